What follows belongs to an exercise in optimizing a design on an open flow for small area and a short achievable clock period; a production flow would make more cautious choices.
RTL that was checked went through simulation tests only; none was proved equivalent to the original.
The runs stand in the order in which they began. Some may have run side by side, so a run need not build on the results above it, and the first need not be the original design.
The series may have gaps, and a smaller design here may also do less where the tests do not look.
For runs 3 to 5, 8, 11 and 12, only the layout was checked, not whether the RTL still works.
Power is estimated from default activity; no workload was simulated.

File: flow/run.sh
#!/bin/bash
# synth_recipe.tcl (not shown) runs the flow's synth.tcl, then flattens the netlist and writes it again
# the make line also repeats each setting of config.mk as NAME=value (left out here)
make -C /OpenROAD-flow-scripts/flow DESIGN_CONFIG=/design/flow/config.mk WORK_HOME=/design/flow/orfs CLKGATE_MAP_FILE= SYNTH_SCRIPT=/design/flow/synth_recipe.tcl finish
File: flow/constraint.sdc
create_clock -name core_clock -period 6.0 [get_ports {clk}]
set_input_delay 1.2000 -clock core_clock [delete_from_list [all_inputs] [get_ports {clk}]]
set_output_delay 1.2000 -clock core_clock [all_outputs]
set_load 0.01 [all_outputs]
File: flow/config.mk
export PLATFORM = sky130hd
export DESIGN_NAME = rx_queue_map_top
export DESIGN_NICKNAME = rx_queue_map_top
export VERILOG_FILES = /design/flow/design.v
export SDC_FILE = /design/flow/constraint.sdc
export NUM_CORES = 4
export LEC_CHECK = 0
export CAP_MARGIN = 20
export CORE_MARGIN = 2
export CORE_UTILIZATION = 45
export PLACE_DENSITY = 0.6
export SLEW_MARGIN = 20
File: flow/design.v
`resetall
`timescale 1ns / 1ps
`default_nettype none
module mqnic_rx_queue_map #
(
    parameter PORTS = 1,
    parameter QUEUE_INDEX_WIDTH = 10,
    parameter INDIR_TBL_ADDR_WIDTH = QUEUE_INDEX_WIDTH > 8 ? 8 : QUEUE_INDEX_WIDTH,
    parameter ID_WIDTH = $clog2(PORTS),
    parameter DEST_WIDTH = QUEUE_INDEX_WIDTH+1,
    parameter HASH_WIDTH = 32,
    parameter TAG_WIDTH = 8,
    parameter REG_ADDR_WIDTH = $clog2(16 + PORTS*16),
    parameter REG_DATA_WIDTH = 32,
    parameter REG_STRB_WIDTH = (REG_DATA_WIDTH/8),
    parameter RB_BASE_ADDR = 0,
    parameter RB_NEXT_PTR = 0,
    parameter AXIL_DATA_WIDTH = 32,
    parameter AXIL_ADDR_WIDTH = $clog2(PORTS)+INDIR_TBL_ADDR_WIDTH+2,
    parameter AXIL_STRB_WIDTH = (AXIL_DATA_WIDTH/8),
    parameter AXIL_BASE_ADDR = 0
)
(
    input  wire                          clk,
    input  wire                          rst,
    input  wire [REG_ADDR_WIDTH-1:0]     reg_wr_addr,
    input  wire [REG_DATA_WIDTH-1:0]     reg_wr_data,
    input  wire [REG_STRB_WIDTH-1:0]     reg_wr_strb,
    input  wire                          reg_wr_en,
    output wire                          reg_wr_wait,
    output wire                          reg_wr_ack,
    input  wire [REG_ADDR_WIDTH-1:0]     reg_rd_addr,
    input  wire                          reg_rd_en,
    output wire [REG_DATA_WIDTH-1:0]     reg_rd_data,
    output wire                          reg_rd_wait,
    output wire                          reg_rd_ack,
    input  wire [AXIL_ADDR_WIDTH-1:0]    s_axil_awaddr,
    input  wire [2:0]                    s_axil_awprot,
    input  wire                          s_axil_awvalid,
    output wire                          s_axil_awready,
    input  wire [AXIL_DATA_WIDTH-1:0]    s_axil_wdata,
    input  wire [AXIL_STRB_WIDTH-1:0]    s_axil_wstrb,
    input  wire                          s_axil_wvalid,
    output wire                          s_axil_wready,
    output wire [1:0]                    s_axil_bresp,
    output wire                          s_axil_bvalid,
    input  wire                          s_axil_bready,
    input  wire [AXIL_ADDR_WIDTH-1:0]    s_axil_araddr,
    input  wire [2:0]                    s_axil_arprot,
    input  wire                          s_axil_arvalid,
    output wire                          s_axil_arready,
    output wire [AXIL_DATA_WIDTH-1:0]    s_axil_rdata,
    output wire [1:0]                    s_axil_rresp,
    output wire                          s_axil_rvalid,
    input  wire                          s_axil_rready,
    input  wire [ID_WIDTH-1:0]           req_id,
    input  wire [DEST_WIDTH-1:0]         req_dest,
    input  wire [HASH_WIDTH-1:0]         req_hash,
    input  wire [TAG_WIDTH-1:0]          req_tag,
    input  wire                          req_valid,
    output wire [QUEUE_INDEX_WIDTH-1:0]  resp_queue,
    output wire [TAG_WIDTH-1:0]          resp_tag,
    output wire                          resp_valid
);
localparam CL_PORTS = $clog2(PORTS);
localparam FULL_TABLE_ADDR_WIDTH = CL_PORTS+INDIR_TBL_ADDR_WIDTH;
localparam RBB = RB_BASE_ADDR & {REG_ADDR_WIDTH{1'b1}};
reg [AXIL_DATA_WIDTH-1:0] indir_tbl_mem[(2**FULL_TABLE_ADDR_WIDTH)-1:0];
reg reg_wr_ack_reg;
reg [REG_DATA_WIDTH-1:0] reg_rd_data_reg;
reg reg_rd_ack_reg;
reg [QUEUE_INDEX_WIDTH-1:0] offset_reg[PORTS-1:0];
reg [PORTS-1:0] app_direct_en_reg;
reg [QUEUE_INDEX_WIDTH-1:0] hash_mask_reg[PORTS-1:0];
reg [QUEUE_INDEX_WIDTH-1:0] app_mask_reg[PORTS-1:0];
reg [FULL_TABLE_ADDR_WIDTH-1:0] indir_tbl_index_reg;
reg [QUEUE_INDEX_WIDTH-1:0] indir_tbl_queue_reg;
reg [DEST_WIDTH-1:0] req_dest_d1_reg, req_dest_d2_reg;
reg [TAG_WIDTH-1:0] req_tag_d1_reg, req_tag_d2_reg;
reg req_valid_d1_reg, req_valid_d2_reg;
reg [QUEUE_INDEX_WIDTH-1:0] resp_queue_reg;
reg [TAG_WIDTH-1:0] resp_tag_reg;
reg resp_valid_reg;
assign reg_wr_wait = 1'b0;
assign reg_wr_ack = reg_wr_ack_reg;
assign reg_rd_data = reg_rd_data_reg;
assign reg_rd_wait = 1'b0;
assign reg_rd_ack = reg_rd_ack_reg;
assign resp_queue = resp_queue_reg;
assign resp_tag = resp_tag_reg;
assign resp_valid = resp_valid_reg;
integer k;
always @(posedge clk) begin
    reg_wr_ack_reg <= 1'b0;
    reg_rd_data_reg <= 0;
    reg_rd_ack_reg <= 1'b0;
    if (reg_wr_en && !reg_wr_ack_reg) begin
        reg_wr_ack_reg <= 1'b0;
        for (k = 0; k < PORTS; k = k + 1) begin
            if ({reg_wr_addr >> 2, 2'b00} == RBB+7'h14 + k*16) begin
                hash_mask_reg[k] <= reg_wr_data;
                reg_wr_ack_reg <= 1'b1;
            end
            if ({reg_wr_addr >> 2, 2'b00} == RBB+7'h18 + k*16) begin
                app_mask_reg[k] <= reg_wr_data[30:0];
                app_direct_en_reg[k] <= reg_wr_data[31];
                reg_wr_ack_reg <= 1'b1;
            end
        end
    end
    if (reg_rd_en && !reg_rd_ack_reg) begin
        reg_rd_ack_reg <= 1'b1;
        case ({reg_rd_addr >> 2, 2'b00})
            RBB+7'h00: reg_rd_data_reg <= 32'h0000C090;   
            RBB+7'h04: reg_rd_data_reg <= 32'h00000200;   
            RBB+7'h08: reg_rd_data_reg <= RB_NEXT_PTR;    
            RBB+7'h0C: begin
                reg_rd_data_reg[7:0]  <= PORTS;
                reg_rd_data_reg[15:8] <= INDIR_TBL_ADDR_WIDTH;
            end
            default: reg_rd_ack_reg <= 1'b0;
        endcase
        for (k = 0; k < PORTS; k = k + 1) begin
            if ({reg_rd_addr >> 2, 2'b00} == RBB+7'h10 + k*16) begin
                reg_rd_data_reg <= AXIL_BASE_ADDR + 2**(INDIR_TBL_ADDR_WIDTH+2)*k;
                reg_rd_ack_reg <= 1'b1;
            end
            if ({reg_rd_addr >> 2, 2'b00} == RBB+7'h14 + k*16) begin
                reg_rd_data_reg <= hash_mask_reg[k];
                reg_rd_ack_reg <= 1'b1;
            end
            if ({reg_rd_addr >> 2, 2'b00} == RBB+7'h18 + k*16) begin
                reg_rd_data_reg[30:0] <= app_mask_reg[k];
                reg_rd_data_reg[31] <= app_direct_en_reg[k];
                reg_rd_ack_reg <= 1'b1;
            end
        end
    end
    indir_tbl_index_reg[INDIR_TBL_ADDR_WIDTH-1:0] <= (req_dest & app_mask_reg[req_id]) + (req_hash & hash_mask_reg[req_id]);
    if (PORTS > 1) begin
        indir_tbl_index_reg[FULL_TABLE_ADDR_WIDTH-1:INDIR_TBL_ADDR_WIDTH] <= req_id;
    end
    req_dest_d1_reg <= req_dest;
    req_dest_d1_reg[DEST_WIDTH-1] <= req_dest[DEST_WIDTH-1] & app_direct_en_reg[req_id];
    req_tag_d1_reg <= req_tag;
    req_valid_d1_reg <= req_valid;
    indir_tbl_queue_reg <= indir_tbl_mem[indir_tbl_index_reg];
    req_dest_d2_reg <= req_dest_d1_reg;
    req_tag_d2_reg <= req_tag_d1_reg;
    req_valid_d2_reg <= req_valid_d1_reg;
    if (req_dest_d2_reg[DEST_WIDTH-1]) begin
        resp_queue_reg <= req_dest_d2_reg;
    end else begin
        resp_queue_reg <= indir_tbl_queue_reg;
    end
    resp_tag_reg <= req_tag_d2_reg;
    resp_valid_reg <= req_valid_d2_reg;
    if (rst) begin
        reg_wr_ack_reg <= 1'b0;
        reg_rd_ack_reg <= 1'b0;
        app_direct_en_reg <= 0;
        for (k = 0; k < PORTS; k = k + 1) begin
            offset_reg[k] <= 0;
            hash_mask_reg[k] <= 0;
            app_mask_reg[k] <= 0;
        end
        req_valid_d1_reg <= 1'b0;
        req_valid_d2_reg <= 1'b0;
        resp_valid_reg <= 1'b0;
    end
end
reg read_eligible;
reg write_eligible;
reg mem_wr_en;
reg mem_rd_en;
reg last_read_reg, last_read_next;
reg s_axil_awready_reg, s_axil_awready_next;
reg s_axil_wready_reg, s_axil_wready_next;
reg s_axil_bvalid_reg, s_axil_bvalid_next;
reg s_axil_arready_reg, s_axil_arready_next;
reg [AXIL_DATA_WIDTH-1:0] s_axil_rdata_reg, s_axil_rdata_next;
reg s_axil_rvalid_reg, s_axil_rvalid_next;
reg [AXIL_DATA_WIDTH-1:0] s_axil_rdata_pipe_reg;
reg s_axil_rvalid_pipe_reg;
wire [FULL_TABLE_ADDR_WIDTH-1:0] s_axil_awaddr_valid = s_axil_awaddr >> 2;
wire [FULL_TABLE_ADDR_WIDTH-1:0] s_axil_araddr_valid = s_axil_araddr >> 2;
assign s_axil_awready = s_axil_awready_reg;
assign s_axil_wready = s_axil_wready_reg;
assign s_axil_bresp = 2'b00;
assign s_axil_bvalid = s_axil_bvalid_reg;
assign s_axil_arready = s_axil_arready_reg;
assign s_axil_rdata = s_axil_rdata_pipe_reg;
assign s_axil_rresp = 2'b00;
assign s_axil_rvalid = s_axil_rvalid_pipe_reg;
always @* begin
    mem_wr_en = 1'b0;
    mem_rd_en = 1'b0;
    last_read_next = last_read_reg;
    s_axil_awready_next = 1'b0;
    s_axil_wready_next = 1'b0;
    s_axil_bvalid_next = s_axil_bvalid_reg && !s_axil_bready;
    s_axil_arready_next = 1'b0;
    s_axil_rvalid_next = s_axil_rvalid_reg && !(s_axil_rready || !s_axil_rvalid_pipe_reg);
    write_eligible = s_axil_awvalid && s_axil_wvalid && (!s_axil_bvalid || s_axil_bready) && (!s_axil_awready && !s_axil_wready);
    read_eligible = s_axil_arvalid && (!s_axil_rvalid || s_axil_rready || !s_axil_rvalid_pipe_reg) && (!s_axil_arready);
    if (write_eligible && (!read_eligible || last_read_reg)) begin
        last_read_next = 1'b0;
        s_axil_awready_next = 1'b1;
        s_axil_wready_next = 1'b1;
        s_axil_bvalid_next = 1'b1;
        mem_wr_en = 1'b1;
    end else if (read_eligible) begin
        last_read_next = 1'b1;
        s_axil_arready_next = 1'b1;
        s_axil_rvalid_next = 1'b1;
        mem_rd_en = 1'b1;
    end
end
always @(posedge clk) begin
    last_read_reg <= last_read_next;
    s_axil_awready_reg <= s_axil_awready_next;
    s_axil_wready_reg <= s_axil_wready_next;
    s_axil_bvalid_reg <= s_axil_bvalid_next;
    s_axil_arready_reg <= s_axil_arready_next;
    s_axil_rvalid_reg <= s_axil_rvalid_next;
    if (mem_rd_en) begin
        s_axil_rdata_reg <= indir_tbl_mem[s_axil_araddr_valid];
    end else begin
        if (mem_wr_en) begin
            indir_tbl_mem[s_axil_awaddr_valid] <= s_axil_wdata;
        end
    end
    if (!s_axil_rvalid_pipe_reg || s_axil_rready) begin
        s_axil_rdata_pipe_reg <= s_axil_rdata_reg;
        s_axil_rvalid_pipe_reg <= s_axil_rvalid_reg;
    end
    if (rst) begin
        last_read_reg <= 1'b0;
        s_axil_awready_reg <= 1'b0;
        s_axil_wready_reg <= 1'b0;
        s_axil_bvalid_reg <= 1'b0;
        s_axil_arready_reg <= 1'b0;
        s_axil_rvalid_reg <= 1'b0;
        s_axil_rvalid_pipe_reg <= 1'b0;
    end
end
endmodule
`resetall
`timescale 1ns / 1ps
module rx_queue_map_top (
    input  wire        clk,
    input  wire        rst,
    input  wire [5:0]  reg_wr_addr,
    input  wire [31:0] reg_wr_data,
    input  wire [3:0]  reg_wr_strb,
    input  wire        reg_wr_en,
    output wire        reg_wr_wait,
    output wire        reg_wr_ack,
    input  wire [5:0]  reg_rd_addr,
    input  wire        reg_rd_en,
    output wire [31:0] reg_rd_data,
    output wire        reg_rd_wait,
    output wire        reg_rd_ack,
    input  wire [6:0]  s_axil_awaddr,
    input  wire [2:0]  s_axil_awprot,
    input  wire        s_axil_awvalid,
    output wire        s_axil_awready,
    input  wire [31:0] s_axil_wdata,
    input  wire [3:0]  s_axil_wstrb,
    input  wire        s_axil_wvalid,
    output wire        s_axil_wready,
    output wire [1:0]  s_axil_bresp,
    output wire        s_axil_bvalid,
    input  wire        s_axil_bready,
    input  wire [6:0]  s_axil_araddr,
    input  wire [2:0]  s_axil_arprot,
    input  wire        s_axil_arvalid,
    output wire        s_axil_arready,
    output wire [31:0] s_axil_rdata,
    output wire [1:0]  s_axil_rresp,
    output wire        s_axil_rvalid,
    input  wire        s_axil_rready,
    input  wire [0:0]  req_id,
    input  wire [8:0]  req_dest,
    input  wire [31:0] req_hash,
    input  wire [7:0]  req_tag,
    input  wire        req_valid,
    output wire [7:0]  resp_queue,
    output wire [7:0]  resp_tag,
    output wire        resp_valid
);
mqnic_rx_queue_map #(
    .PORTS(2),
    .QUEUE_INDEX_WIDTH(8),
    .INDIR_TBL_ADDR_WIDTH(4),
    .ID_WIDTH(1),
    .DEST_WIDTH(9),
    .HASH_WIDTH(32),
    .TAG_WIDTH(8),
    .REG_ADDR_WIDTH(6),
    .REG_DATA_WIDTH(32),
    .REG_STRB_WIDTH(4),
    .RB_BASE_ADDR(0),
    .RB_NEXT_PTR(32'h100),
    .AXIL_DATA_WIDTH(32),
    .AXIL_ADDR_WIDTH(7),
    .AXIL_STRB_WIDTH(4),
    .AXIL_BASE_ADDR(32'h1000)
)
mqnic_rx_queue_map_inst (
    .clk(clk), .rst(rst),
    .reg_wr_addr(reg_wr_addr), .reg_wr_data(reg_wr_data), .reg_wr_strb(reg_wr_strb),
    .reg_wr_en(reg_wr_en), .reg_wr_wait(reg_wr_wait), .reg_wr_ack(reg_wr_ack),
    .reg_rd_addr(reg_rd_addr), .reg_rd_en(reg_rd_en), .reg_rd_data(reg_rd_data),
    .reg_rd_wait(reg_rd_wait), .reg_rd_ack(reg_rd_ack),
    .s_axil_awaddr(s_axil_awaddr), .s_axil_awprot(s_axil_awprot), .s_axil_awvalid(s_axil_awvalid),
    .s_axil_awready(s_axil_awready), .s_axil_wdata(s_axil_wdata), .s_axil_wstrb(s_axil_wstrb),
    .s_axil_wvalid(s_axil_wvalid), .s_axil_wready(s_axil_wready), .s_axil_bresp(s_axil_bresp),
    .s_axil_bvalid(s_axil_bvalid), .s_axil_bready(s_axil_bready),
    .s_axil_araddr(s_axil_araddr), .s_axil_arprot(s_axil_arprot), .s_axil_arvalid(s_axil_arvalid),
    .s_axil_arready(s_axil_arready), .s_axil_rdata(s_axil_rdata), .s_axil_rresp(s_axil_rresp),
    .s_axil_rvalid(s_axil_rvalid), .s_axil_rready(s_axil_rready),
    .req_id(req_id), .req_dest(req_dest), .req_hash(req_hash), .req_tag(req_tag), .req_valid(req_valid),
    .resp_queue(resp_queue), .resp_tag(resp_tag), .resp_valid(resp_valid)
);
endmodule
==> flow_summary.yaml, run 1 <==
grt:
  number_of_global_route_vias_before_repair: 26100
  grt_remaining_overflow: 0
  grt_antenna_before_repair: 3
  largest_net_degree_at_the_start_of_global_routing: 105
  grt_usage_pct: 22.0
  first_pass_grt_wire_length_mm: 174
sta:
  timing.clock.skew_ps: 31.4
  holdWs_ps: 324
  slew_headroom_pct: 27.7
  final_clock_period_utilization_by_the_worst_path_pct: 64.3
  finalWorstPathRequiredPeriod_ps: 3860
  tightestPinTransition_ps: 1080
  clock.fmax_ghz: 0.259
  hold_viol_final: 0
  fin_ws_ps: 2140
  setup_total_negative_slack_ps: 0
  finalMaxSlewViolations: 0
  setup_viol_count_final: 0
  rsz0062_at_grt: "no"
synthesis:
  synth.top_cell.area_share_pct: 68.7
  synthDistinctLibCells: 42
  ys.warnings.count: 4
  synth-seq-cells: 1210
  ys_seq_area_share_pct: 73.8
  synthesis.instances: 2761
  ys_top_cells_by_area: "sky130_fd_sc_hd__edfxtp_1 (69%), sky130_fd_sc_hd__mux2i_1 (12%), sky130_fd_sc_hd__dfxtp_1 (5.1%), sky130_fd_sc_hd__mux4_2 (3.8%), sky130_fd_sc_hd__a22oi_1 (1.5%)"
  synth_top_area_cell: "sky130_fd_sc_hd__edfxtp_1"
  mapped_area_sq_um: 47600
  avgSynthCellArea_sq_um: 17.2
critical_path:
  worstPathRequired_ps: 6340
  reg2reg_path_depth: 7
  worst_setup_path_start_kind: "input port"
  critPathMaxStageDelay_ps: 750
  timing.critical_path.fanout_max: 24
  r2r-start: "mqnic_rx_queue_map_inst.s_axil_rvalid_pipe_reg"
  critPathTopFamily: "simple AND/OR/NAND/NOR gates"
  crit_buf_inv: 3
  worstPathCellList: "clkdlybuf4s50_1 > nor2b_1 > inv_2 > nand3b_1 > o21a_1 > nand3b_1 > nor2_4 > buf_4"
  endpoint_kind: "flip-flop"
  worstReg2RegEnd: "mqnic_rx_queue_map_inst.indir_tbl_mem[1][22]"
  worst-setup-path-type: "input port to flip-flop"
  worst_ep_arrival_time_ps: 4200
  r2r_slack_ps: 2700
  cp.depth: 8
  timing.critical_path.slowest_stage_cell: "sky130_fd_sc_hd__nor2_4"
  critical-path-top-cell-by-count: "sky130_fd_sc_hd__nand3b_1"
worst_hold_path:
  min_delay_path_depth: 0
  worst_hold_path_type: "flip-flop to flip-flop"
  worstHoldStart: "mqnic_rx_queue_map_inst.req_tag_d2_reg[0]"
  min_to: "mqnic_rx_queue_map_inst.resp_tag_reg[0]"
floorplanning:
  start_util_pct: 45.3
  floorplan.die.height_microns: 329
  die_area_sq_um: 108000
  design.portCount: 258
  core_area_sq_um: 105000
  die_x_microns: 329
  std_cell_rows: 119
run_status:
  run_status: "timing/DRC/antenna clean"
cells_and_area:
  drive_gt1_share_pct: 13.8
  largest_register_ffs: 1024
  fillerInstances: 8407
  final-instance-count-excl-fill: 4465
  synth_to_layout_area_growth_pct: 16.1
  leading_cell_type_in_the_layout_fill_and_taps_excluded: "sky130_fd_sc_hd__edfxtp_1"
  final_net_count: 3139
  layout.cells.most_common_list: "sky130_fd_sc_hd__edfxtp_1 (1088), sky130_fd_sc_hd__mux2i_1 (553), sky130_fd_sc_hd__clkdlybuf4s50_1 (143)"
route:
  routed_wirelength_mm: 120
  post-route-drc-count: 0
  via_count: 26000
  routedWlPerCell_microns: 26.9
  vias_per_cell: 5.83
  drt_first_pass_iters: 6
  final_antenna_net_count: 0
  drtIter0Drc: 2470
placement:
  dp_hpwl_mm: 68.7
  dp_worst_setup_slack_ps: 1380
  numPlacedInstances: 4238
  port_buffers: 161
  gpl.final_weighted_congestion: 0.805
clock_network:
  clk_path_buf_depth: 3
  post-cts-setup-buffers: 0
  cts_tree: "done"
  worstSkewPairLatency_ps: 710
  clock-sinks: 1210
  hold_buffers: 0
  cts.root.buffer_cell: "sky130_fd_sc_hd__clkbuf_16"
  cts_max_level: 3
  clk_pin_slew_ps: 60
  number_of_instances_resized_during_post_cts_repair: 0
  cts-buffers-inserted: 121
job:
  max_cap_violations: 0
power_and_ir_drop:
  design_power_total_mw: 17.6
  power_leakage_nw: 19.3
  power_density_nw_per_um2: 318
  peak_vdd_ir_v: 0.000242
-- cells in the mapped netlist --
master / count
sky130_fd_sc_hd__dfxtp_1: 122
sky130_fd_sc_hd__nor3b_1: 2
sky130_fd_sc_hd__and2_1: 1
sky130_fd_sc_hd__inv_1: 2
sky130_fd_sc_hd__o21a_1: 2
sky130_fd_sc_hd__conb_1: 1
sky130_fd_sc_hd__buf_1: 23
sky130_fd_sc_hd__and3b_1: 2
sky130_fd_sc_hd__nor3_1: 38
sky130_fd_sc_hd__or2_2: 2
sky130_fd_sc_hd__nand4b_1: 1
sky130_fd_sc_hd__nand3_1: 101
sky130_fd_sc_hd__a21oi_1: 106
sky130_fd_sc_hd__buf_2: 44
sky130_fd_sc_hd__mux2_2: 18
sky130_fd_sc_hd__o31ai_1: 1
sky130_fd_sc_hd__nand2b_1: 9
sky130_fd_sc_hd__a211oi_1: 4
sky130_fd_sc_hd__nand2_1: 110
sky130_fd_sc_hd__fa_1: 1
sky130_fd_sc_hd__clkbuf_1: 84
sky130_fd_sc_hd__a222oi_1: 4
sky130_fd_sc_hd__and4b_1: 1
sky130_fd_sc_hd__or3_1: 2
sky130_fd_sc_hd__or3b_2: 1
sky130_fd_sc_hd__buf_6: 1
sky130_fd_sc_hd__buf_4: 31
sky130_fd_sc_hd__a22o_1: 68
sky130_fd_sc_hd__a21o_1: 2
sky130_fd_sc_hd__a22oi_1: 97
sky130_fd_sc_hd__xnor2_1: 1
sky130_fd_sc_hd__nor2b_1: 21
sky130_fd_sc_hd__nand3b_1: 6
sky130_fd_sc_hd__a31oi_1: 33
sky130_fd_sc_hd__mux4_2: 80
sky130_fd_sc_hd__nor2_1: 86
sky130_fd_sc_hd__edfxtp_1: 1088
sky130_fd_sc_hd__mux2i_1: 553
sky130_fd_sc_hd__o21ai_0: 4
sky130_fd_sc_hd__a2bb2oi_1: 2
sky130_fd_sc_hd__xor2_1: 3
sky130_fd_sc_hd__ha_1: 3
-- per-stage QoR --
| step | utilization, % | instance area (sq um) |
|---|---|---|
| floorplan | - | 47700 |
| global placement | 48.8 | 51300 |
| detailed placement | 48.9 | 51400 |
| CTS | 52.6 | 55300 |
| global route | 52.5 | 55200 |
| finish | 52.5 | 55200 |
-- worst max-delay path by stage --
stage | start | endpoint | slack, ps
6_report | s_axil_rready | mqnic_rx_queue_map_inst.indir_tbl_mem[1][22] | 2140
5_1_grt | s_axil_rready | mqnic_rx_queue_map_inst.indir_tbl_mem[1][12] | 2090
4_1_cts | s_axil_bready | mqnic_rx_queue_map_inst.indir_tbl_mem[20][9] | 2110
3_5_place_dp | s_axil_bready | mqnic_rx_queue_map_inst.indir_tbl_mem[20][10] | 1380
3_3_place_gp | s_axil_bready | mqnic_rx_queue_map_inst.indir_tbl_mem[20][9] | 1440
2_1_floorplan | s_axil_rready | mqnic_rx_queue_map_inst.indir_tbl_mem[12][0] | 1510
-- layout make-up --
type                       count  area, sq um  share of cell area [%]
antenna                        1         2.50                 0.00453
inverter                       2         7.51                  0.0136
sequential                  1210        35100                    63.6
multi-input combinational   1388        12000                    21.6
timing repair buffer         248         2530                    4.59
tap                         1391         1740                    3.15
clock inverter                63          482                   0.872
clock buffer                 162         3390                    6.14
-- report_power, final --
| group | switching, mW | leakage [nW] | internal, mW |
|---|---|---|---|
| clock network | 3.13 | 1.90 | 4.17 |
| logic | 0.583 | 6.49 | 0.358 |
| registers | 0.0409 | 10.9 | 9.29 |
-- worst reg2reg max path, stage by stage, from the launching register on --
cell	delay, ps
sky130_fd_sc_hd__dfxtp_1	320
sky130_fd_sc_hd__nor2b_1	240
sky130_fd_sc_hd__inv_2	70
sky130_fd_sc_hd__nand3b_1	150
sky130_fd_sc_hd__o21a_1	180
sky130_fd_sc_hd__nand3b_1	660
sky130_fd_sc_hd__nor2_4	750
sky130_fd_sc_hd__buf_4	540
-- layer usage --
layer,track usage (%),part of all wire [%]
met1,31.5,43
met2,34.7,47
met3,3.47,6.9
met4,6.79,2.5
met5,0,0.017
-- cell families after synthesis --
kind of cell,share of synthesized area (%)
AOI/OAI and AO/OA,4.64
xor gates and xnor gates,0.0736
adders and majority gates,0.121
buffers and inverters,1.84
DFF,73.8
muxes,15.8
other,0.00788
and+or+nand+nor,3.69
==> run 2, diff against run 1 <==
==> flow/design.v (replaced) <==
`resetall
`timescale 1ns / 1ps
`default_nettype none
module mqnic_rx_queue_map #
(
    parameter PORTS = 2,
    parameter QUEUE_INDEX_WIDTH = 8,
    parameter INDIR_TBL_ADDR_WIDTH = 4,
    parameter ID_WIDTH = 1,
    parameter DEST_WIDTH = QUEUE_INDEX_WIDTH+1,
    parameter HASH_WIDTH = 32,
    parameter TAG_WIDTH = 8,
    parameter REG_ADDR_WIDTH = 6,
    parameter REG_DATA_WIDTH = 32,
    parameter REG_STRB_WIDTH = (REG_DATA_WIDTH/8),
    parameter RB_BASE_ADDR = 0,
    parameter RB_NEXT_PTR = 0,
    parameter AXIL_DATA_WIDTH = 32,
    parameter AXIL_ADDR_WIDTH = 7,
    parameter AXIL_STRB_WIDTH = (AXIL_DATA_WIDTH/8),
    parameter AXIL_BASE_ADDR = 0
)
(
    input  wire                          clk,
    input  wire                          rst,
    input  wire [REG_ADDR_WIDTH-1:0]     reg_wr_addr,
    input  wire [REG_DATA_WIDTH-1:0]     reg_wr_data,
    input  wire [REG_STRB_WIDTH-1:0]     reg_wr_strb,
    input  wire                          reg_wr_en,
    output wire                          reg_wr_wait,
    output wire                          reg_wr_ack,
    input  wire [REG_ADDR_WIDTH-1:0]     reg_rd_addr,
    input  wire                          reg_rd_en,
    output wire [REG_DATA_WIDTH-1:0]     reg_rd_data,
    output wire                          reg_rd_wait,
    output wire                          reg_rd_ack,
    input  wire [AXIL_ADDR_WIDTH-1:0]    s_axil_awaddr,
    input  wire [2:0]                    s_axil_awprot,
    input  wire                          s_axil_awvalid,
    output wire                          s_axil_awready,
    input  wire [AXIL_DATA_WIDTH-1:0]    s_axil_wdata,
    input  wire [AXIL_STRB_WIDTH-1:0]    s_axil_wstrb,
    input  wire                          s_axil_wvalid,
    output wire                          s_axil_wready,
    output wire [1:0]                    s_axil_bresp,
    output wire                          s_axil_bvalid,
    input  wire                          s_axil_bready,
    input  wire [AXIL_ADDR_WIDTH-1:0]    s_axil_araddr,
    input  wire [2:0]                    s_axil_arprot,
    input  wire                          s_axil_arvalid,
    output wire                          s_axil_arready,
    output wire [AXIL_DATA_WIDTH-1:0]    s_axil_rdata,
    output wire [1:0]                    s_axil_rresp,
    output wire                          s_axil_rvalid,
    input  wire                          s_axil_rready,
    input  wire [ID_WIDTH-1:0]           req_id,
    input  wire [DEST_WIDTH-1:0]         req_dest,
    input  wire [HASH_WIDTH-1:0]         req_hash,
    input  wire [TAG_WIDTH-1:0]          req_tag,
    input  wire                          req_valid,
    output wire [QUEUE_INDEX_WIDTH-1:0]  resp_queue,
    output wire [TAG_WIDTH-1:0]          resp_tag,
    output wire                          resp_valid
);
reg [31:0] indir_tbl_mem[31:0];
reg reg_wr_ack_reg;
reg [31:0] reg_rd_data_reg;
reg reg_rd_ack_reg;
reg [1:0] app_direct_en_reg;
reg [7:0] hash_mask_reg[1:0];
reg [7:0] app_mask_reg[1:0];
reg       lk1_direct_reg, lk2_direct_reg;
reg [7:0] lk1_val_reg, lk2_val_reg;
reg [7:0] req_tag_d1_reg, req_tag_d2_reg;
reg req_valid_d1_reg, req_valid_d2_reg;
reg [7:0] resp_queue_reg;
reg [7:0] resp_tag_reg;
reg resp_valid_reg;
assign reg_wr_wait = 1'b0;
assign reg_wr_ack = reg_wr_ack_reg;
assign reg_rd_data = reg_rd_data_reg;
assign reg_rd_wait = 1'b0;
assign reg_rd_ack = reg_rd_ack_reg;
assign resp_queue = resp_queue_reg;
assign resp_tag = resp_tag_reg;
assign resp_valid = resp_valid_reg;
wire [3:0] wr_word = reg_wr_addr[5:2];
wire [3:0] rd_word = reg_rd_addr[5:2];
wire [7:0] cur_app_mask = app_mask_reg[req_id];
wire [7:0] cur_hash_mask = hash_mask_reg[req_id];
wire [3:0] lk_index = (req_dest[3:0] & cur_app_mask[3:0]) + (req_hash[3:0] & cur_hash_mask[3:0]);
wire lk_direct = req_dest[8] & app_direct_en_reg[req_id];
always @(posedge clk) begin
    reg_wr_ack_reg <= 1'b0;
    reg_rd_data_reg <= 32'd0;
    reg_rd_ack_reg <= 1'b0;
    if (reg_wr_en && !reg_wr_ack_reg) begin
        case (wr_word)
            4'h5: begin
                hash_mask_reg[0] <= reg_wr_data[7:0];
                reg_wr_ack_reg <= 1'b1;
            end
            4'h6: begin
                app_mask_reg[0] <= reg_wr_data[7:0];
                app_direct_en_reg[0] <= reg_wr_data[31];
                reg_wr_ack_reg <= 1'b1;
            end
            4'h9: begin
                hash_mask_reg[1] <= reg_wr_data[7:0];
                reg_wr_ack_reg <= 1'b1;
            end
            4'hA: begin
                app_mask_reg[1] <= reg_wr_data[7:0];
                app_direct_en_reg[1] <= reg_wr_data[31];
                reg_wr_ack_reg <= 1'b1;
            end
            default: ;
        endcase
    end
    if (reg_rd_en && !reg_rd_ack_reg) begin
        reg_rd_ack_reg <= 1'b1;
        case (rd_word)
            4'h0: reg_rd_data_reg <= 32'h0000C090;
            4'h1: reg_rd_data_reg <= 32'h00000200;
            4'h2: reg_rd_data_reg <= RB_NEXT_PTR;
            4'h3: reg_rd_data_reg <= 32'h00000402;
            4'h4: reg_rd_data_reg <= AXIL_BASE_ADDR;
            4'h5: reg_rd_data_reg <= {24'd0, hash_mask_reg[0]};
            4'h6: reg_rd_data_reg <= {app_direct_en_reg[0], 23'd0, app_mask_reg[0]};
            4'h8: reg_rd_data_reg <= AXIL_BASE_ADDR + 64;
            4'h9: reg_rd_data_reg <= {24'd0, hash_mask_reg[1]};
            4'hA: reg_rd_data_reg <= {app_direct_en_reg[1], 23'd0, app_mask_reg[1]};
            default: reg_rd_ack_reg <= 1'b0;
        endcase
    end
    lk1_direct_reg <= lk_direct;
    lk1_val_reg <= lk_direct ? req_dest[7:0] : {3'b000, req_id, lk_index};
    req_tag_d1_reg <= req_tag;
    req_valid_d1_reg <= req_valid;
    lk2_direct_reg <= lk1_direct_reg;
    lk2_val_reg <= lk1_val_reg;
    req_tag_d2_reg <= req_tag_d1_reg;
    req_valid_d2_reg <= req_valid_d1_reg;
    resp_queue_reg <= lk2_direct_reg ? lk2_val_reg : indir_tbl_mem[lk2_val_reg[4:0]][7:0];
    resp_tag_reg <= req_tag_d2_reg;
    resp_valid_reg <= req_valid_d2_reg;
    if (rst) begin
        reg_wr_ack_reg <= 1'b0;
        reg_rd_ack_reg <= 1'b0;
        app_direct_en_reg <= 2'b00;
        hash_mask_reg[0] <= 8'd0;
        hash_mask_reg[1] <= 8'd0;
        app_mask_reg[0] <= 8'd0;
        app_mask_reg[1] <= 8'd0;
        req_valid_d1_reg <= 1'b0;
        req_valid_d2_reg <= 1'b0;
        resp_valid_reg <= 1'b0;
    end
end
reg last_read_reg;
reg s_axil_awready_reg;
reg s_axil_bvalid_reg;
reg s_axil_arready_reg;
reg s_axil_rvalid_reg;
reg [31:0] s_axil_rdata_reg;
reg [31:0] s_axil_rdata_pipe_reg;
reg s_axil_rvalid_pipe_reg;
reg mem_wr_pend_reg;
reg [4:0] mem_wr_addr_reg;
reg [31:0] mem_wr_data_reg;
reg mem_rd_pend_reg;
reg [4:0] mem_rd_addr_reg;
assign s_axil_awready = s_axil_awready_reg;
assign s_axil_wready = s_axil_awready_reg;
assign s_axil_bresp = 2'b00;
assign s_axil_bvalid = s_axil_bvalid_reg;
assign s_axil_arready = s_axil_arready_reg;
assign s_axil_rdata = s_axil_rdata_pipe_reg;
assign s_axil_rresp = 2'b00;
assign s_axil_rvalid = s_axil_rvalid_pipe_reg;
wire pipe_ready = !s_axil_rvalid_pipe_reg || s_axil_rready;
wire write_eligible = s_axil_awvalid && s_axil_wvalid && (!s_axil_bvalid_reg || s_axil_bready) && !s_axil_awready_reg;
wire read_eligible = s_axil_arvalid && pipe_ready && !s_axil_arready_reg;
wire mem_wr_en = write_eligible && (!read_eligible || last_read_reg);
wire mem_rd_en = read_eligible && !mem_wr_en;
wire [31:0] rdata_cur = mem_rd_pend_reg ? indir_tbl_mem[mem_rd_addr_reg] : s_axil_rdata_reg;
always @(posedge clk) begin
    if (mem_wr_en) begin
        last_read_reg <= 1'b0;
    end else if (read_eligible) begin
        last_read_reg <= 1'b1;
    end
    s_axil_awready_reg <= mem_wr_en;
    s_axil_bvalid_reg <= mem_wr_en || (s_axil_bvalid_reg && !s_axil_bready);
    s_axil_arready_reg <= mem_rd_en;
    s_axil_rvalid_reg <= mem_rd_en || (s_axil_rvalid_reg && !pipe_ready);
    mem_wr_pend_reg <= mem_wr_en;
    mem_wr_addr_reg <= s_axil_awaddr[6:2];
    mem_wr_data_reg <= s_axil_wdata;
    if (mem_wr_pend_reg) begin
        indir_tbl_mem[mem_wr_addr_reg] <= mem_wr_data_reg;
    end
    mem_rd_pend_reg <= mem_rd_en;
    mem_rd_addr_reg <= s_axil_araddr[6:2];
    s_axil_rdata_reg <= rdata_cur;
    if (pipe_ready) begin
        s_axil_rdata_pipe_reg <= rdata_cur;
        s_axil_rvalid_pipe_reg <= s_axil_rvalid_reg;
    end
    if (rst) begin
        last_read_reg <= 1'b0;
        s_axil_awready_reg <= 1'b0;
        s_axil_bvalid_reg <= 1'b0;
        s_axil_arready_reg <= 1'b0;
        s_axil_rvalid_reg <= 1'b0;
        s_axil_rvalid_pipe_reg <= 1'b0;
    end
end
endmodule
`resetall
`timescale 1ns / 1ps
module rx_queue_map_top (
    input  wire        clk,
    input  wire        rst,
    input  wire [5:0]  reg_wr_addr,
    input  wire [31:0] reg_wr_data,
    input  wire [3:0]  reg_wr_strb,
    input  wire        reg_wr_en,
    output wire        reg_wr_wait,
    output wire        reg_wr_ack,
    input  wire [5:0]  reg_rd_addr,
    input  wire        reg_rd_en,
    output wire [31:0] reg_rd_data,
    output wire        reg_rd_wait,
    output wire        reg_rd_ack,
    input  wire [6:0]  s_axil_awaddr,
    input  wire [2:0]  s_axil_awprot,
    input  wire        s_axil_awvalid,
    output wire        s_axil_awready,
    input  wire [31:0] s_axil_wdata,
    input  wire [3:0]  s_axil_wstrb,
    input  wire        s_axil_wvalid,
    output wire        s_axil_wready,
    output wire [1:0]  s_axil_bresp,
    output wire        s_axil_bvalid,
    input  wire        s_axil_bready,
    input  wire [6:0]  s_axil_araddr,
    input  wire [2:0]  s_axil_arprot,
    input  wire        s_axil_arvalid,
    output wire        s_axil_arready,
    output wire [31:0] s_axil_rdata,
    output wire [1:0]  s_axil_rresp,
    output wire        s_axil_rvalid,
    input  wire        s_axil_rready,
    input  wire [0:0]  req_id,
    input  wire [8:0]  req_dest,
    input  wire [31:0] req_hash,
    input  wire [7:0]  req_tag,
    input  wire        req_valid,
    output wire [7:0]  resp_queue,
    output wire [7:0]  resp_tag,
    output wire        resp_valid
);
mqnic_rx_queue_map #(
    .PORTS(2),
    .QUEUE_INDEX_WIDTH(8),
    .INDIR_TBL_ADDR_WIDTH(4),
    .ID_WIDTH(1),
    .DEST_WIDTH(9),
    .HASH_WIDTH(32),
    .TAG_WIDTH(8),
    .REG_ADDR_WIDTH(6),
    .REG_DATA_WIDTH(32),
    .REG_STRB_WIDTH(4),
    .RB_BASE_ADDR(0),
    .RB_NEXT_PTR(32'h100),
    .AXIL_DATA_WIDTH(32),
    .AXIL_ADDR_WIDTH(7),
    .AXIL_STRB_WIDTH(4),
    .AXIL_BASE_ADDR(32'h1000)
)
mqnic_rx_queue_map_inst (
    .clk(clk), .rst(rst),
    .reg_wr_addr(reg_wr_addr), .reg_wr_data(reg_wr_data), .reg_wr_strb(reg_wr_strb),
    .reg_wr_en(reg_wr_en), .reg_wr_wait(reg_wr_wait), .reg_wr_ack(reg_wr_ack),
    .reg_rd_addr(reg_rd_addr), .reg_rd_en(reg_rd_en), .reg_rd_data(reg_rd_data),
    .reg_rd_wait(reg_rd_wait), .reg_rd_ack(reg_rd_ack),
    .s_axil_awaddr(s_axil_awaddr), .s_axil_awprot(s_axil_awprot), .s_axil_awvalid(s_axil_awvalid),
    .s_axil_awready(s_axil_awready), .s_axil_wdata(s_axil_wdata), .s_axil_wstrb(s_axil_wstrb),
    .s_axil_wvalid(s_axil_wvalid), .s_axil_wready(s_axil_wready), .s_axil_bresp(s_axil_bresp),
    .s_axil_bvalid(s_axil_bvalid), .s_axil_bready(s_axil_bready),
    .s_axil_araddr(s_axil_araddr), .s_axil_arprot(s_axil_arprot), .s_axil_arvalid(s_axil_arvalid),
    .s_axil_arready(s_axil_arready), .s_axil_rdata(s_axil_rdata), .s_axil_rresp(s_axil_rresp),
    .s_axil_rvalid(s_axil_rvalid), .s_axil_rready(s_axil_rready),
    .req_id(req_id), .req_dest(req_dest), .req_hash(req_hash), .req_tag(req_tag), .req_valid(req_valid),
    .resp_queue(resp_queue), .resp_tag(resp_tag), .resp_valid(resp_valid)
);
endmodule
==> run 2 against run 1 <==
Setup slack better by 250 ps. Synthesized cell count up 1.1%. Global-route usage up 0.85 points. Combinational power up 1%. Maximum frequency up 6.9%. Worst hold slack about the same. Critical path type is now flip-flop to flip-flop. Die area up 1.3%. Power up 7.0%.
==> flow_summary.yaml, run 2 <==
clock_network:
  cts-buffers-inserted: 133
  clk_pin_slew_ps: 60
  hold_buffers: 0
  number_of_instances_resized_during_post_cts_repair: 0
  clk_path_buf_depth: 3
  clock-sinks: 1241
  worstSkewPairLatency_ps: 730
  cts_max_level: 4
  cts_tree: "done"
  cts.root.buffer_cell: "sky130_fd_sc_hd__clkbuf_16"
  post-cts-setup-buffers: 0
grt:
  number_of_global_route_vias_before_repair: 26800
  grt_antenna_before_repair: 7
  grt_remaining_overflow: 0
  grt_usage_pct: 22.8
  first_pass_grt_wire_length_mm: 182
  largest_net_degree_at_the_start_of_global_routing: 97
sta:
  timing.clock.skew_ps: 18.3
  clock.fmax_ghz: 0.277
  final_clock_period_utilization_by_the_worst_path_pct: 60.1
  finalMaxSlewViolations: 0
  tightestPinTransition_ps: 1110
  rsz0062_at_grt: "no"
  setup_total_negative_slack_ps: 0
  finalWorstPathRequiredPeriod_ps: 3610
  slew_headroom_pct: 25.8
  setup_viol_count_final: 0
  hold_viol_final: 0
synthesis:
  synthArstFlopShare_pct: 0
  ys_seq_area_share_pct: 73.4
  avgSynthCellArea_sq_um: 17.3
  synthDistinctLibCells: 44
  fraction_of_the_mapped_netlist_area_in_simple_logic_gates_pct: 2.08
  synth_top_area_cell: "sky130_fd_sc_hd__edfxtp_1"
  main_combinational_cell_family_by_area_after_synthesis: "multiplexers"
  synth.top_cell.area_share_pct: 65.8
  ys_top_cells_by_area: "sky130_fd_sc_hd__edfxtp_1 (66%), sky130_fd_sc_hd__mux2i_1 (12%), sky130_fd_sc_hd__dfxtp_1 (7.7%), sky130_fd_sc_hd__a22oi_1 (4.1%), sky130_fd_sc_hd__mux4_2 (3.2%)"
  synth_top_cells_by_count: "sky130_fd_sc_hd__edfxtp_1 (1056), sky130_fd_sc_hd__mux2i_1 (573), sky130_fd_sc_hd__a22oi_1 (262)"
  synth_compound_area_share_pct: 6.25
  mapped_area_sq_um: 48200
  post_synth_xor_area_fraction_pct: 0.0363
  post_synth_fa_ha_maj_area_fraction_pct: 0.119
  synth-edff-count: 1056
  ys.warnings.count: 3
  muxShareOfSynthArea_pct: 16.0
  synthesis.instances: 2792
  yosys.cell_count.top_type: "sky130_fd_sc_hd__edfxtp_1"
  dominant_register_cell_in_the_synthesized_netlist: "sky130_fd_sc_hd__edfxtp_1"
  synth-seq-cells: 1241
floorplanning:
  die_area_sq_um: 110000
  std_cell_rows: 120
  design.portCount: 258
  die_x_microns: 331
  core_area_sq_um: 107000
  floorplan.die.height_microns: 331
  start_util_pct: 45.2
route:
  routed_wirelength_mm: 126
  via_count: 26400
  drtIter0Drc: 2419
  post-route-drc-count: 0
  routedWlPerCell_microns: 28.0
  vias_per_cell: 5.86
  drt_first_pass_iters: 5
  final_antenna_net_count: 0
critical_path:
  timing.critical_path.fanout_max: 55
  worst_setup_path_start_kind: "flip-flop"
  worstPathRequired_ps: 6590
  worst_ep_arrival_time_ps: 4200
  worst-setup-path-type: "flip-flop to flip-flop"
  endpoint_kind: "flip-flop"
cells_and_area:
  final_core_utilization_pct: 52.6
  final_net_count: 3158
  leading_cell_type_in_the_layout_fill_and_taps_excluded: "sky130_fd_sc_hd__edfxtp_1"
  sequential_cell_area_sq_um: 35400
  layout.cells.most_common_list: "sky130_fd_sc_hd__edfxtp_1 (1056), sky130_fd_sc_hd__mux2i_1 (573), sky130_fd_sc_hd__a22oi_1 (262)"
  largest_register_ffs: 1024
  multiInputGateArea_sq_um: 12200
  synth_to_layout_area_growth_pct: 16.4
  fillerInstances: 8429
  drive_gt1_share_pct: 13.6
placement:
  dp_hpwl_mm: 67.1
  port_buffers: 161
  gpl.final_weighted_congestion: 0.799
job:
  max_cap_violations: 0
power_and_ir_drop:
  power_leakage_nw: 19.4
  peak_vdd_ir_v: 0.000210
  power_density_nw_per_um2: 335
worst_hold_path:
  worst_hold_path_type: "flip-flop to flip-flop"
run_status:
  run_status: "timing/DRC/antenna clean"
==> run 2: changes by cell type in the layout (fill, tap and decap cells not counted), sizes merged, moves of 35 or more <==
cell,delta
dfxtp,+63
buf,-35
nand3,-92
nand2,-85
a22oi,+165
a21oi,+40
clkbuf,+39
a22o,-60
==> run 2: final timing paths <==
kind                                                   from                                          endpoint  slack (ps)  depth (start not counted)
hold reg to reg   mqnic_rx_queue_map_inst.req_tag_d2_reg[3]           mqnic_rx_queue_map_inst.resp_tag_reg[3]         320                          0
setup reg to reg                                  flip-flop  mqnic_rx_queue_map_inst.s_axil_rdata_pipe_reg[4]        2390                          6
hold / removal    mqnic_rx_queue_map_inst.req_tag_d2_reg[3]           mqnic_rx_queue_map_inst.resp_tag_reg[3]         320                          0
setup / recovery                                  flip-flop  mqnic_rx_queue_map_inst.s_axil_rdata_pipe_reg[4]        2390                          6
==> run 2: cell type report <==
class,instances,share of cell area (%)
diodes,1,0.00446
clock buffers,201,6.92
multi-input cells,1373,21.7
clock inverters,47,0.948
flip-flops and latches,1241,63.1
repair buffers,231,4.10
well taps,1403,3.13
inverters,10,0.0669
==> run 2: kinds of logic (layout without fill, tap and decap cells) <==
group,Yosys count,count (layout)
simple gates,211,211
compound gates,452,452
xor+xnor,2,2
flops,1241,1241
other cells,1,24
fa+ha+maj,4,4
buf+inv,200,489
mux,681,681
==> run 2: power breakdown <==
part           internal, mW  switching (mW)
clock                  4.88            3.28
sequential             9.53           0.157
combinational         0.434           0.515
total                  14.8            3.95
==> run 2: stage by stage <==
step	setup slack, ps	cell area [sq um]	cells	total power [mW]	hold WS (ps)
after global placement	2000	51600	4253	10.8	311
after global routing	2360	56100	4506	19.4	333
after floorplan	2750	48300	2814	10.4	310
final	2390	56100	4507	18.8	324
after CTS	2490	56100	4505	19.0	326
after detailed placement	2090	51700	4257	10.8	313
==> run 2: critical path, stage by stage (launching register included) <==
cell                      delay [ps]
sky130_fd_sc_hd__dfxtp_4        1050
sky130_fd_sc_hd__buf_4           760
sky130_fd_sc_hd__mux2i_1         180
sky130_fd_sc_hd__a22oi_1         250
sky130_fd_sc_hd__a21oi_1         150
sky130_fd_sc_hd__nor4_1          650
sky130_fd_sc_hd__mux2_2          290
==> run 2: layer usage <==
metal	up-vias	track usage [%]	part of all wire (%)
met5	-	0	0.043
met4	10	7.03	2.4
met3	209	4.61	7.4
met2	1043	37.2	48
met1	13600	30.9	42
li1	11500	-	-
==> run 3, diff against run 2 <==
--- a/flow/design.v
+++ b/flow/design.v
@@ -69,8 +69,8 @@
 reg [1:0] app_direct_en_reg;
 reg [7:0] hash_mask_reg[1:0];
 reg [7:0] app_mask_reg[1:0];
-reg       lk1_direct_reg, lk2_direct_reg;
-reg [7:0] lk1_val_reg, lk2_val_reg;
+reg       lk1_direct_reg;
+reg [7:0] lk1_val_reg, lk2_queue_reg;
 reg [7:0] req_tag_d1_reg, req_tag_d2_reg;
 reg req_valid_d1_reg, req_valid_d2_reg;
 reg [7:0] resp_queue_reg;
@@ -90,6 +90,14 @@
 wire [7:0] cur_hash_mask = hash_mask_reg[req_id];
 wire [3:0] lk_index = (req_dest[3:0] & cur_app_mask[3:0]) + (req_hash[3:0] & cur_hash_mask[3:0]);
 wire lk_direct = req_dest[8] & app_direct_en_reg[req_id];
+reg [7:0] lk_queue;
+integer i;
+always @* begin
+    lk_queue = lk1_direct_reg ? lk1_val_reg : 8'd0;
+    for (i = 0; i < 32; i = i + 1) begin
+        lk_queue = lk_queue | (indir_tbl_mem[i][7:0] & {8{!lk1_direct_reg && lk1_val_reg[4:0] == i}});
+    end
+end
 always @(posedge clk) begin
     reg_wr_ack_reg <= 1'b0;
     reg_rd_data_reg <= 32'd0;
@@ -137,11 +145,10 @@
     lk1_val_reg <= lk_direct ? req_dest[7:0] : {3'b000, req_id, lk_index};
     req_tag_d1_reg <= req_tag;
     req_valid_d1_reg <= req_valid;
-    lk2_direct_reg <= lk1_direct_reg;
-    lk2_val_reg <= lk1_val_reg;
+    lk2_queue_reg <= lk_queue;
     req_tag_d2_reg <= req_tag_d1_reg;
     req_valid_d2_reg <= req_valid_d1_reg;
-    resp_queue_reg <= lk2_direct_reg ? lk2_val_reg : indir_tbl_mem[lk2_val_reg[4:0]][7:0];
+    resp_queue_reg <= lk2_queue_reg;
     resp_tag_reg <= req_tag_d2_reg;
     resp_valid_reg <= req_valid_d2_reg;
     if (rst) begin
@@ -165,9 +172,6 @@
 reg [31:0] s_axil_rdata_reg;
 reg [31:0] s_axil_rdata_pipe_reg;
 reg s_axil_rvalid_pipe_reg;
-reg mem_wr_pend_reg;
-reg [4:0] mem_wr_addr_reg;
-reg [31:0] mem_wr_data_reg;
 reg mem_rd_pend_reg;
 reg [4:0] mem_rd_addr_reg;
 assign s_axil_awready = s_axil_awready_reg;
@@ -183,7 +187,14 @@
 wire read_eligible = s_axil_arvalid && pipe_ready && !s_axil_arready_reg;
 wire mem_wr_en = write_eligible && (!read_eligible || last_read_reg);
 wire mem_rd_en = read_eligible && !mem_wr_en;
-wire [31:0] rdata_cur = mem_rd_pend_reg ? indir_tbl_mem[mem_rd_addr_reg] : s_axil_rdata_reg;
+reg [31:0] rdata_cur;
+integer j;
+always @* begin
+    rdata_cur = mem_rd_pend_reg ? 32'd0 : s_axil_rdata_reg;
+    for (j = 0; j < 32; j = j + 1) begin
+        rdata_cur = rdata_cur | (indir_tbl_mem[j] & {32{mem_rd_pend_reg && mem_rd_addr_reg == j}});
+    end
+end
 always @(posedge clk) begin
     if (mem_wr_en) begin
         last_read_reg <= 1'b0;
@@ -194,11 +205,8 @@
     s_axil_bvalid_reg <= mem_wr_en || (s_axil_bvalid_reg && !s_axil_bready);
     s_axil_arready_reg <= mem_rd_en;
     s_axil_rvalid_reg <= mem_rd_en || (s_axil_rvalid_reg && !pipe_ready);
-    mem_wr_pend_reg <= mem_wr_en;
-    mem_wr_addr_reg <= s_axil_awaddr[6:2];
-    mem_wr_data_reg <= s_axil_wdata;
-    if (mem_wr_pend_reg) begin
-        indir_tbl_mem[mem_wr_addr_reg] <= mem_wr_data_reg;
+    if (mem_wr_en) begin
+        indir_tbl_mem[s_axil_awaddr[6:2]] <= s_axil_wdata;
     end
     mem_rd_pend_reg <= mem_rd_en;
     mem_rd_addr_reg <= s_axil_araddr[6:2];
--- a/flow/config.mk
+++ b/flow/config.mk
@@ -9,4 +9,5 @@
 export CORE_MARGIN = 2
 export CORE_UTILIZATION = 45
 export PLACE_DENSITY = 0.6
+export SETUP_SLACK_MARGIN = 3.3
 export SLEW_MARGIN = 20
==> run 3 against run 2 <==
Still clean on timing, DRC and antenna. Clock power decreased by 2.7%. Flip-flop and latch count is 39 lower. Worst hold slack improved by 1.9 ps. Via count grew 23%. Area after synthesis is 5.5% lower. Power fell by 3.0%. Largest power group unchanged. Highest routed layer unchanged.
==> flow_summary.yaml, run 3 <==
synthesis:
  synth-edff-count: 1056
  muxShareOfSynthArea_pct: 2.11
  mapped_area_sq_um: 45600
  synthesis.instances: 2839
  yosys.cell_count.top_type: "sky130_fd_sc_hd__edfxtp_1"
  synthDistinctLibCells: 73
  synth_compound_area_share_pct: 10.4
  ys.warnings.count: 3
  avgSynthCellArea_sq_um: 16.0
  fraction_of_the_mapped_netlist_area_in_simple_logic_gates_pct: 8.98
  post_synth_fa_ha_maj_area_fraction_pct: 0.126
  ys_seq_area_share_pct: 76.0
  ys_top_cells_by_area: "sky130_fd_sc_hd__edfxtp_1 (70%), sky130_fd_sc_hd__a22oi_1 (6.4%), sky130_fd_sc_hd__dfxtp_1 (6.4%), sky130_fd_sc_hd__and3_1 (1.9%), sky130_fd_sc_hd__mux2i_1 (1.7%)"
  dominant_register_cell_in_the_synthesized_netlist: "sky130_fd_sc_hd__edfxtp_1"
  synth_top_area_cell: "sky130_fd_sc_hd__edfxtp_1"
  synthArstFlopShare_pct: 0
  synth_top_cells_by_count: "sky130_fd_sc_hd__edfxtp_1 (1056), sky130_fd_sc_hd__a22oi_1 (391), sky130_fd_sc_hd__dfxtp_1 (146)"
  main_combinational_cell_family_by_area_after_synthesis: "compound AO/OA/AOI/OAI gates"
  post_synth_xor_area_fraction_pct: 0.0384
  synth.top_cell.area_share_pct: 69.6
  synth-seq-cells: 1202
clock_network:
  clock-sinks: 1202
  cts-buffers-inserted: 120
  clk_pin_slew_ps: 60
  cts_max_level: 3
  worstSkewPairLatency_ps: 740
  cts_tree: "done"
  clk_path_buf_depth: 3
  cts.root.buffer_cell: "sky130_fd_sc_hd__clkbuf_16"
sta:
  timing.clock.skew_ps: 64.1
  setup_total_negative_slack_ps: 0
  finalMaxSlewViolations: 0
  slew_headroom_pct: 18.1
  clock.fmax_ghz: 0.358
  final_clock_period_utilization_by_the_worst_path_pct: 46.5
  rsz0062_at_grt: "yes"
  tightestPinTransition_ps: 1220
  hold_viol_final: 0
  finalWorstPathRequiredPeriod_ps: 2790
  setup_viol_count_final: 0
job:
  max_cap_violations: 0
grt:
  grt_antenna_before_repair: 7
  grt_usage_pct: 35.2
  first_pass_grt_wire_length_mm: 250
  number_of_global_route_vias_before_repair: 30900
  grt_remaining_overflow: 0
  largest_net_degree_at_the_start_of_global_routing: 46
route:
  final_antenna_net_count: 0
  drtIter0Drc: 6235
  drt_first_pass_iters: 7
  vias_per_cell: 6.91
  via_count: 32400
  post-route-drc-count: 0
  routed_wirelength_mm: 185
  routedWlPerCell_microns: 39.4
run_status:
  run_status: "timing/DRC/antenna clean"
placement:
  post_placement_cell_area_sq_um: 49300
  dp_hpwl_mm: 94.5
  port_buffers: 161
  gpl.final_weighted_congestion: 0.926
cells_and_area:
  leading_cell_type_in_the_layout_fill_and_taps_excluded: "sky130_fd_sc_hd__edfxtp_1"
  sequential_cell_area_sq_um: 34700
  fin_area_sq_um: 56400
  drive_gt1_share_pct: 20.0
  fillerInstances: 7683
  largest_register_ffs: 1024
  final_net_count: 3376
  multiInputGateArea_sq_um: 11000
  layout.cells.most_common_list: "sky130_fd_sc_hd__edfxtp_1 (1056), sky130_fd_sc_hd__a22oi_1 (390), sky130_fd_sc_hd__buf_4 (150)"
  synth_to_layout_area_growth_pct: 23.7
critical_path:
  origin_of_the_worst_setup_path: "mqnic_rx_queue_map_inst.mem_rd_pend_reg"
  endpoint_kind: "flip-flop"
  worst-setup-path-type: "flip-flop to flip-flop"
  r2r-start: "mqnic_rx_queue_map_inst.mem_rd_pend_reg"
  timing.critical_path.fanout_max: 14
  worst_ep_arrival_time_ps: 3240
  worstPathRequired_ps: 6450
  worst_setup_path_start_kind: "flip-flop"
floorplanning:
  start_util_pct: 45.4
  design.portCount: 258
  std_cell_rows: 116
  die_area_sq_um: 104000
  core_area_sq_um: 100000
  die_x_microns: 322
  floorplan.die.height_microns: 322
worst_hold_path:
  worst_hold_path_type: "flip-flop to flip-flop"
  worstHoldStart: "mqnic_rx_queue_map_inst.req_tag_d2_reg[0]"
power_and_ir_drop:
  peak_vdd_ir_v: 0.000245
  power_density_nw_per_um2: 324
  power_leakage_nw: 19.4
run 3: area by class of cell:
class                   instances  share of cell area, %
flip-flops and latches       1202                   61.5
repair buffers                427                   8.46
clock inverters                72                   1.49
diodes                         14                 0.0622
multi-input cells            1448                   19.4
clock buffers                 158                   5.99
inverters                       9                 0.0622
well taps                    1357                   3.01
run 3: critical path, stage by stage, from the launching register on:
cell	delay, ps
sky130_fd_sc_hd__dfxtp_4	420
sky130_fd_sc_hd__buf_6	210
sky130_fd_sc_hd__and4b_4	300
sky130_fd_sc_hd__and2_4	220
sky130_fd_sc_hd__buf_6	200
sky130_fd_sc_hd__a2111oi_2	400
sky130_fd_sc_hd__nand3_1	150
sky130_fd_sc_hd__or4_4	600
run 3: timing repair:
item,4_1_cts,5_1_grt
gates cloned,21,1
setup endpoints to repair,1169,689
buffers inserted,117,21
pin swaps,46,12
hold buffers,0,0
endpoints found under the hold margin,0,0
gates resized for setup,311,57
run 3: per-layer routing:
layer	part of all wire, %	vias to the layer above	routed length [microns]	GRT usage (%)
met4	6.8	8	12500	19.3
met3	15	734	28200	10.7
met2	43	3037	79200	51.6
met1	35	16200	64700	47.0
li1	-	12400	-	-
met5	0.049	-	91	0
run 3: cells by family (layout without fill, tap and decap cells):
family | after synthesis | after routing
other | 1 | 37
flip-flops | 1202 | 1202
AO/OA/AOI/OAI | 606 | 606
XOR/XNOR | 2 | 2
multiplexers | 94 | 94
adder cells (fa/ha/maj) | 4 | 4
AND/OR/NAND/NOR | 712 | 719
buffers and inverters | 218 | 666
run 3: where the power goes:
| part | leakage [nW] | internal [mW] | switching, mW |
|---|---|---|---|
| sequential | 10.8 | 9.28 | 0.0656 |
| clock | 2.05 | 4.62 | 3.32 |
| combinational | 6.55 | 0.350 | 0.617 |
run 3: path summary, 6_finish.rpt:
check                                                      end  slack (ps)  depth (start not counted)
max          mqnic_rx_queue_map_inst.s_axil_rdata_pipe_reg[31]        3210                          7
min                    mqnic_rx_queue_map_inst.resp_tag_reg[0]         330                          0
max reg2reg  mqnic_rx_queue_map_inst.s_axil_rdata_pipe_reg[31]        3210                          7
min reg2reg            mqnic_rx_queue_map_inst.resp_tag_reg[0]         330                          0
run 3: through the flow:
stage          total power, mW  hold WS (ps)  utilization, %  setup slack [ps]  instances
2_1_floorplan             9.87           310               -              2790       2861
3_3_place_gp              10.4           311            49.2              1440       4282
3_5_place_dp              10.4           312            49.2              1410       4283
4_1_cts                   18.2           327            55.8              3180       4651
5_1_grt                   18.6           329            56.2              3210       4674
6_report                  18.2           326            56.2              3210       4687
==> run 4, diff against run 3 <==
--- a/flow/design.v
+++ b/flow/design.v
@@ -70,7 +70,10 @@
 reg [7:0] hash_mask_reg[1:0];
 reg [7:0] app_mask_reg[1:0];
 reg       lk1_direct_reg;
-reg [7:0] lk1_val_reg, lk2_queue_reg;
+reg [7:0] lk1_dest_reg;
+reg [3:0] lk1_lo_reg;
+reg [7:0] lk1_hi_reg;
+reg [7:0] lk2_queue_reg;
 reg [7:0] req_tag_d1_reg, req_tag_d2_reg;
 reg req_valid_d1_reg, req_valid_d2_reg;
 reg [7:0] resp_queue_reg;
@@ -93,9 +96,9 @@
 reg [7:0] lk_queue;
 integer i;
 always @* begin
-    lk_queue = lk1_direct_reg ? lk1_val_reg : 8'd0;
+    lk_queue = lk1_direct_reg ? lk1_dest_reg : 8'd0;
     for (i = 0; i < 32; i = i + 1) begin
-        lk_queue = lk_queue | (indir_tbl_mem[i][7:0] & {8{!lk1_direct_reg && lk1_val_reg[4:0] == i}});
+        lk_queue = lk_queue | (indir_tbl_mem[i][7:0] & {8{lk1_lo_reg[i%4] && lk1_hi_reg[i/4]}});
     end
 end
 always @(posedge clk) begin
@@ -142,7 +145,9 @@
         endcase
     end
     lk1_direct_reg <= lk_direct;
-    lk1_val_reg <= lk_direct ? req_dest[7:0] : {3'b000, req_id, lk_index};
+    lk1_dest_reg <= req_dest[7:0];
+    lk1_lo_reg <= 4'b0001 << lk_index[1:0];
+    lk1_hi_reg <= lk_direct ? 8'd0 : 8'b00000001 << {req_id, lk_index[3:2]};
     req_tag_d1_reg <= req_tag;
     req_valid_d1_reg <= req_valid;
     lk2_queue_reg <= lk_queue;
@@ -173,7 +178,8 @@
 reg [31:0] s_axil_rdata_pipe_reg;
 reg s_axil_rvalid_pipe_reg;
 reg mem_rd_pend_reg;
-reg [4:0] mem_rd_addr_reg;
+reg [3:0] mem_rd_lo_reg;
+reg [7:0] mem_rd_hi_reg;
 assign s_axil_awready = s_axil_awready_reg;
 assign s_axil_wready = s_axil_awready_reg;
 assign s_axil_bresp = 2'b00;
@@ -192,7 +198,7 @@
 always @* begin
     rdata_cur = mem_rd_pend_reg ? 32'd0 : s_axil_rdata_reg;
     for (j = 0; j < 32; j = j + 1) begin
-        rdata_cur = rdata_cur | (indir_tbl_mem[j] & {32{mem_rd_pend_reg && mem_rd_addr_reg == j}});
+        rdata_cur = rdata_cur | (indir_tbl_mem[j] & {32{mem_rd_lo_reg[j%4] && mem_rd_hi_reg[j/4]}});
     end
 end
 always @(posedge clk) begin
@@ -209,7 +215,8 @@
         indir_tbl_mem[s_axil_awaddr[6:2]] <= s_axil_wdata;
     end
     mem_rd_pend_reg <= mem_rd_en;
-    mem_rd_addr_reg <= s_axil_araddr[6:2];
+    mem_rd_lo_reg <= 4'b0001 << s_axil_araddr[3:2];
+    mem_rd_hi_reg <= mem_rd_en ? 8'b00000001 << s_axil_araddr[6:4] : 8'd0;
     s_axil_rdata_reg <= rdata_cur;
     if (pipe_ready) begin
         s_axil_rdata_pipe_reg <= rdata_cur;
--- a/flow/config.mk
+++ b/flow/config.mk
@@ -9,5 +9,5 @@
 export CORE_MARGIN = 2
 export CORE_UTILIZATION = 45
 export PLACE_DENSITY = 0.6
-export SETUP_SLACK_MARGIN = 3.3
+export SETUP_SLACK_MARGIN = 3.5
 export SLEW_MARGIN = 20
==> run 4 against run 3 <==
Still clean. First-iteration DRC count down 15%. Via count down 7.1%. Count of clock-buffer cells in the layout unchanged. Flip-flop and latch count up 19. Combinational power down 2.3%. Clock power down 9.1%. Setup slack better by 270 ps. Area after synthesis down 0.60%. Worst hold slack worse by 0.88 ps. Synthesized cell count down 1.4%.
==> flow_summary.yaml, run 4 <==
route:
  via_count: 30100
  post-route-drc-count: 0
  routedWlPerCell_microns: 34.6
  final_antenna_net_count: 0
  vias_per_cell: 6.75
  routed_wirelength_mm: 154
  drtIter0Drc: 5283
  drt_first_pass_iters: 7
critical_path:
  timing.critical_path.fanout_max: 19
  worstPathRequired_ps: 6430
  worst_setup_path_start_kind: "flip-flop"
  r2r-start: "mqnic_rx_queue_map_inst.mem_rd_hi_reg[5]"
  crit_buf_inv: 1
  worstPathCellList: "clkinvlp_4 > o22ai_1 > or4_1 > or4_1"
  worst-setup-path-type: "flip-flop to flip-flop"
  origin_of_the_worst_setup_path: "mqnic_rx_queue_map_inst.mem_rd_hi_reg[5]"
  endpoint_kind: "flip-flop"
  timing.critical_path.slowest_stage_cell: "sky130_fd_sc_hd__or4_1"
  critical-path-top-cell-by-count: "sky130_fd_sc_hd__or4_1"
  critPathTopFamily: "simple AND/OR/NAND/NOR gates"
  critPathMaxStageDelay_ps: 580
  worst_ep_arrival_time_ps: 2950
floorplanning:
  die_area_sq_um: 103000
  design.portCount: 258
  std_cell_rows: 116
  core_area_sq_um: 100000
  start_util_pct: 45.3
  die_x_microns: 321
  floorplan.die.height_microns: 321
sta:
  setup_total_negative_slack_ps: 0
  slew_headroom_pct: 24.0
  timing.clock.skew_ps: 33.6
  fin_ws_ps: 3480
  tightestPinTransition_ps: 1140
  finalWorstPathRequiredPeriod_ps: 2520
  rsz0062_at_grt: "yes"
  holdWs_ps: 325
  clock.fmax_ghz: 0.396
  final_clock_period_utilization_by_the_worst_path_pct: 42.1
  setup_viol_count_final: 0
  finalMaxSlewViolations: 0
  hold_viol_final: 0
placement:
  dp_worst_setup_slack_ps: 1170
  dp_hpwl_mm: 74.3
  post_placement_cell_area_sq_um: 48500
  port_buffers: 161
  gpl.final_weighted_congestion: 0.869
  numPlacedInstances: 4134
job:
  max_cap_violations: 0
clock_network:
  cts_max_level: 3
  cts.root.buffer_cell: "sky130_fd_sc_hd__clkbuf_16"
  cts_tree: "done"
  clock-sinks: 1221
  clk_path_buf_depth: 3
  worstSkewPairLatency_ps: 710
  cts-buffers-inserted: 117
  clk_pin_slew_ps: 60
worst_hold_path:
  worst_hold_path_type: "flip-flop to flip-flop"
  worstHoldStart: "mqnic_rx_queue_map_inst.req_tag_d2_reg[6]"
cells_and_area:
  synth_to_layout_area_growth_pct: 18.9
  fin_area_sq_um: 53900
  sequential_cell_area_sq_um: 35100
  final_core_utilization_pct: 53.9
  drive_gt1_share_pct: 15.5
  leading_cell_type_in_the_layout_fill_and_taps_excluded: "sky130_fd_sc_hd__edfxtp_1"
  largest_register_ffs: 1024
  final-instance-count-excl-fill: 4458
  layout.cells.most_common_list: "sky130_fd_sc_hd__edfxtp_1 (1056), sky130_fd_sc_hd__a22oi_1 (402), sky130_fd_sc_hd__nand3_1 (150)"
  fillerInstances: 7815
  multiInputGateArea_sq_um: 9500
  final_net_count: 3221
synthesis:
  avgSynthCellArea_sq_um: 16.2
  synthDistinctLibCells: 68
  ys_top_cells_by_area: "sky130_fd_sc_hd__edfxtp_1 (70%), sky130_fd_sc_hd__dfxtp_1 (7.3%), sky130_fd_sc_hd__a22oi_1 (6.7%), sky130_fd_sc_hd__a222oi_1 (2.0%), sky130_fd_sc_hd__nand3_1 (1.7%)"
  synthesis.instances: 2798
  yosys.cell_count.top_type: "sky130_fd_sc_hd__edfxtp_1"
  synth_top_cells_by_count: "sky130_fd_sc_hd__edfxtp_1 (1056), sky130_fd_sc_hd__a22oi_1 (402), sky130_fd_sc_hd__dfxtp_1 (165)"
  synth-seq-cells: 1221
  mapped_area_sq_um: 45300
  ys_seq_area_share_pct: 77.3
  synth_top_area_cell: "sky130_fd_sc_hd__edfxtp_1"
  dominant_register_cell_in_the_synthesized_netlist: "sky130_fd_sc_hd__edfxtp_1"
  ys.warnings.count: 3
  synthArstFlopShare_pct: 0
  synth-edff-count: 1056
  synth.top_cell.area_share_pct: 70.0
power_and_ir_drop:
  power_density_nw_per_um2: 328
  power_leakage_nw: 17.5
  peak_vdd_ir_v: 0.000256
  design_power_total_mw: 17.7
grt:
  grt_remaining_overflow: 0
  grt_antenna_before_repair: 4
  number_of_global_route_vias_before_repair: 29500
  grt_usage_pct: 29.3
  first_pass_grt_wire_length_mm: 214
  largest_net_degree_at_the_start_of_global_routing: 56
run_status:
  run_status: "timing/DRC/antenna clean"
-- run 4: cell types whose count changed in the layout (fill, tap and decap cells not counted), moves of 37 or more --
cell | previous run | this run
sky130_fd_sc_hd__buf_2 | 10 | 48
sky130_fd_sc_hd__and3_1 | 140 | 8
sky130_fd_sc_hd__o22ai_1 | 2 | 39
sky130_fd_sc_hd__nand4_1 | 100 | 21
sky130_fd_sc_hd__a222oi_1 | 14 | 89
sky130_fd_sc_hd__dlygate4sd2_1 | 71 | 16
sky130_fd_sc_hd__buf_4 | 150 | 80
sky130_fd_sc_hd__a21oi_1 | 21 | 65
sky130_fd_sc_hd__a22o_1 | 23 | 85
-- run 4: repair_timing --
action                     4_1_cts  5_1_grt
gates cloned                     9        2
resized for setup              338       39
setup endpoints to repair     1172      713
pin swaps                       20        5
hold buffers                     0        0
setup buffers                   64       23
-- run 4: per-layer routing --
metal | vias to the layer above | part of all wire (%) | global-route usage, %
met5 | - | 0.013 | 0
met4 | 2 | 4.1 | 11.4
met1 | 15100 | 37 | 41.1
met2 | 2601 | 44 | 43.8
li1 | 12000 | - | -
met3 | 415 | 15 | 7.52
-- run 4: logic make-up (layout without fill, tap and decap cells) --
kind of cell / after synthesis / after routing / share of synthesized area (%)
mux: 43 / 43 / 0.950
simple gates: 458 / 458 / 5.08
other cells: 1 / 28 / 0.00828
xor+xnor: 4 / 4 / 0.141
flops: 1221 / 1221 / 77.3
fa+ha+maj: 4 / 4 / 0.127
buf+inv: 256 / 591 / 2.57
compound gates: 811 / 811 / 13.8
-- run 4: cell type report --
cell class                      count  area share [%]
Clock buffer                      158            5.96
Antenna cell                        5          0.0232
Inverter                           32           0.286
Tap cell                         1298            3.02
Timing Repair Buffer              338            7.00
Sequential cell                  1221            65.1
Multi-Input combinational cell   1343            17.6
Clock inverter                     63           0.971
-- run 4: report_power, final --
part           internal (mW)  switching (mW)
registers               9.39          0.0924
logic                  0.322           0.623
clock network           4.05            3.17
-- run 4: final timing paths --
path,to,slack (ps),cells past startpoint
worst max-delay path,mqnic_rx_queue_map_inst.s_axil_rdata_pipe_reg[16],3480,4
worst min-delay path,mqnic_rx_queue_map_inst.resp_tag_reg[6],320,0
worst max register to register,mqnic_rx_queue_map_inst.s_axil_rdata_pipe_reg[16],3480,4
worst min register to register,mqnic_rx_queue_map_inst.resp_tag_reg[6],320,0
==> run 5, diff against run 4 <==
==> flow/flow/run.sh (new file) <==
#!/bin/bash
# Standard ORFS layout (standard.sh, unchanged synthesis) with:
#  - port buffers made of buf_2 instead of the resizer's default pick
#  - repair allowed to change cell footprints (so port buffers can be resized)
# The make output goes to flow_make.log; every ORFS step keeps its own log
# under orfs/logs/.
set -euo pipefail
bash standard.sh \
  MATCH_CELL_FOOTPRINT=0 \
  "BUFFER_PORTS_ARGS=-buffer_cell sky130_fd_sc_hd__buf_2" \
  finish > flow_make.log 2>&1
==> flow/standard.sh (new file) <==
#!/bin/bash
# synth_recipe.tcl (not shown) runs the flow's synth.tcl, then flattens the netlist and writes it again
# the make line also repeats each setting of config.mk as NAME=value (left out here)
make -C /OpenROAD-flow-scripts/flow DESIGN_CONFIG=/design/flow/config.mk WORK_HOME=/design/flow/orfs CLKGATE_MAP_FILE= SYNTH_SCRIPT=/design/flow/synth_recipe.tcl "${@:-finish}"
removed: flow/run.sh
==> run 5 against run 4 <==
First-iteration DRC count decreased by 4.6%. Final area decreased by 1.7%. Combinational power decreased by 4.2%. Flip-flop and latch count unchanged. Sequential power about the same. Critical path depth increased by 1. Wire length decreased by 1.6%. Non-clock buffer count decreased by 21. Cell count decreased by 0.34%. Register-to-register slack improved by 20 ps. Power increased by 1.3%. Critical endpoint is now mqnic_rx_queue_map_inst.s_axil_rdata_pipe_reg[29].
==> flow_summary.yaml, run 5 <==
cells_and_area:
  fillerInstances: 7921
  leading_cell_type_in_the_layout_fill_and_taps_excluded: "sky130_fd_sc_hd__edfxtp_1"
  final_net_count: 3204
  synth_to_layout_area_growth_pct: 16.9
  layout.cells.most_common_list: "sky130_fd_sc_hd__edfxtp_1 (1056), sky130_fd_sc_hd__a22oi_1 (402), sky130_fd_sc_hd__buf_2 (161)"
  final_core_utilization_pct: 52.9
  largest_register_ffs: 1024
  drive_gt1_share_pct: 18.1
  fin_area_sq_um: 52900
route:
  post-route-drc-count: 0
  via_count: 29700
  drt_first_pass_iters: 9
  routedWlPerCell_microns: 34.1
  routed_wirelength_mm: 152
  drtIter0Drc: 5039
  vias_per_cell: 6.69
  final_antenna_net_count: 0
sta:
  setup_total_negative_slack_ps: 0
  final_clock_period_utilization_by_the_worst_path_pct: 41.8
  finalMaxSlewViolations: 0
  hold_viol_final: 0
  clock.fmax_ghz: 0.399
  setup_viol_count_final: 0
  timing.clock.skew_ps: 30.8
  tightestPinTransition_ps: 1050
  slew_headroom_pct: 30.2
  finalWorstPathRequiredPeriod_ps: 2510
  rsz0062_at_grt: "yes"
  holdWs_ps: 325
placement:
  port_buffers: 161
  gpl.final_weighted_congestion: 0.900
  dp_hpwl_mm: 74.9
  post_placement_cell_area_sq_um: 47700
synthesis:
  synth-edff-count: 1056
  synthDistinctLibCells: 68
  yosys.cell_count.top_type: "sky130_fd_sc_hd__edfxtp_1"
  ys_seq_area_share_pct: 77.3
  synthesis.instances: 2798
  synth.top_cell.area_share_pct: 70.0
  ys_top_cells_by_area: "sky130_fd_sc_hd__edfxtp_1 (70%), sky130_fd_sc_hd__dfxtp_1 (7.3%), sky130_fd_sc_hd__a22oi_1 (6.7%), sky130_fd_sc_hd__a222oi_1 (2.0%), sky130_fd_sc_hd__nand3_1 (1.7%)"
  synthArstFlopShare_pct: 0
  avgSynthCellArea_sq_um: 16.2
  synth-seq-cells: 1221
  synth_top_cells_by_count: "sky130_fd_sc_hd__edfxtp_1 (1056), sky130_fd_sc_hd__a22oi_1 (402), sky130_fd_sc_hd__dfxtp_1 (165)"
  mapped_area_sq_um: 45300
  dominant_register_cell_in_the_synthesized_netlist: "sky130_fd_sc_hd__edfxtp_1"
  synth_top_area_cell: "sky130_fd_sc_hd__edfxtp_1"
  ys.warnings.count: 3
floorplanning:
  core_area_sq_um: 100000
  floorplan.die.height_microns: 321
  die_x_microns: 321
  start_util_pct: 45.3
  std_cell_rows: 116
  design.portCount: 258
  die_area_sq_um: 103000
job:
  max_cap_violations: 0
critical_path:
  worstPathCellList: "inv_8 > buf_8 > o22ai_1 > or4_1 > or3_1"
  worst_ep_arrival_time_ps: 2910
  worstPathRequired_ps: 6400
  timing.critical_path.fanout_max: 27
  critPathMaxStageDelay_ps: 490
  timing.critical_path.slowest_stage_cell: "sky130_fd_sc_hd__dfxtp_4"
  endpoint_kind: "flip-flop"
  worst-setup-path-type: "flip-flop to flip-flop"
  worst_setup_path_start_kind: "flip-flop"
grt:
  grt_antenna_before_repair: 5
  largest_net_degree_at_the_start_of_global_routing: 63
  grt_remaining_overflow: 0
  number_of_global_route_vias_before_repair: 29200
  first_pass_grt_wire_length_mm: 211
  grt_usage_pct: 28.7
run_status:
  run_status: "timing/DRC/antenna clean"
clock_network:
  cts-buffers-inserted: 120
  clock-sinks: 1221
  cts.root.buffer_cell: "sky130_fd_sc_hd__clkbuf_16"
  cts_tree: "done"
  worstSkewPairLatency_ps: 720
  clk_path_buf_depth: 3
  cts_max_level: 3
  clk_pin_slew_ps: 60
worst_hold_path:
  worst_hold_path_type: "flip-flop to flip-flop"
power_and_ir_drop:
  power_leakage_nw: 17.3
  power_density_nw_per_um2: 338
  peak_vdd_ir_v: 0.000266
run 5: path summary, 6_finish.rpt:
kind,start,end,slack (ps),cells past startpoint
max,mqnic_rx_queue_map_inst.mem_rd_lo_reg[1],mqnic_rx_queue_map_inst.s_axil_rdata_pipe_reg[29],3490,5
min,mqnic_rx_queue_map_inst.req_tag_d2_reg[4],mqnic_rx_queue_map_inst.resp_tag_reg[4],320,0
max reg2reg,mqnic_rx_queue_map_inst.mem_rd_lo_reg[1],mqnic_rx_queue_map_inst.s_axil_rdata_pipe_reg[29],3490,5
min reg2reg,mqnic_rx_queue_map_inst.req_tag_d2_reg[4],mqnic_rx_queue_map_inst.resp_tag_reg[4],320,0
run 5: worst max-delay path: cells and delay by family, from the launching register on:
family                 cells  cell delay [ps]
AO/OA/AOI/OAI              1              130
AND/OR/NAND/NOR            2              940
flip-flops                 1              490
buffers and inverters      2              590
run 5: through the flow:
step,cells,setup WS [ps],total power [mW]
finish,4443,3490,17.9
global route,4441,3480,18.4
CTS,4428,3450,17.9
detailed placement,4136,1540,10.5
global placement,4136,1590,10.5
floorplan,2820,2600,10.0
run 5: final cells by class:
| cell class | count | area [sq um] | share of cell area, % |
|---|---|---|---|
| Timing Repair Buffer | 317 | 2650 | 5.00 |
| Sequential cell | 1221 | 35100 | 66.2 |
| Inverter | 32 | 154 | 0.291 |
| Tap cell | 1298 | 1620 | 3.07 |
| Multi-Input combinational cell | 1344 | 9500 | 17.9 |
| Clock inverter | 54 | 492 | 0.929 |
| Antenna cell | 2 | 5.00 | 0.00945 |
| Clock buffer | 175 | 3460 | 6.54 |
run 5: cell families (layout without fill, tap and decap cells):
group	Yosys count	in the layout	synth area share [%]
multiplexers	43	43	0.950
buffers and inverters	256	578	2.57
other	1	25	0.00828
adder cells (fa/ha/maj)	4	4	0.127
AND/OR/NAND/NOR	458	459	5.08
XOR/XNOR	4	4	0.141
AO/OA/AOI/OAI	811	811	13.8
flip-flops	1221	1221	77.3
run 5: power by group:
part	internal [mW]	switching [mW]	total (mW)
clock	4.30	3.19	7.50
combinational	0.277	0.628	0.905
sequential	9.39	0.0840	9.47
total	14.0	3.91	17.9
run 5: layer usage:
layer,vias to the layer above,global-route usage (%),wire (microns)
met2,2319,44.3,68200
met3,422,7.37,20600
li1,12000,-,-
met4,4,10.9,6150
met5,-,0,25
met1,15000,39.1,56600
run 5: what timing repair did:
action,CTS,global route
pin swaps,17,3
gates resized for setup,75,25
hold buffers,0,0
cloned,4,3
setup buffers,59,10
endpoints found under the setup margin,1083,283
==> run 6, diff against run 5 <==
--- a/flow/design.v
+++ b/flow/design.v
@@ -93,14 +93,18 @@
 wire [7:0] cur_hash_mask = hash_mask_reg[req_id];
 wire [3:0] lk_index = (req_dest[3:0] & cur_app_mask[3:0]) + (req_hash[3:0] & cur_hash_mask[3:0]);
 wire lk_direct = req_dest[8] & app_direct_en_reg[req_id];
-reg [7:0] lk_queue;
-integer i;
-always @* begin
-    lk_queue = lk1_direct_reg ? lk1_dest_reg : 8'd0;
-    for (i = 0; i < 32; i = i + 1) begin
-        lk_queue = lk_queue | (indir_tbl_mem[i][7:0] & {8{lk1_lo_reg[i%4] && lk1_hi_reg[i/4]}});
+wire [7:0] lk_queue;
+genvar lb, lw;
+generate
+    for (lb = 0; lb < 8; lb = lb + 1) begin : lk_bit
+        wire [32:0] terms;
+        for (lw = 0; lw < 32; lw = lw + 1) begin : lk_word
+            assign terms[lw] = indir_tbl_mem[lw][lb] & lk1_lo_reg[lw%4] & lk1_hi_reg[lw/4];
+        end
+        assign terms[32] = lk1_dest_reg[lb] & lk1_direct_reg;
+        assign lk_queue[lb] = |terms;
     end
-end
+endgenerate
 always @(posedge clk) begin
     reg_wr_ack_reg <= 1'b0;
     reg_rd_data_reg <= 32'd0;
@@ -178,8 +182,7 @@
 reg [31:0] s_axil_rdata_pipe_reg;
 reg s_axil_rvalid_pipe_reg;
 reg mem_rd_pend_reg;
-reg [3:0] mem_rd_lo_reg;
-reg [7:0] mem_rd_hi_reg;
+reg [31:0] mem_rd_sel_reg;
 assign s_axil_awready = s_axil_awready_reg;
 assign s_axil_wready = s_axil_awready_reg;
 assign s_axil_bresp = 2'b00;
@@ -193,14 +196,18 @@
 wire read_eligible = s_axil_arvalid && pipe_ready && !s_axil_arready_reg;
 wire mem_wr_en = write_eligible && (!read_eligible || last_read_reg);
 wire mem_rd_en = read_eligible && !mem_wr_en;
-reg [31:0] rdata_cur;
-integer j;
-always @* begin
-    rdata_cur = mem_rd_pend_reg ? 32'd0 : s_axil_rdata_reg;
-    for (j = 0; j < 32; j = j + 1) begin
-        rdata_cur = rdata_cur | (indir_tbl_mem[j] & {32{mem_rd_lo_reg[j%4] && mem_rd_hi_reg[j/4]}});
+wire [31:0] rdata_cur;
+genvar gb, gw;
+generate
+    for (gb = 0; gb < 32; gb = gb + 1) begin : rd_bit
+        wire [32:0] terms;
+        for (gw = 0; gw < 32; gw = gw + 1) begin : rd_word
+            assign terms[gw] = indir_tbl_mem[gw][gb] & mem_rd_sel_reg[gw];
+        end
+        assign terms[32] = s_axil_rdata_reg[gb] & !mem_rd_pend_reg;
+        assign rdata_cur[gb] = |terms;
     end
-end
+endgenerate
 always @(posedge clk) begin
     if (mem_wr_en) begin
         last_read_reg <= 1'b0;
@@ -215,8 +222,7 @@
         indir_tbl_mem[s_axil_awaddr[6:2]] <= s_axil_wdata;
     end
     mem_rd_pend_reg <= mem_rd_en;
-    mem_rd_lo_reg <= 4'b0001 << s_axil_araddr[3:2];
-    mem_rd_hi_reg <= mem_rd_en ? 8'b00000001 << s_axil_araddr[6:4] : 8'd0;
+    mem_rd_sel_reg <= mem_rd_en ? 32'd1 << s_axil_araddr[6:2] : 32'd0;
     s_axil_rdata_reg <= rdata_cur;
     if (pipe_ready) begin
         s_axil_rdata_pipe_reg <= rdata_cur;
==> flow/flow/run.sh (replaced) <==
#!/bin/bash
# Layout flow: standard.sh (ORFS, the standard flow's synthesis script) with
#  - an area-recovering ABC mapping script (combinational logic only; the
#    registers are mapped by dfflibmap before ABC, exactly as in the
#    standard synthesis),
#  - buf_2 port buffers, repair free to change cell footprints,
#  - a clock tree with larger sink clusters and no dummy loads.
# make's output goes to flow_make.log; each ORFS step keeps its own log under
# orfs/logs/.
set -euo pipefail
W=$PWD
rm -rf "$W/scripts_abc"
cp -r "$FLOW_HOME/scripts" "$W/scripts_abc"
cp "$W/flow/abc_speed.script" "$W/scripts_abc/abc_speed.script"
bash standard.sh \
  "SCRIPTS_DIR=$W/scripts_abc" \
  MATCH_CELL_FOOTPRINT=0 \
  "BUFFER_PORTS_ARGS=-buffer_cell sky130_fd_sc_hd__buf_2" \
  "CTS_ARGS=-sink_clustering_enable -repair_clock_nets -dont_use_dummy_load -sink_clustering_size 20 -sink_clustering_max_diameter 100" \
  finish > flow_make.log 2>&1
==> flow/flow/abc_speed.script (new file) <==
&get -n
&st
&dch
&nf -R 1000
&put
--- a/flow/config.mk
+++ b/flow/config.mk
@@ -9,5 +9,5 @@
 export CORE_MARGIN = 2
 export CORE_UTILIZATION = 45
 export PLACE_DENSITY = 0.6
-export SETUP_SLACK_MARGIN = 3.5
+export SETUP_SLACK_MARGIN = 3.6
 export SLEW_MARGIN = 20
==> run 6 against run 5 <==
Via count down 7.2%. Register-to-register slack gained 180 ps. Still clean on timing, DRC and antenna. Worst hold slack worse by 45 ps. Final area is 2.8% lower. Synthesized cell count down 13%. Clock skew up 19 ps. Setup slack lost 37 ps. Sequential power increased by 2%.
==> flow_summary.yaml, run 6 <==
power_and_ir_drop:
  internal_dissipation_mw: 12.0
  power_leakage_nw: 17.0
  p_switching_mw: 3.24
  clkPwrFrac_pct: 31.1
  switching_share_pct: 21.3
  power_density_nw_per_um2: 296
  sequentialPowerShare_pct: 63.2
  power.combinational.fraction_pct: 5.7
  peak_vdd_ir_v: 0.000248
route:
  routed_wirelength_mm: 139
  drtIter0Drc: 5254
  routedWlPerCell_microns: 33.4
  vias_per_cell: 6.62
  final_antenna_net_count: 0
  drt_first_pass_iters: 10
  post-route-drc-count: 0
  via_count: 27600
placement:
  numPlacedInstances: 3932
  gpl.final_weighted_congestion: 0.848
  port_buffers: 161
  dp_hpwl_mm: 68.2
synthesis:
  fraction_of_the_mapped_netlist_area_in_simple_logic_gates_pct: 5.47
  post_synth_fa_ha_maj_area_fraction_pct: 0.132
  post_synth_xor_area_fraction_pct: 0.101
  ys_seq_area_share_pct: 81.4
  synth-edff-count: 1056
  avgSynthCellArea_sq_um: 17.9
  ys_top_cells_by_area: "sky130_fd_sc_hd__edfxtp_1 (73%), sky130_fd_sc_hd__dfxtp_1 (8.5%), sky130_fd_sc_hd__a222oi_1 (5.5%), sky130_fd_sc_hd__a22oi_1 (4.4%), sky130_fd_sc_hd__nand2_1 (1.3%)"
  yosys.cell_count.top_type: "sky130_fd_sc_hd__edfxtp_1"
  mapped_area_sq_um: 43500
  synth_top_cells_by_count: "sky130_fd_sc_hd__edfxtp_1 (1056), sky130_fd_sc_hd__a22oi_1 (256), sky130_fd_sc_hd__a222oi_1 (237)"
  synth_top_area_cell: "sky130_fd_sc_hd__edfxtp_1"
  synth_compound_area_share_pct: 12.0
  muxShareOfSynthArea_pct: 0.299
  dominant_register_cell_in_the_synthesized_netlist: "sky130_fd_sc_hd__edfxtp_1"
  synthDistinctLibCells: 35
  synth-seq-cells: 1241
  synth.top_cell.area_share_pct: 72.9
  main_combinational_cell_family_by_area_after_synthesis: "compound AO/OA/AOI/OAI gates"
  ys.warnings.count: 3
  synthesis.instances: 2431
  synthArstFlopShare_pct: 0
sta:
  timing.clock.skew_ps: 49.5
  setup_viol_count_final: 0
  finalWorstPathRequiredPeriod_ps: 2540
  clock.fmax_ghz: 0.393
  tightestPinTransition_ps: 985
  rsz0062_at_grt: "yes"
  final_clock_period_utilization_by_the_worst_path_pct: 42.4
  finalMaxSlewViolations: 0
  setup_total_negative_slack_ps: 0
  holdWs_ps: 279
  hold_viol_final: 0
  slew_headroom_pct: 34.4
worst_hold_path:
  worst_hold_path_type: "flip-flop to flip-flop"
cells_and_area:
  antenna-diode-count: 0
  final_core_utilization_pct: 53.4
  layout.cells.most_common_list: "sky130_fd_sc_hd__edfxtp_1 (1056), sky130_fd_sc_hd__a22oi_1 (256), sky130_fd_sc_hd__a222oi_1 (237)"
  final-instance-count-excl-fill: 4168
  leading_cell_type_in_the_layout_fill_and_taps_excluded: "sky130_fd_sc_hd__edfxtp_1"
  drive_gt1_share_pct: 18.4
  largest_register_ffs: 1024
  final_net_count: 3062
  synth_to_layout_area_growth_pct: 18.3
grt:
  number_of_global_route_vias_before_repair: 26100
  grt_remaining_overflow: 0
  grt_usage_pct: 26.8
  grt_antenna_before_repair: 2
  largest_net_degree_at_the_start_of_global_routing: 65
  first_pass_grt_wire_length_mm: 188
critical_path:
  critPathTopFamily: "buffers and inverters"
  r2r_slack_ps: 3670
  crit_buf_inv: 8
  worstPathCellList: "buf_6 > nor2b_4 > clkinvlp_4 > nand3b_1 > buf_4 > o21a_4 > nand3b_1 > buf_12 > buf_12 > nor2_4 > buf_6 > buf_8 > buf_12"
  worst-setup-path-type: "input port to flip-flop"
  timing.critical_path.fanout_max: 5
  worst_ep_arrival_time_ps: 2880
  critical-path-top-cell-by-count: "sky130_fd_sc_hd__buf_12"
  critPathMaxStageDelay_ps: 160
  endpoint_kind: "flip-flop"
  worst_setup_path_start_kind: "input port"
  timing.critical_path.slowest_stage_cell: "sky130_fd_sc_hd__buf_12"
  worstPathRequired_ps: 6330
floorplanning:
  core_area_sq_um: 96300
  start_util_pct: 45.2
  die_area_sq_um: 99100
  std_cell_rows: 114
  design.portCount: 258
  floorplan.die.height_microns: 315
  die_x_microns: 315
clock_network:
  hold_buffers: 0
  worstSkewPairLatency_ps: 660
  cts-buffers-inserted: 72
  cts_max_level: 3
  clk_path_buf_depth: 3
  clock-sinks: 1241
  clk_pin_slew_ps: 80
  cts.root.buffer_cell: "sky130_fd_sc_hd__clkbuf_16"
  cts_tree: "done"
job:
  max_cap_violations: 0
run_status:
  run_status: "timing/DRC/antenna clean"
run 6: cell families (layout without fill, tap and decap cells):
kind of cell,after synthesis,count (layout)
AO/OA/AOI/OAI,629,629
XOR/XNOR,5,5
adder cells (fa/ha/maj),4,4
buffers and inverters,35,465
flip-flops,1241,1241
multiplexers,13,13
other,1,23
AND/OR/NAND/NOR,503,512
run 6: power by group through the flow:
stage | Combinational [mW] | Clock [mW] | Sequential (mW)
3_5_place_dp | 0.808 | 0 | 9.82
4_1_cts | 0.843 | 4.80 | 9.62
6_report | 0.861 | 4.73 | 9.62
2_1_floorplan | 0.314 | 0 | 9.88
5_1_grt | 0.923 | 5.09 | 9.63
3_3_place_gp | 0.788 | 0 | 9.81
run 6: final cells by class:
type                    count  area (sq um)
well taps                1276          1600
inverters                  10          41.3
fillers                  7535         44800
clock buffers              72          1800
repair buffers            383          4210
multi-input cells        1186          8340
flip-flops and latches   1241         35400
run 6: timing repair:
item	4_1_cts	5_1_grt
resized for setup	154	66
gates cloned	24	18
buffers inserted	106	16
pin swaps	45	22
setup endpoints to repair	1032	922
run 6: path summary, 6_finish.rpt:
check,startpoint,to,depth (start not counted)
setup / recovery,s_axil_rready,mqnic_rx_queue_map_inst.indir_tbl_mem[30][27],13
hold / removal,mqnic_rx_queue_map_inst.req_tag_d1_reg[6],mqnic_rx_queue_map_inst.req_tag_d2_reg[6],0
setup reg to reg,mqnic_rx_queue_map_inst.mem_rd_sel_reg[30],mqnic_rx_queue_map_inst.s_axil_rdata_pipe_reg[16],4
hold reg to reg,mqnic_rx_queue_map_inst.req_tag_d1_reg[6],mqnic_rx_queue_map_inst.req_tag_d2_reg[6],0
run 6: metal layers:
metal	wire, microns	global-route usage, %	up-vias
met2	63300	41.5	2073
met3	18400	5.89	265
met5	9	0	-
li1	-	-	11300
met4	5010	9.74	2
met1	52400	37.4	13900
run 6: stage by stage:
| step | cell area [sq um] | worst slack (ps) | total power [mW] |
|---|---|---|---|
| after floorplan | 43900 | 2010 | 10.2 |
| after global placement | 46600 | 1480 | 10.6 |
| after detailed placement | 46600 | 1410 | 10.6 |
| after CTS | 50500 | 3480 | 15.3 |
| after global routing | 51400 | 3410 | 15.6 |
| final | 51400 | 3460 | 15.2 |
==> run 7, diff against run 6 <==
--- a/flow/config.mk
+++ b/flow/config.mk
@@ -11,3 +11,4 @@
 export PLACE_DENSITY = 0.6
 export SETUP_SLACK_MARGIN = 3.6
 export SLEW_MARGIN = 20
+export TNS_END_PERCENT = 5
==> run 7 against run 6 <==
Register-to-register slack improved by 50 ps. First-iteration DRC count shrank 16%. Worst hold slack gained 3.4 ps. Still clean. Critical path type unchanged. Largest cell class unchanged. Final area down 3.3%.
==> flow_summary.yaml, run 7 <==
run_status:
  run_status: "timing/DRC/antenna clean"
route:
  post-route-drc-count: 0
  drt_first_pass_iters: 7
  drtIter0Drc: 4434
  routedWlPerCell_microns: 31.2
  via_count: 26500
  routed_wirelength_mm: 127
  vias_per_cell: 6.49
  final_antenna_net_count: 0
critical_path:
  worstPathRequired_ps: 6300
  worst_setup_path_start_kind: "input port"
  timing.critical_path.fanout_max: 13
  r2r-start: "mqnic_rx_queue_map_inst.mem_rd_sel_reg[23]"
  worst_ep_arrival_time_ps: 2860
  endpoint_kind: "flip-flop"
  origin_of_the_worst_setup_path: "s_axil_rready"
  worst-setup-path-type: "input port to flip-flop"
grt:
  grt_remaining_overflow: 0
  first_pass_grt_wire_length_mm: 179
  grt_antenna_before_repair: 3
  grt_usage_pct: 25.1
  largest_net_degree_at_the_start_of_global_routing: 65
  number_of_global_route_vias_before_repair: 26100
synthesis:
  synthArstFlopShare_pct: 0
  synth_top_cells_by_count: "sky130_fd_sc_hd__edfxtp_1 (1056), sky130_fd_sc_hd__a22oi_1 (256), sky130_fd_sc_hd__a222oi_1 (237)"
  synth_top_area_cell: "sky130_fd_sc_hd__edfxtp_1"
  dominant_register_cell_in_the_synthesized_netlist: "sky130_fd_sc_hd__edfxtp_1"
  synth-edff-count: 1056
  synth-seq-cells: 1241
  synth.top_cell.area_share_pct: 72.9
  avgSynthCellArea_sq_um: 17.9
  synthDistinctLibCells: 35
  ys.warnings.count: 3
  ys_seq_area_share_pct: 81.4
  synthesis.instances: 2431
  mapped_area_sq_um: 43500
  yosys.cell_count.top_type: "sky130_fd_sc_hd__edfxtp_1"
  ys_top_cells_by_area: "sky130_fd_sc_hd__edfxtp_1 (73%), sky130_fd_sc_hd__dfxtp_1 (8.5%), sky130_fd_sc_hd__a222oi_1 (5.5%), sky130_fd_sc_hd__a22oi_1 (4.4%), sky130_fd_sc_hd__nand2_1 (1.3%)"
clock_network:
  clk_path_buf_depth: 3
  cts_tree: "done"
  clk_pin_slew_ps: 80
  cts-buffers-inserted: 72
  cts.root.buffer_cell: "sky130_fd_sc_hd__clkbuf_16"
  clock-sinks: 1241
  worstSkewPairLatency_ps: 620
  hold_buffers: 0
  cts_max_level: 3
cells_and_area:
  largest_register_ffs: 1024
  synth_to_layout_area_growth_pct: 14.3
  layout.cells.most_common_list: "sky130_fd_sc_hd__edfxtp_1 (1056), sky130_fd_sc_hd__a22oi_1 (256), sky130_fd_sc_hd__a222oi_1 (237)"
  drive_gt1_share_pct: 15.9
  final_net_count: 2975
  leading_cell_type_in_the_layout_fill_and_taps_excluded: "sky130_fd_sc_hd__edfxtp_1"
sta:
  setup_viol_count_final: 0
  rsz0062_at_grt: "yes"
  fin_ws_ps: 3440
  holdWs_ps: 283
  hold_viol_final: 0
  setup_total_negative_slack_ps: 0
  slew_headroom_pct: 15.5
  clock.fmax_ghz: 0.391
  final_clock_period_utilization_by_the_worst_path_pct: 42.7
  finalWorstPathRequiredPeriod_ps: 2560
  finalMaxSlewViolations: 0
  timing.clock.skew_ps: 40.9
  tightestPinTransition_ps: 1270
placement:
  dp_hpwl_mm: 69.1
  port_buffers: 161
  dp_worst_setup_slack_ps: 1350
  gpl.final_weighted_congestion: 0.858
worst_hold_path:
  worst_hold_path_type: "flip-flop to flip-flop"
  worstHoldStart: "mqnic_rx_queue_map_inst.req_tag_d2_reg[7]"
floorplanning:
  floorplan.die.height_microns: 315
  design.portCount: 258
  std_cell_rows: 114
  core_area_sq_um: 96300
  start_util_pct: 45.2
  die_x_microns: 315
  die_area_sq_um: 99100
power_and_ir_drop:
  peak_vdd_ir_v: 0.000216
  design_power_total_mw: 15.2
  power_density_nw_per_um2: 305
  power_leakage_nw: 16.2
job:
  max_cap_violations: 0
run 7: cell counts after synthesis:
Identical to the previous run, type by type.
run 7: kinds of logic after synthesis:
kind of cell / synth area share [%]
AOI/OAI and AO/OA: 12.0
xor gates and xnor gates: 0.101
buffers and inverters: 0.518
DFF: 81.4
and+or+nand+nor: 5.47
other: 0.00862
adders and majority gates: 0.132
muxes: 0.299
run 7: timing repair:
item | 4_1_cts | 5_1_grt
gates resized for setup | 66 | 23
gates cloned | 10 | 7
pin swaps | 38 | 10
hold endpoints to repair | 0 | 0
setup endpoints to repair | 1031 | 1036
setup buffers | 62 | 8
run 7: area by class of cell:
| type | count | area [sq um] |
|---|---|---|
| multi-input combinational | 1184 | 8320 |
| sequential | 1241 | 35400 |
| tap | 1276 | 1600 |
| clock buffer | 72 | 1800 |
| fill | 7728 | 46600 |
| inverter | 10 | 41.3 |
| antenna | 1 | 2.50 |
| timing repair buffer | 298 | 2520 |
run 7: power breakdown:
part	internal [mW]	total [mW]	switching, mW
clock network	2.14	4.72	2.58
logic	0.271	0.827	0.556
registers	9.54	9.63	0.0861
run 7: critical path: stages:
cell and delay, ps:
sky130_fd_sc_hd__buf_6 100, sky130_fd_sc_hd__nor2b_4 130, sky130_fd_sc_hd__clkinvlp_4 90, sky130_fd_sc_hd__nand3b_1 210
sky130_fd_sc_hd__o21a_4 200, sky130_fd_sc_hd__nand3b_1 110, sky130_fd_sc_hd__buf_6 150, sky130_fd_sc_hd__buf_12 140
sky130_fd_sc_hd__nor2_4 220, sky130_fd_sc_hd__buf_6 270
run 7: stage by stage:
stage                     cells  cell area [sq um]  util (%)
after floorplan            2453              43800         -
after global placement     3921              46500      48.3
after CTS                  4065              49400      51.3
after detailed placement   3921              46500      48.3
after global routing       4081              49700      51.6
final                      4082              49700      51.6
run 7: worst paths after layout:
check	endpoint	slack (ps)	cells past startpoint
setup / recovery	mqnic_rx_queue_map_inst.indir_tbl_mem[26][27]	3440	10
hold / removal	mqnic_rx_queue_map_inst.resp_tag_reg[7]	280	0
hold reg to reg	mqnic_rx_queue_map_inst.resp_tag_reg[7]	280	0
setup reg to reg	mqnic_rx_queue_map_inst.s_axil_rdata_pipe_reg[26]	3720	3
run 7: layer usage:
metal	track usage, %	vias up	routed length [microns]
met1	34.8	13400	49000
met2	39.6	1777	59100
met3	5.22	208	15400
li1	-	11100	-
met4	8.47	2	3920
met5	0	-	10
==> run 8, diff against run 7 <==
--- a/flow/design.v
+++ b/flow/design.v
@@ -73,7 +73,10 @@
 reg [7:0] lk1_dest_reg;
 reg [3:0] lk1_lo_reg;
 reg [7:0] lk1_hi_reg;
-reg [7:0] lk2_queue_reg;
+reg       lk2_direct_reg;
+reg [7:0] lk2_dest_reg;
+reg [3:0] lk2_lo_reg;
+reg [7:0] lk2_hi_reg;
 reg [7:0] req_tag_d1_reg, req_tag_d2_reg;
 reg req_valid_d1_reg, req_valid_d2_reg;
 reg [7:0] resp_queue_reg;
@@ -99,9 +102,9 @@
     for (lb = 0; lb < 8; lb = lb + 1) begin : lk_bit
         wire [32:0] terms;
         for (lw = 0; lw < 32; lw = lw + 1) begin : lk_word
-            assign terms[lw] = indir_tbl_mem[lw][lb] & lk1_lo_reg[lw%4] & lk1_hi_reg[lw/4];
+            assign terms[lw] = indir_tbl_mem[lw][lb] & lk2_lo_reg[lw%4] & lk2_hi_reg[lw/4];
         end
-        assign terms[32] = lk1_dest_reg[lb] & lk1_direct_reg;
+        assign terms[32] = lk2_dest_reg[lb] & lk2_direct_reg;
         assign lk_queue[lb] = |terms;
     end
 endgenerate
@@ -154,10 +157,13 @@
     lk1_hi_reg <= lk_direct ? 8'd0 : 8'b00000001 << {req_id, lk_index[3:2]};
     req_tag_d1_reg <= req_tag;
     req_valid_d1_reg <= req_valid;
-    lk2_queue_reg <= lk_queue;
+    lk2_direct_reg <= lk1_direct_reg;
+    lk2_dest_reg <= lk1_dest_reg;
+    lk2_lo_reg <= lk1_lo_reg;
+    lk2_hi_reg <= lk1_hi_reg;
     req_tag_d2_reg <= req_tag_d1_reg;
     req_valid_d2_reg <= req_valid_d1_reg;
-    resp_queue_reg <= lk2_queue_reg;
+    resp_queue_reg <= lk_queue;
     resp_tag_reg <= req_tag_d2_reg;
     resp_valid_reg <= req_valid_d2_reg;
     if (rst) begin
@@ -181,6 +187,9 @@
 reg [31:0] s_axil_rdata_reg;
 reg [31:0] s_axil_rdata_pipe_reg;
 reg s_axil_rvalid_pipe_reg;
+reg mem_wr_pend_reg;
+reg [4:0] mem_wr_addr_reg;
+reg [31:0] mem_wr_data_reg;
 reg mem_rd_pend_reg;
 reg [31:0] mem_rd_sel_reg;
 assign s_axil_awready = s_axil_awready_reg;
@@ -218,8 +227,11 @@
     s_axil_bvalid_reg <= mem_wr_en || (s_axil_bvalid_reg && !s_axil_bready);
     s_axil_arready_reg <= mem_rd_en;
     s_axil_rvalid_reg <= mem_rd_en || (s_axil_rvalid_reg && !pipe_ready);
-    if (mem_wr_en) begin
-        indir_tbl_mem[s_axil_awaddr[6:2]] <= s_axil_wdata;
+    mem_wr_pend_reg <= mem_wr_en;
+    mem_wr_addr_reg <= s_axil_awaddr[6:2];
+    mem_wr_data_reg <= s_axil_wdata;
+    if (mem_wr_pend_reg) begin
+        indir_tbl_mem[mem_wr_addr_reg] <= mem_wr_data_reg;
     end
     mem_rd_pend_reg <= mem_rd_en;
     mem_rd_sel_reg <= mem_rd_en ? 32'd1 << s_axil_araddr[6:2] : 32'd0;
==> run 8 against run 7 <==
Area after synthesis is 2.3% higher. Still clean. Cell count is essentially flat. Count of clock-buffer cells in the layout is 2 higher. Flip-flop and latch count up 51. Maximum frequency decreased by 13%. Non-clock buffer count shrank 51. First-iteration DRC count decreased by 0.81%. Die area grew 2.3%. Synthesized cell count increased by 1.7%. Sequential share of layout area increased by 2.2 points. Wire length is 2.1% higher. Final area shrank 0.16%. Largest cell class unchanged.
==> flow_summary.yaml, run 8 <==
cells_and_area:
  layout.cells.most_common_list: "sky130_fd_sc_hd__edfxtp_1 (1056), sky130_fd_sc_hd__a22oi_1 (260), sky130_fd_sc_hd__a222oi_1 (245)"
  synth_to_layout_area_growth_pct: 11.6
  drive_gt1_share_pct: 13.7
  leading_cell_type_in_the_layout_fill_and_taps_excluded: "sky130_fd_sc_hd__edfxtp_1"
  largest_register_ffs: 1024
  final_net_count: 2961
  final_core_utilization_pct: 50.6
  fillerInstances: 7963
power_and_ir_drop:
  design_power_total_mw: 15.7
  power_leakage_nw: 16.2
  peak_vdd_ir_v: 0.000210
  power_density_nw_per_um2: 316
synthesis:
  synth_top_area_cell: "sky130_fd_sc_hd__edfxtp_1"
  synth_top_cells_by_count: "sky130_fd_sc_hd__edfxtp_1 (1056), sky130_fd_sc_hd__a22oi_1 (260), sky130_fd_sc_hd__a222oi_1 (245)"
  synthDistinctLibCells: 35
  synthesis.instances: 2473
  synthArstFlopShare_pct: 0
  yosys.cell_count.top_type: "sky130_fd_sc_hd__edfxtp_1"
  avgSynthCellArea_sq_um: 18.0
  dominant_register_cell_in_the_synthesized_netlist: "sky130_fd_sc_hd__edfxtp_1"
  ys_seq_area_share_pct: 81.9
  synth-edff-count: 1056
  mapped_area_sq_um: 44500
  ys_top_cells_by_area: "sky130_fd_sc_hd__edfxtp_1 (71%), sky130_fd_sc_hd__dfxtp_1 (11%), sky130_fd_sc_hd__a222oi_1 (5.5%), sky130_fd_sc_hd__a22oi_1 (4.4%), sky130_fd_sc_hd__nor2_1 (1.2%)"
  synth-seq-cells: 1292
  synth.top_cell.area_share_pct: 71.3
  ys.warnings.count: 3
sta:
  hold_viol_final: 0
  tightestPinTransition_ps: 1210
  slew_headroom_pct: 19.4
  clock.fmax_ghz: 0.342
  finalWorstPathRequiredPeriod_ps: 2930
  rsz0062_at_grt: "yes"
  timing.clock.skew_ps: 59.4
  final_clock_period_utilization_by_the_worst_path_pct: 48.8
  setup_total_negative_slack_ps: 0
  finalMaxSlewViolations: 0
  fin_ws_ps: 3070
  setup_viol_count_final: 0
run_status:
  run_status: "timing/DRC/antenna clean"
route:
  routedWlPerCell_microns: 31.9
  final_antenna_net_count: 0
  drtIter0Drc: 4398
  post-route-drc-count: 0
  vias_per_cell: 6.58
  drt_first_pass_iters: 10
  via_count: 26900
  routed_wirelength_mm: 130
floorplanning:
  die_area_sq_um: 101000
  std_cell_rows: 115
  design.portCount: 258
  floorplan.die.height_microns: 318
  start_util_pct: 45.3
  core_area_sq_um: 98100
  die_x_microns: 318
critical_path:
  worstPathCellList: "nand3_1 > nor2_4 > buf_4"
  worstPathRequired_ps: 6290
  timing.critical_path.slowest_stage_cell: "sky130_fd_sc_hd__nor2_4"
  worst_ep_arrival_time_ps: 3220
  worst-setup-path-type: "flip-flop to flip-flop"
  endpoint_kind: "flip-flop"
  timing.critical_path.fanout_max: 20
  critPathTopFamily: "simple AND/OR/NAND/NOR gates"
  crit_buf_inv: 1
  critPathMaxStageDelay_ps: 920
  worst_setup_path_start_kind: "flip-flop"
grt:
  grt_remaining_overflow: 0
  grt_usage_pct: 25.1
  number_of_global_route_vias_before_repair: 26300
  largest_net_degree_at_the_start_of_global_routing: 65
  grt_antenna_before_repair: 4
  first_pass_grt_wire_length_mm: 183
clock_network:
  cts.root.buffer_cell: "sky130_fd_sc_hd__clkbuf_16"
  clk_path_buf_depth: 3
  worstSkewPairLatency_ps: 670
  cts-buffers-inserted: 74
  clk_pin_slew_ps: 80
  number_of_instances_resized_during_post_cts_repair: 0
  hold_buffers: 0
  cts_tree: "done"
  cts_max_level: 3
  clock-sinks: 1292
job:
  max_cap_violations: 0
worst_hold_path:
  worst_hold_path_type: "flip-flop to flip-flop"
placement:
  dp_worst_setup_slack_ps: 2930
  gpl.final_weighted_congestion: 0.823
  port_buffers: 161
  dp_hpwl_mm: 66.3
run 8: changes by cell type after synthesis, moves of 5 or more:
cell                       before  now
sky130_fd_sc_hd__a222oi_1     237  245
sky130_fd_sc_hd__a22o_1        34   28
sky130_fd_sc_hd__nand2_1      150  137
sky130_fd_sc_hd__a21oi_1       41   47
sky130_fd_sc_hd__nand3_1       24   33
sky130_fd_sc_hd__dfxtp_1      185  236
sky130_fd_sc_hd__nand4_1       86   77
sky130_fd_sc_hd__a221oi_1      26   21
run 8: final cells by class:
cell class / instances / area (sq um) / area share [%]
sequential: 1292 / 36500 / 73.4
multi-input combinational: 1168 / 8190 / 16.5
clock buffer: 74 / 1850 / 3.73
tap: 1287 / 1610 / 3.24
timing repair buffer: 247 / 1490 / 3.00
inverter: 10 / 41.3 / 0.0832
antenna: 2 / 5.00 / 0.0101
run 8: kinds of logic after synthesis:
group	Yosys count	synth area share [%]
adders and majority gates	4	0.129
muxes	13	0.292
AOI/OAI and AO/OA	632	11.8
xor gates and xnor gates	5	0.0985
and+or+nand+nor	491	5.25
buffers and inverters	35	0.506
DFF	1292	81.9
other	1	0.00843
run 8: path summary, 6_finish.rpt:
check                                                        startpoint                                             to  slack, ps  depth (start not counted)
worst max-delay path            mqnic_rx_queue_map_inst.mem_wr_pend_reg  mqnic_rx_queue_map_inst.indir_tbl_mem[31][30]       3070                          3
worst max register to register  mqnic_rx_queue_map_inst.mem_wr_pend_reg  mqnic_rx_queue_map_inst.indir_tbl_mem[31][30]       3070                          3
worst min-delay path            mqnic_rx_queue_map_inst.lk1_dest_reg[4]        mqnic_rx_queue_map_inst.lk2_dest_reg[4]        310                          0
worst min register to register  mqnic_rx_queue_map_inst.lk1_dest_reg[4]        mqnic_rx_queue_map_inst.lk2_dest_reg[4]        310                          0
run 8: per-layer routing:
metal	part of all wire (%)	vias to the layer above	GRT usage, %
li1	-	11100	-
met1	38	13600	33.8
met2	47	1813	40.5
met3	11	299	5.21
met4	3.6	2	9.04
met5	0.010	-	0
run 8: what timing repair did:
item                                    CTS  global route
endpoints found under the setup margin  607           775
pin swaps                                 2             4
setup buffers                             4            13
run 8: per-stage QoR:
stage,hold slack (ps),std cells,cell area [sq um]
floorplan,310,2495,44600
global placement,310,3986,47600
detailed placement,313,3986,47600
CTS,314,4064,49500
global route,315,4078,49600
finish,315,4080,49600
run 8: worst reg2reg max path, delay by kind of cell (launching register included):
kind | cells | cell delay (ps)
simple gates | 2 | 1540
buf+inv | 1 | 560
flops | 1 | 490
run 8: where the power goes:
part / switching [mW] / total (mW) / internal, mW / leakage, nW
clock network: 2.69 / 4.89 / 2.20 / 0.912
logic: 0.457 / 0.714 / 0.257 / 3.81
registers: 0.170 / 10.1 / 9.89 / 11.5
total: 3.32 / 15.7 / 12.3 / 16.2
==> run 9, diff against run 8 <==
--- a/flow/design.v
+++ b/flow/design.v
@@ -187,9 +187,10 @@
 reg [31:0] s_axil_rdata_reg;
 reg [31:0] s_axil_rdata_pipe_reg;
 reg s_axil_rvalid_pipe_reg;
-reg mem_wr_pend_reg;
-reg [4:0] mem_wr_addr_reg;
+reg [3:0] mem_wr_lo_reg;
+reg [7:0] mem_wr_hi_reg;
 reg [31:0] mem_wr_data_reg;
+integer j;
 reg mem_rd_pend_reg;
 reg [31:0] mem_rd_sel_reg;
 assign s_axil_awready = s_axil_awready_reg;
@@ -227,11 +228,13 @@
     s_axil_bvalid_reg <= mem_wr_en || (s_axil_bvalid_reg && !s_axil_bready);
     s_axil_arready_reg <= mem_rd_en;
     s_axil_rvalid_reg <= mem_rd_en || (s_axil_rvalid_reg && !pipe_ready);
-    mem_wr_pend_reg <= mem_wr_en;
-    mem_wr_addr_reg <= s_axil_awaddr[6:2];
+    mem_wr_lo_reg <= 4'b0001 << s_axil_awaddr[3:2];
+    mem_wr_hi_reg <= mem_wr_en ? 8'b00000001 << s_axil_awaddr[6:4] : 8'd0;
     mem_wr_data_reg <= s_axil_wdata;
-    if (mem_wr_pend_reg) begin
-        indir_tbl_mem[mem_wr_addr_reg] <= mem_wr_data_reg;
+    for (j = 0; j < 32; j = j + 1) begin
+        if (mem_wr_lo_reg[j%4] && mem_wr_hi_reg[j/4]) begin
+            indir_tbl_mem[j] <= mem_wr_data_reg;
+        end
     end
     mem_rd_pend_reg <= mem_rd_en;
     mem_rd_sel_reg <= mem_rd_en ? 32'd1 << s_axil_araddr[6:2] : 32'd0;
--- a/flow/config.mk
+++ b/flow/config.mk
@@ -7,8 +7,8 @@
 export LEC_CHECK = 0
 export CAP_MARGIN = 20
 export CORE_MARGIN = 2
-export CORE_UTILIZATION = 45
-export PLACE_DENSITY = 0.6
+export CORE_UTILIZATION = 50
+export PLACE_DENSITY = 0.7
 export SETUP_SLACK_MARGIN = 3.6
 export SLEW_MARGIN = 20
 export TNS_END_PERCENT = 5
==> run 9 against run 8 <==
Clock power about the same. Sequential power about the same. Global-route usage increased by 2.0 points. Maximum frequency increased by 24%. Combinational power about the same. Via count increased by 0.74%. Power about the same. Setup slack improved by 560 ps. Final area decreased by 0.67%. Cell count decreased by 2.8%. Still clean. Count of clock-buffer cells in the layout unchanged. Wire length decreased by 3.0%.
==> flow_summary.yaml, run 9 <==
run_status:
  run_status: "timing/DRC/antenna clean"
floorplanning:
  die_area_sq_um: 91800
  std_cell_rows: 109
  design.portCount: 258
  start_util_pct: 50.5
  core_area_sq_um: 88500
  die_x_microns: 303
  floorplan.die.height_microns: 303
sta:
  rsz0062_at_grt: "yes"
  hold_viol_final: 0
  finalMaxSlewViolations: 0
  tightestPinTransition_ps: 1220
  fin_ws_ps: 3630
  timing.clock.skew_ps: 29.0
  slew_headroom_pct: 18.8
  clock.fmax_ghz: 0.422
  holdWs_ps: 326
  setup_viol_count_final: 0
  setup_total_negative_slack_ps: 0
  final_clock_period_utilization_by_the_worst_path_pct: 39.5
  finalWorstPathRequiredPeriod_ps: 2370
synthesis:
  main_combinational_cell_family_by_area_after_synthesis: "compound AO/OA/AOI/OAI gates"
  avgSynthCellArea_sq_um: 17.9
  synth_top_cells_by_count: "sky130_fd_sc_hd__edfxtp_1 (1056), sky130_fd_sc_hd__a22oi_1 (258), sky130_fd_sc_hd__dfxtp_1 (242)"
  fraction_of_the_mapped_netlist_area_in_simple_logic_gates_pct: 5.71
  post_synth_xor_area_fraction_pct: 0.0980
  synth_top_area_cell: "sky130_fd_sc_hd__edfxtp_1"
  synthesis.instances: 2501
  synth.top_cell.area_share_pct: 70.9
  synth-seq-cells: 1298
  synth-edff-count: 1056
  synthArstFlopShare_pct: 0
  ys_seq_area_share_pct: 81.8
  post_synth_fa_ha_maj_area_fraction_pct: 0.129
  yosys.cell_count.top_type: "sky130_fd_sc_hd__edfxtp_1"
  synth_compound_area_share_pct: 11.8
  mapped_area_sq_um: 44700
  ys_top_cells_by_area: "sky130_fd_sc_hd__edfxtp_1 (71%), sky130_fd_sc_hd__dfxtp_1 (11%), sky130_fd_sc_hd__a222oi_1 (5.4%), sky130_fd_sc_hd__a22oi_1 (4.3%), sky130_fd_sc_hd__nand2_1 (1.2%)"
  muxShareOfSynthArea_pct: 0
  ys.warnings.count: 4
  dominant_register_cell_in_the_synthesized_netlist: "sky130_fd_sc_hd__edfxtp_1"
  synthDistinctLibCells: 35
worst_hold_path:
  min_delay_path_depth: 0
  worst_hold_path_type: "flip-flop to flip-flop"
route:
  final_antenna_net_count: 0
  met1Wirelength_mm: 44.7
  via_count: 27100
  post-route-drc-count: 0
  drtIter0Drc: 4999
  routedWlPerCell_microns: 31.8
  top_signal_layer_used: "met5"
  wl_met2_mm: 55.7
  routed_wire_length_on_met3_mm: 20.1
  drt_first_pass_iters: 22
  routed_wirelength_mm: 126
  vias_per_cell: 6.82
placement:
  dp_hpwl_mm: 63.9
  post_placement_cell_area_sq_um: 47400
  port_buffers: 161
  numPlacedInstances: 3892
  gpl.final_weighted_congestion: 0.856
  dp_worst_setup_slack_ps: 2980
critical_path:
  timing.critical_path.fanout_max: 1
  endpoint_kind: "output pin"
  reg2reg_path_depth: 4
  worst-setup-path-type: "flip-flop to output pin"
  critPathTopFamily: "flip-flops"
  timing.critical_path.slowest_stage_cell: "sky130_fd_sc_hd__edfxtp_1"
  critPathMaxStageDelay_ps: 380
  worst_ep_arrival_time_ps: 1170
  cp.depth: 1
  worst_setup_path_start_kind: "flip-flop"
  crit_buf_inv: 1
  worstPathRequired_ps: 4800
  worstPathCellList: "buf_2"
cells_and_area:
  final_net_count: 2971
  final_core_utilization_pct: 55.7
  fin_area_sq_um: 49300
  synth_to_layout_area_growth_pct: 10.3
  drive_gt1_share_pct: 12.9
  final-instance-count-excl-fill: 3967
  fillerInstances: 6667
  layout.cells.most_common_list: "sky130_fd_sc_hd__edfxtp_1 (1056), sky130_fd_sc_hd__a22oi_1 (258), sky130_fd_sc_hd__a222oi_1 (240)"
  leading_cell_type_in_the_layout_fill_and_taps_excluded: "sky130_fd_sc_hd__edfxtp_1"
  largest_register_ffs: 1024
job:
  max_cap_violations: 0
clock_network:
  cts.root.buffer_cell: "sky130_fd_sc_hd__clkbuf_16"
  cts_max_level: 3
  clk_path_buf_depth: 3
  cts-buffers-inserted: 74
  worstSkewPairLatency_ps: 640
  clk_pin_slew_ps: 80
  cts_tree: "done"
  clock-sinks: 1298
grt:
  first_pass_grt_wire_length_mm: 178
  grt_remaining_overflow: 0
  number_of_global_route_vias_before_repair: 26500
  grt_usage_pct: 27.1
  largest_net_degree_at_the_start_of_global_routing: 65
  grt_antenna_before_repair: 4
power_and_ir_drop:
  power_density_nw_per_um2: 318
  clkPwrFrac_pct: 31.0
  p_switching_mw: 3.28
  design_power_total_mw: 15.7
  power_leakage_nw: 16.2
  switching_share_pct: 20.9
  peak_vdd_ir_v: 0.000229
  internal_dissipation_mw: 12.4
  power.combinational.fraction_pct: 4.6
  sequentialPowerShare_pct: 64.5
==> run 9: cells by family (layout without fill, tap and decap cells) <==
kind of cell | Yosys count | count (layout)
buf+inv | 36 | 314
flops | 1298 | 1298
xor+xnor | 5 | 5
compound gates | 632 | 632
other cells | 1 | 24
fa+ha+maj | 4 | 4
simple gates | 525 | 525
==> run 9: final timing paths <==
| check | slack, ps | startpoint | to |
|---|---|---|---|
| setup / recovery | 3630 | mqnic_rx_queue_map_inst.s_axil_rdata_pipe_reg[2] | s_axil_rdata[2] |
| hold / removal | 330 | mqnic_rx_queue_map_inst.lk1_dest_reg[2] | mqnic_rx_queue_map_inst.lk2_dest_reg[2] |
| setup reg to reg | 3800 | mqnic_rx_queue_map_inst.mem_rd_sel_reg[18] | mqnic_rx_queue_map_inst.s_axil_rdata_pipe_reg[18] |
| hold reg to reg | 330 | mqnic_rx_queue_map_inst.lk1_dest_reg[2] | mqnic_rx_queue_map_inst.lk2_dest_reg[2] |
==> run 9: routing by layer <==
layer,vias up,track usage (%)
li1,11200,-
met1,13300,37.4
met2,2240,40.5
met3,368,8.67
met4,6,10.3
met5,-,0
==> run 9: power by group through the flow <==
stage	clock network [mW]	registers, mW	logic, mW
6_report	4.86	10.1	0.714
5_1_grt	5.23	10.1	0.763
4_1_cts	4.90	10.1	0.704
3_5_place_dp	0	10.3	0.700
3_3_place_gp	0	10.3	0.685
2_1_floorplan	0	10.3	0.306
==> run 9: repair_timing <==
item / 4_1_cts / 5_1_grt
resized for setup: 0 / 4
buffers inserted: 0 / 0
setup endpoints to repair: 0 / 14
hold buffers: 0 / 0
==> run 9: cell type report <==
cell class / instances / area (sq um) / area share [%]
multi-input cells: 1189 / 8060 / 16.3
repair buffers: 229 / 1320 / 2.67
flip-flops and latches: 1298 / 36600 / 74.2
well taps: 1165 / 1460 / 2.96
diodes: 1 / 2.50 / 0.00507
clock buffers: 74 / 1850 / 3.75
inverters: 11 / 45.0 / 0.0913
==> run 10, diff against run 9 <==
--- a/flow/config.mk
+++ b/flow/config.mk
@@ -7,8 +7,8 @@
 export LEC_CHECK = 0
 export CAP_MARGIN = 20
 export CORE_MARGIN = 2
-export CORE_UTILIZATION = 50
-export PLACE_DENSITY = 0.7
+export CORE_UTILIZATION = 45
+export PLACE_DENSITY = 0.6
 export SETUP_SLACK_MARGIN = 3.6
 export SLEW_MARGIN = 20
 export TNS_END_PERCENT = 5
==> run 10 against run 9 <==
First-iteration DRC count decreased by 13%. Synthesized cell count unchanged. Critical path depth unchanged. Die area increased by 11%. Via count decreased by 1.4%. Register-to-register slack got worse by 110 ps. Worst hold slack improved by 5.0 ps. Clock power about the same. Sequential power about the same.
==> flow_summary.yaml, run 10 <==
critical_path:
  timing.critical_path.fanout_max: 1
  worstPathRequired_ps: 4800
  worst_ep_arrival_time_ps: 1180
  timing.critical_path.slowest_stage_cell: "sky130_fd_sc_hd__edfxtp_1"
  critPathTopFamily: "flip-flops"
  r2r-start: "mqnic_rx_queue_map_inst.lk2_lo_reg[0]"
  endpoint_kind: "output pin"
  reg2reg_path_depth: 7
  r2r_slack_ps: 3690
  worstPathCellList: "buf_2"
  crit_buf_inv: 1
  critPathMaxStageDelay_ps: 390
  worstReg2RegEnd: "mqnic_rx_queue_map_inst.resp_queue_reg[1]"
  worst_setup_path_start_kind: "flip-flop"
  worst-setup-path-type: "flip-flop to output pin"
power_and_ir_drop:
  power_leakage_nw: 16.2
  peak_vdd_ir_v: 0.000202
  power_density_nw_per_um2: 317
cells_and_area:
  leading_cell_type_in_the_layout_fill_and_taps_excluded: "sky130_fd_sc_hd__edfxtp_1"
  final_core_utilization_pct: 50.2
  synth_to_layout_area_growth_pct: 10.6
  layout.cells.most_common_list: "sky130_fd_sc_hd__edfxtp_1 (1056), sky130_fd_sc_hd__a22oi_1 (258), sky130_fd_sc_hd__a222oi_1 (240)"
  drive_gt1_share_pct: 13.1
  final-instance-count-excl-fill: 4081
  final_net_count: 2963
  largest_register_ffs: 1024
route:
  vias_per_cell: 6.54
  via_count: 26700
  routed_wirelength_mm: 127
  drt_first_pass_iters: 9
  routedWlPerCell_microns: 31.2
  final_antenna_net_count: 0
  post-route-drc-count: 0
  drtIter0Drc: 4335
synthesis:
  yosys.cell_count.top_type: "sky130_fd_sc_hd__edfxtp_1"
  avgSynthCellArea_sq_um: 17.9
  ys.warnings.count: 4
  synth.top_cell.area_share_pct: 70.9
  ys_seq_area_share_pct: 81.8
  synth-edff-count: 1056
  ys_top_cells_by_area: "sky130_fd_sc_hd__edfxtp_1 (71%), sky130_fd_sc_hd__dfxtp_1 (11%), sky130_fd_sc_hd__a222oi_1 (5.4%), sky130_fd_sc_hd__a22oi_1 (4.3%), sky130_fd_sc_hd__nand2_1 (1.2%)"
  synth-seq-cells: 1298
  mapped_area_sq_um: 44700
  synthArstFlopShare_pct: 0
  synth_top_area_cell: "sky130_fd_sc_hd__edfxtp_1"
  dominant_register_cell_in_the_synthesized_netlist: "sky130_fd_sc_hd__edfxtp_1"
  synthDistinctLibCells: 35
  synthesis.instances: 2501
  synth_top_cells_by_count: "sky130_fd_sc_hd__edfxtp_1 (1056), sky130_fd_sc_hd__a22oi_1 (258), sky130_fd_sc_hd__dfxtp_1 (242)"
floorplanning:
  floorplan.die.height_microns: 319
  design.portCount: 258
  std_cell_rows: 115
  die_x_microns: 319
  start_util_pct: 45.4
  core_area_sq_um: 98400
  die_area_sq_um: 102000
sta:
  setup_viol_count_final: 0
  tightestPinTransition_ps: 1270
  slew_headroom_pct: 15.5
  final_clock_period_utilization_by_the_worst_path_pct: 39.7
  setup_total_negative_slack_ps: 0
  finalWorstPathRequiredPeriod_ps: 2380
  clock.fmax_ghz: 0.419
  hold_viol_final: 0
  finalMaxSlewViolations: 0
  rsz0062_at_grt: "yes"
  timing.clock.skew_ps: 47.3
grt:
  grt_remaining_overflow: 0
  largest_net_degree_at_the_start_of_global_routing: 65
  grt_antenna_before_repair: 3
  number_of_global_route_vias_before_repair: 26200
  first_pass_grt_wire_length_mm: 179
  grt_usage_pct: 24.4
run_status:
  run_status: "timing/DRC/antenna clean"
clock_network:
  post-cts-setup-buffers: 0
  number_of_instances_resized_during_post_cts_repair: 0
  clk_path_buf_depth: 3
  cts_max_level: 3
  hold_buffers: 0
  clk_pin_slew_ps: 80
  cts_tree: "done"
  clock-sinks: 1298
  cts-buffers-inserted: 74
  worstSkewPairLatency_ps: 660
  cts.root.buffer_cell: "sky130_fd_sc_hd__clkbuf_16"
placement:
  numPlacedInstances: 4006
  port_buffers: 161
  dp_hpwl_mm: 64.0
  gpl.final_weighted_congestion: 0.827
worst_hold_path:
  min_delay_path_depth: 0
  worstHoldStart: "mqnic_rx_queue_map_inst.req_tag_d1_reg[5]"
  worst_hold_path_type: "flip-flop to flip-flop"
  min_to: "mqnic_rx_queue_map_inst.req_tag_d2_reg[5]"
job:
  max_cap_violations: 0
run 10: cell types whose count changed in the layout (fill, tap and decap cells not counted):
cell / change
sky130_fd_sc_hd__a21oi_2: -2
sky130_fd_sc_hd__dfxtp_1: -15
sky130_fd_sc_hd__buf_4: -8
sky130_fd_sc_hd__and2_4: +1
sky130_fd_sc_hd__dfxtp_2: +14
sky130_fd_sc_hd__a21oi_1: +2
sky130_fd_sc_hd__dfxtp_4: +1
sky130_fd_sc_hd__and2_2: -1
run 10: worst max-delay path by stage:
stage                                                startpoint                                          to  slack [ps]  depth (start not counted)
5_1_grt        mqnic_rx_queue_map_inst.s_axil_rdata_pipe_reg[0]                             s_axil_rdata[0]        3550                          1
2_1_floorplan                                     s_axil_rready  mqnic_rx_queue_map_inst.mem_rd_sel_reg[19]        3170                          8
3_5_place_dp                                          req_id[0]       mqnic_rx_queue_map_inst.lk1_hi_reg[0]        2970                          9
6_report       mqnic_rx_queue_map_inst.s_axil_rdata_pipe_reg[2]                             s_axil_rdata[2]        3620                          1
3_3_place_gp                                          req_id[0]       mqnic_rx_queue_map_inst.lk1_hi_reg[0]        2940                          9
4_1_cts        mqnic_rx_queue_map_inst.s_axil_rdata_pipe_reg[0]                             s_axil_rdata[0]        3550                          1
run 10: cell type report:
| cell class | instances | area (sq um) |
|---|---|---|
| Antenna cell | 1 | 2.50 |
| Clock buffer | 74 | 1850 |
| Inverter | 11 | 45.0 |
| Multi-Input combinational cell | 1189 | 8060 |
| Tap cell | 1287 | 1610 |
| Fill cell | 8043 | 49000 |
| Sequential cell | 1298 | 36600 |
| Timing Repair Buffer | 221 | 1260 |
run 10: power by group:
part           leakage (nW)  internal, mW  switching, mW
logic                  3.69         0.255          0.429
clock network         0.912          2.20           2.66
registers              11.6          9.93          0.191
run 10: kinds of logic (layout without fill, tap and decap cells):
| group | count (synthesis) | count (layout) | synth area share (%) |
|---|---|---|---|
| AOI/OAI and AO/OA | 632 | 632 | 11.8 |
| xor gates and xnor gates | 5 | 5 | 0.0980 |
| other | 1 | 24 | 0.00839 |
| DFF | 1298 | 1298 | 81.8 |
| buffers and inverters | 36 | 306 | 0.512 |
| and+or+nand+nor | 525 | 525 | 5.71 |
| adders and majority gates | 4 | 4 | 0.129 |
run 10: routing by layer:
layer,GRT usage [%],share of wire [%],vias to the layer above
li1,-,-,11100
met1,33.1,39,13500
met2,39.0,46,1727
met3,4.99,11,310
met4,9.32,4.1,4
met5,0,0.024,-
run 10: metrics by stage:
stage          worst slack, ps  total power [mW]  hold slack [ps]  cell area [sq um]
6_report                  3620              15.7              331              49400
5_1_grt                   3550              16.2              339              49400
4_1_cts                   3550              15.8              331              49400
3_5_place_dp              2970              11.0              312              47600
3_3_place_gp              2940              11.0              310              47600
2_1_floorplan             3170              10.6              310              44800
==> run 11, diff against run 10 <==
--- a/flow/design.v
+++ b/flow/design.v
@@ -70,9 +70,7 @@
 reg [7:0] hash_mask_reg[1:0];
 reg [7:0] app_mask_reg[1:0];
 reg       lk1_direct_reg;
-reg [7:0] lk1_dest_reg;
-reg [3:0] lk1_lo_reg;
-reg [7:0] lk1_hi_reg;
+reg [7:0] lk1_val_reg;
 reg       lk2_direct_reg;
 reg [7:0] lk2_dest_reg;
 reg [3:0] lk2_lo_reg;
@@ -152,15 +150,13 @@
         endcase
     end
     lk1_direct_reg <= lk_direct;
-    lk1_dest_reg <= req_dest[7:0];
-    lk1_lo_reg <= 4'b0001 << lk_index[1:0];
-    lk1_hi_reg <= lk_direct ? 8'd0 : 8'b00000001 << {req_id, lk_index[3:2]};
+    lk1_val_reg <= lk_direct ? req_dest[7:0] : {3'b000, req_id, lk_index};
     req_tag_d1_reg <= req_tag;
     req_valid_d1_reg <= req_valid;
     lk2_direct_reg <= lk1_direct_reg;
-    lk2_dest_reg <= lk1_dest_reg;
-    lk2_lo_reg <= lk1_lo_reg;
-    lk2_hi_reg <= lk1_hi_reg;
+    lk2_dest_reg <= lk1_val_reg;
+    lk2_lo_reg <= 4'b0001 << lk1_val_reg[1:0];
+    lk2_hi_reg <= lk1_direct_reg ? 8'd0 : 8'b00000001 << lk1_val_reg[4:2];
     req_tag_d2_reg <= req_tag_d1_reg;
     req_valid_d2_reg <= req_valid_d1_reg;
     resp_queue_reg <= lk_queue;
==> run 11 against run 10 <==
Power grew 0.38%. Non-clock buffer count increased by 2. Sequential power about the same. Critical endpoint is now s_axil_rdata[0]. Maximum frequency decreased by 1.4%. Combinational power up 11%. Via count grew 1.7%. Largest power group unchanged. Highest routed layer unchanged. Still clean on timing, DRC and antenna. Sequential share of layout area down 0.23 points. Largest cell class unchanged.
==> flow_summary.yaml, run 11 <==
critical_path:
  crit_end: "s_axil_rdata[0]"
  r2r-start: "mqnic_rx_queue_map_inst.lk2_lo_reg[1]"
  critPathTopFamily: "flip-flops"
  critPathMaxStageDelay_ps: 430
  r2r_slack_ps: 3670
  worstPathRequired_ps: 4800
  worst_ep_arrival_time_ps: 1220
  worstReg2RegEnd: "mqnic_rx_queue_map_inst.resp_queue_reg[2]"
  timing.critical_path.slowest_stage_cell: "sky130_fd_sc_hd__edfxtp_1"
  cp.depth: 1
  worstPathCellList: "buf_6"
  worst_setup_path_start_kind: "flip-flop"
  timing.critical_path.fanout_max: 1
  worst-setup-path-type: "flip-flop to output pin"
  endpoint_kind: "output pin"
  crit_buf_inv: 1
  origin_of_the_worst_setup_path: "mqnic_rx_queue_map_inst.s_axil_rdata_pipe_reg[0]"
  reg2reg_path_depth: 7
cells_and_area:
  layout.cells.most_common_list: "sky130_fd_sc_hd__edfxtp_1 (1056), sky130_fd_sc_hd__a22oi_1 (258), sky130_fd_sc_hd__a222oi_1 (252)"
  sequential_cell_area_sq_um: 36400
  fillerInstances: 8027
  fin_area_sq_um: 49300
  leading_cell_type_in_the_layout_fill_and_taps_excluded: "sky130_fd_sc_hd__edfxtp_1"
  synth_to_layout_area_growth_pct: 10.7
  drive_gt1_share_pct: 13.4
  multiInputGateArea_sq_um: 8070
  final_net_count: 2956
  largest_register_ffs: 1024
sta:
  final_clock_period_utilization_by_the_worst_path_pct: 40.3
  finalMaxSlewViolations: 0
  clock.fmax_ghz: 0.414
  timing.clock.skew_ps: 59.4
  finalWorstPathRequiredPeriod_ps: 2420
  slew_headroom_pct: 19.1
  hold_viol_final: 0
  holdWs_ps: 309
  fin_ws_ps: 3580
  setup_viol_count_final: 0
  tightestPinTransition_ps: 1210
  setup_total_negative_slack_ps: 0
  rsz0062_at_grt: "yes"
route:
  final_antenna_net_count: 0
  post-route-drc-count: 0
  vias_per_cell: 6.66
  routed_wirelength_mm: 134
  routedWlPerCell_microns: 32.9
  via_count: 27100
  drt_first_pass_iters: 7
  drtIter0Drc: 4927
power_and_ir_drop:
  design_power_total_mw: 15.7
  power_density_nw_per_um2: 319
  peak_vdd_ir_v: 0.000188
  power_leakage_nw: 16.1
grt:
  largest_net_degree_at_the_start_of_global_routing: 65
  number_of_global_route_vias_before_repair: 26800
  first_pass_grt_wire_length_mm: 187
  grt_antenna_before_repair: 2
  grt_usage_pct: 25.9
  grt_remaining_overflow: 0
synthesis:
  muxShareOfSynthArea_pct: 0
  synth.top_cell.area_share_pct: 71.3
  synth-edff-count: 1056
  ys_seq_area_share_pct: 81.6
  ys_top_cells_by_area: "sky130_fd_sc_hd__edfxtp_1 (71%), sky130_fd_sc_hd__dfxtp_1 (10%), sky130_fd_sc_hd__a222oi_1 (5.7%), sky130_fd_sc_hd__a22oi_1 (4.4%), sky130_fd_sc_hd__nand4_1 (1.1%)"
  post_synth_xor_area_fraction_pct: 0.0591
  synth-seq-cells: 1286
  synth_top_cells_by_count: "sky130_fd_sc_hd__edfxtp_1 (1056), sky130_fd_sc_hd__a22oi_1 (258), sky130_fd_sc_hd__a222oi_1 (252)"
  synth_compound_area_share_pct: 11.8
  synthesis.instances: 2491
  ys.warnings.count: 4
  synthArstFlopShare_pct: 0
  post_synth_fa_ha_maj_area_fraction_pct: 0.129
  main_combinational_cell_family_by_area_after_synthesis: "compound AO/OA/AOI/OAI gates"
  synthDistinctLibCells: 35
  mapped_area_sq_um: 44500
  synth_top_area_cell: "sky130_fd_sc_hd__edfxtp_1"
  dominant_register_cell_in_the_synthesized_netlist: "sky130_fd_sc_hd__edfxtp_1"
  fraction_of_the_mapped_netlist_area_in_simple_logic_gates_pct: 5.77
  avgSynthCellArea_sq_um: 17.9
  yosys.cell_count.top_type: "sky130_fd_sc_hd__edfxtp_1"
placement:
  dp_worst_setup_slack_ps: 3120
  post_placement_cell_area_sq_um: 47400
  dp_hpwl_mm: 67.6
  gpl.final_weighted_congestion: 0.789
  port_buffers: 161
clock_network:
  cts.root.buffer_cell: "sky130_fd_sc_hd__clkbuf_16"
  cts-buffers-inserted: 75
  hold_buffers: 0
  clk_path_buf_depth: 3
  clock-sinks: 1286
  cts_max_level: 3
  worstSkewPairLatency_ps: 670
  cts_tree: "done"
  clk_pin_slew_ps: 80
floorplanning:
  core_area_sq_um: 98100
  die_x_microns: 318
  die_area_sq_um: 101000
  floorplan.die.height_microns: 318
  std_cell_rows: 115
  start_util_pct: 45.3
  design.portCount: 258
worst_hold_path:
  worst_hold_path_type: "flip-flop to flip-flop"
job:
  max_cap_violations: 0
run_status:
  run_status: "timing/DRC/antenna clean"
==> run 11: report_power, final <==
part           switching, mW  internal, mW
Sequential             0.199          9.86
Clock                   2.68          2.23
Combinational          0.483         0.275
Total                   3.37          12.4
==> run 11: cell type report <==
cell class | count | area share [%]
antenna | 2 | 0.0102
clock buffer | 75 | 3.81
inverter | 16 | 0.130
multi-input combinational | 1186 | 16.4
sequential | 1286 | 73.8
tap | 1287 | 3.27
timing repair buffer | 223 | 2.59
==> run 11: metrics by stage <==
step           std cells  util, %
2_1_floorplan       2513        -
3_3_place_gp        3998     48.3
3_5_place_dp        3998     48.3
4_1_cts             4073     50.2
5_1_grt             4073     50.2
6_report            4075     50.2
==> run 11: worst register-to-register path, cell delays in order (launching register included) <==
cell and delay, ps:
sky130_fd_sc_hd__dfxtp_2 870, sky130_fd_sc_hd__buf_4 620, sky130_fd_sc_hd__a22oi_1 230, sky130_fd_sc_hd__nand2_1 150, sky130_fd_sc_hd__a22oi_1 90, sky130_fd_sc_hd__nand2_1 100, sky130_fd_sc_hd__a221oi_1 50, sky130_fd_sc_hd__nand3_1 140
==> run 11: worst min path at each step <==
stage / start / cells after the start / slack, ps / endpoint
final: mqnic_rx_queue_map_inst.req_tag_d2_reg[4] / 0 / 310 / mqnic_rx_queue_map_inst.resp_tag_reg[4]
after global placement: mqnic_rx_queue_map_inst.req_tag_d2_reg[1] / 0 / 310 / mqnic_rx_queue_map_inst.resp_tag_reg[1]
after floorplan: mqnic_rx_queue_map_inst.lk1_val_reg[5] / 0 / 310 / mqnic_rx_queue_map_inst.lk2_dest_reg[5]
after detailed placement: mqnic_rx_queue_map_inst.req_tag_d2_reg[0] / 0 / 310 / mqnic_rx_queue_map_inst.resp_tag_reg[0]
after CTS: mqnic_rx_queue_map_inst.req_tag_d2_reg[4] / 0 / 310 / mqnic_rx_queue_map_inst.resp_tag_reg[4]
after global routing: mqnic_rx_queue_map_inst.req_tag_d2_reg[4] / 0 / 330 / mqnic_rx_queue_map_inst.resp_tag_reg[4]
==> run 11: kinds of logic after synthesis <==
| group | count (synthesis) |
|---|---|
| flops | 1286 |
| xor+xnor | 3 |
| simple gates | 524 |
| buf+inv | 41 |
| other cells | 1 |
| fa+ha+maj | 4 |
| compound gates | 632 |
==> run 11: timing repair <==
action,CTS,global route
gates resized for setup,0,1
endpoints found under the setup margin,12,15
buffers inserted,0,0
==> run 11: metal layers <==
| layer | part of all wire, % | vias up | GRT usage (%) |
|---|---|---|---|
| met2 | 44 | 2012 | 39.1 |
| met1 | 38 | 13700 | 36.5 |
| met4 | 3.7 | 4 | 9.89 |
| met3 | 14 | 315 | 6.07 |
| met5 | 0.017 | - | 0 |
| li1 | - | 11100 | - |
==> run 12, diff against run 11 <==
--- a/flow/config.mk
+++ b/flow/config.mk
@@ -9,6 +9,6 @@
 export CORE_MARGIN = 2
 export CORE_UTILIZATION = 45
 export PLACE_DENSITY = 0.6
-export SETUP_SLACK_MARGIN = 3.6
+export SETUP_SLACK_MARGIN = 3.8
 export SLEW_MARGIN = 20
 export TNS_END_PERCENT = 5
==> run 12 against run 11 <==
Sequential share of layout area is 0.065 points lower. Setup slack better by 10 ps. Via count is 0.31% lower. Final area hardly changed. Critical path depth stayed put. Count of clock-buffer cells in the layout stayed put. Non-clock buffer count is 4 higher. Worst hold slack better by 12 ps. Register-to-register slack better by 90 ps. Critical endpoint is now s_axil_rdata[24]. Largest cell class unchanged. Highest routed layer is now met4.
==> flow_summary.yaml, run 12 <==
worst_hold_path:
  min_delay_path_depth: 0
  worst_hold_path_type: "flip-flop to flip-flop"
grt:
  number_of_global_route_vias_before_repair: 26700
  grt_antenna_before_repair: 6
  largest_net_degree_at_the_start_of_global_routing: 65
  grt_usage_pct: 25.2
  first_pass_grt_wire_length_mm: 183
  grt_remaining_overflow: 0
critical_path:
  endpoint_kind: "output pin"
  crit_buf_inv: 1
  worstPathCellList: "buf_2"
  cp.depth: 1
  r2r_slack_ps: 3760
  worst_ep_arrival_time_ps: 1210
  worstPathRequired_ps: 4800
  timing.critical_path.slowest_stage_cell: "sky130_fd_sc_hd__edfxtp_1"
  critPathMaxStageDelay_ps: 410
  timing.critical_path.fanout_max: 1
  reg2reg_path_depth: 4
  worst-setup-path-type: "flip-flop to output pin"
  worst_setup_path_start_kind: "flip-flop"
  critPathTopFamily: "flip-flops"
synthesis:
  synthArstFlopShare_pct: 0
  synthesis.instances: 2491
  dominant_register_cell_in_the_synthesized_netlist: "sky130_fd_sc_hd__edfxtp_1"
  ys_seq_area_share_pct: 81.6
  synth-edff-count: 1056
  synth-seq-cells: 1286
  ys_top_cells_by_area: "sky130_fd_sc_hd__edfxtp_1 (71%), sky130_fd_sc_hd__dfxtp_1 (10%), sky130_fd_sc_hd__a222oi_1 (5.7%), sky130_fd_sc_hd__a22oi_1 (4.4%), sky130_fd_sc_hd__nand4_1 (1.1%)"
  avgSynthCellArea_sq_um: 17.9
  synth.top_cell.area_share_pct: 71.3
  ys.warnings.count: 4
  synth_top_area_cell: "sky130_fd_sc_hd__edfxtp_1"
  mapped_area_sq_um: 44500
  yosys.cell_count.top_type: "sky130_fd_sc_hd__edfxtp_1"
  synthDistinctLibCells: 35
  synth_top_cells_by_count: "sky130_fd_sc_hd__edfxtp_1 (1056), sky130_fd_sc_hd__a22oi_1 (258), sky130_fd_sc_hd__a222oi_1 (252)"
floorplanning:
  std_cell_rows: 115
  die_area_sq_um: 101000
  die_x_microns: 318
  core_area_sq_um: 98100
  design.portCount: 258
  start_util_pct: 45.3
  floorplan.die.height_microns: 318
sta:
  slew_headroom_pct: 22.3
  final_clock_period_utilization_by_the_worst_path_pct: 40.1
  clock.fmax_ghz: 0.415
  timing.clock.skew_ps: 54.3
  finalWorstPathRequiredPeriod_ps: 2410
  setup_viol_count_final: 0
  finalMaxSlewViolations: 0
  rsz0062_at_grt: "yes"
  hold_viol_final: 0
  tightestPinTransition_ps: 1170
  setup_total_negative_slack_ps: 0
run_status:
  run_status: "timing/DRC/antenna clean"
cells_and_area:
  final-instance-count-excl-fill: 4079
  synth_to_layout_area_growth_pct: 10.8
  fillerInstances: 8019
  final_net_count: 2960
  leading_cell_type_in_the_layout_fill_and_taps_excluded: "sky130_fd_sc_hd__edfxtp_1"
  multiInputGateArea_sq_um: 8080
  drive_gt1_share_pct: 13.4
  largest_register_ffs: 1024
  sequential_cell_area_sq_um: 36400
  layout.cells.most_common_list: "sky130_fd_sc_hd__edfxtp_1 (1056), sky130_fd_sc_hd__a22oi_1 (258), sky130_fd_sc_hd__a222oi_1 (252)"
power_and_ir_drop:
  clkPwrFrac_pct: 31.1
  power_leakage_nw: 16.1
  p_switching_mw: 3.32
  peak_vdd_ir_v: 0.000188
  power_density_nw_per_um2: 318
  sequentialPowerShare_pct: 64.0
  internal_dissipation_mw: 12.4
  switching_share_pct: 21.2
  power.combinational.fraction_pct: 4.9
placement:
  numPlacedInstances: 4001
  gpl.final_weighted_congestion: 0.826
  port_buffers: 161
  dp_hpwl_mm: 67.5
clock_network:
  cts_tree: "done"
  cts_max_level: 3
  clk_path_buf_depth: 3
  cts-buffers-inserted: 75
  worstSkewPairLatency_ps: 650
  clk_pin_slew_ps: 80
  hold_buffers: 0
  cts.root.buffer_cell: "sky130_fd_sc_hd__clkbuf_16"
  clock-sinks: 1286
job:
  max_cap_violations: 0
route:
  via_count: 27000
  final_antenna_net_count: 0
  drt_first_pass_iters: 10
  routedWlPerCell_microns: 32.1
  vias_per_cell: 6.63
  drtIter0Drc: 4887
  routed_wirelength_mm: 131
  post-route-drc-count: 0
-- run 12: path summary, 6_finish.rpt --
kind                                                                        start                                                end
worst max-delay path            mqnic_rx_queue_map_inst.s_axil_rdata_pipe_reg[24]                                   s_axil_rdata[24]
worst min register to register          mqnic_rx_queue_map_inst.req_tag_d2_reg[6]            mqnic_rx_queue_map_inst.resp_tag_reg[6]
worst min-delay path                    mqnic_rx_queue_map_inst.req_tag_d2_reg[6]            mqnic_rx_queue_map_inst.resp_tag_reg[6]
worst max register to register         mqnic_rx_queue_map_inst.mem_rd_sel_reg[31]  mqnic_rx_queue_map_inst.s_axil_rdata_pipe_reg[10]
-- run 12: per-layer routing --
| metal | part of all wire, % | track usage, % | up-vias |
|---|---|---|---|
| met4 | 3.3 | 8.85 | 0 |
| li1 | - | - | 11200 |
| met3 | 14 | 5.75 | 252 |
| met2 | 45 | 38.5 | 2013 |
| met1 | 38 | 35.7 | 13600 |
| met5 | 0 | 0 | - |
-- run 12: area by class of cell --
cell class / count / share of cell area [%]
clock buffers: 75 / 3.81
flip-flops and latches: 1286 / 73.8
repair buffers: 227 / 2.64
diodes: 2 / 0.0102
well taps: 1287 / 3.27
inverters: 16 / 0.129
multi-input cells: 1186 / 16.4
-- run 12: metrics by stage --
| stage | total power [mW] | util (%) | hold slack (ps) | instance area, sq um | worst slack (ps) |
|---|---|---|---|---|---|
| after floorplan | 10.6 | - | 310 | 44600 | 3170 |
| after global placement | 11.0 | 48.3 | 310 | 47400 | 3140 |
| after detailed placement | 11.0 | 48.3 | 313 | 47400 | 3150 |
| after CTS | 15.8 | 50.2 | 323 | 49300 | 3550 |
| after global routing | 16.2 | 50.2 | 326 | 49300 | 3550 |
| final | 15.7 | 50.2 | 321 | 49300 | 3590 |
-- run 12: what timing repair did --
| action | 4_1_cts | 5_1_grt |
|---|---|---|
| pin swaps | 0 | 1 |
| hold endpoints to repair | 0 | 0 |
| resized for setup | 0 | 3 |
| setup endpoints to repair | 70 | 109 |
| buffers inserted | 0 | 1 |
-- run 12: cell families after synthesis --
kind of cell / share of synthesized area [%]
other: 0.00843
adder cells (fa/ha/maj): 0.129
flip-flops: 81.6
AND/OR/NAND/NOR: 5.77
XOR/XNOR: 0.0591
AO/OA/AOI/OAI: 11.8
buffers and inverters: 0.557
-- run 12: power groups by stage --
stage	sequential (mW)	clock [mW]	combinational [mW]
after detailed placement	10.2	0	0.761
after global routing	10.1	5.25	0.827
after CTS	10.0	4.95	0.764
after floorplan	10.3	0	0.327
after global placement	10.2	0	0.756
final	10.0	4.87	0.772
==> run 13, diff against run 12 <==
--- a/flow/design.v
+++ b/flow/design.v
@@ -62,7 +62,35 @@
     output wire [TAG_WIDTH-1:0]          resp_tag,
     output wire                          resp_valid
 );
-reg [31:0] indir_tbl_mem[31:0];
+reg [31:0] tbl0[15:0];
+reg [31:0] tbl1[15:0];
+reg tbl_phase_reg;
+reg mem_wr_pend_reg;     
+reg mem_wr_late_reg;     
+reg [3:0] mem_wr_lo_reg;
+reg [3:0] mem_wr_hi_reg;
+reg mem_wr_b_reg;
+reg [31:0] mem_wr_data_reg;
+wire mem_wr_now = (mem_wr_pend_reg && (tbl_phase_reg != mem_wr_b_reg)) || mem_wr_late_reg;
+wire mem_wr_late_next = mem_wr_pend_reg && (tbl_phase_reg == mem_wr_b_reg);
+function late_hit;
+    input [4:0] x;
+    begin
+        late_hit = mem_wr_late_next && mem_wr_lo_reg[x[2:1]] && mem_wr_hi_reg[x[4:3]] && (mem_wr_b_reg == x[0]);
+    end
+endfunction
+function [4:0] next_slot;
+    input [4:0] x;
+    begin
+        next_slot = {x[4:1], x[0] ^ !tbl_phase_reg};
+    end
+endfunction
+function [31:0] slot_word;
+    input integer s;
+    begin
+        slot_word = s % 2 ? tbl1[s/2] : tbl0[s/2];
+    end
+endfunction
 reg reg_wr_ack_reg;
 reg [31:0] reg_rd_data_reg;
 reg reg_rd_ack_reg;
@@ -71,10 +99,10 @@
 reg [7:0] app_mask_reg[1:0];
 reg       lk1_direct_reg;
 reg [7:0] lk1_val_reg;
-reg       lk2_direct_reg;
 reg [7:0] lk2_dest_reg;
 reg [3:0] lk2_lo_reg;
 reg [7:0] lk2_hi_reg;
+reg       lk2_byp_reg;
 reg [7:0] req_tag_d1_reg, req_tag_d2_reg;
 reg req_valid_d1_reg, req_valid_d2_reg;
 reg [7:0] resp_queue_reg;
@@ -94,15 +122,18 @@
 wire [7:0] cur_hash_mask = hash_mask_reg[req_id];
 wire [3:0] lk_index = (req_dest[3:0] & cur_app_mask[3:0]) + (req_hash[3:0] & cur_hash_mask[3:0]);
 wire lk_direct = req_dest[8] & app_direct_en_reg[req_id];
+wire [4:0] lk_slot = next_slot(lk1_val_reg[4:0]);
+wire lk_hit = late_hit(lk1_val_reg[4:0]);
 wire [7:0] lk_queue;
 genvar lb, lw;
 generate
     for (lb = 0; lb < 8; lb = lb + 1) begin : lk_bit
-        wire [32:0] terms;
+        wire [33:0] terms;
         for (lw = 0; lw < 32; lw = lw + 1) begin : lk_word
-            assign terms[lw] = indir_tbl_mem[lw][lb] & lk2_lo_reg[lw%4] & lk2_hi_reg[lw/4];
+            assign terms[lw] = slot_word(lw) >> lb & lk2_lo_reg[lw%4] & lk2_hi_reg[lw/4];
         end
-        assign terms[32] = lk2_dest_reg[lb] & lk2_direct_reg;
+        assign terms[32] = lk2_dest_reg[lb];
+        assign terms[33] = mem_wr_data_reg[lb] & lk2_byp_reg;
         assign lk_queue[lb] = |terms;
     end
 endgenerate
@@ -153,10 +184,10 @@
     lk1_val_reg <= lk_direct ? req_dest[7:0] : {3'b000, req_id, lk_index};
     req_tag_d1_reg <= req_tag;
     req_valid_d1_reg <= req_valid;
-    lk2_direct_reg <= lk1_direct_reg;
-    lk2_dest_reg <= lk1_val_reg;
-    lk2_lo_reg <= 4'b0001 << lk1_val_reg[1:0];
-    lk2_hi_reg <= lk1_direct_reg ? 8'd0 : 8'b00000001 << lk1_val_reg[4:2];
+    lk2_dest_reg <= lk1_direct_reg ? lk1_val_reg : 8'd0;
+    lk2_lo_reg <= 4'b0001 << lk_slot[1:0];
+    lk2_hi_reg <= lk1_direct_reg || lk_hit ? 8'd0 : 8'b00000001 << lk_slot[4:2];
+    lk2_byp_reg <= !lk1_direct_reg && lk_hit;
     req_tag_d2_reg <= req_tag_d1_reg;
     req_valid_d2_reg <= req_valid_d1_reg;
     resp_queue_reg <= lk_queue;
@@ -183,12 +214,10 @@
 reg [31:0] s_axil_rdata_reg;
 reg [31:0] s_axil_rdata_pipe_reg;
 reg s_axil_rvalid_pipe_reg;
-reg [3:0] mem_wr_lo_reg;
-reg [7:0] mem_wr_hi_reg;
-reg [31:0] mem_wr_data_reg;
 integer j;
 reg mem_rd_pend_reg;
 reg [31:0] mem_rd_sel_reg;
+reg mem_rd_byp_reg;
 assign s_axil_awready = s_axil_awready_reg;
 assign s_axil_wready = s_axil_awready_reg;
 assign s_axil_bresp = 2'b00;
@@ -202,15 +231,25 @@
 wire read_eligible = s_axil_arvalid && pipe_ready && !s_axil_arready_reg;
 wire mem_wr_en = write_eligible && (!read_eligible || last_read_reg);
 wire mem_rd_en = read_eligible && !mem_wr_en;
+wire [4:0] rd_slot = next_slot(s_axil_araddr[6:2]);
+wire rd_hit = late_hit(s_axil_araddr[6:2]);
+reg [31:0] rd_sel_next;
+integer k;
+always @* begin
+    for (k = 0; k < 32; k = k + 1) begin
+        rd_sel_next[k] = mem_rd_en && rd_slot == k && !(k % 2 && mem_wr_late_next && mem_wr_lo_reg[(k/2)%4] && mem_wr_hi_reg[k/8]);
+    end
+end
 wire [31:0] rdata_cur;
 genvar gb, gw;
 generate
     for (gb = 0; gb < 32; gb = gb + 1) begin : rd_bit
-        wire [32:0] terms;
+        wire [33:0] terms;
         for (gw = 0; gw < 32; gw = gw + 1) begin : rd_word
-            assign terms[gw] = indir_tbl_mem[gw][gb] & mem_rd_sel_reg[gw];
+            assign terms[gw] = slot_word(gw) >> gb & mem_rd_sel_reg[gw];
         end
         assign terms[32] = s_axil_rdata_reg[gb] & !mem_rd_pend_reg;
+        assign terms[33] = mem_wr_data_reg[gb] & mem_rd_byp_reg;
         assign rdata_cur[gb] = |terms;
     end
 endgenerate
@@ -224,16 +263,26 @@
     s_axil_bvalid_reg <= mem_wr_en || (s_axil_bvalid_reg && !s_axil_bready);
     s_axil_arready_reg <= mem_rd_en;
     s_axil_rvalid_reg <= mem_rd_en || (s_axil_rvalid_reg && !pipe_ready);
-    mem_wr_lo_reg <= 4'b0001 << s_axil_awaddr[3:2];
-    mem_wr_hi_reg <= mem_wr_en ? 8'b00000001 << s_axil_awaddr[6:4] : 8'd0;
-    mem_wr_data_reg <= s_axil_wdata;
-    for (j = 0; j < 32; j = j + 1) begin
-        if (mem_wr_lo_reg[j%4] && mem_wr_hi_reg[j/4]) begin
-            indir_tbl_mem[j] <= mem_wr_data_reg;
+    mem_wr_pend_reg <= mem_wr_en;
+    mem_wr_late_reg <= mem_wr_late_next;
+    if (mem_wr_en) begin
+        mem_wr_lo_reg <= 4'b0001 << s_axil_awaddr[4:3];
+        mem_wr_hi_reg <= 4'b0001 << s_axil_awaddr[6:5];
+        mem_wr_b_reg <= s_axil_awaddr[2];
+        mem_wr_data_reg <= s_axil_wdata;
+    end
+    tbl_phase_reg <= !tbl_phase_reg;
+    for (j = 0; j < 16; j = j + 1) begin
+        tbl1[j] <= tbl0[j];
+        if (mem_wr_now && mem_wr_lo_reg[j%4] && mem_wr_hi_reg[j/4]) begin
+            tbl0[j] <= mem_wr_data_reg;
+        end else begin
+            tbl0[j] <= tbl1[j];
         end
     end
     mem_rd_pend_reg <= mem_rd_en;
-    mem_rd_sel_reg <= mem_rd_en ? 32'd1 << s_axil_araddr[6:2] : 32'd0;
+    mem_rd_sel_reg <= rd_sel_next;
+    mem_rd_byp_reg <= mem_rd_en && rd_hit;
     s_axil_rdata_reg <= rdata_cur;
     if (pipe_ready) begin
         s_axil_rdata_pipe_reg <= rdata_cur;
--- a/flow/config.mk
+++ b/flow/config.mk
@@ -9,6 +9,6 @@
 export CORE_MARGIN = 2
 export CORE_UTILIZATION = 45
 export PLACE_DENSITY = 0.6
-export SETUP_SLACK_MARGIN = 3.8
+export SETUP_SLACK_MARGIN = 3.6
 export SLEW_MARGIN = 20
 export TNS_END_PERCENT = 5
==> run 13 against run 12 <==
Wire length grew 1.2%. Synthesized cell count is 23% higher. Critical endpoint is now s_axil_rdata[1]. Still clean. Sequential share of layout area decreased by 16 points. Register-to-register slack worse by 180 ps.
==> flow_summary.yaml, run 13 <==
worst_hold_path:
  worstHoldStart: "mqnic_rx_queue_map_inst.tbl0[5][24]"
  worst_hold_path_type: "flip-flop to flip-flop"
  min_to: "mqnic_rx_queue_map_inst.tbl1[5][24]"
  min_delay_path_depth: 0
synthesis:
  synth_top_area_cell: "sky130_fd_sc_hd__dfxtp_1"
  mapped_area_sq_um: 40800
  synth.top_cell.area_share_pct: 59.5
  synth-edff-count: 73
  dominant_register_cell_in_the_synthesized_netlist: "sky130_fd_sc_hd__dfxtp_1"
  synthesis.instances: 3065
  avgSynthCellArea_sq_um: 13.3
  ys.warnings.count: 5
  synthDistinctLibCells: 41
  synth_top_cells_by_count: "sky130_fd_sc_hd__dfxtp_1 (1214), sky130_fd_sc_hd__mux2_1 (512), sky130_fd_sc_hd__a22oi_1 (279)"
  ys_top_cells_by_area: "sky130_fd_sc_hd__dfxtp_1 (59%), sky130_fd_sc_hd__mux2_1 (14%), sky130_fd_sc_hd__a222oi_1 (6.0%), sky130_fd_sc_hd__edfxtp_1 (5.4%), sky130_fd_sc_hd__a22oi_1 (5.1%)"
  synthArstFlopShare_pct: 0
  yosys.cell_count.top_type: "sky130_fd_sc_hd__dfxtp_1"
  synth-seq-cells: 1287
  ys_seq_area_share_pct: 64.9
grt:
  grt_antenna_before_repair: 6
  first_pass_grt_wire_length_mm: 193
  grt_remaining_overflow: 0
  largest_net_degree_at_the_start_of_global_routing: 65
  number_of_global_route_vias_before_repair: 29700
  grt_usage_pct: 27.6
clock_network:
  cts_max_level: 3
  clk_pin_slew_ps: 80
  clock-sinks: 1287
  worstSkewPairLatency_ps: 640
  cts.root.buffer_cell: "sky130_fd_sc_hd__clkbuf_16"
  hold_buffers: 0
  cts_tree: "done"
  clk_path_buf_depth: 3
  cts-buffers-inserted: 74
critical_path:
  timing.critical_path.slowest_stage_cell: "sky130_fd_sc_hd__edfxtp_1"
  timing.critical_path.fanout_max: 1
  worstReg2RegEnd: "mqnic_rx_queue_map_inst.s_axil_rdata_pipe_reg[2]"
  critPathTopFamily: "flip-flops"
  worstPathRequired_ps: 4800
  worstPathCellList: "buf_2"
  critPathMaxStageDelay_ps: 480
  worst_setup_path_start_kind: "flip-flop"
  reg2reg_path_depth: 5
  endpoint_kind: "output pin"
  worst_ep_arrival_time_ps: 1320
  worst-setup-path-type: "flip-flop to output pin"
  r2r_slack_ps: 3580
  crit_buf_inv: 1
  r2r-start: "mqnic_rx_queue_map_inst.mem_rd_sel_reg[0]"
route:
  drtIter0Drc: 3928
  drt_first_pass_iters: 9
  vias_per_cell: 6.42
  final_antenna_net_count: 0
  routed_wirelength_mm: 133
  via_count: 29100
  post-route-drc-count: 0
  routedWlPerCell_microns: 29.3
cells_and_area:
  drive_gt1_share_pct: 10.8
  multiInputGateArea_sq_um: 14300
  fillerInstances: 7744
  final-instance-count-excl-fill: 4531
  leading_cell_type_in_the_layout_fill_and_taps_excluded: "sky130_fd_sc_hd__dfxtp_1"
  layout.cells.most_common_list: "sky130_fd_sc_hd__dfxtp_1 (1177), sky130_fd_sc_hd__mux2_1 (512), sky130_fd_sc_hd__a22oi_1 (279)"
  sequential_cell_area_sq_um: 26600
  synth_to_layout_area_growth_pct: 11.6
  final_net_count: 3524
sta:
  rsz0062_at_grt: "yes"
  finalMaxSlewViolations: 0
  hold_viol_final: 0
  setup_viol_count_final: 0
  setup_total_negative_slack_ps: 0
  final_clock_period_utilization_by_the_worst_path_pct: 42.0
  tightestPinTransition_ps: 983
  timing.clock.skew_ps: 53.9
  finalWorstPathRequiredPeriod_ps: 2520
  clock.fmax_ghz: 0.397
  slew_headroom_pct: 34.4
placement:
  numPlacedInstances: 4451
  gpl.final_weighted_congestion: 0.826
  port_buffers: 161
  dp_hpwl_mm: 68.5
floorplanning:
  core_area_sq_um: 90000
  die_x_microns: 305
  die_area_sq_um: 93200
  start_util_pct: 45.4
  design.portCount: 258
  floorplan.die.height_microns: 305
  std_cell_rows: 110
job:
  max_cap_violations: 0
power_and_ir_drop:
  power_density_nw_per_um2: 391
  peak_vdd_ir_v: 0.000234
  power_leakage_nw: 18.3
  design_power_total_mw: 17.8
run_status:
  run_status: "timing/DRC/antenna clean"
## run 13: power by group
group / internal, mW / switching [mW] / total, mW
clock network: 2.20 / 2.69 / 4.89
logic: 0.756 / 0.703 / 1.46
registers: 10.4 / 1.09 / 11.5
## run 13: cell type report
| class | instances | share of cell area (%) |
|---|---|---|
| inverter | 18 | 0.165 |
| timing repair buffer | 217 | 2.85 |
| sequential | 1287 | 58.2 |
| tap | 1176 | 3.23 |
| clock buffer | 74 | 4.06 |
| multi-input combinational | 1757 | 31.4 |
| timing repair inverter | 1 | 0.0165 |
| antenna | 1 | 0.00549 |
## run 13: worst max path at each step
stage / from / end / depth (start not counted)
floorplan: s_axil_rready / mqnic_rx_queue_map_inst.mem_rd_sel_reg[11] / 8
global placement: s_axil_rready / mqnic_rx_queue_map_inst.mem_rd_sel_reg[15] / 9
detailed placement: s_axil_rready / mqnic_rx_queue_map_inst.mem_rd_sel_reg[1] / 9
CTS: mqnic_rx_queue_map_inst.tbl_phase_reg / mqnic_rx_queue_map_inst.tbl0[4][6] / 6
global route: mqnic_rx_queue_map_inst.s_axil_rdata_pipe_reg[1] / s_axil_rdata[1] / 1
finish: mqnic_rx_queue_map_inst.s_axil_rdata_pipe_reg[1] / s_axil_rdata[1] / 1
## run 13: kinds of logic (layout without fill, tap and decap cells)
kind of cell / after synthesis / in the layout / synth area share, %
and+or+nand+nor: 542 / 542 / 6.32
xor gates and xnor gates: 10 / 10 / 0.214
other: 1 / 24 / 0.00918
muxes: 516 / 516 / 14.3
adders and majority gates: 4 / 4 / 0.141
AOI/OAI and AO/OA: 662 / 662 / 13.5
buffers and inverters: 43 / 310 / 0.625
DFF: 1287 / 1287 / 64.9
## run 13: metrics by stage
step	hold WS [ps]	setup slack [ps]	utilization [%]	area, sq um
after floorplan	310	2300	-	41000
after global placement	310	2410	48.4	43500
after CTS	326	3440	50.6	45500
final	322	3480	50.6	45600
after detailed placement	314	2320	48.4	43500
after global routing	330	3460	50.6	45600
## run 13: metal layers
| metal | global-route usage, % | vias to the layer above | wire length [microns] |
|---|---|---|---|
| met4 | 11.3 | 8 | 5800 |
| li1 | - | 12500 | - |
| met5 | 0 | - | 34 |
| met3 | 5.51 | 346 | 14200 |
| met2 | 43.1 | 1727 | 58400 |
| met1 | 37.5 | 14500 | 54200 |
## run 13: repair_timing
action / CTS / global route
setup buffers: 4 / 0
endpoints found under the hold margin: 0 / 0
gates cloned: 1 / 0
pin swaps: 1 / 0
gates resized for setup: 16 / 18
setup endpoints to repair: 463 / 524
==> run 14, diff against run 13 <==
--- a/flow/design.v
+++ b/flow/design.v
@@ -265,7 +265,7 @@
     s_axil_rvalid_reg <= mem_rd_en || (s_axil_rvalid_reg && !pipe_ready);
     mem_wr_pend_reg <= mem_wr_en;
     mem_wr_late_reg <= mem_wr_late_next;
-    if (mem_wr_en) begin
+    if (!mem_wr_pend_reg) begin
         mem_wr_lo_reg <= 4'b0001 << s_axil_awaddr[4:3];
         mem_wr_hi_reg <= 4'b0001 << s_axil_awaddr[6:5];
         mem_wr_b_reg <= s_axil_awaddr[2];
==> run 14 against run 13 <==
Still clean on timing, DRC and antenna. Register-to-register slack better by 20 ps. Final area down 0.15%. Maximum frequency down 0.28%. Synthesized cell count down 0.20%. Combinational power down 16%. Sequential share of layout area up 0.088 points. Cell count down 0.33%. First-iteration DRC count up 5.7%. Clock skew down 6.8 ps. Critical endpoint is now s_axil_rdata[5]. Largest cell class unchanged. Highest routed layer unchanged.
==> flow_summary.yaml, run 14 <==
synthesis:
  synthesis.instances: 3059
  avgSynthCellArea_sq_um: 13.4
  ys.warnings.count: 5
  ys_top_cells_by_area: "sky130_fd_sc_hd__dfxtp_1 (59%), sky130_fd_sc_hd__mux2_1 (14%), sky130_fd_sc_hd__a222oi_1 (6.1%), sky130_fd_sc_hd__edfxtp_1 (5.4%), sky130_fd_sc_hd__a22oi_1 (5.1%)"
  synthDistinctLibCells: 41
  synth_top_cells_by_count: "sky130_fd_sc_hd__dfxtp_1 (1214), sky130_fd_sc_hd__mux2_1 (512), sky130_fd_sc_hd__a22oi_1 (279)"
  synthArstFlopShare_pct: 0
  yosys.cell_count.top_type: "sky130_fd_sc_hd__dfxtp_1"
  synth_top_area_cell: "sky130_fd_sc_hd__dfxtp_1"
  dominant_register_cell_in_the_synthesized_netlist: "sky130_fd_sc_hd__dfxtp_1"
  ys_seq_area_share_pct: 64.8
  mapped_area_sq_um: 40900
  synth.top_cell.area_share_pct: 59.5
  synth-seq-cells: 1287
  synth-edff-count: 73
power_and_ir_drop:
  peak_vdd_ir_v: 0.000194
  power_leakage_nw: 18.5
  power_density_nw_per_um2: 379
  switching_share_pct: 24.8
  internal_dissipation_mw: 13.0
  power.combinational.fraction_pct: 7.1
  clkPwrFrac_pct: 28.4
  p_switching_mw: 4.27
  sequentialPowerShare_pct: 64.5
critical_path:
  r2r-start: "mqnic_rx_queue_map_inst.mem_rd_sel_reg[8]"
  cp.depth: 1
  worstPathCellList: "buf_2"
  worst_setup_path_start_kind: "flip-flop"
  worstReg2RegEnd: "mqnic_rx_queue_map_inst.s_axil_rdata_pipe_reg[4]"
  origin_of_the_worst_setup_path: "mqnic_rx_queue_map_inst.s_axil_rdata_pipe_reg[5]"
  worst_ep_arrival_time_ps: 1330
  critPathTopFamily: "flip-flops"
  timing.critical_path.slowest_stage_cell: "sky130_fd_sc_hd__edfxtp_1"
  worst-setup-path-type: "flip-flop to output pin"
  timing.critical_path.fanout_max: 1
  crit_buf_inv: 1
  crit_end: "s_axil_rdata[5]"
  critPathMaxStageDelay_ps: 490
  r2r_slack_ps: 3600
  reg2reg_path_depth: 5
  endpoint_kind: "output pin"
  worstPathRequired_ps: 4800
grt:
  grt_antenna_before_repair: 3
  number_of_global_route_vias_before_repair: 29900
  grt_remaining_overflow: 0
  grt_usage_pct: 27.4
  grt_busiest_layer: "met2"
  first_pass_grt_wire_length_mm: 192
  met2_usage_pct: 42.0
  largest_net_degree_at_the_start_of_global_routing: 65
  global_route.usage.met1_pct: 37.1
  grtUsageMet3_pct: 6.14
clock_network:
  cts.root.buffer_cell: "sky130_fd_sc_hd__clkbuf_16"
  cts-buffers-inserted: 74
  cts_tree: "done"
  cts_max_level: 3
  clk_pin_slew_ps: 90
  worstSkewPairLatency_ps: 640
  clock-sinks: 1287
  clk_path_buf_depth: 3
cells_and_area:
  synth_to_layout_area_growth_pct: 11.4
  leading_cell_type_in_the_layout_fill_and_taps_excluded: "sky130_fd_sc_hd__dfxtp_1"
  final_net_count: 3509
  layout.cells.most_common_list: "sky130_fd_sc_hd__dfxtp_1 (1177), sky130_fd_sc_hd__mux2_1 (512), sky130_fd_sc_hd__a22oi_1 (279)"
  final-instance-count-excl-fill: 4516
  final_core_utilization_pct: 50.6
  drive_gt1_share_pct: 10.6
  fillerInstances: 7726
floorplanning:
  design.portCount: 258
  core_area_sq_um: 90000
  start_util_pct: 45.4
  die_x_microns: 305
  std_cell_rows: 110
  floorplan.die.height_microns: 305
  die_area_sq_um: 93200
sta:
  tightestPinTransition_ps: 992
  slew_headroom_pct: 33.9
  rsz0062_at_grt: "yes"
  final_clock_period_utilization_by_the_worst_path_pct: 42.1
  finalMaxSlewViolations: 0
  setup_viol_count_final: 0
  setup_total_negative_slack_ps: 0
  finalWorstPathRequiredPeriod_ps: 2530
  hold_viol_final: 0
  timing.clock.skew_ps: 47.1
  clock.fmax_ghz: 0.396
placement:
  gpl.final_weighted_congestion: 0.805
  dp_hpwl_mm: 68.4
  port_buffers: 161
  numPlacedInstances: 4441
route:
  final_antenna_net_count: 0
  drt_first_pass_iters: 9
  routedWlPerCell_microns: 29.1
  via_count: 28700
  routed_wirelength_mm: 131
  post-route-drc-count: 0
  vias_per_cell: 6.35
  drtIter0Drc: 4150
job:
  max_cap_violations: 0
worst_hold_path:
  worst_hold_path_type: "flip-flop to flip-flop"
run_status:
  run_status: "timing/DRC/antenna clean"
## run 14: cell families (layout without fill, tap and decap cells)
| kind of cell | after synthesis | after routing | synth area share (%) |
|---|---|---|---|
| buffers and inverters | 43 | 301 | 0.625 |
| muxes | 529 | 529 | 14.6 |
| and+or+nand+nor | 534 | 534 | 6.22 |
| other | 1 | 24 | 0.00918 |
| AOI/OAI and AO/OA | 651 | 651 | 13.3 |
| DFF | 1287 | 1287 | 64.8 |
| xor gates and xnor gates | 10 | 10 | 0.214 |
| adders and majority gates | 4 | 4 | 0.141 |
## run 14: worst min path at each step
stage                                                         start                                         to  slack, ps  cells after the start
after global routing      mqnic_rx_queue_map_inst.req_tag_d2_reg[3]    mqnic_rx_queue_map_inst.resp_tag_reg[3]        310                      0
after floorplan           mqnic_rx_queue_map_inst.req_tag_d1_reg[0]  mqnic_rx_queue_map_inst.req_tag_d2_reg[0]        310                      0
final                     mqnic_rx_queue_map_inst.req_tag_d2_reg[3]    mqnic_rx_queue_map_inst.resp_tag_reg[3]        300                      0
after CTS                 mqnic_rx_queue_map_inst.req_tag_d2_reg[3]    mqnic_rx_queue_map_inst.resp_tag_reg[3]        300                      0
after global placement    mqnic_rx_queue_map_inst.req_tag_d2_reg[2]    mqnic_rx_queue_map_inst.resp_tag_reg[2]        310                      0
after detailed placement  mqnic_rx_queue_map_inst.req_tag_d1_reg[1]  mqnic_rx_queue_map_inst.req_tag_d2_reg[1]        310                      0
## run 14: timing repair
item,in CTS,in global routing
hold buffers,0,0
buffers inserted,0,0
gates cloned,0,0
setup endpoints to repair,488,526
gates resized for setup,15,9
## run 14: layer usage
layer  up-vias  wire length, microns
li1      12400                     -
met1     14300                 54300
met4         4                  6300
met2      1605                 57000
met5         -                    22
met3       368                 13900
## run 14: cell type report
class / count / area, sq um / share of cell area [%]
multi-input cells: 1751 / 14400 / 31.6
well taps: 1176 / 1470 / 3.23
flip-flops and latches: 1287 / 26600 / 58.3
diodes: 1 / 2.50 / 0.00550
repair buffers: 209 / 1210 / 2.65
inverters: 18 / 71.3 / 0.157
clock buffers: 74 / 1850 / 4.07
## run 14: metrics by stage
| stage | power (mW) | cell area [sq um] | hold WS, ps | setup slack, ps |
|---|---|---|---|---|
| floorplan | 11.8 | 41000 | 310 | 3070 |
| global placement | 12.3 | 43500 | 311 | 3140 |
| detailed placement | 12.5 | 43500 | 312 | 3140 |
| CTS | 17.3 | 45500 | 299 | 3450 |
| global route | 17.9 | 45500 | 307 | 3440 |
| finish | 17.2 | 45500 | 297 | 3470 |
## run 14: power groups by stage
stage	registers (mW)	logic [mW]	clock network [mW]
finish	11.1	1.22	4.89
global route	11.3	1.34	5.30
CTS	11.1	1.23	5.01
detailed placement	11.3	1.22	0
global placement	11.1	1.16	0
floorplan	11.0	0.780	0
==> run 15, diff against run 14 <==
--- a/flow/config.mk
+++ b/flow/config.mk
@@ -7,8 +7,8 @@
 export LEC_CHECK = 0
 export CAP_MARGIN = 20
 export CORE_MARGIN = 2
-export CORE_UTILIZATION = 45
-export PLACE_DENSITY = 0.6
+export CORE_UTILIZATION = 50
+export PLACE_DENSITY = 0.7
 export SETUP_SLACK_MARGIN = 3.6
 export SLEW_MARGIN = 20
 export TNS_END_PERCENT = 5
==> run 15 against run 14 <==
Sequential power about the same. Still clean on timing, DRC and antenna. Combinational power about the same. Power is 0.43% lower. Wire length down 8.3%. Via count fell by 0.86%. Sequential share of layout area grew 0.16 points. Final area shrank 0.26%. Worst hold slack improved by 34 ps. Non-clock buffer count stayed put. Cell count fell by 2.6%. Maximum frequency up 1.2%. Register-to-register slack lost 20 ps.
==> flow_summary.yaml, run 15 <==
sta:
  clock.fmax_ghz: 0.401
  final_clock_period_utilization_by_the_worst_path_pct: 41.6
  fin_ws_ps: 3500
  timing.clock.skew_ps: 43.7
  finalWorstPathRequiredPeriod_ps: 2500
  tightestPinTransition_ps: 1200
  finalMaxSlewViolations: 0
  rsz0062_at_grt: "yes"
  hold_viol_final: 0
  setup_total_negative_slack_ps: 0
  setup_viol_count_final: 0
  slew_headroom_pct: 20.1
power_and_ir_drop:
  design_power_total_mw: 17.2
  peak_vdd_ir_v: 0.000188
  power_leakage_nw: 18.6
  power_density_nw_per_um2: 378
synthesis:
  synth_top_cells_by_count: "sky130_fd_sc_hd__dfxtp_1 (1214), sky130_fd_sc_hd__mux2_1 (512), sky130_fd_sc_hd__a22oi_1 (279)"
  synth_top_area_cell: "sky130_fd_sc_hd__dfxtp_1"
  muxShareOfSynthArea_pct: 14.6
  synthesis.instances: 3059
  synth.top_cell.area_share_pct: 59.5
  yosys.cell_count.top_type: "sky130_fd_sc_hd__dfxtp_1"
  mapped_area_sq_um: 40900
  main_combinational_cell_family_by_area_after_synthesis: "multiplexers"
  synth-seq-cells: 1287
  ys_seq_area_share_pct: 64.8
  dominant_register_cell_in_the_synthesized_netlist: "sky130_fd_sc_hd__dfxtp_1"
  synth-edff-count: 73
  ys.warnings.count: 5
  fraction_of_the_mapped_netlist_area_in_simple_logic_gates_pct: 6.22
  synthArstFlopShare_pct: 0
  synthDistinctLibCells: 41
  avgSynthCellArea_sq_um: 13.4
  post_synth_xor_area_fraction_pct: 0.214
  ys_top_cells_by_area: "sky130_fd_sc_hd__dfxtp_1 (59%), sky130_fd_sc_hd__mux2_1 (14%), sky130_fd_sc_hd__a222oi_1 (6.1%), sky130_fd_sc_hd__edfxtp_1 (5.4%), sky130_fd_sc_hd__a22oi_1 (5.1%)"
  synth_compound_area_share_pct: 13.3
  post_synth_fa_ha_maj_area_fraction_pct: 0.141
placement:
  dp_hpwl_mm: 63.9
  port_buffers: 161
  gpl.final_weighted_congestion: 0.807
  post_placement_cell_area_sq_um: 43400
  dp_worst_setup_slack_ps: 3100
clock_network:
  cts_tree: "done"
  clk_pin_slew_ps: 80
  cts_max_level: 3
  cts.root.buffer_cell: "sky130_fd_sc_hd__clkbuf_16"
  clock-sinks: 1287
  post-cts-setup-buffers: 0
  clk_path_buf_depth: 3
  cts-buffers-inserted: 74
  hold_buffers: 0
  worstSkewPairLatency_ps: 630
cells_and_area:
  final_core_utilization_pct: 56.3
  synth_to_layout_area_growth_pct: 11.1
  final_net_count: 3509
  fin_area_sq_um: 45400
  layout.cells.most_common_list: "sky130_fd_sc_hd__dfxtp_1 (1176), sky130_fd_sc_hd__mux2_1 (512), sky130_fd_sc_hd__a22oi_1 (279)"
  drive_gt1_share_pct: 10.7
  fillerInstances: 6649
  multiInputGateArea_sq_um: 14400
  leading_cell_type_in_the_layout_fill_and_taps_excluded: "sky130_fd_sc_hd__dfxtp_1"
  sequential_cell_area_sq_um: 26600
  antenna-diode-count: 0
route:
  vias_per_cell: 6.46
  via_count: 28400
  routedWlPerCell_microns: 27.4
  final_antenna_net_count: 0
  routed_wirelength_mm: 121
  routed_wire_length_on_met3_mm: 14.3
  top_signal_layer_used: "met5"
  drt_first_pass_iters: 8
  met1Wirelength_mm: 50.7
  wl_met2_mm: 50.6
  drtIter0Drc: 4059
  post-route-drc-count: 0
critical_path:
  endpoint_kind: "output pin"
  worstPathCellList: "buf_2"
  timing.critical_path.fanout_max: 1
  critPathTopFamily: "flip-flops"
  worst-setup-path-type: "flip-flop to output pin"
  timing.critical_path.slowest_stage_cell: "sky130_fd_sc_hd__edfxtp_1"
  worst_setup_path_start_kind: "flip-flop"
  critPathMaxStageDelay_ps: 470
  worstPathRequired_ps: 4800
  crit_buf_inv: 1
  worst_ep_arrival_time_ps: 1300
floorplanning:
  std_cell_rows: 104
  die_area_sq_um: 84000
  design.portCount: 258
  core_area_sq_um: 80700
  die_x_microns: 290
  start_util_pct: 50.6
  floorplan.die.height_microns: 290
run_status:
  run_status: "timing/DRC/antenna clean"
job:
  max_cap_violations: 0
worst_hold_path:
  worst_hold_path_type: "flip-flop to flip-flop"
grt:
  first_pass_grt_wire_length_mm: 178
  grt_remaining_overflow: 0
  grt_usage_pct: 27.9
  number_of_global_route_vias_before_repair: 28000
  grt_antenna_before_repair: 1
  largest_net_degree_at_the_start_of_global_routing: 65
## run 15: cell counts after synthesis
Identical to the previous run, type by type.
## run 15: worst paths after layout
| kind | from | to | slack, ps | depth (start not counted) |
|---|---|---|---|---|
| min reg2reg | mqnic_rx_queue_map_inst.req_tag_d1_reg[4] | mqnic_rx_queue_map_inst.req_tag_d2_reg[4] | 330 | 0 |
| max | mqnic_rx_queue_map_inst.s_axil_rdata_pipe_reg[5] | s_axil_rdata[5] | 3500 | 1 |
| max reg2reg | mqnic_rx_queue_map_inst.mem_rd_sel_reg[31] | mqnic_rx_queue_map_inst.s_axil_rdata_pipe_reg[8] | 3580 | 4 |
| min | mqnic_rx_queue_map_inst.req_tag_d1_reg[4] | mqnic_rx_queue_map_inst.req_tag_d2_reg[4] | 330 | 0 |
## run 15: timing repair
action | CTS | global route
endpoints found under the hold margin | 0 | 0
gates resized for setup | 27 | 12
endpoints found under the setup margin | 294 | 376
## run 15: metal layers
| metal | vias to the layer above | GRT usage, % |
|---|---|---|
| met5 | - | 0 |
| met4 | 2 | 10.7 |
| met1 | 14000 | 39.6 |
| met3 | 306 | 6.70 |
| li1 | 12500 | - |
| met2 | 1651 | 41.2 |
## run 15: where the power goes
group          switching, mW  leakage [nW]  internal [mW]  total, mW
Clock                   2.68         0.912           2.20       4.88
Combinational          0.577          6.86          0.632       1.21
Sequential             0.941          10.8           10.1       11.1
Total                   4.20          18.6           13.0       17.2
## run 15: cells by family (layout without fill, tap and decap cells)
kind of cell    after synthesis  count (layout)
flops                      1287            1287
xor+xnor                     10              10
buf+inv                      43             301
other cells                   1              23
fa+ha+maj                     4               4
compound gates              651             651
simple gates                534             534
mux                         529             529
## run 15: cell type report
type	count	share of cell area, %
sequential	1287	58.5
multi-input combinational	1751	31.7
timing repair buffer	209	2.69
clock buffer	74	4.08
tap	1060	2.92
inverter	18	0.157
## run 15: through the flow
stage / std cells / hold slack (ps)
finish: 4399 / 331
global route: 4399 / 330
CTS: 4399 / 329
detailed placement: 4325 / 313
global placement: 4325 / 310
floorplan: 3081 / 310
==> run 16, diff against run 15 <==
--- a/flow/config.mk
+++ b/flow/config.mk
@@ -9,6 +9,6 @@
 export CORE_MARGIN = 2
 export CORE_UTILIZATION = 50
 export PLACE_DENSITY = 0.7
-export SETUP_SLACK_MARGIN = 3.6
+export SETUP_SLACK_MARGIN = 3.8
 export SLEW_MARGIN = 20
-export TNS_END_PERCENT = 5
+export TNS_END_PERCENT = 20
==> run 16 against run 15 <==
Clock skew rose by 1.5 ps. Clock power about the same. Setup slack better by 7.9 ps. Wire length decreased by 0.98%. Cell count is 0.18% higher. Sequential share of layout area is 0.37 points lower. Largest cell class unchanged.
==> flow_summary.yaml, run 16 <==
run_status:
  run_status: "timing/DRC/antenna clean"
floorplanning:
  die_x_microns: 290
  start_util_pct: 50.6
  die_area_sq_um: 84000
  core_area_sq_um: 80700
  floorplan.die.height_microns: 290
  std_cell_rows: 104
  design.portCount: 258
synthesis:
  yosys.cell_count.top_type: "sky130_fd_sc_hd__dfxtp_1"
  synthDistinctLibCells: 41
  avgSynthCellArea_sq_um: 13.4
  ys_seq_area_share_pct: 64.8
  synth-edff-count: 73
  dominant_register_cell_in_the_synthesized_netlist: "sky130_fd_sc_hd__dfxtp_1"
  mapped_area_sq_um: 40900
  synth_top_cells_by_count: "sky130_fd_sc_hd__dfxtp_1 (1214), sky130_fd_sc_hd__mux2_1 (512), sky130_fd_sc_hd__a22oi_1 (279)"
  ys_top_cells_by_area: "sky130_fd_sc_hd__dfxtp_1 (59%), sky130_fd_sc_hd__mux2_1 (14%), sky130_fd_sc_hd__a222oi_1 (6.1%), sky130_fd_sc_hd__edfxtp_1 (5.4%), sky130_fd_sc_hd__a22oi_1 (5.1%)"
  synth.top_cell.area_share_pct: 59.5
  synth_top_area_cell: "sky130_fd_sc_hd__dfxtp_1"
  synthesis.instances: 3059
  synth-seq-cells: 1287
  synthArstFlopShare_pct: 0
  ys.warnings.count: 5
clock_network:
  clk_path_buf_depth: 3
  cts-buffers-inserted: 74
  clock-sinks: 1287
  worstSkewPairLatency_ps: 650
  cts.root.buffer_cell: "sky130_fd_sc_hd__clkbuf_16"
  hold_buffers: 0
  clk_pin_slew_ps: 80
  cts_max_level: 3
  cts_tree: "done"
critical_path:
  crit_buf_inv: 1
  endpoint_kind: "output pin"
  worst_setup_path_start_kind: "flip-flop"
  cp.depth: 1
  timing.critical_path.slowest_stage_cell: "sky130_fd_sc_hd__edfxtp_1"
  critPathTopFamily: "flip-flops"
  worst_ep_arrival_time_ps: 1290
  timing.critical_path.fanout_max: 1
  reg2reg_path_depth: 7
  worstPathCellList: "buf_2"
  worstPathRequired_ps: 4800
  worst-setup-path-type: "flip-flop to output pin"
  critPathMaxStageDelay_ps: 460
sta:
  clock.fmax_ghz: 0.402
  hold_viol_final: 0
  setup_total_negative_slack_ps: 0
  slew_headroom_pct: 34.8
  final_clock_period_utilization_by_the_worst_path_pct: 41.5
  holdWs_ps: 318
  tightestPinTransition_ps: 971
  rsz0062_at_grt: "yes"
  setup_viol_count_final: 0
  timing.clock.skew_ps: 45.2
  finalWorstPathRequiredPeriod_ps: 2490
  finalMaxSlewViolations: 0
  fin_ws_ps: 3510
cells_and_area:
  leading_cell_type_in_the_layout_fill_and_taps_excluded: "sky130_fd_sc_hd__dfxtp_1"
  final-instance-count-excl-fill: 4407
  layout.cells.most_common_list: "sky130_fd_sc_hd__dfxtp_1 (1176), sky130_fd_sc_hd__mux2_1 (512), sky130_fd_sc_hd__a22oi_1 (279)"
  final_net_count: 3516
  synth_to_layout_area_growth_pct: 11.9
  fin_area_sq_um: 45700
  drive_gt1_share_pct: 11.3
worst_hold_path:
  worst_hold_path_type: "flip-flop to flip-flop"
  min_delay_path_depth: 0
grt:
  grt_remaining_overflow: 0
  first_pass_grt_wire_length_mm: 174
  largest_net_degree_at_the_start_of_global_routing: 65
  number_of_global_route_vias_before_repair: 27500
  grt_antenna_before_repair: 6
  grt_usage_pct: 27.3
power_and_ir_drop:
  power_leakage_nw: 18.7
  peak_vdd_ir_v: 0.000228
  power_density_nw_per_um2: 375
route:
  routed_wirelength_mm: 119
  via_count: 28400
  post-route-drc-count: 0
  drtIter0Drc: 4124
  routedWlPerCell_microns: 27.1
  drt_first_pass_iters: 9
  vias_per_cell: 6.44
  final_antenna_net_count: 0
placement:
  dp_worst_setup_slack_ps: 3160
  numPlacedInstances: 4325
  port_buffers: 161
  post_placement_cell_area_sq_um: 43400
  dp_hpwl_mm: 64.2
  gpl.final_weighted_congestion: 0.809
job:
  max_cap_violations: 0
run 16: cell families (layout without fill, tap and decap cells):
kind of cell | Yosys count | in the layout | synth area share [%]
compound gates | 651 | 651 | 13.3
xor+xnor | 10 | 10 | 0.214
fa+ha+maj | 4 | 4 | 0.141
buf+inv | 43 | 308 | 0.625
flops | 1287 | 1287 | 64.8
mux | 529 | 529 | 14.6
other cells | 1 | 24 | 0.00918
simple gates | 534 | 534 | 6.22
run 16: final cells by class:
| type | count | area, sq um |
|---|---|---|
| Timing Repair Buffer | 216 | 1470 |
| Clock buffer | 74 | 1850 |
| Multi-Input combinational cell | 1751 | 14400 |
| Inverter | 18 | 75.1 |
| Tap cell | 1060 | 1330 |
| Sequential cell | 1287 | 26600 |
| Antenna cell | 1 | 2.50 |
| Fill cell | 6664 | 35000 |
run 16: report_power, final:
part           internal (mW)  total [mW]  leakage [nW]  switching [mW]
Clock                   2.20        4.86         0.912            2.66
Sequential              10.1        11.1          10.8           0.956
Combinational          0.640        1.19          7.00           0.552
run 16: final timing paths:
| path | endpoint | from | slack [ps] |
|---|---|---|---|
| min | mqnic_rx_queue_map_inst.resp_tag_reg[3] | mqnic_rx_queue_map_inst.req_tag_d2_reg[3] | 320 |
| min reg2reg | mqnic_rx_queue_map_inst.resp_tag_reg[3] | mqnic_rx_queue_map_inst.req_tag_d2_reg[3] | 320 |
| max | s_axil_rdata[24] | mqnic_rx_queue_map_inst.s_axil_rdata_pipe_reg[24] | 3510 |
| max reg2reg | mqnic_rx_queue_map_inst.tbl0[11][4] | mqnic_rx_queue_map_inst.mem_wr_b_reg | 3710 |
run 16: what timing repair did:
item	in CTS	in global routing
pin swaps	0	2
buffers inserted	2	4
endpoints found under the setup margin	581	459
gates resized for setup	47	46
hold endpoints to repair	0	0
cloned	0	1
run 16: stage by stage:
stage	total power, mW	utilization (%)
finish	17.1	56.7
global route	17.8	56.7
CTS	17.2	56.4
detailed placement	12.4	53.8
global placement	12.3	53.8
floorplan	11.8	-
run 16: metal layers:
metal	GRT usage, %	part of all wire [%]
met3	5.49	12
met5	0	0.029
met1	39.5	42
met4	9.13	3.7
met2	40.9	43
==> run 17, diff against run 16 <==
--- a/flow/config.mk
+++ b/flow/config.mk
@@ -7,8 +7,8 @@
 export LEC_CHECK = 0
 export CAP_MARGIN = 20
 export CORE_MARGIN = 2
-export CORE_UTILIZATION = 50
-export PLACE_DENSITY = 0.7
-export SETUP_SLACK_MARGIN = 3.8
+export CORE_UTILIZATION = 60
+export PLACE_DENSITY = 0.75
+export SETUP_SLACK_MARGIN = 3.6
 export SLEW_MARGIN = 20
-export TNS_END_PERCENT = 20
+export TNS_END_PERCENT = 5
==> run 17 against run 16 <==
Still clean on timing, DRC and antenna. Maximum frequency is 0.18% lower. Flip-flop and latch count stayed put. Non-clock buffer count is 3 lower. Die area is 16% lower. Core utilization is 10 points higher. Register-to-register slack worse by 100 ps. Worst hold slack worse by 6.8 ps. Critical endpoint is now s_axil_rdata[3]. Critical path depth stayed put.
==> flow_summary.yaml, run 17 <==
run_status:
  run_status: "timing/DRC/antenna clean"
grt:
  grt_antenna_before_repair: 3
  first_pass_grt_wire_length_mm: 181
  largest_net_degree_at_the_start_of_global_routing: 65
  grt_usage_pct: 34.4
  grt_remaining_overflow: 0
  number_of_global_route_vias_before_repair: 29700
critical_path:
  r2r-start: "mqnic_rx_queue_map_inst.tbl_phase_reg"
  worstPathCellList: "buf_2"
  cp.depth: 1
  timing.critical_path.fanout_max: 1
  critPathMaxStageDelay_ps: 470
  critPathTopFamily: "flip-flops"
  worst_setup_path_start_kind: "flip-flop"
  worstReg2RegEnd: "mqnic_rx_queue_map_inst.tbl0[9][10]"
  worstPathRequired_ps: 4800
  r2r_slack_ps: 3610
  crit_end: "s_axil_rdata[3]"
  worst-setup-path-type: "flip-flop to output pin"
  worst_ep_arrival_time_ps: 1290
  endpoint_kind: "output pin"
  timing.critical_path.slowest_stage_cell: "sky130_fd_sc_hd__edfxtp_1"
  crit_buf_inv: 1
  reg2reg_path_depth: 6
  origin_of_the_worst_setup_path: "mqnic_rx_queue_map_inst.s_axil_rdata_pipe_reg[3]"
synthesis:
  synth_top_cells_by_count: "sky130_fd_sc_hd__dfxtp_1 (1214), sky130_fd_sc_hd__mux2_1 (512), sky130_fd_sc_hd__a22oi_1 (279)"
  synth-edff-count: 73
  synthArstFlopShare_pct: 0
  post_synth_xor_area_fraction_pct: 0.214
  synth-seq-cells: 1287
  synth_compound_area_share_pct: 13.3
  synth_top_area_cell: "sky130_fd_sc_hd__dfxtp_1"
  muxShareOfSynthArea_pct: 14.6
  post_synth_fa_ha_maj_area_fraction_pct: 0.141
  synth.top_cell.area_share_pct: 59.5
  synthesis.instances: 3059
  ys_seq_area_share_pct: 64.8
  dominant_register_cell_in_the_synthesized_netlist: "sky130_fd_sc_hd__dfxtp_1"
  mapped_area_sq_um: 40900
  synthDistinctLibCells: 41
  ys_top_cells_by_area: "sky130_fd_sc_hd__dfxtp_1 (59%), sky130_fd_sc_hd__mux2_1 (14%), sky130_fd_sc_hd__a222oi_1 (6.1%), sky130_fd_sc_hd__edfxtp_1 (5.4%), sky130_fd_sc_hd__a22oi_1 (5.1%)"
  main_combinational_cell_family_by_area_after_synthesis: "multiplexers"
  yosys.cell_count.top_type: "sky130_fd_sc_hd__dfxtp_1"
  ys.warnings.count: 5
  fraction_of_the_mapped_netlist_area_in_simple_logic_gates_pct: 6.22
  avgSynthCellArea_sq_um: 13.4
route:
  drtIter0Drc: 4456
  vias_per_cell: 6.90
  post-route-drc-count: 0
  drt_first_pass_iters: 8
  routed_wirelength_mm: 123
  routedWlPerCell_microns: 29.3
  final_antenna_net_count: 0
  via_count: 29100
placement:
  dp_hpwl_mm: 65.6
  port_buffers: 161
  gpl.final_weighted_congestion: 0.854
  dp_worst_setup_slack_ps: 3110
  post_placement_cell_area_sq_um: 43200
sta:
  fin_ws_ps: 3510
  rsz0062_at_grt: "yes"
  finalMaxSlewViolations: 0
  hold_viol_final: 0
  finalWorstPathRequiredPeriod_ps: 2490
  tightestPinTransition_ps: 964
  clock.fmax_ghz: 0.401
  setup_total_negative_slack_ps: 0
  timing.clock.skew_ps: 30.1
  final_clock_period_utilization_by_the_worst_path_pct: 41.5
  slew_headroom_pct: 35.7
  setup_viol_count_final: 0
cells_and_area:
  fin_area_sq_um: 45200
  synth_to_layout_area_growth_pct: 10.6
  final_net_count: 3514
  layout.cells.most_common_list: "sky130_fd_sc_hd__dfxtp_1 (1177), sky130_fd_sc_hd__mux2_1 (512), sky130_fd_sc_hd__a22oi_1 (279)"
  drive_gt1_share_pct: 10.7
  leading_cell_type_in_the_layout_fill_and_taps_excluded: "sky130_fd_sc_hd__dfxtp_1"
worst_hold_path:
  min_delay_path_depth: 0
  worst_hold_path_type: "flip-flop to flip-flop"
floorplanning:
  floorplan.die.height_microns: 265
  core_area_sq_um: 67300
  start_util_pct: 60.7
  die_x_microns: 265
  design.portCount: 258
  std_cell_rows: 95
  die_area_sq_um: 70200
clock_network:
  cts_max_level: 3
  clk_path_buf_depth: 3
  clk_pin_slew_ps: 80
  worstSkewPairLatency_ps: 630
  cts-buffers-inserted: 74
  cts.root.buffer_cell: "sky130_fd_sc_hd__clkbuf_16"
  cts_tree: "done"
  post-cts-setup-buffers: 0
  clock-sinks: 1287
  hold_buffers: 0
power_and_ir_drop:
  power_density_nw_per_um2: 380
  peak_vdd_ir_v: 0.000230
  power_leakage_nw: 18.6
job:
  max_cap_violations: 0
==> run 17: changes by cell type in the layout (fill, tap and decap cells not counted), sizes merged, moves of 2 or more <==
cell and change:
clkinv +5, inv -4, diode +3, buf -2
==> run 17: logic make-up (layout without fill, tap and decap cells) <==
kind of cell,count (synthesis),in the layout
xor+xnor,10,10
compound gates,651,651
buf+inv,43,305
mux,529,529
other cells,1,27
simple gates,534,535
fa+ha+maj,4,4
flops,1287,1287
==> run 17: through the flow <==
stage / hold slack (ps) / power, mW / instances / utilization (%)
after floorplan: 310 / 11.8 / 3081 / -
after global placement: 310 / 12.2 / 4142 / 64.2
after detailed placement: 312 / 12.5 / 4142 / 64.2
after CTS: 304 / 17.2 / 4217 / 67.1
after global routing: 317 / 17.8 / 4218 / 67.2
final: 311 / 17.2 / 4221 / 67.2
==> run 17: metal layers <==
layer / global-route usage, % / part of all wire (%)
met1: 45.7 / 38
met2: 52.8 / 44
met3: 8.59 / 13
met4: 16.8 / 4.9
met5: 0 / 0
==> run 17: worst min-delay path by stage <==
stage | startpoint | end | slack, ps
after global routing | mqnic_rx_queue_map_inst.req_tag_d1_reg[4] | mqnic_rx_queue_map_inst.req_tag_d2_reg[4] | 320
final | mqnic_rx_queue_map_inst.req_tag_d1_reg[4] | mqnic_rx_queue_map_inst.req_tag_d2_reg[4] | 310
after floorplan | mqnic_rx_queue_map_inst.req_tag_d1_reg[0] | mqnic_rx_queue_map_inst.req_tag_d2_reg[0] | 310
after CTS | mqnic_rx_queue_map_inst.req_tag_d1_reg[4] | mqnic_rx_queue_map_inst.req_tag_d2_reg[4] | 300
after global placement | mqnic_rx_queue_map_inst.req_tag_d1_reg[2] | mqnic_rx_queue_map_inst.req_tag_d2_reg[2] | 310
after detailed placement | mqnic_rx_queue_map_inst.req_tag_d1_reg[3] | mqnic_rx_queue_map_inst.req_tag_d2_reg[3] | 310
==> run 17: worst reg2reg max path, cell delays in order (launching register included) <==
cell and delay [ps]:
sky130_fd_sc_hd__dfxtp_1 550, sky130_fd_sc_hd__xor2_2 270, sky130_fd_sc_hd__a21oi_4 150, sky130_fd_sc_hd__nor2b_4 320, sky130_fd_sc_hd__nand2_4 250, sky130_fd_sc_hd__buf_4 390, sky130_fd_sc_hd__mux2_1 360
==> run 17: area by class of cell <==
cell class | count | area, sq um
fillers | 4841 | 22100
well taps | 873 | 1090
diodes | 4 | 10.0
multi-input cells | 1752 | 14400
clock buffers | 74 | 1850
repair buffers | 213 | 1260
inverters | 18 | 71.3
flip-flops and latches | 1287 | 26500
==> run 17: power breakdown <==
group	switching, mW	leakage, nW	internal (mW)
Combinational	0.625	6.89	0.635
Clock	2.63	0.912	2.20
Sequential	0.957	10.8	10.1
==> run 17: repair_timing <==
action,CTS,global route
resized for setup,26,11
endpoints found under the setup margin,470,367
cloned,1,0
==> run 18, diff against run 17 <==
==> flow/flow/abc_speed.script (replaced) <==
&get -n
&st
&dch
&nf -R 1000
&put
buffer -c
topo
stime -c
upsize -c
dnsize -c
--- a/flow/config.mk
+++ b/flow/config.mk
@@ -7,8 +7,8 @@
 export LEC_CHECK = 0
 export CAP_MARGIN = 20
 export CORE_MARGIN = 2
-export CORE_UTILIZATION = 60
-export PLACE_DENSITY = 0.75
+export CORE_UTILIZATION = 50
+export PLACE_DENSITY = 0.7
 export SETUP_SLACK_MARGIN = 3.6
 export SLEW_MARGIN = 20
 export TNS_END_PERCENT = 5
==> run 18 against run 17 <==
Still clean on timing, DRC and antenna. Power up 0.77%. First-iteration DRC count shrank 4.0%. Critical path depth unchanged. Critical path type unchanged.
==> flow_summary.yaml, run 18 <==
floorplanning:
  floorplan.die.height_microns: 293
  design.portCount: 258
  std_cell_rows: 106
  die_area_sq_um: 86100
  die_x_microns: 293
  start_util_pct: 50.3
  core_area_sq_um: 83300
power_and_ir_drop:
  p_switching_mw: 4.22
  power.combinational.fraction_pct: 7.7
  internal_dissipation_mw: 13.1
  switching_share_pct: 24.4
  power_leakage_nw: 18.4
  peak_vdd_ir_v: 0.000216
  clkPwrFrac_pct: 28.2
  power_density_nw_per_um2: 381
  sequentialPowerShare_pct: 64.1
synthesis:
  synth-edff-count: 73
  avgSynthCellArea_sq_um: 12.7
  synth-seq-cells: 1287
  synthArstFlopShare_pct: 0
  synth_top_area_cell: "sky130_fd_sc_hd__dfxtp_1"
  dominant_register_cell_in_the_synthesized_netlist: "sky130_fd_sc_hd__dfxtp_1"
  synth.top_cell.area_share_pct: 58.0
  synth_top_cells_by_count: "sky130_fd_sc_hd__dfxtp_1 (1214), sky130_fd_sc_hd__mux2_2 (512), sky130_fd_sc_hd__a22oi_1 (279)"
  yosys.cell_count.top_type: "sky130_fd_sc_hd__dfxtp_1"
  synthesis.instances: 3308
  ys_seq_area_share_pct: 63.2
  mapped_area_sq_um: 41900
  synthDistinctLibCells: 51
  ys.warnings.count: 5
  ys_top_cells_by_area: "sky130_fd_sc_hd__dfxtp_1 (58%), sky130_fd_sc_hd__mux2_2 (14%), sky130_fd_sc_hd__a222oi_1 (5.9%), sky130_fd_sc_hd__edfxtp_1 (5.2%), sky130_fd_sc_hd__a22oi_1 (5.0%)"
cells_and_area:
  fin_area_sq_um: 45400
  layout.cells.most_common_list: "sky130_fd_sc_hd__dfxtp_1 (1177), sky130_fd_sc_hd__mux2_2 (512), sky130_fd_sc_hd__a22oi_1 (279)"
  final-instance-count-excl-fill: 4428
  fillerInstances: 7068
  final_net_count: 3512
  leading_cell_type_in_the_layout_fill_and_taps_excluded: "sky130_fd_sc_hd__dfxtp_1"
  synth_to_layout_area_growth_pct: 8.44
  drive_gt1_share_pct: 26.1
  final_core_utilization_pct: 54.6
critical_path:
  critPathMaxStageDelay_ps: 510
  endpoint_kind: "output pin"
  worstPathCellList: "buf_2"
  timing.critical_path.slowest_stage_cell: "sky130_fd_sc_hd__edfxtp_1"
  critPathTopFamily: "flip-flops"
  timing.critical_path.fanout_max: 1
  worst-setup-path-type: "flip-flop to output pin"
  crit_buf_inv: 1
  worstPathRequired_ps: 4800
  worst_ep_arrival_time_ps: 1330
  worst_setup_path_start_kind: "flip-flop"
sta:
  final_clock_period_utilization_by_the_worst_path_pct: 42.2
  timing.clock.skew_ps: 57.0
  finalMaxSlewViolations: 0
  rsz0062_at_grt: "yes"
  slew_headroom_pct: 20.9
  clock.fmax_ghz: 0.395
  setup_total_negative_slack_ps: 0
  finalWorstPathRequiredPeriod_ps: 2530
  hold_viol_final: 0
  tightestPinTransition_ps: 1190
  setup_viol_count_final: 0
  holdWs_ps: 315
clock_network:
  clock-sinks: 1287
  cts_max_level: 3
  hold_buffers: 0
  worstSkewPairLatency_ps: 650
  cts-buffers-inserted: 74
  clk_path_buf_depth: 3
  clk_pin_slew_ps: 80
  cts_tree: "done"
  cts.root.buffer_cell: "sky130_fd_sc_hd__clkbuf_16"
run_status:
  run_status: "timing/DRC/antenna clean"
route:
  drt_first_pass_iters: 10
  routedWlPerCell_microns: 27.8
  top_signal_layer_used: "met5"
  drtIter0Drc: 4277
  met1Wirelength_mm: 51.3
  vias_per_cell: 6.45
  routed_wire_length_on_met3_mm: 13.9
  wl_met2_mm: 53.8
  routed_wirelength_mm: 123
  via_count: 28500
  final_antenna_net_count: 0
  post-route-drc-count: 0
placement:
  numPlacedInstances: 4346
  dp_hpwl_mm: 67.5
  gpl.final_weighted_congestion: 0.827
  post_placement_cell_area_sq_um: 43400
  port_buffers: 161
grt:
  first_pass_grt_wire_length_mm: 177
  grt_usage_pct: 27.4
  number_of_global_route_vias_before_repair: 27200
  grt_antenna_before_repair: 9
  grt_remaining_overflow: 0
  largest_net_degree_at_the_start_of_global_routing: 65
job:
  max_cap_violations: 0
worst_hold_path:
  worst_hold_path_type: "flip-flop to flip-flop"
==> run 18: cell types whose count changed in the layout (fill, tap and decap cells not counted), moves of 3 or more <==
cell,previous run,this run
sky130_fd_sc_hd__nor2b_2,0,3
sky130_fd_sc_hd__mux2_1,512,0
sky130_fd_sc_hd__inv_1,0,14
sky130_fd_sc_hd__and2_1,0,17
sky130_fd_sc_hd__mux2_2,0,512
sky130_fd_sc_hd__and2_0,17,0
sky130_fd_sc_hd__clkinv_1,15,0
sky130_fd_sc_hd__nor2b_4,5,2
==> run 18: path summary, 6_finish.rpt <==
check / endpoint / cells past startpoint / from / slack [ps]
setup / recovery: s_axil_rdata[31] / 1 / mqnic_rx_queue_map_inst.s_axil_rdata_pipe_reg[31] / 3470
hold / removal: mqnic_rx_queue_map_inst.tbl1[7][18] / 0 / mqnic_rx_queue_map_inst.tbl0[7][18] / 310
setup reg to reg: mqnic_rx_queue_map_inst.tbl0[0][30] / 6 / mqnic_rx_queue_map_inst.mem_wr_b_reg / 3490
hold reg to reg: mqnic_rx_queue_map_inst.tbl1[7][18] / 0 / mqnic_rx_queue_map_inst.tbl0[7][18] / 310
==> run 18: power groups by stage <==
stage / logic [mW] / clock network [mW] / registers (mW)
after floorplan: 1.04 / 0 / 10.9
after global placement: 1.27 / 0 / 11.2
after detailed placement: 1.31 / 0 / 11.2
after CTS: 1.32 / 4.94 / 11.1
after global routing: 1.43 / 5.25 / 11.3
final: 1.33 / 4.88 / 11.1
==> run 18: worst reg2reg max path: cells and delay by family, from the launching register on <==
family,cells,cell delay [ps]
multiplexers,1,410
XOR/XNOR,1,220
flip-flops,1,500
buffers and inverters,1,460
AND/OR/NAND/NOR,2,460
AO/OA/AOI/OAI,1,330
==> run 18: cell type report <==
cell class	count	area, sq um	area share, %
flip-flops and latches	1287	26600	58.4
multi-input cells	1751	14300	31.5
clock buffers	74	1850	4.08
well taps	1080	1350	2.97
repair buffers	211	1260	2.77
inverters	18	80.1	0.176
diodes	6	15.0	0.0330
repair inverters	1	8.76	0.0193
==> run 18: kinds of logic (layout without fill, tap and decap cells) <==
logic type | after synthesis | count (layout) | share of synthesized area (%)
buf+inv | 292 | 304 | 3.04
flops | 1287 | 1287 | 63.2
compound gates | 651 | 651 | 13.0
mux | 529 | 529 | 14.3
simple gates | 534 | 534 | 6.08
other cells | 1 | 29 | 0.00895
xor+xnor | 10 | 10 | 0.209
fa+ha+maj | 4 | 4 | 0.137
==> run 18: per-layer routing <==
| metal | GRT usage, % | vias to the layer above |
|---|---|---|
| li1 | - | 12500 |
| met1 | 38.7 | 14200 |
| met2 | 41.4 | 1572 |
| met3 | 5.90 | 241 |
| met4 | 10.3 | 2 |
| met5 | 0 | - |
==> run 18: through the flow <==
step                      setup slack [ps]  power (mW)
after detailed placement              2740        12.6
after global placement                2760        12.5
after CTS                             3410        17.3
after floorplan                       3270        11.9
after global routing                  3450        17.9
final                                 3470        17.3
==> run 18: repair_timing <==
action / in CTS / in global routing
gates cloned: 0 / 1
setup buffers: 0 / 1
resized for setup: 11 / 28
endpoints found under the setup margin: 468 / 491
==> run 19, diff against run 18 <==
--- a/flow/flow/run.sh
+++ b/flow/flow/run.sh
@@ -16,5 +16,5 @@
   "SCRIPTS_DIR=$W/scripts_abc" \
   MATCH_CELL_FOOTPRINT=0 \
   "BUFFER_PORTS_ARGS=-buffer_cell sky130_fd_sc_hd__buf_2" \
-  "CTS_ARGS=-sink_clustering_enable -repair_clock_nets -dont_use_dummy_load -sink_clustering_size 20 -sink_clustering_max_diameter 100" \
+  "CTS_ARGS=-sink_clustering_enable -repair_clock_nets -dont_use_dummy_load -sink_clustering_size 25 -sink_clustering_max_diameter 100" \
   finish > flow_make.log 2>&1
==> flow/flow/abc_speed.script (replaced) <==
&get -n
&st
&dch
&nf -R 1000
&put
==> run 19 against run 18 <==
Critical path depth did not move. Setup slack gained 23 ps. Sequential power about the same. Die area shrank 2.4%. Clock skew down 3.9 ps. Sequential share of layout area is 0.65 points higher. Register-to-register slack better by 20 ps. Global-route usage grew 0.26 points. Power shrank 4.5%. Final area is 1.1% lower. Synthesized cell count shrank 7.5%.
==> flow_summary.yaml, run 19 <==
sta:
  finalWorstPathRequiredPeriod_ps: 2510
  timing.clock.skew_ps: 53.1
  slew_headroom_pct: 21.0
  clock.fmax_ghz: 0.399
  fin_ws_ps: 3490
  tightestPinTransition_ps: 1190
  rsz0062_at_grt: "yes"
  final_clock_period_utilization_by_the_worst_path_pct: 41.8
  setup_viol_count_final: 0
  hold_viol_final: 0
  finalMaxSlewViolations: 0
  setup_total_negative_slack_ps: 0
  holdWs_ps: 322
synthesis:
  synth_top_cells_by_count: "sky130_fd_sc_hd__dfxtp_1 (1214), sky130_fd_sc_hd__mux2_1 (512), sky130_fd_sc_hd__a22oi_1 (279)"
  avgSynthCellArea_sq_um: 13.4
  synth.top_cell.area_share_pct: 59.5
  synth_top_area_cell: "sky130_fd_sc_hd__dfxtp_1"
  ys.warnings.count: 5
  synth-edff-count: 73
  mapped_area_sq_um: 40900
  synthDistinctLibCells: 41
  synthesis.instances: 3059
  synth-seq-cells: 1287
  synthArstFlopShare_pct: 0
  ys_seq_area_share_pct: 64.8
  yosys.cell_count.top_type: "sky130_fd_sc_hd__dfxtp_1"
  ys_top_cells_by_area: "sky130_fd_sc_hd__dfxtp_1 (59%), sky130_fd_sc_hd__mux2_1 (14%), sky130_fd_sc_hd__a222oi_1 (6.1%), sky130_fd_sc_hd__edfxtp_1 (5.4%), sky130_fd_sc_hd__a22oi_1 (5.1%)"
  dominant_register_cell_in_the_synthesized_netlist: "sky130_fd_sc_hd__dfxtp_1"
critical_path:
  r2r_slack_ps: 3510
  crit_end: "s_axil_rdata[5]"
  critPathTopFamily: "flip-flops"
  endpoint_kind: "output pin"
  reg2reg_path_depth: 6
  worstPathRequired_ps: 4800
  cp.depth: 1
  crit_buf_inv: 1
  worst_ep_arrival_time_ps: 1310
  worst-setup-path-type: "flip-flop to output pin"
  critPathMaxStageDelay_ps: 480
  origin_of_the_worst_setup_path: "mqnic_rx_queue_map_inst.s_axil_rdata_pipe_reg[5]"
  worst_setup_path_start_kind: "flip-flop"
  worstReg2RegEnd: "mqnic_rx_queue_map_inst.tbl0[2][14]"
  timing.critical_path.fanout_max: 1
  timing.critical_path.slowest_stage_cell: "sky130_fd_sc_hd__edfxtp_1"
  r2r-start: "mqnic_rx_queue_map_inst.mem_wr_b_reg"
  worstPathCellList: "buf_2"
worst_hold_path:
  worst_hold_path_type: "flip-flop to flip-flop"
floorplanning:
  core_area_sq_um: 80700
  std_cell_rows: 104
  design.portCount: 258
  floorplan.die.height_microns: 290
  die_area_sq_um: 84000
  start_util_pct: 50.6
  die_x_microns: 290
grt:
  grt_remaining_overflow: 0
  first_pass_grt_wire_length_mm: 177
  number_of_global_route_vias_before_repair: 27900
  largest_net_degree_at_the_start_of_global_routing: 65
  grt_usage_pct: 27.7
  grt_antenna_before_repair: 1
route:
  routedWlPerCell_microns: 27.4
  drt_first_pass_iters: 7
  vias_per_cell: 6.45
  post-route-drc-count: 0
  final_antenna_net_count: 0
  via_count: 28300
  drtIter0Drc: 3825
  routed_wirelength_mm: 120
  met1Wirelength_mm: 50.2
  routed_wire_length_on_met3_mm: 14.6
  wl_met2_mm: 50.8
  top_signal_layer_used: "met5"
cells_and_area:
  layout.cells.most_common_list: "sky130_fd_sc_hd__dfxtp_1 (1177), sky130_fd_sc_hd__mux2_1 (512), sky130_fd_sc_hd__a22oi_1 (279)"
  fillerInstances: 6715
  synth_to_layout_area_growth_pct: 9.98
  final-instance-count-excl-fill: 4382
  drive_gt1_share_pct: 10.1
  antenna-diode-count: 0
  leading_cell_type_in_the_layout_fill_and_taps_excluded: "sky130_fd_sc_hd__dfxtp_1"
  final_net_count: 3492
  final_core_utilization_pct: 55.7
  fin_area_sq_um: 44900
placement:
  port_buffers: 161
  dp_worst_setup_slack_ps: 3100
  gpl.final_weighted_congestion: 0.807
  post_placement_cell_area_sq_um: 43400
  numPlacedInstances: 4325
  dp_hpwl_mm: 63.9
power_and_ir_drop:
  design_power_total_mw: 16.5
  power_leakage_nw: 18.4
  peak_vdd_ir_v: 0.000236
  power_density_nw_per_um2: 368
clock_network:
  cts_max_level: 2
  worstSkewPairLatency_ps: 680
  cts.root.buffer_cell: "sky130_fd_sc_hd__clkbuf_16"
  clock-sinks: 1287
  clk_path_buf_depth: 3
  cts-buffers-inserted: 57
  clk_pin_slew_ps: 100
  cts_tree: "done"
job:
  max_cap_violations: 0
run_status:
  run_status: "timing/DRC/antenna clean"
run 19: cells by family (layout without fill, tap and decap cells):
logic type                 count (synthesis)  count (layout)  share of synthesized area, %
adders and majority gates                  4               4                         0.141
buffers and inverters                     43             284                         0.625
muxes                                    529             529                          14.6
AOI/OAI and AO/OA                        651             651                          13.3
DFF                                     1287            1287                          64.8
and+or+nand+nor                          534             534                          6.22
xor gates and xnor gates                  10              10                         0.214
other                                      1              23                       0.00918
run 19: how the worst min path moves through the flow:
stage | endpoint | cells past startpoint | slack [ps] | startpoint
floorplan | mqnic_rx_queue_map_inst.req_tag_d2_reg[0] | 0 | 310 | mqnic_rx_queue_map_inst.req_tag_d1_reg[0]
global placement | mqnic_rx_queue_map_inst.req_tag_d2_reg[2] | 0 | 310 | mqnic_rx_queue_map_inst.req_tag_d1_reg[2]
detailed placement | mqnic_rx_queue_map_inst.req_tag_d2_reg[6] | 0 | 310 | mqnic_rx_queue_map_inst.req_tag_d1_reg[6]
CTS | mqnic_rx_queue_map_inst.tbl1[3][26] | 0 | 330 | mqnic_rx_queue_map_inst.tbl0[3][26]
global route | mqnic_rx_queue_map_inst.tbl1[2][14] | 0 | 330 | mqnic_rx_queue_map_inst.tbl0[2][14]
finish | mqnic_rx_queue_map_inst.tbl1[3][26] | 0 | 320 | mqnic_rx_queue_map_inst.tbl0[3][26]
run 19: cell type report:
| type | count | area, sq um | area share [%] |
|---|---|---|---|
| clock buffers | 57 | 1430 | 3.17 |
| inverters | 18 | 71.3 | 0.159 |
| repair buffers | 209 | 1210 | 2.69 |
| well taps | 1060 | 1330 | 2.95 |
| multi-input cells | 1751 | 14400 | 31.9 |
| flip-flops and latches | 1287 | 26600 | 59.1 |
run 19: timing repair:
action,CTS,global route
gates resized for setup,10,20
buffers inserted,0,0
endpoints found under the setup margin,284,471
pin swaps,0,0
hold buffers,0,0
run 19: power breakdown:
part           internal, mW  leakage [nW]  switching (mW)  total [mW]
clock                  1.70         0.702            2.56        4.26
sequential             10.1          10.8           0.941        11.1
combinational         0.631          6.85           0.577        1.21
run 19: routing by layer:
metal  vias up  global-route usage (%)
met4         2                    10.4
li1      12400                       -
met5         -                       0
met1     13900                    39.6
met2      1615                    41.2
met3       279                    5.92
run 19: worst register-to-register path: stages (launching register included):
cell	delay [ps]
sky130_fd_sc_hd__edfxtp_1	460
sky130_fd_sc_hd__xor2_1	200
sky130_fd_sc_hd__a21oi_2	380
sky130_fd_sc_hd__nor2b_4	160
sky130_fd_sc_hd__nand2_2	100
sky130_fd_sc_hd__buf_4	630
sky130_fd_sc_hd__mux2_1	420
==> run 20, diff against run 19 <==
--- a/flow/flow/run.sh
+++ b/flow/flow/run.sh
@@ -16,5 +16,5 @@
   "SCRIPTS_DIR=$W/scripts_abc" \
   MATCH_CELL_FOOTPRINT=0 \
   "BUFFER_PORTS_ARGS=-buffer_cell sky130_fd_sc_hd__buf_2" \
-  "CTS_ARGS=-sink_clustering_enable -repair_clock_nets -dont_use_dummy_load -sink_clustering_size 25 -sink_clustering_max_diameter 100" \
+  "CTS_ARGS=-sink_clustering_enable -repair_clock_nets -dont_use_dummy_load -sink_clustering_size 20 -sink_clustering_max_diameter 100" \
   finish > flow_make.log 2>&1
--- a/flow/config.mk
+++ b/flow/config.mk
@@ -9,6 +9,6 @@
 export CORE_MARGIN = 2
 export CORE_UTILIZATION = 50
 export PLACE_DENSITY = 0.7
-export SETUP_SLACK_MARGIN = 3.6
+export SETUP_SLACK_MARGIN = 3.45
 export SLEW_MARGIN = 20
 export TNS_END_PERCENT = 5
==> run 20 against run 19 <==
Critical path depth increased by 5. Die area unchanged. Wire length increased by 0.42%. Global-route usage increased by 0.17 points. Critical endpoint is now mqnic_rx_queue_map_inst.tbl0[15][14].
==> flow_summary.yaml, run 20 <==
synthesis:
  dominant_register_cell_in_the_synthesized_netlist: "sky130_fd_sc_hd__dfxtp_1"
  mapped_area_sq_um: 40900
  ys.warnings.count: 5
  synth_top_cells_by_count: "sky130_fd_sc_hd__dfxtp_1 (1214), sky130_fd_sc_hd__mux2_1 (512), sky130_fd_sc_hd__a22oi_1 (279)"
  synthesis.instances: 3059
  synth.top_cell.area_share_pct: 59.5
  ys_top_cells_by_area: "sky130_fd_sc_hd__dfxtp_1 (59%), sky130_fd_sc_hd__mux2_1 (14%), sky130_fd_sc_hd__a222oi_1 (6.1%), sky130_fd_sc_hd__edfxtp_1 (5.4%), sky130_fd_sc_hd__a22oi_1 (5.1%)"
  synth_top_area_cell: "sky130_fd_sc_hd__dfxtp_1"
  avgSynthCellArea_sq_um: 13.4
  ys_seq_area_share_pct: 64.8
  synth-edff-count: 73
  yosys.cell_count.top_type: "sky130_fd_sc_hd__dfxtp_1"
  synth-seq-cells: 1287
  synthDistinctLibCells: 41
  synthArstFlopShare_pct: 0
power_and_ir_drop:
  clkPwrFrac_pct: 28.4
  power_leakage_nw: 18.6
  power_density_nw_per_um2: 379
  switching_share_pct: 24.4
  sequentialPowerShare_pct: 64.5
  power.combinational.fraction_pct: 7.0
  internal_dissipation_mw: 13.0
  p_switching_mw: 4.19
  peak_vdd_ir_v: 0.000189
route:
  vias_per_cell: 6.45
  routedWlPerCell_microns: 27.4
  final_antenna_net_count: 0
  drt_first_pass_iters: 10
  via_count: 28400
  drtIter0Drc: 4043
  routed_wirelength_mm: 121
  post-route-drc-count: 0
sta:
  timing.clock.skew_ps: 44.3
  setup_viol_count_final: 0
  finalMaxSlewViolations: 0
  slew_headroom_pct: 19.4
  final_clock_period_utilization_by_the_worst_path_pct: 42.6
  finalWorstPathRequiredPeriod_ps: 2560
  setup_total_negative_slack_ps: 0
  hold_viol_final: 0
  rsz0062_at_grt: "yes"
  clock.fmax_ghz: 0.391
  holdWs_ps: 331
  tightestPinTransition_ps: 1210
cells_and_area:
  antenna-diode-count: 0
  leading_cell_type_in_the_layout_fill_and_taps_excluded: "sky130_fd_sc_hd__dfxtp_1"
  final_net_count: 3509
  fin_area_sq_um: 45300
  layout.cells.most_common_list: "sky130_fd_sc_hd__dfxtp_1 (1177), sky130_fd_sc_hd__mux2_1 (512), sky130_fd_sc_hd__a22oi_1 (279)"
  synth_to_layout_area_growth_pct: 10.8
  drive_gt1_share_pct: 10.6
critical_path:
  timing.critical_path.fanout_max: 24
  r2r_slack_ps: 3440
  r2r-start: "mqnic_rx_queue_map_inst.tbl_phase_reg"
  worst-setup-path-type: "flip-flop to flip-flop"
  worst_setup_path_start_kind: "flip-flop"
  reg2reg_path_depth: 6
  endpoint_kind: "flip-flop"
  worstPathRequired_ps: 6490
  worst_ep_arrival_time_ps: 3050
  worstReg2RegEnd: "mqnic_rx_queue_map_inst.tbl0[15][14]"
floorplanning:
  die_x_microns: 290
  std_cell_rows: 104
  core_area_sq_um: 80700
  design.portCount: 258
  die_area_sq_um: 84000
  start_util_pct: 50.6
  floorplan.die.height_microns: 290
clock_network:
  cts_max_level: 3
  clock-sinks: 1287
  hold_buffers: 0
  clk_pin_slew_ps: 80
  cts-buffers-inserted: 74
  cts.root.buffer_cell: "sky130_fd_sc_hd__clkbuf_16"
  cts_tree: "done"
  clk_path_buf_depth: 3
  post-cts-setup-buffers: 0
  worstSkewPairLatency_ps: 630
grt:
  first_pass_grt_wire_length_mm: 177
  grt_usage_pct: 27.9
  grt_antenna_before_repair: 1
  largest_net_degree_at_the_start_of_global_routing: 65
  number_of_global_route_vias_before_repair: 28000
  grt_remaining_overflow: 0
worst_hold_path:
  worst_hold_path_type: "flip-flop to flip-flop"
  min_delay_path_depth: 0
  min_to: "mqnic_rx_queue_map_inst.req_tag_d2_reg[4]"
  worstHoldStart: "mqnic_rx_queue_map_inst.req_tag_d1_reg[4]"
job:
  max_cap_violations: 0
placement:
  port_buffers: 161
  dp_hpwl_mm: 63.9
  post_placement_cell_area_sq_um: 43400
  gpl.final_weighted_congestion: 0.807
run_status:
  run_status: "timing/DRC/antenna clean"
run 20: cell counts after synthesis:
Identical to the previous run, type by type.
run 20: final cells by class:
class	count	area, sq um
Fill cell	6672	35400
Sequential cell	1287	26600
Multi-Input combinational cell	1751	14300
Clock buffer	74	1850
Tap cell	1060	1330
Timing Repair Buffer	209	1180
Inverter	18	71.3
run 20: how the worst max path moves through the flow:
stage	start	endpoint	slack (ps)	cells after the start
detailed placement	mqnic_rx_queue_map_inst.tbl_phase_reg	mqnic_rx_queue_map_inst.tbl0[10][31]	3100	6
finish	mqnic_rx_queue_map_inst.tbl_phase_reg	mqnic_rx_queue_map_inst.tbl0[15][14]	3440	6
global route	mqnic_rx_queue_map_inst.tbl_phase_reg	mqnic_rx_queue_map_inst.tbl0[15][14]	3360	6
global placement	mqnic_rx_queue_map_inst.tbl_phase_reg	mqnic_rx_queue_map_inst.tbl0[10][0]	3140	6
floorplan	s_axil_rready	mqnic_rx_queue_map_inst.mem_rd_sel_reg[11]	3070	8
CTS	mqnic_rx_queue_map_inst.tbl_phase_reg	mqnic_rx_queue_map_inst.tbl0[9][25]	3320	6
run 20: kinds of logic after synthesis:
group,synth area share [%]
muxes,14.6
buffers and inverters,0.625
and+or+nand+nor,6.22
other,0.00918
DFF,64.8
adders and majority gates,0.141
AOI/OAI and AO/OA,13.3
xor gates and xnor gates,0.214
run 20: worst max-delay path, cell delays in order (launching register included):
cell and delay (ps):
sky130_fd_sc_hd__dfxtp_1 510, sky130_fd_sc_hd__xor2_1 290, sky130_fd_sc_hd__a21oi_2 150, sky130_fd_sc_hd__nor2b_2 340, sky130_fd_sc_hd__nand2_2 360, sky130_fd_sc_hd__buf_6 380, sky130_fd_sc_hd__mux2_1 370
run 20: through the flow:
stage,util (%),total power [mW],std cells,setup WS (ps)
floorplan,-,11.8,3081,3070
global placement,53.8,12.3,4325,3140
detailed placement,53.8,12.4,4325,3100
CTS,56.1,17.2,4399,3320
global route,56.1,17.8,4399,3360
finish,56.1,17.1,4399,3440
run 20: per-layer routing:
layer | share of wire, % | vias up | global-route usage [%]
met3 | 12 | 294 | 6.72
met2 | 42 | 1653 | 41.2
met4 | 3.9 | 2 | 10.4
met5 | 0.0091 | - | 0
li1 | - | 12500 | -
met1 | 42 | 13900 | 39.6
run 20: power by group through the flow:
| stage | Sequential (mW) | Clock [mW] | Combinational [mW] |
|---|---|---|---|
| finish | 11.1 | 4.87 | 1.21 |
| CTS | 11.0 | 4.96 | 1.21 |
| floorplan | 11.0 | 0 | 0.780 |
| global route | 11.2 | 5.25 | 1.32 |
| detailed placement | 11.2 | 0 | 1.20 |
| global placement | 11.2 | 0 | 1.16 |
run 20: what timing repair did:
action,CTS,global route
resized for setup,8,5
gates cloned,0,0
endpoints found under the hold margin,0,0
setup endpoints to repair,178,406
==> run 21, diff against run 20 <==
--- a/flow/config.mk
+++ b/flow/config.mk
@@ -9,6 +9,6 @@
 export CORE_MARGIN = 2
 export CORE_UTILIZATION = 50
 export PLACE_DENSITY = 0.7
-export SETUP_SLACK_MARGIN = 3.45
+export SETUP_SLACK_MARGIN = 3.3
 export SLEW_MARGIN = 20
 export TNS_END_PERCENT = 5
==> run 21 against run 20 <==
Clock skew rose by 1.1 ps. Register-to-register slack got worse by 95 ps. Sequential power barely moved. Global-route usage is essentially flat. Flip-flop and latch count unchanged. Die area did not move. Worst hold slack barely moved.
==> flow_summary.yaml, run 21 <==
sta:
  clock.fmax_ghz: 0.377
  setup_total_negative_slack_ps: 0
  setup_viol_count_final: 0
  finalWorstPathRequiredPeriod_ps: 2650
  tightestPinTransition_ps: 1170
  rsz0062_at_grt: "yes"
  hold_viol_final: 0
  fin_ws_ps: 3350
  slew_headroom_pct: 21.9
  final_clock_period_utilization_by_the_worst_path_pct: 44.2
  timing.clock.skew_ps: 45.4
  finalMaxSlewViolations: 0
grt:
  first_pass_grt_wire_length_mm: 177
  number_of_global_route_vias_before_repair: 28000
  largest_net_degree_at_the_start_of_global_routing: 65
  grt_remaining_overflow: 0
  grt_usage_pct: 27.9
  grt_antenna_before_repair: 2
clock_network:
  clk_pin_slew_ps: 80
  cts_tree: "done"
  clock-sinks: 1287
  cts.root.buffer_cell: "sky130_fd_sc_hd__clkbuf_16"
  clk_path_buf_depth: 3
  hold_buffers: 0
  cts-buffers-inserted: 74
  worstSkewPairLatency_ps: 630
  cts_max_level: 3
placement:
  dp_hpwl_mm: 63.9
  dp_worst_setup_slack_ps: 3100
  port_buffers: 161
  gpl.final_weighted_congestion: 0.807
synthesis:
  synthArstFlopShare_pct: 0
  synth.top_cell.area_share_pct: 59.5
  synth_top_area_cell: "sky130_fd_sc_hd__dfxtp_1"
  mapped_area_sq_um: 40900
  ys_top_cells_by_area: "sky130_fd_sc_hd__dfxtp_1 (59%), sky130_fd_sc_hd__mux2_1 (14%), sky130_fd_sc_hd__a222oi_1 (6.1%), sky130_fd_sc_hd__edfxtp_1 (5.4%), sky130_fd_sc_hd__a22oi_1 (5.1%)"
  synth-edff-count: 73
  synthDistinctLibCells: 41
  ys.warnings.count: 5
  synth-seq-cells: 1287
  avgSynthCellArea_sq_um: 13.4
  synth_top_cells_by_count: "sky130_fd_sc_hd__dfxtp_1 (1214), sky130_fd_sc_hd__mux2_1 (512), sky130_fd_sc_hd__a22oi_1 (279)"
  synthesis.instances: 3059
  yosys.cell_count.top_type: "sky130_fd_sc_hd__dfxtp_1"
  ys_seq_area_share_pct: 64.8
  dominant_register_cell_in_the_synthesized_netlist: "sky130_fd_sc_hd__dfxtp_1"
power_and_ir_drop:
  power_leakage_nw: 18.6
  power_density_nw_per_um2: 379
  power.combinational.fraction_pct: 7.0
  switching_share_pct: 24.4
  internal_dissipation_mw: 13.0
  clkPwrFrac_pct: 28.5
  p_switching_mw: 4.19
  peak_vdd_ir_v: 0.000188
  sequentialPowerShare_pct: 64.5
route:
  final_antenna_net_count: 0
  vias_per_cell: 6.46
  via_count: 28400
  drt_first_pass_iters: 7
  routed_wirelength_mm: 120
  routedWlPerCell_microns: 27.4
  drtIter0Drc: 4011
  post-route-drc-count: 0
critical_path:
  r2r-start: "mqnic_rx_queue_map_inst.tbl_phase_reg"
  timing.critical_path.fanout_max: 24
  critPathMaxStageDelay_ps: 510
  worstPathCellList: "xor2_1 > a21oi_1 > nor2b_1 > nand2_2 > buf_6 > mux2_1"
  critPathTopFamily: "simple AND/OR/NAND/NOR gates"
  worst-setup-path-type: "flip-flop to flip-flop"
  worst_setup_path_start_kind: "flip-flop"
  worstPathRequired_ps: 6500
  origin_of_the_worst_setup_path: "mqnic_rx_queue_map_inst.tbl_phase_reg"
  endpoint_kind: "flip-flop"
  crit_buf_inv: 1
  timing.critical_path.slowest_stage_cell: "sky130_fd_sc_hd__dfxtp_1"
  worst_ep_arrival_time_ps: 3150
cells_and_area:
  fillerInstances: 6675
  leading_cell_type_in_the_layout_fill_and_taps_excluded: "sky130_fd_sc_hd__dfxtp_1"
  final_net_count: 3509
  synth_to_layout_area_growth_pct: 10.8
  drive_gt1_share_pct: 10.5
  layout.cells.most_common_list: "sky130_fd_sc_hd__dfxtp_1 (1177), sky130_fd_sc_hd__mux2_1 (512), sky130_fd_sc_hd__a22oi_1 (279)"
floorplanning:
  start_util_pct: 50.6
  die_x_microns: 290
  design.portCount: 258
  floorplan.die.height_microns: 290
  std_cell_rows: 104
  core_area_sq_um: 80700
  die_area_sq_um: 84000
job:
  max_cap_violations: 0
worst_hold_path:
  worst_hold_path_type: "flip-flop to flip-flop"
  worstHoldStart: "mqnic_rx_queue_map_inst.req_tag_d1_reg[4]"
run_status:
  run_status: "timing/DRC/antenna clean"
-- run 21: cell counts after synthesis --
No cell type changed its count.
-- run 21: path summary, 6_finish.rpt --
path,end,slack (ps),depth (start not counted)
setup / recovery,mqnic_rx_queue_map_inst.tbl0[5][11],3350,6
hold / removal,mqnic_rx_queue_map_inst.req_tag_d2_reg[4],330,0
setup reg to reg,mqnic_rx_queue_map_inst.tbl0[5][11],3350,6
hold reg to reg,mqnic_rx_queue_map_inst.req_tag_d2_reg[4],330,0
-- run 21: power groups by stage --
stage | Clock (mW) | Sequential [mW] | Combinational, mW
finish | 4.88 | 11.1 | 1.20
global route | 5.25 | 11.2 | 1.32
CTS | 4.96 | 11.0 | 1.20
detailed placement | 0 | 11.2 | 1.20
global placement | 0 | 11.2 | 1.16
floorplan | 0 | 11.0 | 0.780
-- run 21: kinds of logic after synthesis --
group	after synthesis	synth area share [%]
adders and majority gates	4	0.141
xor gates and xnor gates	10	0.214
buffers and inverters	43	0.625
AOI/OAI and AO/OA	651	13.3
and+or+nand+nor	534	6.22
muxes	529	14.6
DFF	1287	64.8
other	1	0.00918
-- run 21: routing by layer --
metal / up-vias / part of all wire [%] / global-route usage [%] / wire (microns)
met5: - / 0.0091 / 0 / 11
met4: 2 / 4.2 / 10.6 / 5080
met3: 308 / 12 / 6.77 / 14400
met2: 1658 / 42 / 41.0 / 50400
met1: 14000 / 42 / 39.6 / 50500
li1: 12500 / - / - / -
-- run 21: what timing repair did --
action | 4_1_cts | 5_1_grt
setup buffers | 0 | 0
endpoints found under the setup margin | 54 | 207
gates resized for setup | 1 | 10
-- run 21: final cells by class --
type                       instances  area [sq um]  share of cell area [%]
tap                             1060          1330                    2.93
clock buffer                      74          1850                    4.09
antenna                            1          2.50                 0.00553
timing repair buffer             209          1180                    2.62
multi-input combinational       1751         14300                    31.6
inverter                          18          71.3                   0.158
sequential                      1287         26600                    58.6
-- run 21: worst reg2reg max path: cells and delay by family (launching register included) --
family / cells / cell delay, ps
mux: 1 / 410
compound gates: 1 / 430
buf+inv: 1 / 430
flops: 1 / 510
xor+xnor: 1 / 150
simple gates: 2 / 610
-- run 21: through the flow --
step	hold WS (ps)	cell area, sq um	power (mW)	std cells	utilization, %
finish	331	45300	17.1	4400	56.1
global route	330	45300	17.8	4399	56.1
CTS	329	45200	17.2	4399	56.1
detailed placement	313	43400	12.4	4325	53.8
global placement	310	43400	12.3	4325	53.8
floorplan	310	41000	11.8	3081	-
==> run 22, diff against run 21 <==
--- a/flow/design.v
+++ b/flow/design.v
@@ -66,12 +66,12 @@
 reg [31:0] tbl1[15:0];
 reg tbl_phase_reg;
 reg mem_wr_pend_reg;     
-reg mem_wr_late_reg;     
 reg [3:0] mem_wr_lo_reg;
 reg [3:0] mem_wr_hi_reg;
 reg mem_wr_b_reg;
 reg [31:0] mem_wr_data_reg;
-wire mem_wr_now = (mem_wr_pend_reg && (tbl_phase_reg != mem_wr_b_reg)) || mem_wr_late_reg;
+reg [15:0] tbl_we_reg;
+reg [15:0] tbl_nwe_reg;
 wire mem_wr_late_next = mem_wr_pend_reg && (tbl_phase_reg == mem_wr_b_reg);
 function late_hit;
     input [4:0] x;
@@ -264,7 +264,6 @@
     s_axil_arready_reg <= mem_rd_en;
     s_axil_rvalid_reg <= mem_rd_en || (s_axil_rvalid_reg && !pipe_ready);
     mem_wr_pend_reg <= mem_wr_en;
-    mem_wr_late_reg <= mem_wr_late_next;
     if (!mem_wr_pend_reg) begin
         mem_wr_lo_reg <= 4'b0001 << s_axil_awaddr[4:3];
         mem_wr_hi_reg <= 4'b0001 << s_axil_awaddr[6:5];
@@ -274,11 +273,11 @@
     tbl_phase_reg <= !tbl_phase_reg;
     for (j = 0; j < 16; j = j + 1) begin
         tbl1[j] <= tbl0[j];
-        if (mem_wr_now && mem_wr_lo_reg[j%4] && mem_wr_hi_reg[j/4]) begin
-            tbl0[j] <= mem_wr_data_reg;
-        end else begin
-            tbl0[j] <= tbl1[j];
-        end
+        tbl0[j] <= (mem_wr_data_reg & {32{tbl_we_reg[j]}}) | (tbl1[j] & {32{tbl_nwe_reg[j]}});
+        tbl_we_reg[j] <= (mem_wr_en && (tbl_phase_reg == s_axil_awaddr[2]) && s_axil_awaddr[6:3] == j) ||
+            (mem_wr_late_next && mem_wr_lo_reg[j%4] && mem_wr_hi_reg[j/4]);
+        tbl_nwe_reg[j] <= !((mem_wr_en && (tbl_phase_reg == s_axil_awaddr[2]) && s_axil_awaddr[6:3] == j) ||
+            (mem_wr_late_next && mem_wr_lo_reg[j%4] && mem_wr_hi_reg[j/4]));
     end
     mem_rd_pend_reg <= mem_rd_en;
     mem_rd_sel_reg <= rd_sel_next;
--- a/flow/config.mk
+++ b/flow/config.mk
@@ -9,6 +9,6 @@
 export CORE_MARGIN = 2
 export CORE_UTILIZATION = 50
 export PLACE_DENSITY = 0.7
-export SETUP_SLACK_MARGIN = 3.3
+export SETUP_SLACK_MARGIN = 3.6
 export SLEW_MARGIN = 20
 export TNS_END_PERCENT = 5
==> run 22 against run 21 <==
Sequential share of layout area grew 2.1 points. Die area fell by 1.0%. Synthesized cell count rose by 2.4%. Clock skew up 18 ps. Combinational power up 6%. First-iteration DRC count grew 29%. Final area shrank 1.1%. Setup slack better by 260 ps. Register-to-register slack better by 340 ps. Clock power grew 2%. Largest cell class unchanged.
==> flow_summary.yaml, run 22 <==
sta:
  finalWorstPathRequiredPeriod_ps: 2390
  final_clock_period_utilization_by_the_worst_path_pct: 39.9
  tightestPinTransition_ps: 1300
  timing.clock.skew_ps: 63.8
  rsz0062_at_grt: "yes"
  holdWs_ps: 303
  slew_headroom_pct: 13.6
  hold_viol_final: 0
  finalMaxSlewViolations: 0
  clock.fmax_ghz: 0.418
  setup_total_negative_slack_ps: 0
  setup_viol_count_final: 0
  fin_ws_ps: 3610
clock_network:
  post-cts-setup-buffers: 0
  hold_buffers: 0
  worstSkewPairLatency_ps: 670
  cts_tree: "done"
  number_of_instances_resized_during_post_cts_repair: 0
  clk_path_buf_depth: 3
  clock-sinks: 1318
  clk_pin_slew_ps: 90
  cts.root.buffer_cell: "sky130_fd_sc_hd__clkbuf_16"
  cts-buffers-inserted: 75
  cts_max_level: 3
synthesis:
  yosys.cell_count.top_type: "sky130_fd_sc_hd__dfxtp_1"
  synth-seq-cells: 1318
  post_synth_fa_ha_maj_area_fraction_pct: 0.142
  ys_top_cells_by_area: "sky130_fd_sc_hd__dfxtp_1 (62%), sky130_fd_sc_hd__a22o_1 (11%), sky130_fd_sc_hd__a222oi_1 (6.1%), sky130_fd_sc_hd__edfxtp_1 (5.4%), sky130_fd_sc_hd__a22oi_1 (5.1%)"
  synth.top_cell.area_share_pct: 61.6
  avgSynthCellArea_sq_um: 12.9
  post_synth_xor_area_fraction_pct: 0.238
  synth_top_cells_by_count: "sky130_fd_sc_hd__dfxtp_1 (1245), sky130_fd_sc_hd__a22o_1 (528), sky130_fd_sc_hd__a22oi_1 (277)"
  mapped_area_sq_um: 40400
  dominant_register_cell_in_the_synthesized_netlist: "sky130_fd_sc_hd__dfxtp_1"
  muxShareOfSynthArea_pct: 0.545
  synth-edff-count: 73
  synthArstFlopShare_pct: 0
  synthDistinctLibCells: 43
  main_combinational_cell_family_by_area_after_synthesis: "compound AO/OA/AOI/OAI gates"
  synth_top_area_cell: "sky130_fd_sc_hd__dfxtp_1"
  synth_compound_area_share_pct: 24.6
  synthesis.instances: 3133
  ys_seq_area_share_pct: 67.1
  ys.warnings.count: 5
  fraction_of_the_mapped_netlist_area_in_simple_logic_gates_pct: 6.55
worst_hold_path:
  min_to: "mqnic_rx_queue_map_inst.tbl1[13][28]"
  worstHoldStart: "mqnic_rx_queue_map_inst.tbl0[13][28]"
  worst_hold_path_type: "flip-flop to flip-flop"
  min_delay_path_depth: 0
critical_path:
  r2r_slack_ps: 3690
  worst-setup-path-type: "flip-flop to output pin"
  r2r-start: "mqnic_rx_queue_map_inst.mem_rd_sel_reg[28]"
  timing.critical_path.slowest_stage_cell: "sky130_fd_sc_hd__edfxtp_1"
  worstPathRequired_ps: 4800
  worst_ep_arrival_time_ps: 1190
  worstPathCellList: "buf_2"
  crit_buf_inv: 1
  timing.critical_path.fanout_max: 1
  worst_setup_path_start_kind: "flip-flop"
  reg2reg_path_depth: 5
  critPathMaxStageDelay_ps: 370
  worstReg2RegEnd: "mqnic_rx_queue_map_inst.s_axil_rdata_pipe_reg[0]"
  endpoint_kind: "output pin"
  critPathTopFamily: "flip-flops"
route:
  vias_per_cell: 6.89
  via_count: 30800
  final_antenna_net_count: 0
  routedWlPerCell_microns: 29.2
  routed_wirelength_mm: 130
  drt_first_pass_iters: 9
  drtIter0Drc: 5167
  post-route-drc-count: 0
placement:
  port_buffers: 161
  gpl.final_weighted_congestion: 0.824
  dp_worst_setup_slack_ps: 3010
  dp_hpwl_mm: 67.1
  post_placement_cell_area_sq_um: 42900
cells_and_area:
  synth_to_layout_area_growth_pct: 10.8
  fin_area_sq_um: 44800
  leading_cell_type_in_the_layout_fill_and_taps_excluded: "sky130_fd_sc_hd__dfxtp_1"
  antenna-diode-count: 0
  final_net_count: 3582
  drive_gt1_share_pct: 10.1
  layout.cells.most_common_list: "sky130_fd_sc_hd__dfxtp_1 (1193), sky130_fd_sc_hd__a22o_1 (528), sky130_fd_sc_hd__a22oi_1 (277)"
floorplanning:
  std_cell_rows: 104
  start_util_pct: 50.4
  floorplan.die.height_microns: 288
  core_area_sq_um: 80300
  die_x_microns: 288
  die_area_sq_um: 83200
  design.portCount: 258
grt:
  first_pass_grt_wire_length_mm: 190
  grt_usage_pct: 30.5
  grt_antenna_before_repair: 2
  grt_remaining_overflow: 0
  number_of_global_route_vias_before_repair: 29300
  largest_net_degree_at_the_start_of_global_routing: 65
job:
  max_cap_violations: 0
power_and_ir_drop:
  power_density_nw_per_um2: 391
  design_power_total_mw: 17.5
  power_leakage_nw: 18.0
  peak_vdd_ir_v: 0.000192
run_status:
  run_status: "timing/DRC/antenna clean"
==> run 22: worst max-delay path by stage <==
stage / to / from / slack [ps] / depth (start not counted)
2_1_floorplan: mqnic_rx_queue_map_inst.tbl_nwe_reg[12] / s_axil_rready / 3070 / 8
3_3_place_gp: mqnic_rx_queue_map_inst.mem_rd_sel_reg[27] / s_axil_rready / 3060 / 10
3_5_place_dp: mqnic_rx_queue_map_inst.mem_rd_sel_reg[27] / s_axil_rready / 3010 / 10
4_1_cts: s_axil_rdata[9] / mqnic_rx_queue_map_inst.s_axil_rdata_pipe_reg[9] / 3600 / 1
5_1_grt: s_axil_rdata[9] / mqnic_rx_queue_map_inst.s_axil_rdata_pipe_reg[9] / 3580 / 1
6_report: s_axil_rdata[9] / mqnic_rx_queue_map_inst.s_axil_rdata_pipe_reg[9] / 3610 / 1
==> run 22: final cells by class <==
class	instances	area [sq um]
flip-flops and latches	1318	27200
repair buffers	207	1150
clock buffers	75	1880
well taps	1060	1330
fillers	6790	35500
inverters	40	154
multi-input cells	1772	13100
==> run 22: per-stage QoR <==
step                util [%]  cells
floorplan                  -   3155
global placement        53.4   4397
detailed placement      53.4   4397
CTS                     55.8   4472
global route            55.8   4472
finish                  55.8   4472
==> run 22: where the power goes <==
group	internal (mW)	leakage (nW)	switching, mW
combinational	0.707	5.82	0.561
sequential	10.3	11.2	1.01
clock	2.23	0.924	2.73
==> run 22: logic make-up after synthesis <==
| logic type | count (synthesis) |
|---|---|
| other cells | 1 |
| simple gates | 551 |
| fa+ha+maj | 4 |
| buf+inv | 65 |
| xor+xnor | 11 |
| mux | 17 |
| compound gates | 1166 |
| flops | 1318 |
==> run 22: metal layers <==
metal	up-vias	wire (microns)	global-route usage, %
met5	-	11	0
met4	2	6260	12.7
met3	393	17900	8.31
met2	2126	54800	44.9
met1	15100	51400	42.5
li1	13200	-	-
==> run 23, diff against run 22 <==
--- a/flow/flow/run.sh
+++ b/flow/flow/run.sh
@@ -16,5 +16,5 @@
   "SCRIPTS_DIR=$W/scripts_abc" \
   MATCH_CELL_FOOTPRINT=0 \
   "BUFFER_PORTS_ARGS=-buffer_cell sky130_fd_sc_hd__buf_2" \
-  "CTS_ARGS=-sink_clustering_enable -repair_clock_nets -dont_use_dummy_load -sink_clustering_size 20 -sink_clustering_max_diameter 100" \
+  "CTS_ARGS=-sink_clustering_enable -repair_clock_nets -dont_use_dummy_load -sink_clustering_size 25 -sink_clustering_max_diameter 100" \
   finish > flow_make.log 2>&1
==> run 23 against run 22 <==
Global-route usage shrank 0.21 points. Sequential power is essentially flat. Die area is the same. First-iteration DRC count shrank 4.9%. Setup slack lost 4.0 ps.
==> flow_summary.yaml, run 23 <==
clock_network:
  hold_buffers: 0
  cts_tree: "done"
  clk_path_buf_depth: 3
  worstSkewPairLatency_ps: 670
  post-cts-setup-buffers: 0
  cts-buffers-inserted: 58
  clock-sinks: 1318
  cts.root.buffer_cell: "sky130_fd_sc_hd__clkbuf_16"
  cts_max_level: 2
  clk_pin_slew_ps: 90
synthesis:
  synth_top_area_cell: "sky130_fd_sc_hd__dfxtp_1"
  avgSynthCellArea_sq_um: 12.9
  synthDistinctLibCells: 43
  synth-edff-count: 73
  ys_seq_area_share_pct: 67.1
  synthesis.instances: 3133
  ys_top_cells_by_area: "sky130_fd_sc_hd__dfxtp_1 (62%), sky130_fd_sc_hd__a22o_1 (11%), sky130_fd_sc_hd__a222oi_1 (6.1%), sky130_fd_sc_hd__edfxtp_1 (5.4%), sky130_fd_sc_hd__a22oi_1 (5.1%)"
  synth-seq-cells: 1318
  synth_top_cells_by_count: "sky130_fd_sc_hd__dfxtp_1 (1245), sky130_fd_sc_hd__a22o_1 (528), sky130_fd_sc_hd__a22oi_1 (277)"
  synth.top_cell.area_share_pct: 61.6
  dominant_register_cell_in_the_synthesized_netlist: "sky130_fd_sc_hd__dfxtp_1"
  ys.warnings.count: 5
  synthArstFlopShare_pct: 0
  yosys.cell_count.top_type: "sky130_fd_sc_hd__dfxtp_1"
  mapped_area_sq_um: 40400
critical_path:
  critPathTopFamily: "flip-flops"
  timing.critical_path.fanout_max: 1
  worstPathCellList: "buf_2"
  crit_buf_inv: 1
  r2r-start: "mqnic_rx_queue_map_inst.mem_rd_sel_reg[27]"
  endpoint_kind: "output pin"
  worst-setup-path-type: "flip-flop to output pin"
  worst_setup_path_start_kind: "flip-flop"
  critPathMaxStageDelay_ps: 380
  reg2reg_path_depth: 3
  worstReg2RegEnd: "mqnic_rx_queue_map_inst.s_axil_rdata_pipe_reg[29]"
  r2r_slack_ps: 3670
  worstPathRequired_ps: 4800
  timing.critical_path.slowest_stage_cell: "sky130_fd_sc_hd__edfxtp_1"
  worst_ep_arrival_time_ps: 1200
sta:
  finalMaxSlewViolations: 0
  finalWorstPathRequiredPeriod_ps: 2400
  clock.fmax_ghz: 0.417
  setup_total_negative_slack_ps: 0
  tightestPinTransition_ps: 1290
  setup_viol_count_final: 0
  hold_viol_final: 0
  slew_headroom_pct: 14.3
  holdWs_ps: 332
  final_clock_period_utilization_by_the_worst_path_pct: 39.9
  rsz0062_at_grt: "yes"
  timing.clock.skew_ps: 20.0
route:
  vias_per_cell: 6.87
  final_antenna_net_count: 0
  routed_wirelength_mm: 130
  drtIter0Drc: 4914
  post-route-drc-count: 0
  routedWlPerCell_microns: 29.1
  drt_first_pass_iters: 10
  via_count: 30600
power_and_ir_drop:
  peak_vdd_ir_v: 0.000240
  power_density_nw_per_um2: 382
  power_leakage_nw: 17.8
floorplanning:
  die_area_sq_um: 83200
  die_x_microns: 288
  design.portCount: 258
  std_cell_rows: 104
  start_util_pct: 50.4
  core_area_sq_um: 80300
  floorplan.die.height_microns: 288
grt:
  grt_antenna_before_repair: 1
  grt_remaining_overflow: 0
  largest_net_degree_at_the_start_of_global_routing: 65
  first_pass_grt_wire_length_mm: 189
  number_of_global_route_vias_before_repair: 29100
  grt_usage_pct: 30.3
cells_and_area:
  final-instance-count-excl-fill: 4456
  final_core_utilization_pct: 55.3
  drive_gt1_share_pct: 9.66
  layout.cells.most_common_list: "sky130_fd_sc_hd__dfxtp_1 (1193), sky130_fd_sc_hd__a22o_1 (528), sky130_fd_sc_hd__a22oi_1 (277)"
  final_net_count: 3565
  synth_to_layout_area_growth_pct: 9.74
  leading_cell_type_in_the_layout_fill_and_taps_excluded: "sky130_fd_sc_hd__dfxtp_1"
worst_hold_path:
  worstHoldStart: "mqnic_rx_queue_map_inst.req_tag_d1_reg[6]"
  min_to: "mqnic_rx_queue_map_inst.req_tag_d2_reg[6]"
  worst_hold_path_type: "flip-flop to flip-flop"
  min_delay_path_depth: 0
placement:
  gpl.final_weighted_congestion: 0.824
  dp_hpwl_mm: 67.1
  numPlacedInstances: 4397
  port_buffers: 161
job:
  max_cap_violations: 0
run_status:
  run_status: "timing/DRC/antenna clean"
run 23: report_power, final:
part           internal (mW)  total, mW  switching, mW
combinational          0.707       1.27          0.560
sequential              10.3       11.3           1.01
clock                   1.73       4.35           2.63
total                   12.7       16.9           4.20
run 23: final cells by class:
class / instances / area [sq um]
antenna: 1 / 2.50
sequential: 1318 / 27200
fill: 6827 / 35900
multi-input combinational: 1772 / 13100
tap: 1060 / 1330
clock buffer: 58 / 1450
inverter: 40 / 154
timing repair buffer: 207 / 1150
run 23: worst max path at each step:
stage,start,end,slack (ps),depth (start not counted)
after detailed placement,s_axil_rready,mqnic_rx_queue_map_inst.mem_rd_sel_reg[27],3010,10
after global placement,s_axil_rready,mqnic_rx_queue_map_inst.mem_rd_sel_reg[27],3060,10
after CTS,mqnic_rx_queue_map_inst.s_axil_rdata_pipe_reg[25],s_axil_rdata[25],3560,1
after floorplan,s_axil_rready,mqnic_rx_queue_map_inst.tbl_nwe_reg[12],3070,8
after global routing,mqnic_rx_queue_map_inst.s_axil_rdata_pipe_reg[25],s_axil_rdata[25],3550,1
final,mqnic_rx_queue_map_inst.s_axil_rdata_pipe_reg[11],s_axil_rdata[11],3600,1
run 23: routing by layer:
layer,up-vias,GRT usage [%],share of wire [%]
met5,-,0,0.0062
met2,2046,44.9,43
met3,342,7.49,13
li1,13100,-,-
met4,2,12.5,4.3
met1,15100,42.5,40
run 23: cells by family (layout without fill, tap and decap cells):
logic type	count (synthesis)	after routing	share of synthesized area, %
compound gates	1166	1166	24.6
xor+xnor	11	11	0.238
fa+ha+maj	4	4	0.142
buf+inv	65	305	0.835
flops	1318	1318	67.1
mux	17	17	0.545
other cells	1	24	0.00927
simple gates	551	551	6.55
run 23: timing repair:
item                                    4_1_cts  5_1_grt
gates resized for setup                       0        0
endpoints found under the setup margin       19       32
cloned                                        0        0
pin swaps                                     0        0
run 23: worst reg2reg max path: stages, from the launching register on:
cell	delay, ps
sky130_fd_sc_hd__dfxtp_2	710
sky130_fd_sc_hd__a222oi_1	610
sky130_fd_sc_hd__nand4_1	140
sky130_fd_sc_hd__or4_1	590
run 23: stage by stage:
step	worst slack [ps]	area, sq um	total power, mW
6_report	3600	44400	16.9
5_1_grt	3550	44400	17.6
4_1_cts	3560	44400	16.9
3_5_place_dp	3010	42900	12.7
3_3_place_gp	3060	42900	12.6
2_1_floorplan	3070	40500	12.0

-- re-timing with driven ports --
The results above use ideal ports. As a check the final layouts listed here were re-extracted and re-timed, cells and wires unchanged. Step 1 sets driving cells, clkbuf_16 on the clock port and buf_2 on the other inputs (assumed; they add their load-dependent delay and slew). Step 2 times the ports against the registers' clock, not the clock port: input delays grow and output delays shrink by t, the midpoint of the rising clock arrivals with the driver on. a / b / c = ideal ports / drivers / drivers and shift; a / b = the first two.
run | t, ns | slack for setup (ns) | worst register clock-pin slew, ns
run 1 | 0.771 | 2.143 / 2.186 / 1.415 | 0.07 / 0.07
run 2 | 0.796 | 2.393 / 2.393 / 2.031 | 0.06 / 0.06
run 3 | 0.789 | 3.209 / 3.209 / 2.557 | 0.07 / 0.07
run 4 | 0.767 | 3.475 / 3.448 / 2.789 | 0.07 / 0.07
run 5 | 0.768 | 3.493 / 3.456 / 2.786 | 0.07 / 0.07
run 6 | 0.711 | 3.456 / 3.500 / 2.789 | 0.09 / 0.09
run 7 | 0.690 | 3.439 / 3.480 / 2.790 | 0.09 / 0.09
run 8 | 0.713 | 3.073 / 3.073 / 2.967 | 0.09 / 0.09
run 9 | 0.695 | 3.632 / 3.566 / 3.092 | 0.09 / 0.09
run 10 | 0.711 | 3.616 / 3.545 / 3.057 | 0.09 / 0.09
run 11 | 0.704 | 3.582 / 3.516 / 3.076 | 0.09 / 0.09
run 12 | 0.674 | 3.592 / 3.520 / 3.158 | 0.09 / 0.09
run 13 | 0.687 | 3.482 / 3.414 / 2.965 | 0.09 / 0.09
run 14 | 0.684 | 3.475 / 3.406 / 3.112 | 0.09 / 0.09
run 15 | 0.684 | 3.504 / 3.435 / 3.141 | 0.09 / 0.09
run 16 | 0.693 | 3.512 / 3.444 / 3.113 | 0.09 / 0.09
run 17 | 0.682 | 3.508 / 3.443 / 3.077 | 0.08 / 0.08
run 18 | 0.684 | 3.470 / 3.409 / 3.049 | 0.09 / 0.09
run 19 | 0.719 | 3.492 / 3.424 / 3.118 | 0.10 / 0.10
run 20 | 0.682 | 3.444 / 3.436 / 3.132 | 0.09 / 0.09
run 21 | 0.680 | 3.349 / 3.349 / 3.122 | 0.09 / 0.09
run 22 | 0.713 | 3.608 / 3.537 / 3.084 | 0.09 / 0.09
run 23 | 0.729 | 3.604 / 3.535 / 2.998 | 0.10 / 0.10
After both steps every run listed still meets setup and hold. The setup slack of run 1, which loses most, moves by +0.043 ns with the drivers and by -0.728 ns with both steps.
